Background: an optimization exercise with open tools, aiming at small area, a short achievable clock period and few clock cycles per item. Do not read the settings as production practice.
In this exercise RTL edits were held to simulation tests only and were not proved equivalent to the original.
Order is by start time. A run may have started before the one above it ended, and the first run may already hold edits.
The series may have gaps, and a smaller design here may also do less where the tests do not look.
No activity file was given, so power comes from the tool's default toggle rates.

==> design.v <==
module vmicro16_bram # (
    parameter MEM_WIDTH     = 16,
    parameter MEM_DEPTH     = 64,
    parameter NAME          = "BRAM"
) (
    input clk,
    input reset,
    input      [$clog2(MEM_DEPTH)-1:0] mem_addr,
    input      [MEM_WIDTH-1:0]         mem_in,
    input                              mem_we,
    output reg [MEM_WIDTH-1:0]         mem_out
);
    reg [MEM_WIDTH-1:0] mem [0:MEM_DEPTH-1];
    always @(posedge clk) begin
        if (mem_we)
            mem[mem_addr] <= mem_in;
        else
            mem_out <= mem[mem_addr];
    end
endmodule
module vmicro16_sregs # (
    parameter MEM_WIDTH = 16,
    parameter R0 = 0,
    parameter R1 = 0,
    parameter R2 = 0,
    parameter R3 = 0
) (
    input clk,
    input      [2:0]           mem_addr,
    output reg [MEM_WIDTH-1:0] mem_out
);
    always @(posedge clk)
        case (mem_addr)
            3'd0:    mem_out <= R0;
            3'd1:    mem_out <= R1;
            3'd2:    mem_out <= R2;
            3'd3:    mem_out <= R3;
            default: mem_out <= 0;
        endcase
endmodule
module vmicro16_core_mmu # (
    parameter MEM_WIDTH     = 16,
    parameter MEM_DEPTH     = 64,
    parameter CORE_ID       = 0,
    parameter CORE_ID_BITS  = $clog2(32)
) (
    input clk,
    input reset,
    input  req,
    output busy,
    input      [MEM_WIDTH-1:0]  mmu_addr,
    input      [MEM_WIDTH-1:0]  mmu_in,
    input                       mmu_we,
    input                       mmu_lwex,
    input                       mmu_swex,
    output reg [MEM_WIDTH-1:0]  mmu_out,
    output reg [16*8-1:0] ints_vector,
    output reg [8-1:0]             ints_mask,
    output reg [(2 + $clog2(32) + 16)-1:0]  M_PADDR,
    output reg                   M_PWRITE,
    output reg                   M_PSELx,
    output reg                   M_PENABLE,
    output reg [MEM_WIDTH-1:0]   M_PWDATA,
    input      [MEM_WIDTH-1:0]   M_PRDATA,
    input                        M_PREADY
);
    localparam MMU_STATE_T1  = 0;
    localparam MMU_STATE_T2  = 1;
    localparam MMU_STATE_T3  = 2;
    reg [1:0]  mmu_state;
    reg  [MEM_WIDTH-1:0] per_out;
    wire [MEM_WIDTH-1:0] tim0_out;
    assign busy = req || (mmu_state == MMU_STATE_T2);
    wire tim0_en = ~mmu_addr[12] && ~mmu_addr[9] && ~mmu_addr[7];
    wire sreg_en = mmu_addr[7] && ~mmu_addr[4] && ~mmu_addr[5];
    wire intv_en = mmu_addr[8] && ~mmu_addr[3];
    wire intm_en = mmu_addr[8] && mmu_addr[3];
    wire apb_en    = !(|{tim0_en, sreg_en, intv_en, intm_en});
    wire tim0_we   = (tim0_en && mmu_we);
    wire intv_we   = (intv_en && mmu_we);
    wire intm_we   = (intm_en && mmu_we);
    localparam SPECIAL_REGS = 8;
    wire [MEM_WIDTH-1:0] sr_val;
    wire [2:0] intv_addr = mmu_addr[$clog2(8)-1:0];
    always @(posedge clk)
        if (intv_we)
            ints_vector[intv_addr*16 +: 16] <= mmu_in;
    always @(posedge clk)
        if (intm_we)
            ints_mask <= mmu_in;
    always @(*)
        if      (tim0_en) mmu_out = tim0_out;
        else if (sreg_en) mmu_out = sr_val;
        else if (intv_en) mmu_out = ints_vector[mmu_addr[2:0]*16
                                                    +: 16];
        else if (intm_en) mmu_out = ints_mask;
        else              mmu_out = per_out;
    always @(posedge clk)
        if (reset) begin
            mmu_state <= MMU_STATE_T1;
            M_PENABLE <= 0;
            M_PADDR   <= 0;
            M_PWDATA  <= 0;
            M_PSELx   <= 0;
            M_PWRITE  <= 0;
        end
        else
            casex (mmu_state)
                MMU_STATE_T1: begin
                    if (req && apb_en) begin
                        M_PADDR   <= {mmu_lwex,
                                      mmu_swex,
                                      CORE_ID[CORE_ID_BITS-1:0],
                                      mmu_addr[MEM_WIDTH-1:0]};
                        M_PWDATA  <= mmu_in;
                        M_PSELx   <= 1;
                        M_PWRITE  <= mmu_we;
                        mmu_state <= MMU_STATE_T2;
                    end
                end
                MMU_STATE_T2: begin
                    if (M_PREADY == 1'b1) begin
                        M_PENABLE <= 0;
                        M_PADDR   <= 0;
                        M_PWDATA  <= 0;
                        M_PSELx   <= 0;
                        M_PWRITE  <= 0;
                        per_out   <= M_PRDATA;
                        mmu_state <= MMU_STATE_T1;
                    end else begin
                        M_PENABLE <= 1;
                    end
                end
            endcase
    vmicro16_sregs # (
        .MEM_WIDTH  (MEM_WIDTH),
        .R0         (CORE_ID),
        .R1         (32),
        .R2         (4096),
        .R3         (9)
    ) ram_sr (
        .clk        (clk),
        .mem_addr   (mmu_addr[$clog2(SPECIAL_REGS)-1:0]),
        .mem_out    (sr_val)
    );
    vmicro16_bram # (
        .MEM_WIDTH  (MEM_WIDTH),
        .MEM_DEPTH  (MEM_DEPTH),
        .NAME       ("TIM0")
    ) TIM0 (
        .clk        (clk),
        .reset      (reset),
        .mem_addr   (mmu_addr[$clog2(MEM_DEPTH)-1:0]),
        .mem_in     (mmu_in),
        .mem_we     (tim0_we),
        .mem_out    (tim0_out)
    );
endmodule
module vmicro16_regs # (
    parameter CELL_WIDTH        = 16,
    parameter CELL_DEPTH        = 8,
    parameter CELL_SEL_BITS     = $clog2(CELL_DEPTH),
    parameter PARAM_DEFAULTS_R0 = 16'h0000,
    parameter PARAM_DEFAULTS_R1 = 16'h0000
) (
    input clk,
    input reset,
    input      [CELL_SEL_BITS-1:0]  rs1,  
    output     [CELL_WIDTH-1   :0]  rd1,
    input                           we,
    input [CELL_SEL_BITS-1:0]       ws1,
    input [CELL_WIDTH-1:0]          wd
);
    reg [CELL_WIDTH-1:0] regs [0:CELL_DEPTH-1];
    integer i;
    always @(posedge clk)
        if (reset) begin
            for(i = 0; i < CELL_DEPTH; i = i + 1)
                regs[i] <= 0;
            regs[0] <= PARAM_DEFAULTS_R0;
            regs[1] <= PARAM_DEFAULTS_R1;
        end
        else if (we) begin
            regs[ws1] <= wd;
        end
    assign rd1 = regs[rs1];
endmodule
module vmicro16_dec # (
    parameter INSTR_WIDTH    = 16,
    parameter INSTR_OP_WIDTH = 5,
    parameter INSTR_RS_WIDTH = 3,
    parameter ALU_OP_WIDTH   = 5
) (
    input  [INSTR_WIDTH-1:0]    instr,
    output [INSTR_OP_WIDTH-1:0] opcode,
    output [INSTR_RS_WIDTH-1:0] rd,
    output [INSTR_RS_WIDTH-1:0] ra,
    output [3:0]                imm4,
    output [7:0]                imm8,
    output [11:0]               imm12,
    output [4:0]                simm5,
    output reg [ALU_OP_WIDTH-1:0] alu_op,
    output reg has_imm4,
    output reg has_imm8,
    output reg has_we,
    output reg has_br,
    output reg has_mem,
    output reg has_mem_we,
    output reg has_cmp,
    output halt,
    output intr,
    output reg has_lwex,
    output reg has_swex
);
    assign opcode = instr[15:11];
    assign rd     = instr[10:8];
    assign ra     = instr[7:5];
    assign imm4   = instr[3:0];
    assign imm8   = instr[7:0];
    assign imm12  = instr[11:0];
    assign simm5  = instr[4:0];
    always @(*) case (opcode)
        5'b00000:            alu_op = 5'h08;
        5'b00001:              alu_op = 5'h06;
        5'b00010:              alu_op = 5'h07;
        5'b01101:            alu_op = 5'h06;
        5'b01110:            alu_op = 5'h07;
        5'b00100:             alu_op = 5'h09;
        5'b00101:            alu_op = 5'h0a;
        5'b01000:              alu_op = 5'h1d;
        5'b01011:            alu_op = 5'h1e;
        5'b01001:             alu_op = 5'h19;
        5'b01010:            alu_op = 5'h1a;
        5'b00011:     casez (simm5)
            5'b00000:      alu_op = 5'h00;
            5'b00001:     alu_op = 5'h01;
            5'b00010:     alu_op = 5'h02;
            5'b00011:     alu_op = 5'h03;
            5'b00100:   alu_op = 5'h04;
            5'b00101:   alu_op = 5'h05;
            default:                  alu_op = 5'h1f; endcase
        5'b00110:     casez (simm5)
            5'b11111:  alu_op = 5'h0c;
            5'b10000:  alu_op = 5'h0d;
            5'b0????: alu_op = 5'h1b;
            default:                  alu_op = 5'h1f; endcase
        5'b00111:     casez (simm5)
            5'b11111:  alu_op = 5'h0e;
            5'b10000:  alu_op = 5'h0f;
            5'b0????: alu_op = 5'h1c;
            default:                  alu_op = 5'h1f; endcase
        default:                      alu_op = 5'h08;
    endcase
    assign halt = ((opcode == 5'b00000) &   instr[0]);
    assign intr = ((opcode == 5'b00000) &   instr[1]);
    always @(*) case (opcode)
        5'b01101,
        5'b01110,
        5'b00001,
        5'b00100,
        5'b00101,
        5'b00110,
        5'b00111,
        5'b01010,
        5'b00011,
        5'b01011:      has_we = 1'b1;
        default:                has_we = 1'b0;
    endcase
    always @(*)
        if( ((opcode == 5'b00110) && (simm5[4] == 0)) ||
            ((opcode == 5'b00111) && (simm5[4] == 0)) )
            has_imm4 = 1'b1;
        else
            has_imm4 = 1'b0;
    always @(*) case (opcode)
        5'b00101,
        5'b01000:        has_imm8 = 1'b1;
        default:                has_imm8 = 1'b0;
    endcase
    always @(*) case (opcode)
        5'b01000:    has_br = 1'b1;
        default:            has_br = 1'b0;
    endcase
    always @(*) case (opcode)
        5'b00001,
        5'b00010,
        5'b01101,
        5'b01110:  has_mem = 1'b1;
        default:            has_mem = 1'b0;
    endcase
    always @(*) case (opcode)
        5'b00010,
        5'b01110:  has_mem_we = 1'b1;
        default:            has_mem_we = 1'b0;
    endcase
    always @(*) case (opcode)
        5'b01001:   has_cmp = 1'b1;
        default:            has_cmp = 1'b0;
    endcase
    always @(*) case (opcode)
        5'b01101:   has_lwex = 1'b1;
        default:             has_lwex = 1'b0;
    endcase
    always @(*) case (opcode)
        5'b01110:   has_swex = 1'b1;
        default:             has_swex = 1'b0;
    endcase
endmodule
module vmicro16_alu # (
    parameter OP_WIDTH   = 5,
    parameter DATA_WIDTH = 16,
    parameter CORE_ID    = 0
) (
    input      [OP_WIDTH-1:0]   op,
    input      [DATA_WIDTH-1:0] a,  
    input      [DATA_WIDTH-1:0] b,  
    input      [3:0]            flags,
    output reg [DATA_WIDTH-1:0] c
);
    localparam TOP_BIT = (DATA_WIDTH-1);
    reg [DATA_WIDTH:0] cmp_tmp;  
    wire r_setc;
    always @(*) begin
        cmp_tmp = 0;
        case (op)
        5'h1d,
        5'h08:          c = {DATA_WIDTH{1'b0}};
        5'h06,
        5'h07:           c = b;
        5'h00:       c = a | b;
        5'h01:      c = a ^ b;
        5'h02:      c = a & b;
        5'h03:      c = ~(b);
        5'h04:    c = a << b;
        5'h05:    c = a >> b;
        5'h09:          c = b;
        5'h0a:         c = b;
        5'h0b:       c = b;
        5'h0c:   c = a + b;
        5'h0d:   c = a - b;
        5'h1b:  c = a + b;
        5'h1e:         c = a * b;
        5'h0e:   c = $signed(a) + $signed(b);
        5'h0f:   c = $signed(a) - $signed(b);
        5'h1c:  c = $signed(a) - $signed(b);
        5'h19: begin
            cmp_tmp = a - b;
            c = 0;
            c[4'h03] = cmp_tmp[TOP_BIT];
            c[4'h02] = (cmp_tmp == 0);
            c[4'h01] = 0;
            case(cmp_tmp[TOP_BIT+1:TOP_BIT])
                2'b01:   c[4'h00] = 1;
                2'b10:   c[4'h00] = 1;
                default: c[4'h00] = 0;
            endcase
        end
        5'h1a: c = { {15{1'b0}}, r_setc };
        default: begin
            c       = 0;
            cmp_tmp = 0;
        end
        endcase
    end
    branch setc_check (
        .flags      (flags),
        .cond       (b[7:0]),
        .en         (r_setc)
    );
endmodule
module branch (
    input [3:0] flags,
    input [7:0] cond,
    output reg  en
);
    always @(*)
        case (cond)
            8'h00:  en = 1;
            8'h01:  en = (flags[4'h02] == 1);
            8'h02: en = (flags[4'h02] == 0);
            8'h03:  en = (flags[4'h02] == 0) &&
                                     (flags[4'h03] == flags[4'h00]);
            8'h05:  en = (flags[4'h02] != flags[4'h03]);
            8'h04: en = (flags[4'h02] == flags[4'h03]);
            8'h06: en = (flags[4'h02] == 1) ||
                                     (flags[4'h03] != flags[4'h00]);
            default:            en = 0;
        endcase
endmodule
module vmicro16_core # (
    parameter DATA_WIDTH        = 16,
    parameter MEM_INSTR_DEPTH   = 4096,
    parameter MEM_SCRATCH_DEPTH = 64,
    parameter MEM_WIDTH         = 16,
    parameter CORE_ID           = 0
) (
    input        clk,
    input        reset,
    output [7:0] dbug,
    output       halt,
    input  [8-1:0]             ints,
    input  [8*16-1:0] ints_data,
    output [8-1:0]             ints_ack,
    output  [(2 + $clog2(32) + 16)-1:0]    w_PADDR,
    output                      w_PWRITE,
    output                      w_PSELx,
    output                      w_PENABLE,
    output  [DATA_WIDTH-1:0]    w_PWDATA,
    input   [DATA_WIDTH-1:0]    w_PRDATA,
    input                       w_PREADY,
    output reg [(2 + $clog2(32) + 16)-1:0]    w2_PADDR,
    output reg                     w2_PWRITE,
    output reg                     w2_PSELx,
    output reg                     w2_PENABLE,
    output reg [DATA_WIDTH-1:0]    w2_PWDATA,
    input      [DATA_WIDTH-1:0]    w2_PRDATA,
    input                          w2_PREADY
);
    localparam STATE_IF = 0;
    localparam STATE_R1 = 1;
    localparam STATE_R2 = 2;
    localparam STATE_ME = 3;
    localparam STATE_WB = 4;
    localparam STATE_FE = 5;
    localparam STATE_IDLE = 6;
    localparam STATE_HALT = 7;
    reg  [2:0] r_state;
    reg  [DATA_WIDTH-1:0] r_pc;
    reg  [DATA_WIDTH-1:0] r_instr;
    wire                  w_halt;
    assign dbug = {7'h00, w_halt};
    assign halt = w_halt;
    assign ints_ack = {8{1'b0}};
    wire [8*16-1:0] ints_vector;
    wire [8-1:0]             ints_mask;
    wire [4:0]            r_instr_alu_op;
    wire [2:0]            r_instr_rsd;
    wire [2:0]            r_instr_rsa;
    reg  [DATA_WIDTH-1:0] r_instr_rdd;
    reg  [DATA_WIDTH-1:0] r_instr_rda;
    wire [3:0]            r_instr_imm4;
    wire [7:0]            r_instr_imm8;
    wire [4:0]            r_instr_simm5;
    wire                  r_instr_has_imm4;
    wire                  r_instr_has_imm8;
    wire                  r_instr_has_we;
    wire                  r_instr_has_br;
    wire                  r_instr_has_cmp;
    wire                  r_instr_has_mem;
    wire                  r_instr_has_mem_we;
    wire                  r_instr_has_lwex;
    wire                  r_instr_has_swex;
    wire [DATA_WIDTH-1:0] r_alu_out;
    wire [DATA_WIDTH-1:0] r_mem_scratch_addr = $signed(r_alu_out) + $signed(r_instr_simm5);
    wire [DATA_WIDTH-1:0] r_mem_scratch_in   = r_instr_rdd;
    wire [DATA_WIDTH-1:0] r_mem_scratch_out;
    wire                  r_mem_scratch_we   = r_instr_has_mem_we && (r_state == STATE_ME);
    reg                   r_mem_scratch_req;
    wire                  r_mem_scratch_busy;
    reg  [2:0]            r_reg_rs1;
    wire [DATA_WIDTH-1:0] r_reg_rd1;
    wire [DATA_WIDTH-1:0] r_reg_wd = (r_instr_has_mem) ? r_mem_scratch_out : r_alu_out;
    wire                  r_reg_we = r_instr_has_we && (r_state == STATE_WB);
    wire        w_intr;
    wire        w_branch_en;
    wire        w_branching   = r_instr_has_br && w_branch_en;
    reg  [3:0]  r_cmp_flags;  
    always @(*) begin
        r_reg_rs1 = 0;
        if (r_state == STATE_R1)
            r_reg_rs1 = r_instr_rsd;
        else if (r_state == STATE_R2)
            r_reg_rs1 = r_instr_rsa;
        else
            r_reg_rs1 = 3'h0;
    end
    always @(posedge clk)
        if (reset)
            r_pc <= 0;
        else if (r_state == STATE_WB) begin
            if (w_branching) begin
                r_pc            <= r_instr_rdd;
            end else if (r_pc < (MEM_INSTR_DEPTH-1)) begin
                r_pc            <= r_pc + 1;
            end
        end
    always @(posedge clk)
        if (reset) begin
            r_state           <= STATE_IF;
            r_instr           <= 0;
            r_mem_scratch_req <= 0;
            r_instr_rdd       <= 0;
            r_instr_rda       <= 0;
            r_cmp_flags       <= 0;
            w2_PSELx          <= 0;
            w2_PENABLE        <= 0;
            w2_PADDR          <= 0;
            w2_PWRITE         <= 0;
            w2_PWDATA         <= 0;
        end
        else begin
            if (r_state == STATE_IF) begin
                if (!w2_PREADY) begin
                    w2_PSELx   <= 1;
                    w2_PWRITE  <= 0;
                    w2_PENABLE <= 1;
                    w2_PWDATA  <= 0;
                    w2_PADDR   <= r_pc;
                end else begin
                    w2_PSELx   <= 0;
                    w2_PWRITE  <= 0;
                    w2_PENABLE <= 0;
                    w2_PWDATA  <= 0;
                    r_instr <= w2_PRDATA;
                    r_state <= STATE_R1;
                end
            end
            else if (r_state == STATE_R1) begin
                if (w_halt) begin
                    r_state <= STATE_HALT;
                end else begin
                    r_instr_rdd <= r_reg_rd1;
                    r_state     <= STATE_R2;
                end
            end
            else if (r_state == STATE_R2) begin
                if      (r_instr_has_imm8)  r_instr_rda <= r_instr_imm8;
                else if (r_instr_has_imm4)  r_instr_rda <= r_reg_rd1 + r_instr_imm4;
                else                        r_instr_rda <= r_reg_rd1;
                if (r_instr_has_mem) begin
                    r_state           <= STATE_ME;
                    r_mem_scratch_req <= 1;
                end else
                    r_state <= STATE_WB;
            end
            else if (r_state == STATE_ME) begin
                r_mem_scratch_req <= 0;
                if (!r_mem_scratch_busy)
                    r_state <= STATE_WB;
            end
            else if (r_state == STATE_WB) begin
                if (r_instr_has_cmp) begin
                    r_cmp_flags <= r_alu_out[3:0];
                end
                r_state <= STATE_FE;
            end
            else if (r_state == STATE_FE)
                r_state <= STATE_IF;
        end
    vmicro16_core_mmu # (
        .MEM_WIDTH      (DATA_WIDTH),
        .MEM_DEPTH      (MEM_SCRATCH_DEPTH),
        .CORE_ID        (CORE_ID)
    ) mmu (
        .clk            (clk),
        .reset          (reset),
        .req            (r_mem_scratch_req),
        .busy           (r_mem_scratch_busy),
        .ints_vector    (ints_vector),
        .ints_mask      (ints_mask),
        .mmu_addr       (r_mem_scratch_addr),
        .mmu_in         (r_mem_scratch_in),
        .mmu_we         (r_mem_scratch_we),
        .mmu_lwex       (r_instr_has_lwex),
        .mmu_swex       (r_instr_has_swex),
        .mmu_out        (r_mem_scratch_out),
        .M_PADDR        (w_PADDR),
        .M_PWRITE       (w_PWRITE),
        .M_PSELx        (w_PSELx),
        .M_PENABLE      (w_PENABLE),
        .M_PWDATA       (w_PWDATA),
        .M_PRDATA       (w_PRDATA),
        .M_PREADY       (w_PREADY)
    );
    vmicro16_dec dec (
        .instr          (r_instr),
        .opcode         (),
        .rd             (r_instr_rsd),
        .ra             (r_instr_rsa),
        .imm4           (r_instr_imm4),
        .imm8           (r_instr_imm8),
        .imm12          (),
        .simm5          (r_instr_simm5),
        .alu_op         (r_instr_alu_op),
        .has_imm4       (r_instr_has_imm4),
        .has_imm8       (r_instr_has_imm8),
        .has_we         (r_instr_has_we),
        .has_br         (r_instr_has_br),
        .has_cmp        (r_instr_has_cmp),
        .has_mem        (r_instr_has_mem),
        .has_mem_we     (r_instr_has_mem_we),
        .halt           (w_halt),
        .intr           (w_intr),
        .has_lwex       (r_instr_has_lwex),
        .has_swex       (r_instr_has_swex)
    );
    vmicro16_regs # (
        .CELL_WIDTH (16)
    ) regs (
        .clk        (clk),
        .reset      (reset),
        .rs1        (r_reg_rs1),
        .rd1        (r_reg_rd1),
        .we         (r_reg_we),
        .ws1        (r_instr_rsd),
        .wd         (r_reg_wd)
    );
    vmicro16_alu # (
        .CORE_ID(CORE_ID)
    ) alu (
        .op         (r_instr_alu_op),
        .a          (r_instr_rdd),
        .b          (r_instr_rda),
        .flags      (r_cmp_flags),
        .c          (r_alu_out)
    );
    branch branch_check (
        .flags      (r_cmp_flags),
        .cond       (r_instr_imm8),
        .en         (w_branch_en)
    );
endmodule
==> run.sh <==
#!/bin/bash
# synth_recipe.tcl (not shown) runs the flow's synth.tcl, then flattens the netlist and writes it again
# the make line also repeats each setting of config.mk as NAME=value (left out here)
make -C /OpenROAD-flow-scripts/flow DESIGN_CONFIG=/design/flow/config.mk WORK_HOME=/design/flow/orfs CLKGATE_MAP_FILE= SYNTH_SCRIPT=/design/flow/synth_recipe.tcl finish
==> config.mk <==
export PLATFORM = sky130hd
export DESIGN_NAME = vmicro16_core
export DESIGN_NICKNAME = vmicro16_core
export VERILOG_FILES = /design/flow/design.v
export SDC_FILE = /design/flow/constraint.sdc
export NUM_CORES = 4
export LEC_CHECK = 0
export CAP_MARGIN = 20
export CORE_MARGIN = 2
export CORE_UTILIZATION = 40
export SLEW_MARGIN = 20
==> constraint.sdc <==
create_clock -name core_clock -period 10.0 [get_ports {clk}]
set_input_delay 2.0000 -clock core_clock [delete_from_list [all_inputs] [get_ports {clk}]]
set_output_delay 2.0000 -clock core_clock [all_outputs]
set_load 0.01 [all_outputs]
==> impl_metrics.csv, run 1 <==
group,metric,value,unit
route,route.detailed.drc,0,
logic_synthesis,synth_cells,4955,
sta,relSlewSlack,22.5,%
sta,tns,0,ns
cts,clk_transition_reported_paths,0.06,ns
route,drt_pass1_iterations,8,
placed_design,hpwlAfterDp,142000,um
cts,cts_buffers,151,
cts,h-tree-depth,4,
logic_synthesis,ys_seq_area_share,64.2,%
cts,clock_path_buffers,3,
sta,rsz0062_at_grt,"false",
logic_synthesis,synthFlopType,"edfxtp_1",
global_routing,grt_use_total,25.3,%
floorplan,core_area,0.163,mm2
global_routing,antenna_found_initial,5,
cts,hold_buffers,0,
sta,timing.fmax,112,MHz
cts,cts.sinks,1449,
cells_and_area,final_cell_count_no_fill,7491,
setup_path,r2r_slack,1.08,ns
placed_design,gp_congestion,0.985,
sta,finalMaxSlewViolations,0,
setup_path,cp-start-kind,"flip-flop",
logic_synthesis,yosysMostFrequentCell,"edfxtp_1",
sta,hold_viol,0,
pwr,powerDensity,248,mW/mm2
route,routed_via_density,6.10,
floorplan,ios,273,
global_routing,grt_max_degree,129,
setup_path,path_class,"reg -> reg",
setup_path,worst_ep_required_time,10.49,ns
cells_and_area,nNetsFinal,5572,
route,vias,45700,
worst_hold_path,holdCritPathClass,"reg -> reg",
placed_design,place_area,0.0712,mm2
logic_synthesis,synth_top_area_cell,"edfxtp_1",
placed_design,dp.cells,7211,
cts,cts_root_buf,"clkbuf_16",
sta,finalSetupViolations,0,
global_routing,grt_pass1_wl,312000,um
setup_path,crit_fanout,51,
logic_synthesis,async_flop_share,0,%
route,routed_wl,217000,um
pwr,p_leak,26.2,nW
sta,finalCriticalPeriod,8.92,ns
setup_path,reg2regPathDepth,24,
logic_synthesis,syn-cell-area,0.0658,mm2
cells_and_area,area_growth_syn_to_layout,15.5,%
route,drt_iter0_drc,6826,
setup_path,crit_start,"r_instr_rdd[7]",
cts,cts_setup_buffers,0,
setup_path,cp_data_arrival_time,9.41,ns
logic_synthesis,netlist_top_cells_area,"edfxtp_1 (60%), dfxtp_1 (3.9%), a222oi_1 (3.1%)",
floorplan,row_count,148,
logic_synthesis,ys_seq_elements,1449,
cells_and_area,diodes,0,
cells_and_area,final_util,46.6,%
cells_and_area,regArea,0.0423,mm2
cts,cts_resized,0,
floorplan,die_area,0.168,mm2
cells_and_area,largest_register_ff_count,1024,
logic_synthesis,synth_top_area_share,60.2,%
floorplan,start_util,40.3,%
logic_synthesis,synth.distinct_cells,105,
pwr,peakVddDrop,0.206,mV
cells_and_area,design_area,0.0760,mm2
global_routing,overflow,0,
cells_and_area,multi_input_area,0.0212,mm2
outcome,status,"finished clean",
logic_synthesis,syn_avg_cell_area,13.3,um2
route,wl_per_cell,28.9,um
pwr,power,18.8,mW
cells_and_area,fill_cells,14300,
logic_synthesis,ys_warn_count,8,
global_routing,grt_pass1_vias,43900,
cts,cts_tree,"done",
cells_and_area,drive_above_1_share,13.6,%
route,antenna_left,0,
sta,worst_slew_pin_slew,1.13,ns
setup_path,cp-end-kind,"flip-flop",
sta,period_share,89.2,%
logic_synthesis,synth_edf_count,1320,
floorplan,die_w,410,um
cts,clock_latency,0.82,ns
logic_synthesis,synth_commonest_cells,"edfxtp_1 (1320), nor2_1 (425), nand2_1 (329), a21oi_1 (278), inv_1 (268)",
sta,clock_skew,0.0439,ns
floorplan,die_y,410,um
placed_design,port_buffers,92,
setup_path,crit_path_end,"mmu.TIM0.mem[55][9]",
setup_path,r2r-start,"r_instr_rdd[7]",
flow_run,maxCapViolCount,0,
setup_path,r2r-end,"mmu.TIM0.mem[55][9]",
## logic make-up after synthesis
group	count (synthesis)	share of synthesized area, %
AOI/OAI and AO/OA	1249	14.3
xor gates and xnor gates	86	1.17
adders and majority gates	211	4.97
buffers and inverters	671	4.24
DFF	1449	64.2
muxes	137	3.25
other	1	0.00570
and+or+nand+nor	1151	7.89
## worst min path at each step
stage	startpoint	endpoint	slack, ns	depth (start not counted)
6_report	w2_PADDR[0]	w2_PADDR[0]	0.46	2
5_1_grt	w2_PADDR[10]	w2_PADDR[10]	0.48	2
4_1_cts	w2_PADDR[0]	w2_PADDR[0]	0.46	2
3_5_place_dp	w2_PADDR[0]	w2_PADDR[0]	0.45	2
3_3_place_gp	w2_PADDR[7]	w2_PADDR[7]	0.45	2
2_1_floorplan	r_pc[14]	w2_PADDR[14]	0.44	2
## routing by layer
layer	up-vias	global-route usage, %	share of wire (%)
li1	19600	-	-
met1	23300	35.9	41
met2	2466	38.7	45
met3	331	5.50	10
met4	0	8.28	3.1
met5	-	0	0
## power breakdown
part | total (mW) | internal (mW) | switching, mW
logic | 6.18 | 1.96 | 4.23
registers | 7.14 | 6.93 | 0.214
clock network | 5.52 | 3.08 | 2.44
## critical path, stage by stage (launching register included)
cell,delay (ns)
dfxtp_4,0.82
buf_4,0.66
nand2_1,0.15
fa_1,0.50
fa_1,0.56
inv_1,0.06
fa_1,0.38
inv_1,0.08
fa_1,0.41
inv_1,0.09
fa_1,0.41
fa_1,0.49
ha_1,0.37
nand2_1,0.07
o31ai_1,0.40
xnor2_1,0.22
nor2_1,0.07
or4b_4,0.53
ha_1,0.35
a21boi_1,0.38
o21ai_2,0.16
buf_4,0.22
or3_1,0.43
nor2_1,0.49
buf_12,0.23
## cell type report
| class | instances | share of cell area (%) |
|---|---|---|
| clock buffer | 190 | 5.24 |
| inverter | 275 | 1.36 |
| tap | 2175 | 3.58 |
| sequential | 1449 | 55.6 |
| timing repair buffer | 434 | 5.19 |
| clock inverter | 90 | 1.16 |
| multi-input combinational | 2878 | 27.8 |
## metrics by stage
stage / worst slack, ns / hold slack (ns)
floorplan: 0.0210 / 0.440
global placement: 1.33 / 0.448
detailed placement: 1.25 / 0.451
CTS: 1.18 / 0.459
global route: 0.740 / 0.480
finish: 1.08 / 0.458
## cell usage in the layout (no fill, tap or decap), types with 50 or more instances in the layout
cell type        instances
xnor2_1                 59
a22oi_1                126
inv_1                  268
clkdlybuf4s50_1         91
nand2_1                329
fa_1                    84
nor3_1                  57
edfxtp_1              1320
a21oi_1                277
clkbuf_16              152
mux2i_1                 59
mux4_2                  50
nand3_1                138
a211oi_1                81
a22o_1                 139
dfxtp_1                109
ha_1                   127
a222oi_1               204
buf_4                  305
a221oi_1                75
nor2_1                 416
o21ai_0                 92
Testbench counts, summed over its fixed seeds: cycles 36,618, items 5,575.
==> inputs of run 2 (changes only) <==
==> design.v (replaced) <==
module vmicro16_core # (
    parameter DATA_WIDTH = 16,
    parameter CORE_ID    = 0
) (
    input         clk,
    input         reset,
    output [7:0]  dbug,
    output        halt,
    input  [7:0]   ints,
    input  [127:0] ints_data,
    output [7:0]   ints_ack,
    output reg [22:0] w_PADDR,
    output reg        w_PWRITE,
    output reg        w_PSELx,
    output reg        w_PENABLE,
    output reg [15:0] w_PWDATA,
    input      [15:0] w_PRDATA,
    input             w_PREADY,
    output [22:0] w2_PADDR,
    output        w2_PWRITE,
    output        w2_PSELx,
    output        w2_PENABLE,
    output [15:0] w2_PWDATA,
    input  [15:0] w2_PRDATA,
    input         w2_PREADY
);
    reg  [15:0] regs [0:7];
    reg  [3:0]  flags;               
    reg  [15:0] tim0 [0:63];         
    reg  [15:0] intv [0:7];          
    reg  [7:0]  intm;                
    reg         freq;                
    reg  [11:0] faddr;               
    reg  [11:0] npc;                 
    reg         fdrop;               
    reg  [15:0] ir, sb;              
    reg         iv, sv;
    reg         ldw;                 
    reg  [5:0]  prevb;               
    assign w2_PADDR   = {11'd0, faddr};
    assign w2_PSELx   = freq;
    assign w2_PENABLE = freq;
    assign w2_PWRITE  = 1'b0;
    assign w2_PWDATA  = 16'd0;
    assign ints_ack   = 8'd0;
    wire [4:0] op   = ir[15:11];
    wire [2:0] rd   = ir[10:8];
    wire [2:0] ra   = ir[7:5];
    wire [4:0] s5   = ir[4:0];
    wire [7:0] imm8 = ir[7:0];
    wire op_spcl  = (op == 5'b00000);
    wire op_lw    = (op == 5'b00001);
    wire op_sw    = (op == 5'b00010);
    wire op_bit   = (op == 5'b00011);
    wire op_mov   = (op == 5'b00100);
    wire op_movi  = (op == 5'b00101);
    wire op_aru   = (op == 5'b00110);
    wire op_ars   = (op == 5'b00111);
    wire op_br    = (op == 5'b01000);
    wire op_cmp   = (op == 5'b01001);
    wire op_setc  = (op == 5'b01010);
    wire op_mult  = (op == 5'b01011);
    wire op_lwex  = (op == 5'b01101);
    wire op_swex  = (op == 5'b01110);
    wire is_halt  = op_spcl & ir[0];
    wire is_mem   = op_lw | op_sw | op_lwex | op_swex;
    wire is_st    = op_sw | op_swex;
    wire is_ld    = op_lw | op_lwex | op_swex;       
    wire has_we   = op_lw | op_lwex | op_swex | op_mov | op_movi | op_aru |
                    op_ars | op_setc | op_bit | op_mult;
    wire [15:0] A = regs[rd];
    wire [15:0] B = regs[ra];
    function cond_ok(input [3:0] f, input [7:0] c);
        reg n, z, v;
        begin
            n = f[3]; z = f[2]; v = f[0];
            case (c)
                8'd0:    cond_ok = 1'b1;
                8'd1:    cond_ok = z;
                8'd2:    cond_ok = ~z;
                8'd3:    cond_ok = ~z & (n == v);
                8'd4:    cond_ok = (z == n);
                8'd5:    cond_ok = (z != n);
                8'd6:    cond_ok = z | (n != v);
                default: cond_ok = 1'b0;
            endcase
        end
    endfunction
    wire        ar_sub  = (op_aru & (s5 == 5'b10000)) |
                          (op_ars & (s5 == 5'b10000 || !s5[4]));
    wire        ar_imm  = !s5[4];
    wire [15:0] ar_i    = ar_imm ? {12'd0, s5[3:0]} : 16'd0;
    wire [15:0] ar_sum  = ar_sub ? (A - B - ar_i) : (A + B + ar_i);
    wire        ar_ok   = (s5 == 5'b11111) | (s5 == 5'b10000) | !s5[4];
    wire [16:0] cmp_t   = {1'b0, A} - {1'b0, B};
    wire [3:0]  cmp_f   = {cmp_t[15], (cmp_t[15:0] == 16'd0), 1'b0,
                           cmp_t[16] ^ cmp_t[15]};
    reg  [15:0] bit_res;
    always @(*)
        case (s5)
            5'd0:    bit_res = A | B;
            5'd1:    bit_res = A ^ B;
            5'd2:    bit_res = A & B;
            5'd3:    bit_res = ~B;
            5'd4:    bit_res = A << B;
            5'd5:    bit_res = A >> B;
            default: bit_res = 16'd0;
        endcase
    wire [15:0] mul_res = A * B;
    reg  [15:0] alu_res;
    always @(*) begin
        alu_res = 16'd0;
        if (op_bit)                 alu_res = bit_res;
        if (op_mov)                 alu_res = B;
        if (op_movi)                alu_res = {8'd0, imm8};
        if ((op_aru | op_ars) & ar_ok) alu_res = ar_sum;
        if (op_setc)                alu_res = {15'd0, cond_ok(flags, B[7:0])};
        if (op_mult)                alu_res = mul_res;
    end
    wire [15:0] addr    = B + {{11{s5[4]}}, s5};
    wire        tim0_en = ~addr[12] & ~addr[9] & ~addr[7];
    wire        sreg_en = addr[7] & ~addr[5] & ~addr[4];
    wire        intv_en = addr[8] & ~addr[3];
    wire        intm_en = addr[8] & addr[3];
    wire        apb_en  = ~(tim0_en | sreg_en | intv_en | intm_en);
    reg  [15:0] sr_val;
    always @(*)
        case (addr[2:0])
            3'd0:    sr_val = CORE_ID;
            3'd1:    sr_val = 16'd32;
            3'd2:    sr_val = 16'd4096;
            3'd3:    sr_val = 16'd9;
            default: sr_val = 16'd0;
        endcase
    wire [5:0]  rd_a6  = op_swex ? prevb + {s5[4], s5} : addr[5:0];
    wire [15:0] loc_rd = tim0_en ? tim0[rd_a6] :
                         sreg_en ? sr_val :
                         intv_en ? intv[addr[2:0]] :
                                   {8'd0, intm};
    wire mem_apb  = is_mem & apb_en;
    wire bus_done = w_PSELx & w_PENABLE & w_PREADY;
    wire bus_free = ~w_PSELx | bus_done;
    wire issue_bus = iv & mem_apb & ~ldw & bus_free;
    wire ex_go     = iv & ~is_halt &
                     (~mem_apb | (op_sw & bus_free) | (ldw & bus_done));
    wire redirect  = ex_go & op_br & cond_ok(flags, imm8);
    assign halt = iv & is_halt & ~w_PSELx;
    assign dbug = {7'd0, halt};
    wire [15:0] wdata = ldw ? w_PRDATA : (is_ld ? loc_rd : alu_res);
    wire        reg_we = ex_go & has_we;
    wire        loc_we = ex_go & is_st & ~apb_en;
    integer i;
    always @(posedge clk)
        if (reset) begin
            for (i = 0; i < 8; i = i + 1)
                regs[i] <= 16'd0;
            flags <= 4'd0;
            prevb <= 6'd0;
        end else begin
            if (reg_we)
                regs[rd] <= wdata;
            if (ex_go & op_cmp)
                flags <= cmp_f;
            if (ex_go)
                prevb <= (op_movi | op_br) ? imm8[5:0] :
                         ((op_aru | op_ars) & ar_imm) ? B[5:0] + s5[3:0] :
                         B[5:0];
        end
    always @(posedge clk) begin
        if (loc_we & tim0_en)
            tim0[addr[5:0]] <= A;
        if (loc_we & intv_en)
            intv[addr[2:0]] <= A;
        if (loc_we & intm_en)
            intm <= A[7:0];
    end
    always @(posedge clk)
        if (reset) begin
            w_PSELx   <= 1'b0;
            w_PENABLE <= 1'b0;
            ldw       <= 1'b0;
        end else begin
            if (issue_bus) begin
                w_PSELx   <= 1'b1;
                w_PENABLE <= 1'b0;
            end else if (bus_done) begin
                w_PSELx   <= 1'b0;
                w_PENABLE <= 1'b0;
            end else if (w_PSELx)
                w_PENABLE <= 1'b1;
            if (issue_bus & is_ld)
                ldw <= 1'b1;
            else if (ex_go)
                ldw <= 1'b0;
        end
    always @(posedge clk)
        if (issue_bus) begin
            w_PADDR  <= {op_lwex, op_swex, 5'd0, addr};
            w_PWRITE <= is_st;
            w_PWDATA <= A;
        end
    wire        fin    = freq & w2_PREADY;
    wire        fgood  = fin & ~fdrop & ~redirect;
    wire        ir_free = ~iv | ex_go;
    reg         iv_n, sv_n;
    always @(*) begin
        if (redirect) begin
            iv_n = 1'b0; sv_n = 1'b0;
        end else if (ir_free) begin
            iv_n = sv | fgood;
            sv_n = sv & fgood;
        end else begin
            iv_n = iv;
            sv_n = sv | fgood;
        end
    end
    wire        still  = freq & ~w2_PREADY;
    wire        issue  = ~still & ~(iv_n & sv_n);
    wire [11:0] npc_e  = redirect ? A[11:0] : npc;
    always @(posedge clk)
        if (reset) begin
            iv    <= 1'b0;
            sv    <= 1'b0;
            freq  <= 1'b1;
            faddr <= 12'd0;
            npc   <= 12'd1;
            fdrop <= 1'b0;
        end else begin
            iv <= iv_n;
            sv <= sv_n;
            freq <= still | issue;
            if (issue) begin
                faddr <= npc_e;
                npc   <= (npc_e == 12'hfff) ? npc_e : npc_e + 12'd1;
            end else if (redirect)
                npc <= npc_e;
            if (redirect & still)
                fdrop <= 1'b1;
            else if (fin)
                fdrop <= 1'b0;
        end
    always @(posedge clk) begin
        if (ir_free) begin
            if (sv)
                ir <= sb;
            else
                ir <= w2_PRDATA;
        end
        if (fin & (ir_free ? sv : ~sv))
            sb <= w2_PRDATA;
    end
endmodule
==> run 2 against run 1 <==
Compared with the run above:
- still clean on timing, DRC and antenna
- first-iteration DRC count is 17% lower
- hold slack better by 0.023 ns
- total power is 9.9% lower
- synthesized area is 4.0% higher
- register-to-register slack better by 0.26 ns
- via count grew 2.3%
==> impl_metrics.csv, run 2 <==
group,metric,value,unit
outcome,status,"finished clean",
route,antenna_left,0,
placed_design,place_area,0.0723,mm2
route,drt_pass1_iterations,6,
cells_and_area,multi_input_area,0.0246,mm2
cells_and_area,mostFrequentLayoutCell,"edfxtp_1",
logic_synthesis,async_flop_share,0,%
logic_synthesis,synth_commonest_cells,"edfxtp_1 (1355), nand2_1 (977), nor2_1 (401), nand3_1 (387), a21oi_1 (184)",
sta,timing.fmax,116,MHz
setup_path,path_cells,"mux2i_1, mux4_2, inv_1, ha_1, fa_1, inv_1, fa_1, fa_1, fa_1, inv_1, fa_1, inv_1, fa_1, inv_1, ha_1, a21o_1, a41oi_1, o21ai_0, xnor2_1, o21ai_1, a211oi_1, or2_1, nor2_1",
placed_design,gp_congestion,0.956,
cts,hold_buffers,0,
cts,clk_transition_reported_paths,0.06,ns
floorplan,core_area,0.170,mm2
sta,hold_viol,0,
placed_design,dp.cells,7684,
setup_path,crit_family,"adder cells",
cts,cts_buffers,150,
pwr,powerDensity,220,mW/mm2
cells_and_area,design_area,0.0770,mm2
logic_synthesis,synth_top_area_share,59.5,%
route,vias,46800,
logic_synthesis,synth.distinct_cells,106,
setup_path,cp-start-kind,"flip-flop",
setup_path,cpMaxStageDelayCell,"dfxtp_2",
sta,finalMaxSlewViolations,0,
logic_synthesis,syn-cell-area,0.0684,mm2
cells_and_area,fill_cells,15200,
global_routing,antenna_found_initial,6,
route,route.detailed.drc,0,
setup_path,path_class,"reg -> reg",
placed_design,hpwlAfterDp,136000,um
route,drt_iter0_drc,5634,
setup_path,crit_top_cell,"fa_1",
sta,finalSetupViolations,0,
sta,rsz0062_at_grt,"false",
sta,fin_ws,1.34,ns
sta,period_share,86.6,%
setup_path,crit_fanout,26,
route,routed_via_density,5.88,
setup_path,crit_buf_inv,5,
setup_path,cp_data_arrival_time,9.17,ns
placed_design,port_buffers,88,
sta,worst_slew_pin_slew,1.11,ns
cells_and_area,final_cell_count_no_fill,7952,
logic_synthesis,ys_warn_count,1,
cells_and_area,final_util,45.4,%
setup_path,cpPeakStageDelay,0.88,ns
route,routed_wl,216000,um
logic_synthesis,yosysMostFrequentCell,"edfxtp_1",
pwr,p_leak,27.0,nW
cts,clock_path_buffers,3,
pwr,peakVddDrop,0.167,mV
cts,cts_resized,0,
cells_and_area,drive_above_1_share,12.4,%
cells_and_area,largest_register_ff_count,1024,
logic_synthesis,synthFlopType,"edfxtp_1",
cts,cts_root_buf,"clkbuf_16",
setup_path,r2r_slack,1.34,ns
logic_synthesis,netlist_top_cells_area,"edfxtp_1 (59%), nand2_1 (5.4%), mux4_2 (4.7%)",
global_routing,grt_pass1_wl,314000,um
setup_path,worst_ep_required_time,10.52,ns
cts,h-tree-depth,4,
logic_synthesis,synth_top_area_cell,"edfxtp_1",
placed_design,pre_cts_slack,1.50,ns
logic_synthesis,ys_seq_area_share,60.8,%
floorplan,die_w,418,um
cts,cts.sinks,1401,
logic_synthesis,ys_seq_elements,1401,
sta,finalCriticalPeriod,8.66,ns
sta,relSlewSlack,26.0,%
cts,cts_tree,"done",
floorplan,ios,273,
pwr,power,17.0,mW
floorplan,start_util,40.3,%
logic_synthesis,synth_edf_count,1355,
flow_run,maxCapViolCount,0,
cells_and_area,final_cell_mix,"edfxtp_1 (1355), nand2_1 (976), nand3_1 (387), nor2_1 (380), buf_4 (195)",
floorplan,die_area,0.174,mm2
cts,clock_latency,0.81,ns
setup_path,cp-end-kind,"flip-flop",
worst_hold_path,holdCritPathClass,"reg -> reg",
logic_synthesis,syn_avg_cell_area,12.4,um2
global_routing,overflow,0,
global_routing,grt_pass1_vias,45400,
cells_and_area,nNetsFinal,6040,
logic_synthesis,synth_cells,5504,
sta,whs,0.481,ns
floorplan,row_count,151,
sta,tns,0,ns
cells_and_area,regArea,0.0416,mm2
route,wl_per_cell,27.2,um
sta,clock_skew,0.0726,ns
global_routing,grt_use_total,24.5,%
cells_and_area,area_growth_syn_to_layout,12.5,%
floorplan,die_y,418,um
cts,cts_setup_buffers,0,
global_routing,grt_max_degree,131,
==> run 2: power breakdown <==
group          internal (mW)  switching, mW
Sequential              6.59         0.0374
Combinational           1.59           3.40
Clock                   2.96           2.39
Total                   11.1           5.83
==> run 2: final timing paths <==
path,start,to,depth (start not counted)
max,flip-flop,regs[0][14],23
min reg2reg,prevb[5],prevb[5],2
max reg2reg,flip-flop,regs[0][14],23
min,prevb[5],prevb[5],2
==> run 2: per-layer routing <==
layer	GRT usage (%)	vias up	wire, um
met5	0	-	13
met1	33.9	23600	88700
met4	11.3	2	10500
met2	38.0	2278	99200
li1	-	20500	-
met3	3.84	444	17800
==> run 2: final cells by class <==
class	instances	share of cell area, %
Tap cell	2218	3.60
Sequential cell	1401	54.0
Clock inverter	76	1.02
Multi-Input combinational cell	3583	31.9
Timing Repair Buffer	296	3.37
Clock buffer	191	5.12
Inverter	186	0.918
Antenna cell	1	0.00325
==> run 2: cells by family (layout without fill, tap and decap cells) <==
family	after synthesis	in the layout	share of synthesized area [%]
mux	276	276	6.93
xor+xnor	104	104	1.37
flops	1401	1401	60.8
simple gates	2136	2136	13.7
buf+inv	567	749	3.87
fa+ha+maj	250	250	5.58
other cells	1	49	0.00548
compound gates	769	769	7.69
==> run 2: worst min-delay path: stages, from the launching register on <==
cell     delay [ns]
dfxtp_1        0.32
nand2_1        0.06
a21oi_1        0.06
Testbench counts for the RTL of run 2, summed over its fixed seeds: cycles 6,046, items 5,575.
==> inputs of run 3 (changes only) <==
--- a/design.v
+++ b/design.v
@@ -35,7 +35,14 @@
     reg         fdrop;               
     reg  [15:0] ir, sb;              
     reg         iv, sv;
-    reg         ldw;                 
+    reg  [15:0] ex;                  
+    reg         ev;
+    reg  [15:0] opA, opB;            
+    reg         pl;                  
+    reg  [2:0]  pl_rd;               
+    reg         mph;                 
+    reg  [15:0] ms, mc;              
+    reg  [7:0]  mhs, mhc;
     reg  [5:0]  prevb;               
     assign w2_PADDR   = {11'd0, faddr};
     assign w2_PSELx   = freq;
@@ -43,11 +50,26 @@
     assign w2_PWRITE  = 1'b0;
     assign w2_PWDATA  = 16'd0;
     assign ints_ack   = 8'd0;
-    wire [4:0] op   = ir[15:11];
-    wire [2:0] rd   = ir[10:8];
-    wire [2:0] ra   = ir[7:5];
-    wire [4:0] s5   = ir[4:0];
-    wire [7:0] imm8 = ir[7:0];
+    function cond_ok(input [3:0] f, input [7:0] c);
+        reg n, z, v;
+        begin
+            n = f[3]; z = f[2]; v = f[0];
+            case (c)
+                8'd0:    cond_ok = 1'b1;
+                8'd1:    cond_ok = z;
+                8'd2:    cond_ok = ~z;
+                8'd3:    cond_ok = ~z & (n == v);
+                8'd4:    cond_ok = (z == n);
+                8'd5:    cond_ok = (z != n);
+                8'd6:    cond_ok = z | (n != v);
+                default: cond_ok = 1'b0;
+            endcase
+        end
+    endfunction
+    wire [4:0] op   = ex[15:11];
+    wire [2:0] rd   = ex[10:8];
+    wire [4:0] s5   = ex[4:0];
+    wire [7:0] imm8 = ex[7:0];
     wire op_spcl  = (op == 5'b00000);
     wire op_lw    = (op == 5'b00001);
     wire op_sw    = (op == 5'b00010);
@@ -62,30 +84,14 @@
     wire op_mult  = (op == 5'b01011);
     wire op_lwex  = (op == 5'b01101);
     wire op_swex  = (op == 5'b01110);
-    wire is_halt  = op_spcl & ir[0];
+    wire is_halt  = op_spcl & ex[0];
     wire is_mem   = op_lw | op_sw | op_lwex | op_swex;
     wire is_st    = op_sw | op_swex;
     wire is_ld    = op_lw | op_lwex | op_swex;       
     wire has_we   = op_lw | op_lwex | op_swex | op_mov | op_movi | op_aru |
                     op_ars | op_setc | op_bit | op_mult;
-    wire [15:0] A = regs[rd];
-    wire [15:0] B = regs[ra];
-    function cond_ok(input [3:0] f, input [7:0] c);
-        reg n, z, v;
-        begin
-            n = f[3]; z = f[2]; v = f[0];
-            case (c)
-                8'd0:    cond_ok = 1'b1;
-                8'd1:    cond_ok = z;
-                8'd2:    cond_ok = ~z;
-                8'd3:    cond_ok = ~z & (n == v);
-                8'd4:    cond_ok = (z == n);
-                8'd5:    cond_ok = (z != n);
-                8'd6:    cond_ok = z | (n != v);
-                default: cond_ok = 1'b0;
-            endcase
-        end
-    endfunction
+    wire [15:0] A = opA;
+    wire [15:0] B = opB;
     wire        ar_sub  = (op_aru & (s5 == 5'b10000)) |
                           (op_ars & (s5 == 5'b10000 || !s5[4]));
     wire        ar_imm  = !s5[4];
@@ -106,16 +112,68 @@
             5'd5:    bit_res = A >> B;
             default: bit_res = 16'd0;
         endcase
-    wire [15:0] mul_res = A * B;
+    wire [15:0] pp0 = B[0] ? A << 0 : 16'd0;
+    wire [15:0] pp1 = B[1] ? A << 1 : 16'd0;
+    wire [15:0] pp2 = B[2] ? A << 2 : 16'd0;
+    wire [15:0] pp3 = B[3] ? A << 3 : 16'd0;
+    wire [15:0] pp4 = B[4] ? A << 4 : 16'd0;
+    wire [15:0] pp5 = B[5] ? A << 5 : 16'd0;
+    wire [15:0] pp6 = B[6] ? A << 6 : 16'd0;
+    wire [15:0] pp7 = B[7] ? A << 7 : 16'd0;
+    wire [7:0]  pp8 = B[8] ? A[7:0] << 0 : 8'd0;
+    wire [7:0]  pp9 = B[9] ? A[7:0] << 1 : 8'd0;
+    wire [7:0]  pp10 = B[10] ? A[7:0] << 2 : 8'd0;
+    wire [7:0]  pp11 = B[11] ? A[7:0] << 3 : 8'd0;
+    wire [7:0]  pp12 = B[12] ? A[7:0] << 4 : 8'd0;
+    wire [7:0]  pp13 = B[13] ? A[7:0] << 5 : 8'd0;
+    wire [7:0]  pp14 = B[14] ? A[7:0] << 6 : 8'd0;
+    wire [7:0]  pp15 = B[15] ? A[7:0] << 7 : 8'd0;
+    wire [15:0] cl0s = pp0 ^ pp1 ^ pp2;
+    wire [15:0] cl0c = ((pp0 & pp1) | (pp0 & pp2) | (pp1 & pp2)) << 1;
+    wire [15:0] cl1s = pp3 ^ pp4 ^ pp5;
+    wire [15:0] cl1c = ((pp3 & pp4) | (pp3 & pp5) | (pp4 & pp5)) << 1;
+    wire [15:0] cl2s = cl0s ^ cl0c ^ cl1s;
+    wire [15:0] cl2c = ((cl0s & cl0c) | (cl0s & cl1s) | (cl0c & cl1s)) << 1;
+    wire [15:0] cl3s = cl1c ^ pp6 ^ pp7;
+    wire [15:0] cl3c = ((cl1c & pp6) | (cl1c & pp7) | (pp6 & pp7)) << 1;
+    wire [15:0] cl4s = cl2s ^ cl2c ^ cl3s;
+    wire [15:0] cl4c = ((cl2s & cl2c) | (cl2s & cl3s) | (cl2c & cl3s)) << 1;
+    wire [15:0] cl5s = cl4s ^ cl4c ^ cl3c;
+    wire [15:0] cl5c = ((cl4s & cl4c) | (cl4s & cl3c) | (cl4c & cl3c)) << 1;
+    wire [7:0] ch0s = pp8 ^ pp9 ^ pp10;
+    wire [7:0] ch0c = ((pp8 & pp9) | (pp8 & pp10) | (pp9 & pp10)) << 1;
+    wire [7:0] ch1s = pp11 ^ pp12 ^ pp13;
+    wire [7:0] ch1c = ((pp11 & pp12) | (pp11 & pp13) | (pp12 & pp13)) << 1;
+    wire [7:0] ch2s = ch0s ^ ch0c ^ ch1s;
+    wire [7:0] ch2c = ((ch0s & ch0c) | (ch0s & ch1s) | (ch0c & ch1s)) << 1;
+    wire [7:0] ch3s = ch1c ^ pp14 ^ pp15;
+    wire [7:0] ch3c = ((ch1c & pp14) | (ch1c & pp15) | (pp14 & pp15)) << 1;
+    wire [7:0] ch4s = ch2s ^ ch2c ^ ch3s;
+    wire [7:0] ch4c = ((ch2s & ch2c) | (ch2s & ch3s) | (ch2c & ch3s)) << 1;
+    wire [7:0] ch5s = ch4s ^ ch4c ^ ch3c;
+    wire [7:0] ch5c = ((ch4s & ch4c) | (ch4s & ch3c) | (ch4c & ch3c)) << 1;
+    always @(posedge clk) begin
+        ms  <= cl5s;
+        mc  <= cl5c;
+        mhs <= ch5s;
+        mhc <= ch5c;
+    end
+    wire [15:0] m2a = {mhs, 8'd0};
+    wire [15:0] m2b = {mhc, 8'd0};
+    wire [15:0] m3s = ms ^ mc ^ m2a;
+    wire [15:0] m3c = ((ms & mc) | (ms & m2a) | (mc & m2a)) << 1;
+    wire [15:0] m4s = m3s ^ m3c ^ m2b;
+    wire [15:0] m4c = ((m3s & m3c) | (m3s & m2b) | (m3c & m2b)) << 1;
+    wire [15:0] mul_res = m4s + m4c;
     reg  [15:0] alu_res;
     always @(*) begin
         alu_res = 16'd0;
-        if (op_bit)                 alu_res = bit_res;
-        if (op_mov)                 alu_res = B;
-        if (op_movi)                alu_res = {8'd0, imm8};
+        if (op_bit)                    alu_res = bit_res;
+        if (op_mov)                    alu_res = B;
+        if (op_movi)                   alu_res = {8'd0, imm8};
         if ((op_aru | op_ars) & ar_ok) alu_res = ar_sum;
-        if (op_setc)                alu_res = {15'd0, cond_ok(flags, B[7:0])};
-        if (op_mult)                alu_res = mul_res;
+        if (op_setc)                   alu_res = {15'd0, cond_ok(flags, B[7:0])};
+        if (op_mult)                   alu_res = mul_res;
     end
     wire [15:0] addr    = B + {{11{s5[4]}}, s5};
     wire        tim0_en = ~addr[12] & ~addr[9] & ~addr[7];
@@ -137,18 +195,23 @@
                          sreg_en ? sr_val :
                          intv_en ? intv[addr[2:0]] :
                                    {8'd0, intm};
-    wire mem_apb  = is_mem & apb_en;
+    wire busy     = w_PSELx;
     wire bus_done = w_PSELx & w_PENABLE & w_PREADY;
-    wire bus_free = ~w_PSELx | bus_done;
-    wire issue_bus = iv & mem_apb & ~ldw & bus_free;
-    wire ex_go     = iv & ~is_halt &
-                     (~mem_apb | (op_sw & bus_free) | (ldw & bus_done));
-    wire redirect  = ex_go & op_br & cond_ok(flags, imm8);
-    assign halt = iv & is_halt & ~w_PSELx;
+    wire pl_done  = pl & bus_done;
+    wire hz       = pl & ((rd == pl_rd) |
+                          ((ex[7:5] == pl_rd) & ~op_movi & ~op_br));
+    wire stall     = is_halt | (op_mult & ~mph) | hz |
+                     (is_mem & busy & ~bus_done) | (pl_done & has_we);
+    wire e_go      = ev & ~stall;
+    wire issue_bus = e_go & is_mem & apb_en;
+    wire redirect  = e_go & op_br & cond_ok(flags, imm8);
+    assign halt = ev & is_halt & ~busy;
     assign dbug = {7'd0, halt};
-    wire [15:0] wdata = ldw ? w_PRDATA : (is_ld ? loc_rd : alu_res);
-    wire        reg_we = ex_go & has_we;
-    wire        loc_we = ex_go & is_st & ~apb_en;
+    wire [15:0] e_wdata = is_ld ? loc_rd : alu_res;
+    wire        wp_en   = (e_go & has_we) | pl_done;
+    wire [2:0]  wp_idx  = pl_done ? pl_rd : rd;
+    wire [15:0] wp_data = pl_done ? w_PRDATA : e_wdata;
+    wire        loc_we  = e_go & is_st;
     integer i;
     always @(posedge clk)
         if (reset) begin
@@ -157,11 +220,11 @@
             flags <= 4'd0;
             prevb <= 6'd0;
         end else begin
-            if (reg_we)
-                regs[rd] <= wdata;
-            if (ex_go & op_cmp)
+            if (wp_en)
+                regs[wp_idx] <= wp_data;
+            if (e_go & op_cmp)
                 flags <= cmp_f;
-            if (ex_go)
+            if (e_go)
                 prevb <= (op_movi | op_br) ? imm8[5:0] :
                          ((op_aru | op_ars) & ar_imm) ? B[5:0] + s5[3:0] :
                          B[5:0];
@@ -178,8 +241,10 @@
         if (reset) begin
             w_PSELx   <= 1'b0;
             w_PENABLE <= 1'b0;
-            ldw       <= 1'b0;
+            pl        <= 1'b0;
+            mph       <= 1'b0;
         end else begin
+            mph <= ev & op_mult & ~e_go & ~hz;
             if (issue_bus) begin
                 w_PSELx   <= 1'b1;
                 w_PENABLE <= 1'b0;
@@ -189,19 +254,45 @@
             end else if (w_PSELx)
                 w_PENABLE <= 1'b1;
             if (issue_bus & is_ld)
-                ldw <= 1'b1;
-            else if (ex_go)
-                ldw <= 1'b0;
-        end
+                pl <= 1'b1;
+            else if (bus_done)
+                pl <= 1'b0;
+        end
+    always @(posedge clk)
+        if (issue_bus & is_ld)
+            pl_rd <= rd;
     always @(posedge clk)
         if (issue_bus) begin
             w_PADDR  <= {op_lwex, op_swex, 5'd0, addr};
             w_PWRITE <= is_st;
             w_PWDATA <= A;
         end
-    wire        fin    = freq & w2_PREADY;
-    wire        fgood  = fin & ~fdrop & ~redirect;
-    wire        ir_free = ~iv | ex_go;
+    wire [2:0]  d_rd = ir[10:8];
+    wire [2:0]  d_ra = ir[7:5];
+    wire [15:0] d_A  = (wp_en && wp_idx == d_rd) ? wp_data : regs[d_rd];
+    wire [15:0] d_B  = (wp_en && wp_idx == d_ra) ? wp_data : regs[d_ra];
+    wire        e_free = ~ev | e_go;
+    wire        d_go   = iv & e_free & ~redirect;
+    always @(posedge clk)
+        if (reset)
+            ev <= 1'b0;
+        else if (e_free)
+            ev <= d_go;
+    always @(posedge clk) begin
+        if (d_go)
+            ex <= ir;
+        if (d_go)
+            opA <= d_A;
+        else if (pl_done & (rd == pl_rd))
+            opA <= w_PRDATA;
+        if (d_go)
+            opB <= d_B;
+        else if (pl_done & (ex[7:5] == pl_rd))
+            opB <= w_PRDATA;
+    end
+    wire        fin     = freq & w2_PREADY;
+    wire        fgood   = fin & ~fdrop & ~redirect;
+    wire        ir_free = ~iv | d_go;
     reg         iv_n, sv_n;
     always @(*) begin
         if (redirect) begin
@@ -217,6 +308,8 @@
     wire        still  = freq & ~w2_PREADY;
     wire        issue  = ~still & ~(iv_n & sv_n);
     wire [11:0] npc_e  = redirect ? A[11:0] : npc;
+    wire [11:0] npc_inc = (npc == 12'hfff) ? npc : npc + 12'd1;
+    wire [11:0] tgt_inc = (A[11:0] == 12'hfff) ? A[11:0] : A[11:0] + 12'd1;
     always @(posedge clk)
         if (reset) begin
             iv    <= 1'b0;
@@ -229,11 +322,12 @@
             iv <= iv_n;
             sv <= sv_n;
             freq <= still | issue;
-            if (issue) begin
+            if (issue)
                 faddr <= npc_e;
-                npc   <= (npc_e == 12'hfff) ? npc_e : npc_e + 12'd1;
-            end else if (redirect)
-                npc <= npc_e;
+            if (issue)
+                npc <= redirect ? tgt_inc : npc_inc;
+            else if (redirect)
+                npc <= A[11:0];
             if (redirect & still)
                 fdrop <= 1'b1;
             else if (fin)
--- a/config.mk
+++ b/config.mk
@@ -8,4 +8,5 @@
 export CAP_MARGIN = 20
 export CORE_MARGIN = 2
 export CORE_UTILIZATION = 40
+export SETUP_SLACK_MARGIN = 5
 export SLEW_MARGIN = 20
==> run 3 against run 2 <==
Compared with the run above:
- flip-flop and latch count rose by 91
- combinational power rose by 3%
- synthesized area rose by 5.3%
- utilization rose by 0.93 points
- fmax rose by 73%
- sequential power rose by 7.5%
- critical endpoint is now regs[3][1]
- largest cell class unchanged
- largest power group unchanged
==> impl_metrics.csv, run 3 <==
group,metric,value,unit
global_routing,use_met3,5.56,%
logic_synthesis,syn-cell-area,0.0721,mm2
setup_path,cpMaxStageDelayCell,"or4_1",
placed_design,hpwlAfterDp,148000,um
cells_and_area,multi_input_area,0.0268,mm2
worst_hold_path,min_path_cells,0,
pwr,p_leak,28.5,nW
cts,clk_transition_reported_paths,0.06,ns
floorplan,ios,273,
cts,cts_buffers,155,
route,routed_wl,243000,um
pwr,power,18.0,mW
route,antenna_left,0,
sta,finalSetupViolations,0,
sta,relSlewSlack,26.8,%
logic_synthesis,ys_warn_count,1,
setup_path,cp-end-kind,"flip-flop",
cells_and_area,nNetsFinal,6030,
floorplan,die_area,0.184,mm2
floorplan,row_count,155,
floorplan,die_y,428,um
setup_path,r2r_slack,5.00,ns
cts,cts_tree,"done",
logic_synthesis,synth_cells,5435,
logic_synthesis,synth_edf_count,1406,
global_routing,grt_use_total,25.6,%
logic_synthesis,synth_commonest_cells,"edfxtp_1 (1406), nand2_1 (526), nor2_1 (462), a211oi_1 (185)",
cts,clock_latency,0.86,ns
cells_and_area,area_growth_syn_to_layout,14.9,%
cells_and_area,drive_above_1_share,16.0,%
floorplan,die_w,428,um
cells_and_area,final_util,46.3,%
setup_path,crit_fanout,15,
logic_synthesis,ys_seq_area_share,61.0,%
cells_and_area,final_cell_mix,"edfxtp_1 (1406), nand2_1 (502), nor2_1 (434), buf_4 (215), a211oi_1 (180)",
global_routing,antenna_found_initial,7,
sta,whs,0.424,ns
cells_and_area,largest_register_ff_count,1024,
setup_path,cp_data_arrival_time,5.65,ns
route,drt_iter0_drc,7375,
setup_path,crit_family,"simple AND/OR/NAND/NOR gates",
global_routing,grt_max_degree,80,
route,route.detailed.drc,0,
cells_and_area,mostFrequentLayoutCell,"edfxtp_1",
logic_synthesis,synthFlopType,"edfxtp_1",
sta,worst_slew_pin_slew,1.10,ns
setup_path,cpPeakStageDelay,0.73,ns
logic_synthesis,syn_avg_cell_area,13.3,um2
sta,tns,0,ns
outcome,status,"finished clean",
route,wl_per_cell,30.0,um
pwr,powerDensity,218,mW/mm2
setup_path,reg2regPathDepth,12,
pwr,peakVddDrop,0.246,mV
logic_synthesis,synth.distinct_cells,109,
setup_path,r2r-start,"opB[13]",
setup_path,path_class,"reg -> reg",
cts,cts_root_buf,"clkbuf_16",
logic_synthesis,netlist_top_cells_area,"edfxtp_1 (59%), mux4_2 (5.6%), nand2_1 (2.7%)",
setup_path,cp-start-kind,"flip-flop",
global_routing,overflow,0,
setup_path,r2r-end,"regs[3][1]",
cells_and_area,fill_cells,15700,
setup_path,crit_buf_inv,2,
setup_path,path_cells,"nor4_1, nand3_1, or4_1, a221oi_1, a211oi_1, o21ai_1, nand4_1, o211ai_1, buf_4, a21oi_4, buf_12, nor2_1",
logic_synthesis,async_flop_share,0,%
logic_synthesis,yosysMostFrequentCell,"edfxtp_1",
floorplan,core_area,0.179,mm2
cells_and_area,regArea,0.0439,mm2
cts,clock_path_buffers,3,
cts,h-tree-depth,4,
logic_synthesis,synth_top_area_share,58.6,%
sta,clock_skew,0.0603,ns
worst_hold_path,holdPathEnd,"ex[14]",
placed_design,port_buffers,88,
worst_hold_path,holdCritPathClass,"reg -> reg",
global_routing,grt_use_met2,38.6,%
sta,rsz0062_at_grt,"true",
floorplan,start_util,40.3,%
flow_run,maxCapViolCount,0,
logic_synthesis,ys_seq_elements,1492,
global_routing,grtUsageMet1,35.2,%
global_routing,grt_pass1_wl,341000,um
sta,timing.fmax,200,MHz
global_routing,grt_pass1_vias,47100,
logic_synthesis,synth_top_area_cell,"edfxtp_1",
placed_design,gp_congestion,0.957,
global_routing,busiest_layer,"met2",
route,vias,50300,
worst_hold_path,min-delay-start,"ir[14]",
sta,finalCriticalPeriod,5.00,ns
sta,hold_viol,0,
sta,period_share,50.0,%
route,drt_pass1_iterations,8,
sta,finalMaxSlewViolations,0,
cts,cts.sinks,1492,
placed_design,dp.cells,7743,
setup_path,worst_ep_required_time,10.65,ns
cells_and_area,final_cell_count_no_fill,8095,
route,routed_via_density,6.21,
## run 3: cell count changes after synthesis, moves of 39 or more
cell / change
a211oi_1: +103
nand3_1: -262
dfxtp_1: +40
nor2_1: +61
nor2b_1: -43
and3_1: +76
clkbuf_1: +43
nand2_1: -451
a311oi_1: -68
edfxtp_1: +51
buf_2: -39
o21ai_0: +57
## run 3: worst max path at each step
stage | end | from | slack [ns] | cells after the start
2_1_floorplan | sb[0] | w_PREADY | 5.10 | 12
3_3_place_gp | sb[8] | w_PREADY | 3.10 | 12
6_report | regs[3][1] | opB[13] | 5.00 | 12
4_1_cts | regs[1][12] | w_PREADY | 4.67 | 9
5_1_grt | opB[13] | ex[0] | 4.99 | 18
3_5_place_dp | sb[8] | w_PREADY | 3.05 | 12
## run 3: per-layer routing
layer  up-vias  routed length (um)
met1     25500               97100
met3       532               26000
met4         0               12200
met5         -                   0
li1      21200                   -
met2      3075              107000
## run 3: worst register-to-register path, delay by kind of cell (launching register included)
family	cells	cell delay, ns
buffers and inverters	2	0.38
flip-flops	1	0.61
AND/OR/NAND/NOR	5	2.45
AO/OA/AOI/OAI	5	1.40
## run 3: per-stage QoR
| stage | instance area [um2] | setup slack (ns) |
|---|---|---|
| after CTS | 82300 | 4.67 |
| after floorplan | 72300 | 5.10 |
| after global placement | 76000 | 3.10 |
| final | 82800 | 5.00 |
| after detailed placement | 76000 | 3.05 |
| after global routing | 82800 | 4.99 |
## run 3: area by class of cell
class	count	area share, %
clock buffer	195	4.91
timing repair buffer	353	4.18
clock inverter	87	1.14
tap	2355	3.56
inverter	174	0.829
multi-input combinational	3437	32.3
timing repair inverter	1	0.00604
antenna	1	0.00302
sequential	1492	53.1
## run 3: report_power, final
part           switching [mW]  internal [mW]  leakage (nW)
registers              0.0898           7.04          13.6
logic                    3.43           1.72          12.5
clock network            2.55           3.19          2.43
total                    6.07           11.9          28.5
## run 3: kinds of logic after synthesis
group,count (synthesis),synth area share (%)
xor gates and xnor gates,108,1.34
buffers and inverters,565,3.60
and+or+nand+nor,1629,10.6
muxes,327,7.70
AOI/OAI and AO/OA,1069,10.5
DFF,1492,61.0
adders and majority gates,244,5.24
other,1,0.00520
## run 3: timing repair
action                     in CTS  in global routing
hold endpoints to repair        0                  0
setup endpoints to repair     466                589
hold buffers                    0                  0
pin swaps                      22                  9
buffers inserted               35                 13
gates cloned                   16                  5
resized for setup             149                 70
Testbench counts for the RTL of run 3, summed over its fixed seeds: cycles 6,322, items 5,575.
==> inputs of run 4 (changes only) <==
--- a/config.mk
+++ b/config.mk
@@ -7,6 +7,6 @@
 export LEC_CHECK = 0
 export CAP_MARGIN = 20
 export CORE_MARGIN = 2
-export CORE_UTILIZATION = 40
+export CORE_UTILIZATION = 60
 export SETUP_SLACK_MARGIN = 5
 export SLEW_MARGIN = 20
==> run 4 against run 3 <==
Compared with the run above:
- hold slack worse by 0.00083 ns
- largest cell class unchanged
- wire length is 4.0% lower
- register-to-register slack worse by 0.02 ns
- non-clock buffer count is 2 lower
- cell area is 1.0% lower
- first-iteration DRC count is 1.1% higher
- clock skew is 0.032 ns lower
- die area is 33% lower
- combinational power hardly changed
- sequential power hardly changed
- still clean on timing, DRC and antenna
- total power is 0.16% lower
==> impl_metrics.csv, run 4 <==
group,metric,value,unit
cells_and_area,nNetsFinal,6016,
global_routing,grt_max_degree,82,
placed_design,hpwlAfterDp,143000,um
cells_and_area,area_growth_syn_to_layout,13.7,%
logic_synthesis,yosysMostFrequentCell,"edfxtp_1",
sta,finalCriticalPeriod,5.17,ns
cts,clock_latency,0.81,ns
logic_synthesis,ys_seq_elements,1492,
route,vias,50100,
sta,finalSetupViolations,0,
setup_path,cpMaxStageDelayCell,"nand3_1",
floorplan,die_w,351,um
setup_path,worst_ep_required_time,10.44,ns
route,drt_pass1_iterations,7,
floorplan,core_area,0.119,mm2
logic_synthesis,async_flop_share,0,%
setup_path,path_class,"in -> reg",
cts,cts_tree,"done",
cells_and_area,diodes,0,
logic_synthesis,synth_edf_count,1406,
sta,worst_slew_pin_slew,1.16,ns
route,wl_per_cell,31.8,um
pwr,power,18.0,mW
global_routing,antenna_found_initial,3,
setup_path,cpPeakStageDelay,0.82,ns
logic_synthesis,ys_seq_area_share,61.0,%
cells_and_area,mostFrequentLayoutCell,"edfxtp_1",
cts,cts_root_buf,"clkbuf_16",
cts,h-tree-depth,4,
route,route.detailed.drc,0,
sta,timing.fmax,193,MHz
logic_synthesis,netlist_top_cells_area,"edfxtp_1 (59%), mux4_2 (5.6%), nand2_1 (2.7%)",
sta,tns,0,ns
sta,clock_skew,0.0283,ns
worst_hold_path,holdCritPathClass,"reg -> reg",
worst_hold_path,min-delay-start,"ir[4]",
route,antenna_left,0,
logic_synthesis,ys_warn_count,1,
logic_synthesis,syn-cell-area,0.0721,mm2
cts,clk_transition_reported_paths,0.06,ns
sta,hold_viol,0,
placed_design,port_buffers,88,
pwr,powerDensity,219,mW/mm2
placed_design,gp_congestion,1.01,
floorplan,ios,273,
global_routing,grt_use_total,37.6,%
sta,relSlewSlack,22.9,%
pwr,p_leak,28.6,nW
cells_and_area,drive_above_1_share,16.1,%
pwr,peakVddDrop,0.349,mV
cts,hold_buffers,0,
floorplan,start_util,60.3,%
cts,cts.sinks,1492,
setup_path,cp-end-kind,"flip-flop",
floorplan,row_count,127,
setup_path,crit_fanout,17,
floorplan,die_area,0.123,mm2
logic_synthesis,synth_commonest_cells,"edfxtp_1 (1406), nand2_1 (526), nor2_1 (462), a211oi_1 (185)",
cts,clock_path_buffers,3,
sta,period_share,51.7,%
outcome,status,"finished clean",
setup_path,r2r-start,"opB[8]",
logic_synthesis,synth_top_area_share,58.6,%
sta,rsz0062_at_grt,"true",
global_routing,grt_pass1_wl,328000,um
setup_path,cp_data_arrival_time,5.61,ns
logic_synthesis,synth_top_area_cell,"edfxtp_1",
cells_and_area,largest_register_ff_count,1024,
route,routed_wl,233000,um
route,drt_iter0_drc,7457,
setup_path,path_cells,"clkdlybuf4s50_1, a21boi_0, nand4_1, o211ai_1, a211oi_1, a31oi_1, nor3_1, nand3_1, nand2b_4",
global_routing,grt_pass1_vias,46500,
cells_and_area,fill_cells,8565,
sta,finalMaxSlewViolations,0,
logic_synthesis,syn_avg_cell_area,13.3,um2
floorplan,die_y,351,um
cells_and_area,final_cell_mix,"edfxtp_1 (1406), nand2_1 (509), nor2_1 (430), buf_4 (203), a211oi_1 (180)",
logic_synthesis,synth_cells,5435,
setup_path,cp-start-kind,"input port",
logic_synthesis,synth.distinct_cells,109,
flow_run,maxCapViolCount,0,
logic_synthesis,synthFlopType,"edfxtp_1",
route,routed_via_density,6.83,
cts,cts_buffers,152,
global_routing,overflow,0,
setup_path,crit_start,"w_PREADY",
==> run 4: cell count changes in the layout (fill, tap and decap cells not counted), moves of 8 or more <==
cell / before / now
clkinv_2: 27 / 36
clkinv_1: 34 / 21
nand2_2: 16 / 8
buf_6: 14 / 24
buf_4: 215 / 203
==> run 4: per-stage QoR <==
step	util [%]	setup WS, ns	hold slack (ns)	instance area [um2]	instances
floorplan	-	5.10	0.400	72300	5482
global placement	62.7	3.70	0.405	74900	6990
detailed placement	62.7	3.62	0.406	75000	6990
CTS	68.1	4.80	0.424	81400	7305
global route	68.6	4.68	0.428	82000	7332
finish	68.6	4.83	0.423	82000	7332
==> run 4: cells by family (layout without fill, tap and decap cells) <==
family                   Yosys count  after routing  share of synthesized area (%)
XOR/XNOR                         108            108                           1.34
AND/OR/NAND/NOR                 1629           1633                           10.6
multiplexers                     327            327                           7.70
other                              1             48                        0.00520
adder cells (fa/ha/maj)          244            244                           5.24
AO/OA/AOI/OAI                   1069           1069                           10.5
flip-flops                      1492           1492                           61.0
buffers and inverters            565            799                           3.60
==> run 4: worst paths after layout <==
| path | cells after the start | to | slack (ns) |
|---|---|---|---|
| setup / recovery | 9 | regs[1][9] | 4.83 |
| hold / removal | 0 | ex[4] | 0.42 |
| setup reg to reg | 12 | regs[0][1] | 4.98 |
| hold reg to reg | 0 | ex[4] | 0.42 |
==> run 4: timing repair <==
action	CTS	global route
gates cloned	11	5
setup buffers	30	21
resized for setup	170	67
endpoints found under the setup margin	981	534
pin swaps	20	10
==> run 4: routing by layer <==
layer / part of all wire [%] / up-vias / global-route usage [%]
li1: - / 21100 / -
met1: 39 / 25100 / 54.4
met2: 44 / 3271 / 54.3
met3: 12 / 565 / 8.78
met4: 4.9 / 0 / 17.2
met5: 0 / - / 0.118
==> run 4: power by group <==
group | switching [mW] | leakage [nW] | total (mW) | internal, mW
clock | 2.43 | 2.44 | 5.70 | 3.27
sequential | 0.0886 | 13.6 | 7.13 | 7.04
combinational | 3.41 | 12.5 | 5.16 | 1.75
==> run 4: critical path, delay by kind of cell <==
kind,cells,cell delay (ns)
AOI/OAI and AO/OA,4,1.00
buffers and inverters,1,0.49
and+or+nand+nor,4,2.13
==> run 4: cell type report <==
cell class | count | area [um2] | area share [%]
sequential | 1492 | 43900 | 53.6
multi-input combinational | 3429 | 26800 | 32.7
clock buffer | 194 | 4120 | 5.03
timing repair buffer | 351 | 3530 | 4.30
tap | 1612 | 2020 | 2.46
clock inverter | 80 | 857 | 1.05
inverter | 174 | 687 | 0.838
==> inputs of run 5 (changes only) <==
--- a/design.v
+++ b/design.v
@@ -31,15 +31,21 @@
     reg  [7:0]  intm;                
     reg         freq;                
     reg  [11:0] faddr;               
-    reg  [11:0] npc;                 
+    reg  [11:0] rtgt;                
+    reg         rpend;
     reg         fdrop;               
     reg  [15:0] ir, sb;              
     reg         iv, sv;
     reg  [15:0] ex;                  
+    reg  [21:0] ec;                  
+    reg         ex_res;              
+    reg         dres;                
     reg         ev;
     reg  [15:0] opA, opB;            
     reg         pl;                  
     reg  [2:0]  pl_rd;               
+    reg         ld_rdy;              
+    reg  [15:0] ld_data;
     reg         mph;                 
     reg  [15:0] ms, mc;              
     reg  [7:0]  mhs, mhc;
@@ -66,38 +72,67 @@
             endcase
         end
     endfunction
+    function [21:0] decode(input [15:0] in);
+        reg [4:0] o, f;
+        reg lw, sw, bt, mv, mvi, aru, ars, br, cmp, setc, mult, lwex, swex;
+        begin
+            o = in[15:11]; f = in[4:0];
+            lw   = (o == 5'b00001);
+            sw   = (o == 5'b00010);
+            bt   = (o == 5'b00011);
+            mv   = (o == 5'b00100);
+            mvi  = (o == 5'b00101);
+            aru  = (o == 5'b00110);
+            ars  = (o == 5'b00111);
+            br   = (o == 5'b01000);
+            cmp  = (o == 5'b01001);
+            setc = (o == 5'b01010);
+            mult = (o == 5'b01011);
+            lwex = (o == 5'b01101);
+            swex = (o == 5'b01110);
+            decode = {
+                (aru | ars) & ~f[4],                             
+                (aru | ars) & ((f == 5'b11111) | (f == 5'b10000) | ~f[4]),  
+                (aru & (f == 5'b10000)) | (ars & ((f == 5'b10000) | ~f[4])),  
+                ~(mvi | br),                                     
+                lw | lwex | swex | mv | mvi | aru | ars | setc | bt | mult,  
+                lw | lwex | swex,                                
+                sw | swex,                                       
+                lw | sw | lwex | swex,                           
+                (o == 5'b00000) & in[0],                         
+                swex, lwex, mult, setc, cmp, br, ars, aru, mvi, mv, bt, sw, lw};
+        end
+    endfunction
     wire [4:0] op   = ex[15:11];
     wire [2:0] rd   = ex[10:8];
     wire [4:0] s5   = ex[4:0];
     wire [7:0] imm8 = ex[7:0];
-    wire op_spcl  = (op == 5'b00000);
-    wire op_lw    = (op == 5'b00001);
-    wire op_sw    = (op == 5'b00010);
-    wire op_bit   = (op == 5'b00011);
-    wire op_mov   = (op == 5'b00100);
-    wire op_movi  = (op == 5'b00101);
-    wire op_aru   = (op == 5'b00110);
-    wire op_ars   = (op == 5'b00111);
-    wire op_br    = (op == 5'b01000);
-    wire op_cmp   = (op == 5'b01001);
-    wire op_setc  = (op == 5'b01010);
-    wire op_mult  = (op == 5'b01011);
-    wire op_lwex  = (op == 5'b01101);
-    wire op_swex  = (op == 5'b01110);
-    wire is_halt  = op_spcl & ex[0];
-    wire is_mem   = op_lw | op_sw | op_lwex | op_swex;
-    wire is_st    = op_sw | op_swex;
-    wire is_ld    = op_lw | op_lwex | op_swex;       
-    wire has_we   = op_lw | op_lwex | op_swex | op_mov | op_movi | op_aru |
-                    op_ars | op_setc | op_bit | op_mult;
+    wire op_lw    = ec[0];
+    wire op_sw    = ec[1];
+    wire op_bit   = ec[2];
+    wire op_mov   = ec[3];
+    wire op_movi  = ec[4];
+    wire op_aru   = ec[5];
+    wire op_ars   = ec[6];
+    wire op_br    = ec[7];
+    wire op_cmp   = ec[8];
+    wire op_setc  = ec[9];
+    wire op_mult  = ec[10];
+    wire op_lwex  = ec[11];
+    wire op_swex  = ec[12];
+    wire is_halt  = ec[13];
+    wire is_mem   = ec[14];
+    wire is_st    = ec[15];
+    wire is_ld    = ec[16];              
+    wire has_we   = ec[17];
+    wire uses_ra  = ec[18];
+    wire ar_sub   = ec[19];
+    wire ar_res   = ec[20];              
+    wire ar_imm   = ec[21];              
     wire [15:0] A = opA;
     wire [15:0] B = opB;
-    wire        ar_sub  = (op_aru & (s5 == 5'b10000)) |
-                          (op_ars & (s5 == 5'b10000 || !s5[4]));
-    wire        ar_imm  = !s5[4];
     wire [15:0] ar_i    = ar_imm ? {12'd0, s5[3:0]} : 16'd0;
     wire [15:0] ar_sum  = ar_sub ? (A - B - ar_i) : (A + B + ar_i);
-    wire        ar_ok   = (s5 == 5'b11111) | (s5 == 5'b10000) | !s5[4];
     wire [16:0] cmp_t   = {1'b0, A} - {1'b0, B};
     wire [3:0]  cmp_f   = {cmp_t[15], (cmp_t[15:0] == 16'd0), 1'b0,
                            cmp_t[16] ^ cmp_t[15]};
@@ -171,7 +206,7 @@
         if (op_bit)                    alu_res = bit_res;
         if (op_mov)                    alu_res = B;
         if (op_movi)                   alu_res = {8'd0, imm8};
-        if ((op_aru | op_ars) & ar_ok) alu_res = ar_sum;
+        if (ar_res)                    alu_res = ar_sum;
         if (op_setc)                   alu_res = {15'd0, cond_ok(flags, B[7:0])};
         if (op_mult)                   alu_res = mul_res;
     end
@@ -197,20 +232,20 @@
                                    {8'd0, intm};
     wire busy     = w_PSELx;
     wire bus_done = w_PSELx & w_PENABLE & w_PREADY;
-    wire pl_done  = pl & bus_done;
+    wire pl_done  = ld_rdy;              
     wire hz       = pl & ((rd == pl_rd) |
-                          ((ex[7:5] == pl_rd) & ~op_movi & ~op_br));
+                          ((ex[7:5] == pl_rd) & uses_ra));
     wire stall     = is_halt | (op_mult & ~mph) | hz |
-                     (is_mem & busy & ~bus_done) | (pl_done & has_we);
+                     (is_mem & busy) | (pl_done & has_we);
     wire e_go      = ev & ~stall;
     wire issue_bus = e_go & is_mem & apb_en;
-    wire redirect  = e_go & op_br & cond_ok(flags, imm8);
+    wire redirect  = e_go & op_br & ~ex_res & cond_ok(flags, imm8);
     assign halt = ev & is_halt & ~busy;
     assign dbug = {7'd0, halt};
     wire [15:0] e_wdata = is_ld ? loc_rd : alu_res;
     wire        wp_en   = (e_go & has_we) | pl_done;
     wire [2:0]  wp_idx  = pl_done ? pl_rd : rd;
-    wire [15:0] wp_data = pl_done ? w_PRDATA : e_wdata;
+    wire [15:0] wp_data = pl_done ? ld_data : e_wdata;
     wire        loc_we  = e_go & is_st;
     integer i;
     always @(posedge clk)
@@ -226,7 +261,7 @@
                 flags <= cmp_f;
             if (e_go)
                 prevb <= (op_movi | op_br) ? imm8[5:0] :
-                         ((op_aru | op_ars) & ar_imm) ? B[5:0] + s5[3:0] :
+                         ar_imm ? B[5:0] + s5[3:0] :
                          B[5:0];
         end
     always @(posedge clk) begin
@@ -242,6 +277,7 @@
             w_PSELx   <= 1'b0;
             w_PENABLE <= 1'b0;
             pl        <= 1'b0;
+            ld_rdy    <= 1'b0;
             mph       <= 1'b0;
         end else begin
             mph <= ev & op_mult & ~e_go & ~hz;
@@ -255,10 +291,14 @@
                 w_PENABLE <= 1'b1;
             if (issue_bus & is_ld)
                 pl <= 1'b1;
-            else if (bus_done)
+            else if (ld_rdy)
                 pl <= 1'b0;
+            ld_rdy <= pl & bus_done;
         end
     always @(posedge clk)
+        if (bus_done)
+            ld_data <= w_PRDATA;
+    always @(posedge clk)
         if (issue_bus & is_ld)
             pl_rd <= rd;
     always @(posedge clk)
@@ -273,6 +313,13 @@
     wire [15:0] d_B  = (wp_en && wp_idx == d_ra) ? wp_data : regs[d_ra];
     wire        e_free = ~ev | e_go;
     wire        d_go   = iv & e_free & ~redirect;
+    wire        d_br     = iv & (ir[15:11] == 5'b01000);
+    wire        e_wr_rd  = ev & has_we & (rd == d_rd);
+    wire        d_tgt_ok = ~(ev & op_cmp) & ~(pl & (pl_rd == d_rd)) &
+                           (~e_wr_rd | op_movi);
+    wire [11:0] d_tgt    = e_wr_rd ? {4'd0, imm8} : regs[d_rd][11:0];
+    wire        d_res    = d_br & d_tgt_ok & ~dres & ~redirect;
+    wire        d_redir  = d_res & cond_ok(flags, ir[7:0]);
     always @(posedge clk)
         if (reset)
             ev <= 1'b0;
@@ -282,21 +329,27 @@
         if (d_go)
             ex <= ir;
         if (d_go)
+            ec <= decode(ir);
+        if (d_go)
+            ex_res <= dres | d_res;
+        if (d_go)
             opA <= d_A;
         else if (pl_done & (rd == pl_rd))
-            opA <= w_PRDATA;
+            opA <= ld_data;
         if (d_go)
             opB <= d_B;
         else if (pl_done & (ex[7:5] == pl_rd))
-            opB <= w_PRDATA;
+            opB <= ld_data;
     end
     wire        fin     = freq & w2_PREADY;
-    wire        fgood   = fin & ~fdrop & ~redirect;
+    wire        fgood   = fin & ~fdrop & ~redirect & ~d_redir;
     wire        ir_free = ~iv | d_go;
     reg         iv_n, sv_n;
     always @(*) begin
         if (redirect) begin
             iv_n = 1'b0; sv_n = 1'b0;
+        end else if (d_redir) begin
+            iv_n = ~d_go; sv_n = 1'b0;
         end else if (ir_free) begin
             iv_n = sv | fgood;
             sv_n = sv & fgood;
@@ -307,28 +360,30 @@
     end
     wire        still  = freq & ~w2_PREADY;
     wire        issue  = ~still & ~(iv_n & sv_n);
-    wire [11:0] npc_e  = redirect ? A[11:0] : npc;
-    wire [11:0] npc_inc = (npc == 12'hfff) ? npc : npc + 12'd1;
-    wire [11:0] tgt_inc = (A[11:0] == 12'hfff) ? A[11:0] : A[11:0] + 12'd1;
+    wire        redir  = redirect | d_redir;
+    wire [11:0] tgt    = redirect ? A[11:0] : d_tgt;
+    wire [11:0] seq    = (faddr == 12'hfff) ? faddr : faddr + 12'd1;
+    wire [11:0] npc_e  = redir ? tgt : rpend ? rtgt : seq;
     always @(posedge clk)
         if (reset) begin
             iv    <= 1'b0;
             sv    <= 1'b0;
             freq  <= 1'b1;
             faddr <= 12'd0;
-            npc   <= 12'd1;
+            rpend <= 1'b0;
             fdrop <= 1'b0;
+            dres  <= 1'b0;
         end else begin
             iv <= iv_n;
             sv <= sv_n;
             freq <= still | issue;
             if (issue)
                 faddr <= npc_e;
-            if (issue)
-                npc <= redirect ? tgt_inc : npc_inc;
-            else if (redirect)
-                npc <= A[11:0];
-            if (redirect & still)
+            if (redir)
+                rtgt <= tgt;
+            rpend <= ~issue & (redir | rpend);
+            dres <= ~redirect & ~ir_free & (dres | d_res);
+            if (redir & still)
                 fdrop <= 1'b1;
             else if (fin)
                 fdrop <= 1'b0;
--- a/config.mk
+++ b/config.mk
@@ -7,6 +7,6 @@
 export LEC_CHECK = 0
 export CAP_MARGIN = 20
 export CORE_MARGIN = 2
-export CORE_UTILIZATION = 60
+export CORE_UTILIZATION = 40
 export SETUP_SLACK_MARGIN = 5
 export SLEW_MARGIN = 20
==> run 5 against run 4 <==
Compared with the run above:
- synthesized area grew 0.51%
- sequential share of layout area rose by 0.85 points
- hold slack improved by 0.032 ns
- cell area grew 0.87%
- non-clock buffer count is 36 lower
- combinational power fell by 39%
- fmax rose by 2.1%
- die area grew 50%
- largest power group unchanged
- highest routed layer unchanged
==> impl_metrics.csv, run 5 <==
group,metric,value,unit
logic_synthesis,synthFlopType,"edfxtp_1",
floorplan,die_area,0.184,mm2
cts,cts.sinks,1525,
cts,cts_tree,"done",
global_routing,overflow,0,
route,routed_via_density,6.00,
global_routing,grt_pass1_wl,317000,um
logic_synthesis,synth_top_area_share,60.0,%
sta,whs,0.455,ns
sta,hold_viol,0,
sta,tns,0,ns
logic_synthesis,ys_seq_elements,1525,
sta,relSlewSlack,24.2,%
logic_synthesis,synth_cells,4929,
setup_path,cp-end-kind,"flip-flop",
cells_and_area,nNetsFinal,5553,
global_routing,grt_pass1_vias,44500,
placed_design,port_buffers,88,
floorplan,die_w,430,um
floorplan,core_area,0.180,mm2
cts,cts_buffers,157,
sta,clock_skew,0.0317,ns
sta,finalMaxSlewViolations,0,
logic_synthesis,synth_top_area_cell,"edfxtp_1",
pwr,peakVddDrop,0.208,mV
sta,worst_slew_pin_slew,1.14,ns
flow_run,maxCapViolCount,0,
global_routing,grt_max_degree,87,
sta,rsz0062_at_grt,"true",
sta,fin_ws,4.93,ns
setup_path,path_cells,"buf_6, ha_1, fa_2, mux2_4, mux4_2, nand2_1, and3_1, o21ai_0, or4b_1, a21o_1, o21ai_0",
logic_synthesis,synth_edf_count,1448,
logic_synthesis,syn_avg_cell_area,14.7,um2
floorplan,ios,273,
setup_path,path_class,"reg -> reg",
cells_and_area,final_cell_mix,"edfxtp_1 (1448), nor2_1 (466), nand2_1 (357), mux4_2 (317), buf_4 (193)",
cts,cts_root_buf,"clkbuf_16",
sta,finalCriticalPeriod,5.07,ns
setup_path,crit_top_cell,"o21ai_0",
cells_and_area,largest_register_ff_count,1024,
logic_synthesis,async_flop_share,0,%
cells_and_area,fill_cells,15800,
route,wl_per_cell,29.0,um
cells_and_area,drive_above_1_share,18.2,%
setup_path,cp_data_arrival_time,5.71,ns
route,vias,45800,
route,drt_iter0_drc,5954,
setup_path,cpMaxStageDelayCell,"fa_2",
route,antenna_left,0,
route,routed_wl,221000,um
worst_hold_path,min_path_cells,0,
floorplan,die_y,430,um
placed_design,gp_congestion,0.966,
setup_path,crit_fanout,32,
outcome,status,"finished clean",
setup_path,crit_family,"compound AO/OA/AOI/OAI gates",
setup_path,path_depth,11,
setup_path,cp-start-kind,"flip-flop",
cts,clock_latency,0.83,ns
cells_and_area,final_util,45.8,%
logic_synthesis,synth_commonest_cells,"edfxtp_1 (1448), nor2_1 (484), nand2_1 (359), mux4_2 (317), mux2i_1 (183)",
cts,clk_transition_reported_paths,0.06,ns
floorplan,start_util,40.2,%
logic_synthesis,ys_warn_count,1,
global_routing,grt_use_total,23.5,%
route,drt_pass1_iterations,6,
worst_hold_path,holdCritPathClass,"reg -> reg",
route,route.detailed.drc,0,
logic_synthesis,ys_seq_area_share,62.2,%
cells_and_area,area_growth_syn_to_layout,14.1,%
sta,timing.fmax,197,MHz
setup_path,reg2regPathDepth,11,
cts,clock_path_buffers,3,
sta,period_share,50.7,%
placed_design,pre_cts_slack,3.88,ns
cts,h-tree-depth,4,
logic_synthesis,yosysMostFrequentCell,"edfxtp_1",
setup_path,cpPeakStageDelay,0.75,ns
logic_synthesis,synth.distinct_cells,91,
sta,finalSetupViolations,0,
logic_synthesis,netlist_top_cells_area,"edfxtp_1 (60%), mux4_2 (9.9%), fa_1 (2.7%)",
floorplan,row_count,156,
global_routing,antenna_found_initial,3,
pwr,p_leak,28.3,nW
setup_path,worst_ep_required_time,10.64,ns
setup_path,crit_buf_inv,1,
placed_design,hpwlAfterDp,139000,um
cells_and_area,mostFrequentLayoutCell,"edfxtp_1",
pwr,powerDensity,195,mW/mm2
logic_synthesis,syn-cell-area,0.0724,mm2
==> run 5: path summary, 6_finish.rpt <==
check	startpoint	end	slack, ns
max	ex[0]	opA[8]	4.93
min	ec[11]	w_PADDR[22]	0.45
max reg2reg	ex[0]	opA[8]	4.93
min reg2reg	ec[11]	w_PADDR[22]	0.45
==> run 5: what timing repair did <==
action,4_1_cts,5_1_grt
gates cloned,5,2
hold buffers,0,0
pin swaps,7,7
endpoints found under the setup margin,221,349
resized for setup,70,53
buffers inserted,19,15
==> run 5: area by class of cell <==
class | count | area [um2] | area share (%)
clock buffers | 192 | 4120 | 4.99
inverters | 174 | 671 | 0.811
diodes | 1 | 2.50 | 0.00303
clock inverters | 98 | 937 | 1.13
well taps | 2370 | 2970 | 3.59
repair inverters | 1 | 5.00 | 0.00605
multi-input cells | 2964 | 26000 | 31.5
flip-flops and latches | 1525 | 45000 | 54.5
repair buffers | 315 | 2930 | 3.55
==> run 5: cell families after synthesis <==
family,share of synthesized area (%)
AO/OA/AOI/OAI,7.23
XOR/XNOR,1.41
adder cells (fa/ha/maj),5.22
buffers and inverters,3.06
flip-flops,62.2
multiplexers,13.2
other,0.00518
AND/OR/NAND/NOR,7.69
==> run 5: through the flow <==
| step | instance area (um2) | cells | total power [mW] |
|---|---|---|---|
| floorplan | 72600 | 4976 | 9.09 |
| global placement | 76500 | 7307 | 10.2 |
| detailed placement | 76500 | 7307 | 10.2 |
| CTS | 82200 | 7621 | 16.1 |
| global route | 82700 | 7639 | 16.6 |
| finish | 82700 | 7640 | 16.1 |
==> run 5: where the power goes <==
group / internal [mW] / switching [mW] / total (mW)
clock network: 3.25 / 2.56 / 5.81
registers: 7.09 / 0.0736 / 7.16
logic: 1.13 / 2.03 / 3.15
==> run 5: routing by layer <==
layer / global-route usage (%) / wire (um) / vias up
met2: 36.1 / 100000 / 2392
met5: 0 / 0 / -
met1: 33.7 / 92200 / 23600
li1: - / - / 19400
met3: 4.00 / 20000 / 396
met4: 8.62 / 8600 / 0
Testbench counts for the RTL of run 5, summed over its fixed seeds: cycles 6,292, items 5,575.
==> inputs of run 6 (changes only) <==
==> flow/run.sh (new file) <==
#!/bin/bash
set -euo pipefail
bash standard.sh SETUP_SLACK_MARGIN=7 finish > standard.log 2>&1
==> standard.sh (new file) <==
#!/bin/bash
# synth_recipe.tcl (not shown) runs the flow's synth.tcl, then flattens the netlist and writes it again
# the make line also repeats each setting of config.mk as NAME=value (left out here)
make -C /OpenROAD-flow-scripts/flow DESIGN_CONFIG=/design/flow/config.mk WORK_HOME=/design/flow/orfs CLKGATE_MAP_FILE= SYNTH_SCRIPT=/design/flow/synth_recipe.tcl "${@:-finish}"
removed: run.sh
==> run 6 against run 5 <==
Compared with the run above:
- fmax is 9.0% higher
- non-clock buffer count increased by 498
- global-route usage increased by 3.6 points
- total power increased by 6.2%
- clock power hardly changed
- utilization rose by 6.6 points
- die area did not move
- largest cell class unchanged
==> impl_metrics.csv, run 6 <==
group,metric,value,unit
cells_and_area,largest_register_ff_count,1024,
floorplan,ios,273,
route,vias,50400,
logic_synthesis,synth_commonest_cells,"edfxtp_1 (1448), nor2_1 (484), nand2_1 (359), mux4_2 (317), mux2i_1 (183)",
route,route.detailed.drc,0,
cts,hold_buffers,0,
setup_path,crit_fanout,8,
floorplan,start_util,40.2,%
sta,finalSetupViolations,0,
global_routing,antenna_found_initial,13,
sta,tns,0,ns
sta,hold_viol,0,
logic_synthesis,synth_fa_ha_area_share,5.22,%
route,drt_pass1_iterations,8,
logic_synthesis,synth_compound_gate_area_share,7.23,%
sta,timing.fmax,215,MHz
sta,finalMaxSlewViolations,0,
cts,cts.sinks,1525,
cts,h-tree-depth,4,
cts,cts_root_buf,"clkbuf_16",
outcome,status,"finished clean",
logic_synthesis,synthFlopType,"edfxtp_1",
global_routing,overflow,0,
floorplan,row_count,156,
cells_and_area,mostFrequentLayoutCell,"edfxtp_1",
placed_design,hpwlAfterDp,140000,um
setup_path,cp_data_arrival_time,5.21,ns
logic_synthesis,ys_warn_count,1,
cts,clk_transition_reported_paths,0.07,ns
logic_synthesis,ys_seq_area_share,62.2,%
sta,period_share,46.5,%
pwr,power,17.1,mW
logic_synthesis,synth_top_family_by_area,"multiplexers",
cells_and_area,multi_input_area,0.0297,mm2
cts,clock_path_buffers,3,
route,routed_wl,262000,um
sta,worst_slew_pin_slew,1.19,ns
cells_and_area,final_util,52.5,%
pwr,peakVddDrop,0.198,mV
route,drt_iter0_drc,7505,
logic_synthesis,synth_edf_count,1448,
setup_path,cp-end-kind,"flip-flop",
sta,clock_skew,0.0629,ns
cts,clock_latency,0.85,ns
setup_path,cp-start-kind,"flip-flop",
cts,cts_buffers,158,
global_routing,grt_use_total,27.2,%
floorplan,core_area,0.180,mm2
cells_and_area,nNetsFinal,6057,
cells_and_area,final_cell_mix,"edfxtp_1 (1448), nor2_1 (327), nand2_1 (322), mux4_2 (317), buf_4 (282)",
placed_design,dp.cells,7229,
pwr,p_leak,32.7,nW
worst_hold_path,holdCritPathClass,"reg -> reg",
flow_run,maxCapViolCount,0,
placed_design,gp_congestion,0.969,
sta,finalCriticalPeriod,4.65,ns
logic_synthesis,synth_top_area_share,60.0,%
logic_synthesis,synth_simple_gate_area_share,7.69,%
logic_synthesis,netlist_top_cells_area,"edfxtp_1 (60%), mux4_2 (9.9%), fa_1 (2.7%)",
setup_path,worst_ep_required_time,10.55,ns
route,antenna_left,0,
logic_synthesis,yosysMostFrequentCell,"edfxtp_1",
sta,rsz0062_at_grt,"true",
logic_synthesis,async_flop_share,0,%
pwr,powerDensity,181,mW/mm2
global_routing,grt_max_degree,86,
global_routing,grt_pass1_vias,47900,
cells_and_area,fill_cells,14300,
cells_and_area,final_cell_count_no_fill,8142,
sta,whs,0.472,ns
cells_and_area,area_growth_syn_to_layout,30.7,%
logic_synthesis,synth_mux_area_share,13.2,%
route,routed_via_density,6.19,
global_routing,grt_pass1_wl,359000,um
logic_synthesis,synth.distinct_cells,91,
cells_and_area,regArea,0.0451,mm2
setup_path,path_class,"reg -> reg",
floorplan,die_w,430,um
cells_and_area,drive_above_1_share,34.5,%
cts,cts_tree,"done",
logic_synthesis,synth_top_area_cell,"edfxtp_1",
logic_synthesis,syn-cell-area,0.0724,mm2
logic_synthesis,syn_avg_cell_area,14.7,um2
floorplan,die_y,430,um
placed_design,port_buffers,88,
logic_synthesis,synth_cells,4929,
floorplan,die_area,0.184,mm2
logic_synthesis,synth_xor_area_share,1.41,%
route,wl_per_cell,32.2,um
logic_synthesis,ys_seq_elements,1525,
sta,relSlewSlack,18.4,%
## run 6: cell types whose count changed in the layout (fill, tap and decap cells not counted), moves of 53 or more
cell | previous run | this run
buf_12 | 10 | 176
buf_6 | 12 | 162
nor2_1 | 466 | 327
nor2_4 | 5 | 110
buf_4 | 193 | 282
clkdlybuf4s50_1 | 87 | 34
## run 6: final cells by class
cell class | instances | area share (%)
clock buffer | 193 | 4.41
sequential | 1525 | 47.6
inverter | 174 | 0.812
multi-input combinational | 2969 | 31.4
antenna | 1 | 0.00264
tap | 2370 | 3.13
clock inverter | 96 | 0.949
timing repair inverter | 1 | 0.00925
timing repair buffer | 813 | 11.7
## run 6: per-stage QoR
| step | cell area [um2] | setup WS [ns] |
|---|---|---|
| CTS | 91900 | 5.50 |
| floorplan | 74100 | 5.77 |
| finish | 94700 | 5.35 |
| detailed placement | 77200 | 3.78 |
| global placement | 77200 | 3.81 |
| global route | 94700 | 5.33 |
## run 6: repair_timing
action                                  in CTS  in global routing
gates resized for setup                    965                297
pin swaps                                  210                176
buffers inserted                           415                118
gates cloned                                68                 22
endpoints found under the setup margin    1713               1681
## run 6: routing by layer
layer / GRT usage, % / wire length, um / vias to the layer above
li1: - / - / 20500
met1: 36.7 / 99800 / 25800
met2: 41.3 / 118000 / 3309
met3: 6.11 / 29000 / 710
met4: 13.7 / 15400 / 6
met5: 0 / 44 / -
## run 6: path summary, 6_finish.rpt
path | start | end | slack [ns] | cells past startpoint
hold / removal | prevb[3] | prevb[3] | 0.47 | 2
hold reg to reg | prevb[3] | prevb[3] | 0.47 | 2
setup reg to reg | ex[0] | regs[2][6] | 5.35 | 15
setup / recovery | ex[0] | regs[2][6] | 5.35 | 15
## run 6: logic make-up (layout without fill, tap and decap cells)
kind of cell / count (synthesis) / count (layout)
adder cells (fa/ha/maj): 245 / 245
flip-flops: 1525 / 1525
XOR/XNOR: 117 / 117
other: 1 / 49
AND/OR/NAND/NOR: 1248 / 1251
buffers and inverters: 490 / 1277
multiplexers: 552 / 556
AO/OA/AOI/OAI: 751 / 752
## run 6: where the power goes
| part | internal [mW] | leakage [nW] | switching [mW] |
|---|---|---|---|
| sequential | 7.09 | 13.9 | 0.0729 |
| clock | 3.21 | 2.46 | 2.63 |
| combinational | 1.64 | 16.4 | 2.47 |
## run 6: critical path, stage by stage, from the launching register on
cell,delay [ns]
edfxtp_1,0.44
buf_12,0.18
ha_4,0.17
fa_2,0.35
a211o_1,0.30
and3_4,0.21
o311ai_4,0.30
buf_12,0.16
buf_12,0.13
buf_16,0.14
mux2_4,0.30
o211ai_1,0.81
o22ai_4,0.28
o31ai_4,0.36
buf_12,0.19
nor2_1,0.04
==> inputs of run 7 (changes only) <==
--- a/design.v
+++ b/design.v
@@ -42,6 +42,9 @@
     reg         dres;                
     reg         ev;
     reg  [15:0] opA, opB;            
+    reg  [15:0] mA, mB;              
+    reg  [15:0] lA, lB;              
+    reg  [15:0] sD;                  
     reg         pl;                  
     reg  [2:0]  pl_rd;               
     reg         ld_rdy;              
@@ -50,6 +53,11 @@
     reg  [15:0] ms, mc;              
     reg  [7:0]  mhs, mhc;
     reg  [5:0]  prevb;               
+    reg  [15:0] eaddr;               
+    reg         e_sub;               
+    reg  [15:0] e_y;                 
+    reg  [4:0]  e_reg;               
+    reg  [5:0]  e_rda6;              
     assign w2_PADDR   = {11'd0, faddr};
     assign w2_PSELx   = freq;
     assign w2_PENABLE = freq;
@@ -131,38 +139,37 @@
     wire ar_imm   = ec[21];              
     wire [15:0] A = opA;
     wire [15:0] B = opB;
-    wire [15:0] ar_i    = ar_imm ? {12'd0, s5[3:0]} : 16'd0;
-    wire [15:0] ar_sum  = ar_sub ? (A - B - ar_i) : (A + B + ar_i);
+    wire [15:0] ar_sum  = A + (B ^ {16{e_sub}}) + e_y;
     wire [16:0] cmp_t   = {1'b0, A} - {1'b0, B};
     wire [3:0]  cmp_f   = {cmp_t[15], (cmp_t[15:0] == 16'd0), 1'b0,
                            cmp_t[16] ^ cmp_t[15]};
     reg  [15:0] bit_res;
     always @(*)
         case (s5)
-            5'd0:    bit_res = A | B;
-            5'd1:    bit_res = A ^ B;
-            5'd2:    bit_res = A & B;
-            5'd3:    bit_res = ~B;
-            5'd4:    bit_res = A << B;
-            5'd5:    bit_res = A >> B;
+            5'd0:    bit_res = lA | lB;
+            5'd1:    bit_res = lA ^ lB;
+            5'd2:    bit_res = lA & lB;
+            5'd3:    bit_res = ~lB;
+            5'd4:    bit_res = lA << lB;
+            5'd5:    bit_res = lA >> lB;
             default: bit_res = 16'd0;
         endcase
-    wire [15:0] pp0 = B[0] ? A << 0 : 16'd0;
-    wire [15:0] pp1 = B[1] ? A << 1 : 16'd0;
-    wire [15:0] pp2 = B[2] ? A << 2 : 16'd0;
-    wire [15:0] pp3 = B[3] ? A << 3 : 16'd0;
-    wire [15:0] pp4 = B[4] ? A << 4 : 16'd0;
-    wire [15:0] pp5 = B[5] ? A << 5 : 16'd0;
-    wire [15:0] pp6 = B[6] ? A << 6 : 16'd0;
-    wire [15:0] pp7 = B[7] ? A << 7 : 16'd0;
-    wire [7:0]  pp8 = B[8] ? A[7:0] << 0 : 8'd0;
-    wire [7:0]  pp9 = B[9] ? A[7:0] << 1 : 8'd0;
-    wire [7:0]  pp10 = B[10] ? A[7:0] << 2 : 8'd0;
-    wire [7:0]  pp11 = B[11] ? A[7:0] << 3 : 8'd0;
-    wire [7:0]  pp12 = B[12] ? A[7:0] << 4 : 8'd0;
-    wire [7:0]  pp13 = B[13] ? A[7:0] << 5 : 8'd0;
-    wire [7:0]  pp14 = B[14] ? A[7:0] << 6 : 8'd0;
-    wire [7:0]  pp15 = B[15] ? A[7:0] << 7 : 8'd0;
+    wire [15:0] pp0 = mB[0] ? mA << 0 : 16'd0;
+    wire [15:0] pp1 = mB[1] ? mA << 1 : 16'd0;
+    wire [15:0] pp2 = mB[2] ? mA << 2 : 16'd0;
+    wire [15:0] pp3 = mB[3] ? mA << 3 : 16'd0;
+    wire [15:0] pp4 = mB[4] ? mA << 4 : 16'd0;
+    wire [15:0] pp5 = mB[5] ? mA << 5 : 16'd0;
+    wire [15:0] pp6 = mB[6] ? mA << 6 : 16'd0;
+    wire [15:0] pp7 = mB[7] ? mA << 7 : 16'd0;
+    wire [7:0]  pp8 = mB[8] ? mA[7:0] << 0 : 8'd0;
+    wire [7:0]  pp9 = mB[9] ? mA[7:0] << 1 : 8'd0;
+    wire [7:0]  pp10 = mB[10] ? mA[7:0] << 2 : 8'd0;
+    wire [7:0]  pp11 = mB[11] ? mA[7:0] << 3 : 8'd0;
+    wire [7:0]  pp12 = mB[12] ? mA[7:0] << 4 : 8'd0;
+    wire [7:0]  pp13 = mB[13] ? mA[7:0] << 5 : 8'd0;
+    wire [7:0]  pp14 = mB[14] ? mA[7:0] << 6 : 8'd0;
+    wire [7:0]  pp15 = mB[15] ? mA[7:0] << 7 : 8'd0;
     wire [15:0] cl0s = pp0 ^ pp1 ^ pp2;
     wire [15:0] cl0c = ((pp0 & pp1) | (pp0 & pp2) | (pp1 & pp2)) << 1;
     wire [15:0] cl1s = pp3 ^ pp4 ^ pp5;
@@ -210,12 +217,12 @@
         if (op_setc)                   alu_res = {15'd0, cond_ok(flags, B[7:0])};
         if (op_mult)                   alu_res = mul_res;
     end
-    wire [15:0] addr    = B + {{11{s5[4]}}, s5};
-    wire        tim0_en = ~addr[12] & ~addr[9] & ~addr[7];
-    wire        sreg_en = addr[7] & ~addr[5] & ~addr[4];
-    wire        intv_en = addr[8] & ~addr[3];
-    wire        intm_en = addr[8] & addr[3];
-    wire        apb_en  = ~(tim0_en | sreg_en | intv_en | intm_en);
+    wire [15:0] addr    = eaddr;
+    wire        tim0_en = e_reg[0];
+    wire        sreg_en = e_reg[1];
+    wire        intv_en = e_reg[2];
+    wire        intm_en = e_reg[3];
+    wire        apb_en  = e_reg[4];
     reg  [15:0] sr_val;
     always @(*)
         case (addr[2:0])
@@ -225,8 +232,7 @@
             3'd3:    sr_val = 16'd9;
             default: sr_val = 16'd0;
         endcase
-    wire [5:0]  rd_a6  = op_swex ? prevb + {s5[4], s5} : addr[5:0];
-    wire [15:0] loc_rd = tim0_en ? tim0[rd_a6] :
+    wire [15:0] loc_rd = tim0_en ? tim0[e_rda6] :
                          sreg_en ? sr_val :
                          intv_en ? intv[addr[2:0]] :
                                    {8'd0, intm};
@@ -247,9 +253,12 @@
     wire [2:0]  wp_idx  = pl_done ? pl_rd : rd;
     wire [15:0] wp_data = pl_done ? ld_data : e_wdata;
     wire        loc_we  = e_go & is_st;
+    reg reset_q;
+    always @(posedge clk)
+        reset_q <= reset;
     integer i;
     always @(posedge clk)
-        if (reset) begin
+        if (reset_q) begin
             for (i = 0; i < 8; i = i + 1)
                 regs[i] <= 16'd0;
             flags <= 4'd0;
@@ -260,17 +269,15 @@
             if (e_go & op_cmp)
                 flags <= cmp_f;
             if (e_go)
-                prevb <= (op_movi | op_br) ? imm8[5:0] :
-                         ar_imm ? B[5:0] + s5[3:0] :
-                         B[5:0];
+                prevb <= e_prevb;
         end
     always @(posedge clk) begin
         if (loc_we & tim0_en)
-            tim0[addr[5:0]] <= A;
+            tim0[addr[5:0]] <= sD;
         if (loc_we & intv_en)
-            intv[addr[2:0]] <= A;
+            intv[addr[2:0]] <= sD;
         if (loc_we & intm_en)
-            intm <= A[7:0];
+            intm <= sD[7:0];
     end
     always @(posedge clk)
         if (reset) begin
@@ -305,14 +312,33 @@
         if (issue_bus) begin
             w_PADDR  <= {op_lwex, op_swex, 5'd0, addr};
             w_PWRITE <= is_st;
-            w_PWDATA <= A;
+            w_PWDATA <= sD;
         end
     wire [2:0]  d_rd = ir[10:8];
     wire [2:0]  d_ra = ir[7:5];
     wire [15:0] d_A  = (wp_en && wp_idx == d_rd) ? wp_data : regs[d_rd];
     wire [15:0] d_B  = (wp_en && wp_idx == d_ra) ? wp_data : regs[d_ra];
     wire        e_free = ~ev | e_go;
-    wire        d_go   = iv & e_free & ~redirect;
+    wire [5:0]  e_prevb  = (op_movi | op_br) ? imm8[5:0] :
+                           ar_imm ? B[5:0] + s5[3:0] : B[5:0];
+    wire [21:0] d_dec    = decode(ir);
+    wire [15:0] d_i      = d_dec[21] ? {12'd0, ir[3:0]} : 16'd0;
+    wire [15:0] d_y      = d_dec[19] ? 16'd1 - d_i : d_i;
+    wire        e_wr_ra  = ev & has_we & (rd == d_ra);
+    wire        d_ld_ra  = pl & (pl_rd == d_ra);
+    wire        d_mstall = d_dec[14] & ((e_wr_ra & ~op_movi) | (d_ld_ra & ~ld_rdy));
+    wire [15:0] d_base   = e_wr_ra ? {8'd0, imm8} :
+                           d_ld_ra ? ld_data : regs[d_ra];
+    wire [15:0] d_addr   = d_base + {{11{ir[4]}}, ir[4:0]};
+    wire        d_tim0   = ~d_addr[12] & ~d_addr[9] & ~d_addr[7];
+    wire        d_sreg   = d_addr[7] & ~d_addr[5] & ~d_addr[4];
+    wire        d_intv   = d_addr[8] & ~d_addr[3];
+    wire        d_intm   = d_addr[8] & d_addr[3];
+    wire        d_apb    = ~(d_tim0 | d_sreg | d_intv | d_intm);
+    wire [5:0]  d_prevb  = ev ? e_prevb : prevb;
+    wire [5:0]  d_rda6   = d_dec[12] ? d_prevb + {ir[4], ir[4:0]} : d_addr[5:0];
+    wire        d_mult = (ir[15:11] == 5'b01011);
+    wire        d_go   = iv & e_free & ~redirect & ~d_mstall;
     wire        d_br     = iv & (ir[15:11] == 5'b01000);
     wire        e_wr_rd  = ev & has_we & (rd == d_rd);
     wire        d_tgt_ok = ~(ev & op_cmp) & ~(pl & (pl_rd == d_rd)) &
@@ -329,13 +355,42 @@
         if (d_go)
             ex <= ir;
         if (d_go)
-            ec <= decode(ir);
+            ec <= d_dec;
+        if (d_go) begin
+            e_sub  <= d_dec[19];
+            e_y    <= d_y;
+            eaddr  <= d_addr;
+            e_reg  <= {d_apb, d_intm, d_intv, d_sreg, d_tim0};
+            e_rda6 <= d_rda6;
+        end
         if (d_go)
             ex_res <= dres | d_res;
         if (d_go)
             opA <= d_A;
         else if (pl_done & (rd == pl_rd))
             opA <= ld_data;
+        if (d_go & d_mult) begin
+            mA <= d_A;
+            mB <= d_B;
+        end else if (pl_done & op_mult) begin
+            if (rd == pl_rd)
+                mA <= ld_data;
+            if (ex[7:5] == pl_rd)
+                mB <= ld_data;
+        end
+        if (d_go & d_dec[2]) begin
+            lA <= d_A;
+            lB <= d_B;
+        end else if (pl_done & op_bit) begin
+            if (rd == pl_rd)
+                lA <= ld_data;
+            if (ex[7:5] == pl_rd)
+                lB <= ld_data;
+        end
+        if (d_go & d_dec[15])
+            sD <= d_A;
+        else if (pl_done & is_st & (rd == pl_rd))
+            sD <= ld_data;
         if (d_go)
             opB <= d_B;
         else if (pl_done & (ex[7:5] == pl_rd))
==> run 7 against run 6 <==
Compared with the run above:
- worst setup slack gained 0.50 ns
- combinational power down 28%
- sequential power increased by 6.6%
- total power down 2.1%
- synthesized cell count shrank 0.53%
- register-to-register slack gained 0.50 ns
- count of clock-buffer cells in the layout up 14
- global-route usage is 2.7 points lower
- via count decreased by 3.1%
- clock power increased by 5.7%
- fmax rose by 12%
- critical path type unchanged
==> impl_metrics.csv, run 7 <==
group,metric,value,unit
outcome,status,"finished clean",
setup_path,cpPeakStageDelay,0.51,ns
pwr,pwr-share-clk,36.8,%
logic_synthesis,synth_top_area_share,60.6,%
cells_and_area,area_growth_syn_to_layout,24.3,%
logic_synthesis,syn-cell-area,0.0772,mm2
pwr,peakVddDrop,0.164,mV
sta,finalMaxSlewViolations,0,
floorplan,start_util,40.2,%
pwr,comb_power_share,17.6,%
setup_path,r2r-start,"ec[19]",
floorplan,die_y,443,um
cells_and_area,nNetsFinal,5846,
logic_synthesis,synthFlopType,"edfxtp_1",
cts,cts.sinks,1647,
route,vias,48800,
sta,tns,0,ns
cts,clock_latency,0.82,ns
worst_hold_path,min-delay-start,"ec[12]",
logic_synthesis,async_flop_share,0,%
route,drt_pass1_iterations,8,
worst_hold_path,holdPathEnd,"w_PADDR[21]",
floorplan,ios,273,
logic_synthesis,netlist_top_cells_area,"edfxtp_1 (61%), mux4_2 (12%), fa_1 (2.7%)",
route,route.detailed.drc,0,
global_routing,grt_pass1_vias,46900,
pwr,p_leak,33.1,nW
pwr,seqPwrFrac,45.5,%
floorplan,row_count,161,
setup_path,r2r_slack,5.84,ns
pwr,p_switching,4.46,mW
logic_synthesis,synth_commonest_cells,"edfxtp_1 (1560), mux4_2 (418), nor2_1 (334), nand2_1 (291), inv_1 (227)",
route,routed_via_density,6.02,
cts,clock_path_buffers,3,
global_routing,grtUsageMet1,33.2,%
global_routing,overflow,0,
route,routed_wl,248000,um
flow_run,maxCapViolCount,0,
global_routing,grt_pass1_wl,347000,um
worst_hold_path,holdCritPathClass,"reg -> reg",
cts,clk_transition_reported_paths,0.07,ns
global_routing,busiest_layer,"met2",
setup_path,cpMaxStageDelayCell,"fa_1",
sta,hold_viol,0,
cells_and_area,largest_register_ff_count,1024,
placed_design,hpwlAfterDp,148000,um
floorplan,core_area,0.192,mm2
pwr,swShare,26.6,%
pwr,p_int,12.3,mW
cells_and_area,final_util,50.0,%
global_routing,antenna_found_initial,7,
sta,relSlewSlack,13.7,%
sta,worst_slew_pin_slew,1.29,ns
floorplan,die_w,443,um
placed_design,place_area,0.0815,mm2
sta,rsz0062_at_grt,"true",
sta,finalCriticalPeriod,4.16,ns
global_routing,grt_use_total,24.5,%
logic_synthesis,syn_avg_cell_area,15.8,um2
sta,finalSetupViolations,0,
setup_path,crit_fanout,6,
route,antenna_left,0,
route,drt_iter0_drc,6185,
setup_path,reg2regPathDepth,16,
cts,cts_buffers,167,
cells_and_area,final_cell_count_no_fill,8113,
logic_synthesis,ys_warn_count,1,
logic_synthesis,synth_top_area_cell,"edfxtp_1",
placed_design,gp_congestion,0.974,
setup_path,cp-start-kind,"flip-flop",
global_routing,grt_use_met2,38.5,%
cells_and_area,mostFrequentLayoutCell,"edfxtp_1",
logic_synthesis,ys_seq_area_share,62.9,%
setup_path,cp-end-kind,"flip-flop",
floorplan,die_area,0.197,mm2
cells_and_area,final_cell_mix,"edfxtp_1 (1560), mux4_2 (418), buf_4 (335), nand2_1 (254), inv_1 (214)",
setup_path,crit_top_cell,"buf_6",
logic_synthesis,yosysMostFrequentCell,"edfxtp_1",
placed_design,dp.cells,7374,
logic_synthesis,synth.distinct_cells,102,
setup_path,r2r-end,"mB[14]",
global_routing,use_met3,4.99,%
sta,timing.fmax,241,MHz
worst_hold_path,min_path_cells,0,
setup_path,worst_ep_required_time,10.64,ns
placed_design,port_buffers,88,
setup_path,path_cells,"buf_6, buf_6, xnor2_2, fa_1, inv_2, ha_4, o21a_1, o211ai_1, buf_4, a211oi_4, nor3_2, or4_4, a32oi_4, buf_6, a2bb2oi_4, o22a_1",
cts,cts_root_buf,"clkbuf_16",
logic_synthesis,synth_edf_count,1560,
cts,h-tree-depth,4,
logic_synthesis,synth_cells,4903,
sta,period_share,41.6,%
route,wl_per_cell,30.5,um
sta,clock_skew,0.0642,ns
global_routing,grt_max_degree,75,
pwr,powerDensity,175,mW/mm2
logic_synthesis,ys_seq_elements,1647,
setup_path,path_class,"reg -> reg",
cells_and_area,design_area,0.0960,mm2
cts,cts_tree,"done",
setup_path,cp_data_arrival_time,4.79,ns
sta,whs,0.424,ns
cells_and_area,drive_above_1_share,35.3,%
cts,hold_buffers,0,
[run 7: critical path: cells and delay by family (launching register included)]
| kind | cells | cell delay [ns] |
|---|---|---|
| AO/OA/AOI/OAI | 6 | 1.34 |
| XOR/XNOR | 1 | 0.13 |
| adder cells (fa/ha/maj) | 2 | 0.77 |
| buffers and inverters | 5 | 0.68 |
| flip-flops | 1 | 0.50 |
| AND/OR/NAND/NOR | 2 | 0.58 |
[run 7: worst max-delay path by stage]
stage                     depth (start not counted)  slack [ns]       from  endpoint
after floorplan                                  13        6.30     opB[1]    lB[13]
after global placement                           10        4.50  flip-flop     lA[0]
after detailed placement                          9        4.42  flip-flop    mA[14]
after CTS                                        15        5.95     opB[1]     mA[5]
after global routing                             14        5.78     ec[19]     lA[7]
final                                            16        5.84     ec[19]    mB[14]
[run 7: layout make-up]
cell class | count | area (um2)
fill | 15800 | 96100
sequential | 1647 | 48700
multi-input combinational | 2743 | 30500
timing repair buffer | 650 | 7340
clock buffer | 207 | 4490
tap | 2526 | 3160
inverter | 235 | 923
clock inverter | 100 | 901
timing repair inverter | 2 | 17.5
antenna | 3 | 7.51
[run 7: through the flow]
step | power, mW | worst slack (ns)
floorplan | 9.16 | 6.30
global placement | 9.86 | 4.50
detailed placement | 9.87 | 4.42
CTS | 16.6 | 5.95
global route | 17.2 | 5.78
finish | 16.8 | 5.84
[run 7: kinds of logic after synthesis]
group	after synthesis	synth area share, %
flops	1647	62.9
simple gates	1058	6.56
mux	646	15.3
compound gates	631	5.72
buf+inv	564	3.30
fa+ha+maj	231	4.74
xor+xnor	125	1.45
other cells	1	0.00485
[run 7: power by group through the flow]
stage | Combinational, mW | Sequential [mW] | Clock [mW]
after detailed placement | 2.06 | 7.81 | 0
after floorplan | 1.42 | 7.74 | 0
after CTS | 2.72 | 7.63 | 6.24
after global routing | 3.05 | 7.64 | 6.51
after global placement | 2.05 | 7.81 | 0
final | 2.96 | 7.63 | 6.17
[run 7: per-layer routing]
| metal | vias up | wire length, um |
|---|---|---|
| li1 | 20100 | - |
| met1 | 25400 | 96700 |
| met4 | 6 | 12500 |
| met3 | 606 | 23600 |
| met5 | - | 69 |
| met2 | 2730 | 115000 |
[run 7: timing repair]
| item | in CTS | in global routing |
|---|---|---|
| cloned | 38 | 6 |
| pin swaps | 186 | 170 |
| resized for setup | 874 | 346 |
| endpoints found under the setup margin | 1791 | 1126 |
| buffers inserted | 309 | 76 |
Testbench counts for the RTL of run 7, summed over its fixed seeds: cycles 6,319, items 5,575.
==> inputs of run 8 (changes only) <==
--- a/design.v
+++ b/design.v
@@ -36,6 +36,7 @@
     reg         fdrop;               
     reg  [15:0] ir, sb;              
     reg         iv, sv;
+    reg         ir_res, sb_res;      
     reg  [15:0] ex;                  
     reg  [21:0] ec;                  
     reg         ex_res;              
@@ -232,7 +233,14 @@
             3'd3:    sr_val = 16'd9;
             default: sr_val = 16'd0;
         endcase
-    wire [15:0] loc_rd = tim0_en ? tim0[e_rda6] :
+    reg  [15:0] tim0_rd;
+    integer w;
+    always @(*) begin
+        tim0_rd = 16'd0;
+        for (w = 0; w < 64; w = w + 1)
+            tim0_rd = tim0_rd | (tim0[w] & {16{e_rda6 == w}});
+    end
+    wire [15:0] loc_rd = tim0_en ? tim0_rd :
                          sreg_en ? sr_val :
                          intv_en ? intv[addr[2:0]] :
                                    {8'd0, intm};
@@ -242,7 +250,7 @@
     wire hz       = pl & ((rd == pl_rd) |
                           ((ex[7:5] == pl_rd) & uses_ra));
     wire stall     = is_halt | (op_mult & ~mph) | hz |
-                     (is_mem & busy) | (pl_done & has_we);
+                     (is_mem & apb_en & busy) | (pl_done & has_we);
     wire e_go      = ev & ~stall;
     wire issue_bus = e_go & is_mem & apb_en;
     wire redirect  = e_go & op_br & ~ex_res & cond_ok(flags, imm8);
@@ -344,7 +352,8 @@
     wire        d_tgt_ok = ~(ev & op_cmp) & ~(pl & (pl_rd == d_rd)) &
                            (~e_wr_rd | op_movi);
     wire [11:0] d_tgt    = e_wr_rd ? {4'd0, imm8} : regs[d_rd][11:0];
-    wire        d_res    = d_br & d_tgt_ok & ~dres & ~redirect;
+    wire        d_done   = dres | ir_res;
+    wire        d_res    = d_br & d_tgt_ok & ~d_done & ~redirect;
     wire        d_redir  = d_res & cond_ok(flags, ir[7:0]);
     always @(posedge clk)
         if (reset)
@@ -364,7 +373,7 @@
             e_rda6 <= d_rda6;
         end
         if (d_go)
-            ex_res <= dres | d_res;
+            ex_res <= d_done | d_res;
         if (d_go)
             opA <= d_A;
         else if (pl_done & (rd == pl_rd))
@@ -399,6 +408,11 @@
     wire        fin     = freq & w2_PREADY;
     wire        fgood   = fin & ~fdrop & ~redirect & ~d_redir;
     wire        ir_free = ~iv | d_go;
+    wire        e_cmp   = ev & op_cmp;
+    wire        f_res   = fgood & (w2_PRDATA[15:11] == 5'b01000) &
+                          iv & ~sv & (ir[15:11] == 5'b00101) &
+                          (ir[10:8] == w2_PRDATA[10:8]) & (~e_cmp | e_go);
+    wire        f_redir = f_res & cond_ok(e_cmp ? cmp_f : flags, w2_PRDATA[7:0]);
     reg         iv_n, sv_n;
     always @(*) begin
         if (redirect) begin
@@ -418,7 +432,8 @@
     wire        redir  = redirect | d_redir;
     wire [11:0] tgt    = redirect ? A[11:0] : d_tgt;
     wire [11:0] seq    = (faddr == 12'hfff) ? faddr : faddr + 12'd1;
-    wire [11:0] npc_e  = redir ? tgt : rpend ? rtgt : seq;
+    wire [11:0] npc_e  = redir ? tgt : f_redir ? {4'd0, ir[7:0]} :
+                         rpend ? rtgt : seq;
     always @(posedge clk)
         if (reset) begin
             iv    <= 1'b0;
@@ -436,7 +451,9 @@
                 faddr <= npc_e;
             if (redir)
                 rtgt <= tgt;
-            rpend <= ~issue & (redir | rpend);
+            else if (f_redir)
+                rtgt <= {4'd0, ir[7:0]};
+            rpend <= ~issue & (redir | f_redir | rpend);
             dres <= ~redirect & ~ir_free & (dres | d_res);
             if (redir & still)
                 fdrop <= 1'b1;
@@ -445,12 +462,17 @@
         end
     always @(posedge clk) begin
         if (ir_free) begin
-            if (sv)
-                ir <= sb;
-            else
-                ir <= w2_PRDATA;
+            if (sv) begin
+                ir     <= sb;
+                ir_res <= sb_res;
+            end else begin
+                ir     <= w2_PRDATA;
+                ir_res <= f_res;
+            end
+        end
+        if (fin & (ir_free ? sv : ~sv)) begin
+            sb     <= w2_PRDATA;
+            sb_res <= f_res;
         end
-        if (fin & (ir_free ? sv : ~sv))
-            sb <= w2_PRDATA;
     end
 endmodule
==> run.sh (new file) <==
#!/bin/bash
# synth_recipe.tcl (not shown) runs the flow's synth.tcl, then flattens the netlist and writes it again
# the make line also repeats each setting of config.mk as NAME=value (left out here)
make -C /OpenROAD-flow-scripts/flow DESIGN_CONFIG=/design/flow/config.mk WORK_HOME=/design/flow/orfs CLKGATE_MAP_FILE= SYNTH_SCRIPT=/design/flow/synth_recipe.tcl finish
--- a/config.mk
+++ b/config.mk
@@ -10,3 +10,4 @@
 export CORE_UTILIZATION = 40
 export SETUP_SLACK_MARGIN = 5
 export SLEW_MARGIN = 20
+export TNS_END_PERCENT = 5
removed: flow/run.sh
removed: standard.sh
==> run 8 against run 7 <==
Compared with the run above:
- die area shrank 3.3%
- clock skew shrank 0.0078 ns
- count of clock-buffer cells in the layout grew 2
- wire length grew 11%
- global-route usage grew 3.7 points
- clock power is essentially flat
- hold slack lost 0.0069 ns
- final cell count grew 0.16%
- worst setup slack lost 1.2 ns
- via count grew 4.1%
- fmax shrank 23%
==> impl_metrics.csv, run 8 <==
group,metric,value,unit
outcome,status,"finished clean",
sta,relSlewSlack,15.1,%
global_routing,grt_use_met2,42.4,%
route,routed_wl,275000,um
cts,cts.sinks,1643,
setup_path,cp_data_arrival_time,5.97,ns
route,routed_via_density,6.26,
logic_synthesis,syn_avg_cell_area,13.9,um2
logic_synthesis,synth_commonest_cells,"edfxtp_1 (1562), a22oi_1 (514), nand2_1 (455), nor2_1 (408), clkbuf_1 (216)",
logic_synthesis,synthFlopType,"edfxtp_1",
logic_synthesis,async_flop_share,0,%
floorplan,row_count,158,
setup_path,crit_path_end,"sD[4]",
sta,clock_skew,0.0564,ns
sta,hold_viol,0,
route,vias,50800,
pwr,p_leak,29.1,nW
sta,rsz0062_at_grt,"true",
placed_design,hpwlAfterDp,173000,um
logic_synthesis,ys_seq_area_share,65.0,%
global_routing,overflow,0,
global_routing,grt_pass1_vias,47500,
floorplan,ios,273,
route,antenna_left,0,
global_routing,grt_use_total,28.2,%
logic_synthesis,synth_top_area_cell,"edfxtp_1",
setup_path,path_class,"reg -> reg",
floorplan,core_area,0.185,mm2
global_routing,busiest_layer,"met2",
cells_and_area,final_util,45.9,%
setup_path,reg2regPathDepth,11,
pwr,peakVddDrop,0.206,mV
logic_synthesis,ys_seq_elements,1643,
logic_synthesis,ys_warn_count,1,
placed_design,pre_cts_slack,4.12,ns
cts,cts_root_buf,"clkbuf_16",
sta,tns,0,ns
sta,finalCriticalPeriod,5.40,ns
cells_and_area,fill_cells,16300,
logic_synthesis,yosysMostFrequentCell,"edfxtp_1",
floorplan,start_util,40.2,%
pwr,powerDensity,180,mW/mm2
worst_hold_path,min-delay-start,"eaddr[8]",
floorplan,die_w,436,um
cts,hold_buffers,0,
cells_and_area,final_cell_mix,"edfxtp_1 (1562), a22oi_1 (513), nand2_1 (449), nor2_1 (323), inv_1 (211)",
route,drt_pass1_iterations,8,
cells_and_area,mostFrequentLayoutCell,"edfxtp_1",
worst_hold_path,holdCritPathClass,"reg -> reg",
cts,clock_path_buffers,3,
floorplan,die_area,0.190,mm2
sta,timing.fmax,185,MHz
floorplan,die_y,436,um
logic_synthesis,synth_cells,5357,
setup_path,path_cells,"or4_1, nor2_1, buf_4, a22oi_1, nand2_1, nor3_1, nand4_1, a21oi_1, o31a_1, mux2i_1, mux2_2",
setup_path,cpMaxStageDelayCell,"nor3_1",
placed_design,port_buffers,88,
logic_synthesis,netlist_top_cells_area,"edfxtp_1 (63%), a22oi_1 (5.2%), mux4_2 (3.5%)",
setup_path,cp-end-kind,"flip-flop",
route,route.detailed.drc,0,
global_routing,grt_max_degree,75,
setup_path,worst_ep_required_time,10.57,ns
setup_path,r2r_slack,4.60,ns
sta,fin_ws,4.60,ns
global_routing,grt_pass1_wl,375000,um
logic_synthesis,synth_top_area_share,62.8,%
sta,period_share,54.0,%
placed_design,gp_congestion,0.952,
cells_and_area,drive_above_1_share,14.3,%
cts,clock_latency,0.84,ns
cells_and_area,largest_register_ff_count,1024,
cells_and_area,final_cell_count_no_fill,8126,
sta,worst_slew_pin_slew,1.27,ns
cells_and_area,nNetsFinal,5912,
cts,h-tree-depth,4,
setup_path,crit_fanout,16,
cts,clk_transition_reported_paths,0.06,ns
logic_synthesis,syn-cell-area,0.0746,mm2
global_routing,use_met3,8.44,%
global_routing,grtUsageMet1,37.5,%
cts,cts_tree,"done",
setup_path,r2r-start,"e_rda6[4]",
cts,cts_buffers,166,
sta,finalMaxSlewViolations,0,
sta,finalSetupViolations,0,
setup_path,cpPeakStageDelay,0.94,ns
flow_run,maxCapViolCount,0,
setup_path,cp-start-kind,"flip-flop",
cells_and_area,area_growth_syn_to_layout,14.0,%
setup_path,crit_start,"e_rda6[4]",
placed_design,dp.cells,7793,
route,drt_iter0_drc,8589,
setup_path,r2r-end,"sD[4]",
logic_synthesis,synth_edf_count,1562,
logic_synthesis,synth.distinct_cells,105,
global_routing,antenna_found_initial,19,
route,wl_per_cell,33.8,um
-- run 8: cell types whose count changed in the layout (fill, tap and decap cells not counted), moves of 53 or more --
cell	before	now
a21oi_1	78	131
mux4_2	418	116
nand2_1	254	449
buf_4	335	177
buf_6	107	1
o21ai_0	63	133
nor2_1	204	323
a22oi_1	23	513
buf_12	78	3
clkdlybuf4s50_1	35	88
-- run 8: repair_timing --
item / 4_1_cts / 5_1_grt
cloned: 0 / 1
setup buffers: 14 / 14
resized for setup: 37 / 36
setup endpoints to repair: 262 / 242
endpoints found under the hold margin: 0 / 0
pin swaps: 2 / 8
-- run 8: kinds of logic (layout without fill, tap and decap cells) --
family	Yosys count	in the layout	share of synthesized area, %
fa+ha+maj	230	230	4.90
buf+inv	547	784	3.11
flops	1643	1643	65.0
xor+xnor	138	138	1.62
mux	289	289	5.96
compound gates	1120	1120	10.6
simple gates	1389	1389	8.79
other cells	1	53	0.00502
-- run 8: where the power goes --
group	internal, mW	switching, mW	leakage (nW)
sequential	7.54	0.0957	15.0
clock	3.48	2.72	2.59
combinational	0.493	0.994	11.6
-- run 8: worst min-delay path by stage --
stage	endpoint	slack [ns]	cells past startpoint
floorplan	w_PADDR[10]	0.40	0
global placement	w_PADDR[13]	0.41	0
detailed placement	w_PADDR[8]	0.41	0
CTS	w_PADDR[8]	0.42	0
global route	w_PADDR[9]	0.43	0
finish	w_PADDR[8]	0.42	0
-- run 8: cell type report --
cell class / count / area, um2 / area share [%]
Clock buffer: 209 / 4370 / 5.13
Tap cell: 2480 / 3100 / 3.65
Multi-Input combinational cell: 3214 / 24900 / 29.3
Timing Repair Buffer: 272 / 2360 / 2.77
Clock inverter: 88 / 961 / 1.13
Antenna cell: 5 / 12.5 / 0.0147
Inverter: 215 / 810 / 0.951
Sequential cell: 1643 / 48500 / 57.0
-- run 8: per-layer routing --
layer | vias up | wire (um)
li1 | 20800 | -
met1 | 25600 | 101000
met2 | 3771 | 121000
met3 | 663 | 37900
met4 | 10 | 14600
met5 | - | 236
-- run 8: per-stage QoR --
stage | instance area (um2) | hold WS (ns) | total power, mW
global placement | 79100 | 0.407 | 9.14
floorplan | 74800 | 0.400 | 8.55
CTS | 84700 | 0.418 | 15.3
global route | 85100 | 0.431 | 15.7
detailed placement | 79100 | 0.407 | 9.15
finish | 85100 | 0.417 | 15.3
-- run 8: critical path: cells and delay by family (launching register included) --
family                 cells  cell delay [ns]
buffers and inverters      1             0.30
multiplexers               2             0.74
flip-flops                 1             0.77
AND/OR/NAND/NOR            5             2.13
AO/OA/AOI/OAI              3             1.16
Testbench counts for the RTL of run 8, summed over its fixed seeds: cycles 6,061, items 5,575.
==> inputs of run 9 (changes only) <==
==> flow/run.sh (new file) <==
#!/bin/bash
set -euo pipefail
bash standard.sh SETUP_SLACK_MARGIN=7 finish > standard.log 2>&1
==> standard.sh (new file) <==
#!/bin/bash
# synth_recipe.tcl (not shown) runs the flow's synth.tcl, then flattens the netlist and writes it again
# the make line also repeats each setting of config.mk as NAME=value (left out here)
make -C /OpenROAD-flow-scripts/flow DESIGN_CONFIG=/design/flow/config.mk WORK_HOME=/design/flow/orfs CLKGATE_MAP_FILE= SYNTH_SCRIPT=/design/flow/synth_recipe.tcl "${@:-finish}"
removed: run.sh
==> run 9 against run 8 <==
Compared with the run above:
- fmax increased by 21%
- first-iteration DRC count is 7.2% higher
- synthesized cell count unchanged
- hold slack better by 0.0033 ns
- worst setup slack better by 0.95 ns
- global-route usage increased by 0.68 points
- clock power is 5.5% higher
- sequential power about the same
- cell area up 6.4%
- count of clock-buffer cells in the layout increased by 5
- largest cell class unchanged
==> impl_metrics.csv, run 9 <==
group,metric,value,unit
logic_synthesis,ys_warn_count,1,
logic_synthesis,synth_cells,5357,
cts,cts_buffers,168,
cts,cts_tree,"done",
route,drt_iter0_drc,9210,
route,drt_pass1_iterations,8,
worst_hold_path,holdCritPathClass,"reg -> reg",
cells_and_area,fill_cells,15900,
sta,period_share,44.5,%
cells_and_area,final_cell_mix,"edfxtp_1 (1562), a22oi_1 (494), nand2_1 (435), buf_4 (301), nor2_1 (288)",
cells_and_area,final_util,48.8,%
floorplan,die_w,436,um
floorplan,die_area,0.190,mm2
logic_synthesis,synth_top_area_share,62.8,%
route,route.met2.wl,122000,um
logic_synthesis,async_flop_share,0,%
sta,clock_skew,0.0950,ns
flow_run,maxCapViolCount,0,
route,highest_layer,"met5",
floorplan,row_count,158,
logic_synthesis,synth.distinct_cells,105,
pwr,peakVddDrop,0.157,mV
route,routed-wl-met3,39500,um
cts,hold_buffers,0,
route,antenna_left,0,
route,wl_per_cell,34.0,um
sta,tns,0,ns
cells_and_area,area_growth_syn_to_layout,21.2,%
route,wl_met1,105000,um
cts,clock_path_buffers,3,
setup_path,cpPeakStageDelay,0.61,ns
sta,hold_viol,0,
setup_path,crit_top_cell,"buf_4",
setup_path,cp-start-kind,"flip-flop",
sta,timing.fmax,225,MHz
sta,finalMaxSlewViolations,0,
placed_design,hpwlAfterDp,174000,um
global_routing,antenna_found_initial,9,
floorplan,start_util,40.2,%
cells_and_area,nNetsFinal,6164,
floorplan,ios,273,
logic_synthesis,syn-cell-area,0.0746,mm2
cts,clk_transition_reported_paths,0.06,ns
floorplan,die_y,436,um
cells_and_area,multi_input_area,0.0271,mm2
logic_synthesis,syn_avg_cell_area,13.9,um2
setup_path,worst_ep_required_time,10.53,ns
placed_design,dp.cells,7791,
pwr,power,16.0,mW
outcome,status,"finished clean",
cells_and_area,drive_above_1_share,22.1,%
cts,clock_latency,0.88,ns
cells_and_area,mostFrequentLayoutCell,"edfxtp_1",
cts,cts_root_buf,"clkbuf_16",
logic_synthesis,yosysMostFrequentCell,"edfxtp_1",
setup_path,path_class,"reg -> reg",
logic_synthesis,ys_seq_elements,1643,
logic_synthesis,synthFlopType,"edfxtp_1",
logic_synthesis,synth_commonest_cells,"edfxtp_1 (1562), a22oi_1 (514), nand2_1 (455), nor2_1 (408), clkbuf_1 (216)",
sta,worst_slew_pin_slew,1.32,ns
global_routing,grt_use_total,28.9,%
sta,relSlewSlack,12.0,%
pwr,p_leak,31.3,nW
placed_design,port_buffers,88,
global_routing,overflow,0,
global_routing,grt_pass1_wl,385000,um
floorplan,core_area,0.185,mm2
route,routed_via_density,6.29,
logic_synthesis,synth_edf_count,1562,
placed_design,gp_congestion,0.976,
logic_synthesis,netlist_top_cells_area,"edfxtp_1 (63%), a22oi_1 (5.2%), mux4_2 (3.5%)",
setup_path,cpMaxStageDelayCell,"nor4_1",
cells_and_area,final_cell_count_no_fill,8387,
cells_and_area,largest_register_ff_count,1024,
cts,h-tree-depth,4,
global_routing,grt_pass1_vias,48900,
sta,finalSetupViolations,0,
logic_synthesis,synth_top_area_cell,"edfxtp_1",
cells_and_area,regArea,0.0485,mm2
sta,rsz0062_at_grt,"true",
route,routed_wl,285000,um
setup_path,crit_fanout,16,
pwr,powerDensity,176,mW/mm2
route,route.detailed.drc,0,
cts,cts.sinks,1643,
setup_path,cp_data_arrival_time,4.97,ns
setup_path,path_cells,"buf_12, buf_4, nand4bb_1, nor2_1, buf_4, a22oi_1, nand2_2, nor4_1, nand4_1, a21oi_4, o21ai_2, o31ai_4, buf_4, mux2_4, o21ai_2",
logic_synthesis,ys_seq_area_share,65.0,%
route,vias,52800,
setup_path,cp-end-kind,"flip-flop",
sta,finalCriticalPeriod,4.45,ns
global_routing,grt_max_degree,75,
==> run 9: cell types whose count changed in the layout (fill, tap and decap cells not counted), moves of 15 or more <==
cell / before / now
nor2_4: 69 / 95
mux2_4: 1 / 16
nor2_1: 323 / 288
a21oi_2: 10 / 31
mux2_2: 74 / 59
buf_12: 3 / 55
buf_4: 177 / 301
a22oi_2: 2 / 21
nand2_8: 0 / 15
o21ai_0: 133 / 107
nor4_1: 47 / 22
buf_6: 1 / 44
a21oi_1: 131 / 102
a22oi_1: 513 / 494
==> run 9: timing repair <==
item / 4_1_cts / 5_1_grt
buffers inserted: 139 / 119
setup endpoints to repair: 1807 / 1807
gates cloned: 15 / 9
pin swaps: 83 / 110
gates resized for setup: 274 / 301
==> run 9: logic make-up (layout without fill, tap and decap cells) <==
group                    Yosys count  count (layout)  share of synthesized area (%)
flip-flops                      1643            1643                           65.0
AND/OR/NAND/NOR                 1389            1400                           8.79
AO/OA/AOI/OAI                   1120            1121                           10.6
buffers and inverters            547            1031                           3.11
multiplexers                     289             289                           5.96
adder cells (fa/ha/maj)          230             230                           4.90
XOR/XNOR                         138             138                           1.62
other                              1              55                        0.00502
==> run 9: through the flow <==
step | hold slack, ns | setup WS [ns] | instance area [um2]
6_report | 0.420 | 5.55 | 90500
5_1_grt | 0.433 | 5.56 | 90500
4_1_cts | 0.419 | 5.65 | 88000
3_5_place_dp | 0.405 | 4.01 | 79300
3_3_place_gp | 0.407 | 4.05 | 79300
2_1_floorplan | 0.400 | 6.04 | 75100
==> run 9: cell type report <==
class | count | share of cell area (%)
Clock buffer | 214 | 4.89
Inverter | 215 | 0.917
Clock inverter | 92 | 1.41
Timing Repair inverter | 1 | 0.00968
Sequential cell | 1643 | 53.6
Antenna cell | 7 | 0.0194
Multi-Input combinational cell | 3226 | 30.0
Tap cell | 2480 | 3.43
Timing Repair Buffer | 509 | 5.72
==> run 9: final timing paths <==
| check | slack [ns] | depth (start not counted) | from | to |
|---|---|---|---|---|
| worst max register to register | 5.55 | 15 | e_rda6[3] | opA[13] |
| worst min register to register | 0.42 | 0 | ec[12] | w_PADDR[21] |
| worst min-delay path | 0.42 | 0 | ec[12] | w_PADDR[21] |
| worst max-delay path | 5.55 | 15 | e_rda6[3] | opA[13] |
==> run 9: metal layers <==
metal  vias up  global-route usage [%]
met3       838                    9.07
met5         -                       0
met4         4                    15.2
met1     26600                    38.7
li1      21300                       -
met2      4022                    41.9
==> run 9: critical path, delay by kind of cell (launching register included) <==
| kind | cells | cell delay [ns] |
|---|---|---|
| compound gates | 5 | 1.10 |
| simple gates | 5 | 1.68 |
| flops | 1 | 0.39 |
| mux | 1 | 0.22 |
| buf+inv | 4 | 0.75 |
==> run 9: power breakdown <==
part	leakage [nW]	switching (mW)	internal (mW)
Combinational	13.6	1.13	0.679
Sequential	15.0	0.0915	7.54
Clock	2.73	2.83	3.70
Total	31.3	4.05	11.9
==> inputs of run 10 (changes only) <==
--- a/design.v
+++ b/design.v
@@ -56,7 +56,7 @@
     reg  [5:0]  prevb;               
     reg  [15:0] eaddr;               
     reg         e_sub;               
-    reg  [15:0] e_y;                 
+    reg  [15:0] opX;                 
     reg  [4:0]  e_reg;               
     reg  [5:0]  e_rda6;              
     assign w2_PADDR   = {11'd0, faddr};
@@ -140,10 +140,13 @@
     wire ar_imm   = ec[21];              
     wire [15:0] A = opA;
     wire [15:0] B = opB;
-    wire [15:0] ar_sum  = A + (B ^ {16{e_sub}}) + e_y;
-    wire [16:0] cmp_t   = {1'b0, A} - {1'b0, B};
-    wire [3:0]  cmp_f   = {cmp_t[15], (cmp_t[15:0] == 16'd0), 1'b0,
-                           cmp_t[16] ^ cmp_t[15]};
+    wire [15:0] ar_sum;
+    vmicro16_add16 ar_add (.a(A), .b(opX ^ {16{e_sub}}), .ci(e_sub),
+                           .s(ar_sum), .co());
+    wire [15:0] cmp_d;
+    wire        cmp_co;
+    vmicro16_add16 cmp_sub (.a(A), .b(~B), .ci(1'b1), .s(cmp_d), .co(cmp_co));
+    wire [3:0]  cmp_f   = {cmp_d[15], (A == B), 1'b0, ~cmp_co ^ cmp_d[15]};
     reg  [15:0] bit_res;
     always @(*)
         case (s5)
@@ -207,7 +210,8 @@
     wire [15:0] m3c = ((ms & mc) | (ms & m2a) | (mc & m2a)) << 1;
     wire [15:0] m4s = m3s ^ m3c ^ m2b;
     wire [15:0] m4c = ((m3s & m3c) | (m3s & m2b) | (m3c & m2b)) << 1;
-    wire [15:0] mul_res = m4s + m4c;
+    wire [15:0] mul_res;
+    vmicro16_add16 mul_add (.a(m4s), .b(m4c), .ci(1'b0), .s(mul_res), .co());
     reg  [15:0] alu_res;
     always @(*) begin
         alu_res = 16'd0;
@@ -328,16 +332,19 @@
     wire [15:0] d_B  = (wp_en && wp_idx == d_ra) ? wp_data : regs[d_ra];
     wire        e_free = ~ev | e_go;
     wire [5:0]  e_prevb  = (op_movi | op_br) ? imm8[5:0] :
-                           ar_imm ? B[5:0] + s5[3:0] : B[5:0];
+                           ar_imm ? opX[5:0] : B[5:0];
     wire [21:0] d_dec    = decode(ir);
-    wire [15:0] d_i      = d_dec[21] ? {12'd0, ir[3:0]} : 16'd0;
-    wire [15:0] d_y      = d_dec[19] ? 16'd1 - d_i : d_i;
     wire        e_wr_ra  = ev & has_we & (rd == d_ra);
     wire        d_ld_ra  = pl & (pl_rd == d_ra);
-    wire        d_mstall = d_dec[14] & ((e_wr_ra & ~op_movi) | (d_ld_ra & ~ld_rdy));
+    wire        d_mstall = (d_dec[14] | d_dec[21]) &
+                           ((e_wr_ra & ~op_movi) | (d_ld_ra & ~ld_rdy));
     wire [15:0] d_base   = e_wr_ra ? {8'd0, imm8} :
                            d_ld_ra ? ld_data : regs[d_ra];
-    wire [15:0] d_addr   = d_base + {{11{ir[4]}}, ir[4:0]};
+    wire [15:0] d_addr, d_basei;
+    vmicro16_add16 addr_add (.a(d_base), .b({{11{ir[4]}}, ir[4:0]}), .ci(1'b0),
+                             .s(d_addr), .co());
+    vmicro16_add16 imm_add (.a(d_base), .b({12'd0, ir[3:0]}), .ci(1'b0),
+                            .s(d_basei), .co());
     wire        d_tim0   = ~d_addr[12] & ~d_addr[9] & ~d_addr[7];
     wire        d_sreg   = d_addr[7] & ~d_addr[5] & ~d_addr[4];
     wire        d_intv   = d_addr[8] & ~d_addr[3];
@@ -367,7 +374,7 @@
             ec <= d_dec;
         if (d_go) begin
             e_sub  <= d_dec[19];
-            e_y    <= d_y;
+            opX    <= d_dec[21] ? d_basei : d_B;
             eaddr  <= d_addr;
             e_reg  <= {d_apb, d_intm, d_intv, d_sreg, d_tim0};
             e_rda6 <= d_rda6;
@@ -404,6 +411,8 @@
             opB <= d_B;
         else if (pl_done & (ex[7:5] == pl_rd))
             opB <= ld_data;
+        if (~d_go & pl_done & (ex[7:5] == pl_rd))
+            opX <= ld_data;
     end
     wire        fin     = freq & w2_PREADY;
     wire        fgood   = fin & ~fdrop & ~redirect & ~d_redir;
@@ -476,3 +485,24 @@
         end
     end
 endmodule
+module vmicro16_add16 (
+    input  [15:0] a,
+    input  [15:0] b,
+    input         ci,
+    output [15:0] s,
+    output        co
+);
+    wire [15:0] p = a ^ b;
+    wire [15:0] g0 = (a & b) | {15'd0, p[0] & ci};
+    wire [15:0] g1, p1, g2, p2, g3, p3, g4;
+    wire [15:0] p0 = {p[15:1], 1'b0};
+    assign g1 = g0 | (p0 & {g0[14:0], 1'b0});
+    assign p1 = p0 & {p0[14:0], 1'b0};
+    assign g2 = g1 | (p1 & {g1[13:0], 2'b0});
+    assign p2 = p1 & {p1[13:0], 2'b0};
+    assign g3 = g2 | (p2 & {g2[11:0], 4'b0});
+    assign p3 = p2 & {p2[11:0], 4'b0};
+    assign g4 = g3 | (p3 & {g3[7:0], 8'b0});
+    assign s  = p ^ {g4[14:0], ci};
+    assign co = g4[15];
+endmodule
--- a/config.mk
+++ b/config.mk
@@ -10,4 +10,3 @@
 export CORE_UTILIZATION = 40
 export SETUP_SLACK_MARGIN = 5
 export SLEW_MARGIN = 20
-export TNS_END_PERCENT = 5
==> run 10 against run 9 <==
Compared with the run above:
- still clean
- count of clock-buffer cells in the layout shrank 2
- largest cell class unchanged
- sequential share of layout area shrank 4.5 points
- clock power grew 0.9%
- highest routed layer unchanged
- global-route usage grew 2.6 points
- largest power group unchanged
==> impl_metrics.csv, run 10 <==
group,metric,value,unit
setup_path,r2r_slack,5.33,ns
setup_path,r2r-start,"e_rda6[0]",
cts,cts_buffers,172,
setup_path,r2r-end,"mB[14]",
setup_path,reg2regPathDepth,16,
placed_design,port_buffers,88,
logic_synthesis,async_flop_share,0,%
pwr,peakVddDrop,0.187,mV
logic_synthesis,synth_edf_count,1573,
sta,finalSetupViolations,0,
cts,cts_tree,"done",
sta,finalCriticalPeriod,4.67,ns
worst_hold_path,min-delay-start,"eaddr[7]",
floorplan,start_util,40.3,%
setup_path,worst_ep_required_time,10.54,ns
global_routing,grt_pass1_vias,52800,
setup_path,path_class,"reg -> reg",
logic_synthesis,syn_avg_cell_area,13.9,um2
route,antenna_left,0,
sta,relSlewSlack,18.3,%
cts,cts_root_buf,"clkbuf_16",
placed_design,hpwlAfterDp,184000,um
sta,clock_skew,0.0647,ns
logic_synthesis,synth_top_area_cell,"edfxtp_1",
floorplan,core_area,0.188,mm2
floorplan,die_w,439,um
floorplan,ios,273,
sta,tns,0,ns
logic_synthesis,yosysMostFrequentCell,"edfxtp_1",
cells_and_area,final_cell_mix,"edfxtp_1 (1573), buf_4 (402), nand2_1 (394), a22oi_1 (338), buf_12 (201)",
cts,clock_path_buffers,3,
floorplan,die_area,0.193,mm2
global_routing,overflow,0,
pwr,powerDensity,164,mW/mm2
sta,whs,0.417,ns
route,route.detailed.drc,0,
route,drt_pass1_iterations,14,
flow_run,maxCapViolCount,0,
cells_and_area,nNetsFinal,6647,
sta,finalMaxSlewViolations,0,
floorplan,die_y,439,um
logic_synthesis,synthFlopType,"edfxtp_1",
route,routed_via_density,6.47,
worst_hold_path,holdCritPathClass,"reg -> reg",
setup_path,cp-start-kind,"flip-flop",
setup_path,crit_fanout,8,
cells_and_area,mostFrequentLayoutCell,"edfxtp_1",
route,wl_per_cell,36.1,um
cts,h-tree-depth,4,
cells_and_area,largest_register_ff_count,1024,
global_routing,grt_use_total,31.5,%
logic_synthesis,netlist_top_cells_area,"edfxtp_1 (62%), a22oi_1 (3.9%), mux4_2 (3.8%)",
logic_synthesis,ys_seq_area_share,64.4,%
global_routing,grt_max_degree,75,
cts,clk_transition_reported_paths,0.06,ns
logic_synthesis,synth_top_area_share,62.3,%
cts,clock_latency,0.87,ns
sta,worst_slew_pin_slew,1.22,ns
cells_and_area,area_growth_syn_to_layout,31.3,%
worst_hold_path,holdPathEnd,"w_PADDR[7]",
sta,rsz0062_at_grt,"true",
route,vias,57700,
logic_synthesis,synth_cells,5470,
sta,period_share,46.7,%
outcome,status,"finished clean",
global_routing,antenna_found_initial,18,
setup_path,cp_data_arrival_time,5.21,ns
global_routing,grt_pass1_wl,421000,um
pwr,p_leak,35.3,nW
route,routed_wl,322000,um
sta,hold_viol,0,
cells_and_area,drive_above_1_share,33.6,%
floorplan,row_count,159,
setup_path,cp-end-kind,"flip-flop",
cts,cts.sinks,1654,
placed_design,gp_congestion,0.979,
logic_synthesis,ys_warn_count,1,
sta,timing.fmax,214,MHz
worst_hold_path,min_path_cells,0,
logic_synthesis,ys_seq_elements,1654,
logic_synthesis,synth.distinct_cells,117,
logic_synthesis,syn-cell-area,0.0758,mm2
route,drt_iter0_drc,10300,
logic_synthesis,synth_commonest_cells,"edfxtp_1 (1573), nand2_1 (453), a22oi_1 (397), nor2_1 (258), clkbuf_1 (197)",
## run 10: final cells by class
| type | instances | area [um2] |
|---|---|---|
| Antenna cell | 14 | 35.0 |
| Tap cell | 2495 | 3120 |
| Clock inverter | 104 | 1250 |
| Multi-Input combinational cell | 3330 | 29700 |
| Inverter | 172 | 692 |
| Fill cell | 15000 | 88400 |
| Timing Repair Buffer | 938 | 11300 |
| Timing Repair inverter | 1 | 16.3 |
| Sequential cell | 1654 | 48900 |
| Clock buffer | 212 | 4460 |
## run 10: worst max-delay path by stage
stage	from	endpoint	slack, ns	cells past startpoint
2_1_floorplan	flip-flop	e_reg[4]	5.92	20
3_3_place_gp	e_rda6[2]	mA[8]	4.33	11
3_5_place_dp	e_rda6[2]	mA[8]	4.30	11
4_1_cts	e_rda6[0]	sD[5]	5.83	15
5_1_grt	e_rda6[0]	mB[14]	5.48	18
6_report	e_rda6[0]	mB[14]	5.33	16
## run 10: what timing repair did
action / in CTS / in global routing
gates resized for setup: 1122 / 517
buffers inserted: 458 / 187
hold buffers: 0 / 0
setup endpoints to repair: 1945 / 1799
pin swaps: 288 / 248
cloned: 27 / 25
endpoints found under the hold margin: 0 / 0
## run 10: logic make-up (layout without fill, tap and decap cells)
family,Yosys count,in the layout,synth area share (%)
AOI/OAI and AO/OA,1041,1042,9.74
xor gates and xnor gates,134,134,1.55
adders and majority gates,207,207,4.27
buffers and inverters,546,1427,3.23
DFF,1654,1654,64.4
muxes,287,287,6.02
other,1,62,0.00494
and+or+nand+nor,1600,1612,10.8
## run 10: worst max-delay path, stage by stage, from the launching register on
cell and delay [ns]:
edfxtp_1 0.42, buf_6 0.16, buf_6 0.14, and4b_1 0.21
buf_12 0.15, and2_4 0.16, buf_12 0.16, buf_12 0.17
a22oi_2 0.18, nand2_1 0.13, nor4_4 0.47, nand4_1 0.69
a21oi_4 0.52, a31oi_1 0.09, buf_6 0.18, o31ai_4 0.37
a21oi_2 0.13
## run 10: power breakdown
group	internal (mW)	switching (mW)	leakage (nW)	total, mW
logic	0.814	1.27	17.5	2.09
clock network	3.70	2.88	2.75	6.59
registers	7.59	0.0819	15.1	7.67
## run 10: layer usage
layer  global-route usage, %  vias up  share of wire [%]
met5                       0        -              0.021
met4                    18.9       10                7.7
met3                    9.61     1212                 15
met2                    45.2     4993                 42
met1                    41.8    28900                 35
li1                        -    22600                  -
## run 10: per-stage QoR
stage,cells,power [mW],setup slack (ns),utilization [%],area (um2)
finish,8920,16.3,5.33,53.0,99500
global route,8907,16.6,5.48,52.9,99500
CTS,8694,16.0,5.83,50.7,95300
detailed placement,7893,9.18,4.30,42.9,80600
global placement,7889,9.17,4.33,42.8,80500
floorplan,5517,8.61,5.92,-,77000
Testbench counts for the RTL of run 10, summed over its fixed seeds: cycles 6,091, items 5,575.
==> inputs of run 11 (changes only) <==
--- a/design.v
+++ b/design.v
@@ -37,6 +37,7 @@
     reg  [15:0] ir, sb;              
     reg         iv, sv;
     reg         ir_res, sb_res;      
+    reg  [7:0]  ir_rd1h, ir_ra1h;    
     reg  [15:0] ex;                  
     reg  [21:0] ec;                  
     reg         ex_res;              
@@ -328,8 +329,18 @@
         end
     wire [2:0]  d_rd = ir[10:8];
     wire [2:0]  d_ra = ir[7:5];
-    wire [15:0] d_A  = (wp_en && wp_idx == d_rd) ? wp_data : regs[d_rd];
-    wire [15:0] d_B  = (wp_en && wp_idx == d_ra) ? wp_data : regs[d_ra];
+    reg  [15:0] rf_A, rf_B;
+    integer r;
+    always @(*) begin
+        rf_A = 16'd0;
+        rf_B = 16'd0;
+        for (r = 0; r < 8; r = r + 1) begin
+            rf_A = rf_A | (regs[r] & {16{ir_rd1h[r]}});
+            rf_B = rf_B | (regs[r] & {16{ir_ra1h[r]}});
+        end
+    end
+    wire [15:0] d_A  = (wp_en && wp_idx == d_rd) ? wp_data : rf_A;
+    wire [15:0] d_B  = (wp_en && wp_idx == d_ra) ? wp_data : rf_B;
     wire        e_free = ~ev | e_go;
     wire [5:0]  e_prevb  = (op_movi | op_br) ? imm8[5:0] :
                            ar_imm ? opX[5:0] : B[5:0];
@@ -339,7 +350,7 @@
     wire        d_mstall = (d_dec[14] | d_dec[21]) &
                            ((e_wr_ra & ~op_movi) | (d_ld_ra & ~ld_rdy));
     wire [15:0] d_base   = e_wr_ra ? {8'd0, imm8} :
-                           d_ld_ra ? ld_data : regs[d_ra];
+                           d_ld_ra ? ld_data : rf_B;
     wire [15:0] d_addr, d_basei;
     vmicro16_add16 addr_add (.a(d_base), .b({{11{ir[4]}}, ir[4:0]}), .ci(1'b0),
                              .s(d_addr), .co());
@@ -358,7 +369,7 @@
     wire        e_wr_rd  = ev & has_we & (rd == d_rd);
     wire        d_tgt_ok = ~(ev & op_cmp) & ~(pl & (pl_rd == d_rd)) &
                            (~e_wr_rd | op_movi);
-    wire [11:0] d_tgt    = e_wr_rd ? {4'd0, imm8} : regs[d_rd][11:0];
+    wire [11:0] d_tgt    = e_wr_rd ? {4'd0, imm8} : rf_A[11:0];
     wire        d_done   = dres | ir_res;
     wire        d_res    = d_br & d_tgt_ok & ~d_done & ~redirect;
     wire        d_redir  = d_res & cond_ok(flags, ir[7:0]);
@@ -474,9 +485,13 @@
             if (sv) begin
                 ir     <= sb;
                 ir_res <= sb_res;
+                ir_rd1h <= 8'd1 << sb[10:8];
+                ir_ra1h <= 8'd1 << sb[7:5];
             end else begin
                 ir     <= w2_PRDATA;
                 ir_res <= f_res;
+                ir_rd1h <= 8'd1 << w2_PRDATA[10:8];
+                ir_ra1h <= 8'd1 << w2_PRDATA[7:5];
             end
         end
         if (fin & (ir_free ? sv : ~sv)) begin
--- a/config.mk
+++ b/config.mk
@@ -8,5 +8,7 @@
 export CAP_MARGIN = 20
 export CORE_MARGIN = 2
 export CORE_UTILIZATION = 40
+export CTS_BUF_LIST = sky130_fd_sc_hd__clkbuf_8
 export SETUP_SLACK_MARGIN = 5
 export SLEW_MARGIN = 20
+export TNS_END_PERCENT = 5
==> run 11 against run 10 <==
Compared with the run above:
- die area decreased by 0.89%
- still clean
- non-clock buffer count decreased by 278
- synthesized cell count unchanged
- flip-flop and latch count increased by 10
- cell area decreased by 7.7%
- sequential share of layout area increased by 4.4 points
- critical endpoint is now opX[8]
==> impl_metrics.csv, run 11 <==
group,metric,value,unit
outcome,status,"finished clean",
logic_synthesis,syn-cell-area,0.0752,mm2
sta,timing.fmax,226,MHz
worst_hold_path,min_path_cells,0,
setup_path,r2r-start,"e_rda6[3]",
placed_design,hpwlAfterDp,182000,um
global_routing,antenna_found_initial,16,
route,routed-wl-met3,41900,um
worst_hold_path,holdPathEnd,"w_PADDR[15]",
global_routing,grt_use_total,30.1,%
floorplan,die_area,0.191,mm2
setup_path,r2r_slack,5.57,ns
logic_synthesis,async_flop_share,0,%
cts,hold_buffers,0,
setup_path,path_cells,"buf_6, buf_12, buf_8, and4b_4, buf_8, and2_4, buf_12, buf_4, a22oi_2, nand4_1, or4_4, o211ai_1, a32oi_4, mux2i_4, a211oi_2, a21o_1",
floorplan,die_y,437,um
cts,cts_buffers,292,
cts,clk_transition_reported_paths,0.06,ns
setup_path,crit_buf_inv,6,
cts,cts.sinks,1664,
placed_design,port_buffers,88,
route,routed_via_density,6.33,
setup_path,crit_fanout,6,
logic_synthesis,synth.distinct_cells,99,
setup_path,path_class,"reg -> reg",
floorplan,start_util,40.1,%
cts,cts_root_buf,"clkbuf_8",
cells_and_area,nNetsFinal,6469,
cells_and_area,mostFrequentLayoutCell,"edfxtp_1",
sta,finalMaxSlewViolations,0,
floorplan,die_w,437,um
logic_synthesis,synth_top_area_cell,"edfxtp_1",
route,wl_per_cell,34.0,um
pwr,powerDensity,168,mW/mm2
route,vias,55500,
global_routing,grt_max_degree,75,
route,drt_pass1_iterations,14,
setup_path,r2r-end,"opX[8]",
logic_synthesis,ys_seq_area_share,65.5,%
route,wl_met1,108000,um
setup_path,crit_family,"simple AND/OR/NAND/NOR gates",
sta,worst_slew_pin_slew,1.26,ns
setup_path,reg2regPathDepth,16,
floorplan,ios,273,
sta,finalCriticalPeriod,4.43,ns
setup_path,worst_ep_required_time,10.82,ns
logic_synthesis,syn_avg_cell_area,13.7,um2
cts,clock_path_buffers,4,
sta,period_share,44.3,%
logic_synthesis,synth_commonest_cells,"edfxtp_1 (1589), a22oi_1 (489), nand2_1 (354), nor2_1 (291), and2_1 (241)",
cts,clock_latency,1.10,ns
worst_hold_path,min-delay-start,"eaddr[15]",
route,routed_wl,298000,um
worst_hold_path,holdCritPathClass,"reg -> reg",
sta,relSlewSlack,15.3,%
cells_and_area,design_area,0.0919,mm2
cells_and_area,area_growth_syn_to_layout,22.3,%
route,drt_iter0_drc,10100,
sta,finalSetupViolations,0,
sta,rsz0062_at_grt,"true",
logic_synthesis,synth_cells,5470,
cts,h-tree-depth,5,
logic_synthesis,synthFlopType,"edfxtp_1",
flow_run,maxCapViolCount,0,
setup_path,cpPeakStageDelay,0.71,ns
logic_synthesis,ys_warn_count,1,
sta,tns,0,ns
logic_synthesis,synth_edf_count,1589,
pwr,p_leak,32.7,nW
global_routing,grt_pass1_wl,402000,um
cells_and_area,largest_register_ff_count,1024,
route,route.met2.wl,129000,um
cells_and_area,final_cell_mix,"edfxtp_1 (1589), a22oi_1 (453), buf_4 (374), nand2_1 (339), clkbuf_8 (307)",
floorplan,row_count,159,
route,route.detailed.drc,0,
cells_and_area,regArea,0.0492,mm2
pwr,peakVddDrop,0.162,mV
logic_synthesis,netlist_top_cells_area,"edfxtp_1 (63%), a22oi_1 (4.9%), fa_1 (2.3%)",
route,antenna_left,0,
floorplan,core_area,0.187,mm2
global_routing,grt_pass1_vias,50800,
cells_and_area,drive_above_1_share,23.8,%
sta,clock_skew,0.0924,ns
setup_path,cp-end-kind,"flip-flop",
cts,cts_tree,"done",
logic_synthesis,synth_top_area_share,63.5,%
sta,hold_viol,0,
logic_synthesis,yosysMostFrequentCell,"edfxtp_1",
placed_design,gp_congestion,0.980,
cells_and_area,multi_input_area,0.0269,mm2
setup_path,cpMaxStageDelayCell,"or4_4",
setup_path,cp-start-kind,"flip-flop",
cells_and_area,fill_cells,15900,
placed_design,place_area,0.0798,mm2
setup_path,cp_data_arrival_time,5.24,ns
sta,whs,0.379,ns
route,highest_layer,"met5",
logic_synthesis,ys_seq_elements,1664,
global_routing,overflow,0,
[run 11: cell count changes in the layout (fill, tap and decap cells not counted), sizes merged, moves of 48 or more]
| cell | before | now |
|---|---|---|
| inv | 173 | 280 |
| mux4 | 128 | 68 |
| nand2 | 461 | 354 |
| a22oi | 397 | 489 |
| and2 | 206 | 254 |
| buf | 882 | 565 |
| clkdlybuf4s50 | 19 | 69 |
| clkbuf | 235 | 314 |
[run 11: through the flow]
step | util, % | worst slack [ns] | power (mW) | instances
detailed placement | 42.6 | 3.90 | 9.38 | 7906
global placement | 42.5 | 3.93 | 9.37 | 7898
CTS | 47.6 | 5.75 | 15.2 | 8602
floorplan | - | 6.15 | 8.69 | 5517
global route | 49.1 | 5.62 | 15.8 | 8769
finish | 49.1 | 5.57 | 15.4 | 8771
[run 11: cell families after synthesis]
logic type	after synthesis	synth area share, %
buf+inv	557	3.18
other cells	1	0.00499
xor+xnor	132	1.54
fa+ha+maj	206	4.30
compound gates	1094	10.3
flops	1664	65.5
simple gates	1589	10.9
mux	227	4.27
[run 11: how the worst max path moves through the flow]
stage	start	endpoint	slack [ns]	depth (start not counted)
6_report	e_rda6[3]	opX[8]	5.57	16
5_1_grt	e_rda6[3]	lA[4]	5.62	17
4_1_cts	w_PSELx	w_PSELx	5.75	1
3_5_place_dp	e_rda6[1]	opX[6]	3.90	11
3_3_place_gp	e_rda6[1]	sD[6]	3.93	11
2_1_floorplan	ir[6]	e_reg[4]	6.15	20
[run 11: repair_timing]
item,4_1_cts,5_1_grt
setup endpoints to repair,1926,1951
pin swaps,144,116
setup buffers,214,163
gates resized for setup,462,283
gates cloned,6,3
[run 11: area by class of cell]
| cell class | count | area share, % |
|---|---|---|
| diodes | 3 | 0.00817 |
| clock buffers | 307 | 4.60 |
| clock inverters | 169 | 0.816 |
| inverters | 176 | 0.728 |
| multi-input cells | 3297 | 29.3 |
| flip-flops and latches | 1664 | 53.6 |
| well taps | 2495 | 3.40 |
| repair buffers | 660 | 7.59 |
[run 11: routing by layer]
metal  vias to the layer above  track usage, %
li1                      22300               -
met1                     27700            40.5
met2                      4583            44.3
met3                       999            8.16
met4                         8            15.9
met5                         -               0
[run 11: power breakdown]
group	switching, mW	internal (mW)
sequential	0.104	7.67
clock	2.78	2.88
combinational	1.27	0.734
total	4.15	11.3
Testbench counts for the RTL of run 11, summed over its fixed seeds: cycles 6,091, items 5,575.
==> inputs of run 12 (changes only) <==
--- a/design.v
+++ b/design.v
@@ -38,28 +38,28 @@
     reg         iv, sv;
     reg         ir_res, sb_res;      
     reg  [7:0]  ir_rd1h, ir_ra1h;    
+    reg  [7:0]  ir_mrd1h, ir_mra1h;  
     reg  [15:0] ex;                  
     reg  [21:0] ec;                  
     reg         ex_res;              
     reg         dres;                
     reg         ev;
     reg  [15:0] opA, opB;            
-    reg  [15:0] mA, mB;              
+    wire [15:0] mA, mB;              
     reg  [15:0] lA, lB;              
     reg  [15:0] sD;                  
     reg         pl;                  
     reg  [2:0]  pl_rd;               
     reg         ld_rdy;              
     reg  [15:0] ld_data;
-    reg         mph;                 
     reg  [15:0] ms, mc;              
     reg  [7:0]  mhs, mhc;
     reg  [5:0]  prevb;               
     reg  [15:0] eaddr;               
     reg         e_sub;               
     reg  [15:0] opX;                 
-    reg  [4:0]  e_reg;               
-    reg  [5:0]  e_rda6;              
+    reg  [1:0]  e_rlo;               
+    reg  [15:0] e_rhi1h;             
     assign w2_PADDR   = {11'd0, faddr};
     assign w2_PSELx   = freq;
     assign w2_PENABLE = freq;
@@ -199,12 +199,6 @@
     wire [7:0] ch4c = ((ch2s & ch2c) | (ch2s & ch3s) | (ch2c & ch3s)) << 1;
     wire [7:0] ch5s = ch4s ^ ch4c ^ ch3c;
     wire [7:0] ch5c = ((ch4s & ch4c) | (ch4s & ch3c) | (ch4c & ch3c)) << 1;
-    always @(posedge clk) begin
-        ms  <= cl5s;
-        mc  <= cl5c;
-        mhs <= ch5s;
-        mhc <= ch5c;
-    end
     wire [15:0] m2a = {mhs, 8'd0};
     wire [15:0] m2b = {mhc, 8'd0};
     wire [15:0] m3s = ms ^ mc ^ m2a;
@@ -224,11 +218,11 @@
         if (op_mult)                   alu_res = mul_res;
     end
     wire [15:0] addr    = eaddr;
-    wire        tim0_en = e_reg[0];
-    wire        sreg_en = e_reg[1];
-    wire        intv_en = e_reg[2];
-    wire        intm_en = e_reg[3];
-    wire        apb_en  = e_reg[4];
+    wire        tim0_en = ~addr[12] & ~addr[9] & ~addr[7];
+    wire        sreg_en = addr[7] & ~addr[5] & ~addr[4];
+    wire        intv_en = addr[8] & ~addr[3];
+    wire        intm_en = addr[8] & addr[3];
+    wire        apb_en  = ~(tim0_en | sreg_en | intv_en | intm_en);
     reg  [15:0] sr_val;
     always @(*)
         case (addr[2:0])
@@ -242,8 +236,8 @@
     integer w;
     always @(*) begin
         tim0_rd = 16'd0;
-        for (w = 0; w < 64; w = w + 1)
-            tim0_rd = tim0_rd | (tim0[w] & {16{e_rda6 == w}});
+        for (w = 0; w < 16; w = w + 1)
+            tim0_rd = tim0_rd | (tim0[4 * w + e_rlo] & {16{e_rhi1h[w]}});
     end
     wire [15:0] loc_rd = tim0_en ? tim0_rd :
                          sreg_en ? sr_val :
@@ -254,7 +248,7 @@
     wire pl_done  = ld_rdy;              
     wire hz       = pl & ((rd == pl_rd) |
                           ((ex[7:5] == pl_rd) & uses_ra));
-    wire stall     = is_halt | (op_mult & ~mph) | hz |
+    wire stall     = is_halt | hz |
                      (is_mem & apb_en & busy) | (pl_done & has_we);
     wire e_go      = ev & ~stall;
     wire issue_bus = e_go & is_mem & apb_en;
@@ -298,9 +292,7 @@
             w_PENABLE <= 1'b0;
             pl        <= 1'b0;
             ld_rdy    <= 1'b0;
-            mph       <= 1'b0;
         end else begin
-            mph <= ev & op_mult & ~e_go & ~hz;
             if (issue_bus) begin
                 w_PSELx   <= 1'b1;
                 w_PENABLE <= 1'b0;
@@ -356,15 +348,31 @@
                              .s(d_addr), .co());
     vmicro16_add16 imm_add (.a(d_base), .b({12'd0, ir[3:0]}), .ci(1'b0),
                             .s(d_basei), .co());
-    wire        d_tim0   = ~d_addr[12] & ~d_addr[9] & ~d_addr[7];
-    wire        d_sreg   = d_addr[7] & ~d_addr[5] & ~d_addr[4];
-    wire        d_intv   = d_addr[8] & ~d_addr[3];
-    wire        d_intm   = d_addr[8] & d_addr[3];
-    wire        d_apb    = ~(d_tim0 | d_sreg | d_intv | d_intm);
     wire [5:0]  d_prevb  = ev ? e_prevb : prevb;
     wire [5:0]  d_rda6   = d_dec[12] ? d_prevb + {ir[4], ir[4:0]} : d_addr[5:0];
     wire        d_mult = (ir[15:11] == 5'b01011);
-    wire        d_go   = iv & e_free & ~redirect & ~d_mstall;
+    wire        d_mulstall = d_mult &
+                    ((ev & has_we & ((rd == d_rd) | (rd == d_ra))) |
+                     (pl & ((pl_rd == d_rd) | (pl_rd == d_ra))));
+    reg  [15:0] rm_A, rm_B;
+    always @(*) begin
+        rm_A = 16'd0;
+        rm_B = 16'd0;
+        for (r = 0; r < 8; r = r + 1) begin
+            rm_A = rm_A | (regs[r] & {16{ir_mrd1h[r]}});
+            rm_B = rm_B | (regs[r] & {16{ir_mra1h[r]}});
+        end
+    end
+    assign mA = rm_A;
+    assign mB = rm_B;
+    wire        d_go   = iv & e_free & ~redirect & ~d_mstall & ~d_mulstall;
+    always @(posedge clk)
+        if (d_go & d_mult) begin
+            ms  <= cl5s;
+            mc  <= cl5c;
+            mhs <= ch5s;
+            mhc <= ch5c;
+        end
     wire        d_br     = iv & (ir[15:11] == 5'b01000);
     wire        e_wr_rd  = ev & has_we & (rd == d_rd);
     wire        d_tgt_ok = ~(ev & op_cmp) & ~(pl & (pl_rd == d_rd)) &
@@ -387,8 +395,8 @@
             e_sub  <= d_dec[19];
             opX    <= d_dec[21] ? d_basei : d_B;
             eaddr  <= d_addr;
-            e_reg  <= {d_apb, d_intm, d_intv, d_sreg, d_tim0};
-            e_rda6 <= d_rda6;
+            e_rlo   <= d_rda6[1:0];
+            e_rhi1h <= 16'd1 << d_rda6[5:2];
         end
         if (d_go)
             ex_res <= d_done | d_res;
@@ -396,15 +404,6 @@
             opA <= d_A;
         else if (pl_done & (rd == pl_rd))
             opA <= ld_data;
-        if (d_go & d_mult) begin
-            mA <= d_A;
-            mB <= d_B;
-        end else if (pl_done & op_mult) begin
-            if (rd == pl_rd)
-                mA <= ld_data;
-            if (ex[7:5] == pl_rd)
-                mB <= ld_data;
-        end
         if (d_go & d_dec[2]) begin
             lA <= d_A;
             lB <= d_B;
@@ -487,11 +486,17 @@
                 ir_res <= sb_res;
                 ir_rd1h <= 8'd1 << sb[10:8];
                 ir_ra1h <= 8'd1 << sb[7:5];
+                ir_mrd1h <= (sb[15:11] == 5'b01011) ? 8'd1 << sb[10:8] : 8'd0;
+                ir_mra1h <= (sb[15:11] == 5'b01011) ? 8'd1 << sb[7:5] : 8'd0;
             end else begin
                 ir     <= w2_PRDATA;
                 ir_res <= f_res;
                 ir_rd1h <= 8'd1 << w2_PRDATA[10:8];
                 ir_ra1h <= 8'd1 << w2_PRDATA[7:5];
+                ir_mrd1h <= (w2_PRDATA[15:11] == 5'b01011) ?
+                            8'd1 << w2_PRDATA[10:8] : 8'd0;
+                ir_mra1h <= (w2_PRDATA[15:11] == 5'b01011) ?
+                            8'd1 << w2_PRDATA[7:5] : 8'd0;
             end
         end
         if (fin & (ir_free ? sv : ~sv)) begin
--- a/config.mk
+++ b/config.mk
@@ -9,6 +9,8 @@
 export CORE_MARGIN = 2
 export CORE_UTILIZATION = 40
 export CTS_BUF_LIST = sky130_fd_sc_hd__clkbuf_8
+export CTS_CLUSTER_SIZE = 16
+export PLACE_DENSITY = 0.7
 export SETUP_SLACK_MARGIN = 5
 export SLEW_MARGIN = 20
 export TNS_END_PERCENT = 5
==> run 12 against run 11 <==
Compared with the run above:
- via count is 4.4% lower
- global-route usage is 4.9 points lower
- register-to-register slack better by 0.19 ns
- synthesized cell count is 6.2% lower
- still clean
- critical endpoint is now lB[0]
- die area is 2.6% higher
- worst setup slack better by 0.19 ns
==> impl_metrics.csv, run 12 <==
group,metric,value,unit
cells_and_area,fill_cells,15800,
pwr,pwr-share-clk,37.4,%
cells_and_area,nNetsFinal,6110,
sta,period_share,42.3,%
logic_synthesis,synth.distinct_cells,102,
logic_synthesis,synth_cells,5131,
route,route.detailed.drc,0,
cells_and_area,final_cell_mix,"edfxtp_1 (1618), nor2_1 (438), buf_4 (411), mux4_2 (313), a22oi_1 (297)",
route,routed_via_density,6.28,
floorplan,die_area,0.196,mm2
pwr,peakVddDrop,0.150,mV
setup_path,reg2regPathDepth,10,
route,routed_wl,259000,um
setup_path,crit_fanout,12,
logic_synthesis,synthFlopType,"edfxtp_1",
setup_path,r2r-start,"e_rlo[1]",
setup_path,r2r_slack,5.77,ns
route,wl_per_cell,30.6,um
logic_synthesis,syn_avg_cell_area,15.0,um2
cts,hold_buffers,0,
logic_synthesis,ys_seq_area_share,64.0,%
floorplan,core_area,0.192,mm2
route,antenna_left,0,
setup_path,cpPeakStageDelay,1.04,ns
logic_synthesis,async_flop_share,0,%
cells_and_area,mostFrequentLayoutCell,"edfxtp_1",
logic_synthesis,synth_top_area_share,63.0,%
cts,cts_buffers,289,
outcome,status,"finished clean",
cts,clock_path_buffers,4,
cts,clk_transition_reported_paths,0.06,ns
sta,whs,0.428,ns
global_routing,grt_pass1_wl,357000,um
logic_synthesis,synth_commonest_cells,"edfxtp_1 (1618), nor2_1 (479), a22oi_1 (374), mux4_2 (313), clkbuf_1 (253)",
pwr,p_int,11.3,mW
setup_path,crit_buf_inv,2,
worst_hold_path,min_path_cells,0,
flow_run,maxCapViolCount,0,
sta,tns,0,ns
sta,finalCriticalPeriod,4.23,ns
sta,timing.fmax,236,MHz
floorplan,die_y,443,um
route,vias,53100,
setup_path,cpMaxStageDelayCell,"a222oi_1",
global_routing,antenna_found_initial,10,
cts,cts_root_buf,"clkbuf_8",
floorplan,die_w,443,um
global_routing,grt_pass1_vias,50400,
logic_synthesis,synth_edf_count,1618,
setup_path,crit_start,"e_rlo[1]",
setup_path,cp-start-kind,"flip-flop",
global_routing,grt_use_total,25.2,%
floorplan,start_util,40.2,%
setup_path,cp-end-kind,"flip-flop",
global_routing,overflow,0,
worst_hold_path,min-delay-start,"eaddr[11]",
setup_path,worst_ep_required_time,10.67,ns
sta,worst_slew_pin_slew,1.21,ns
sta,rsz0062_at_grt,"true",
logic_synthesis,netlist_top_cells_area,"edfxtp_1 (63%), mux4_2 (9.1%), a22oi_1 (3.6%)",
sta,clock_skew,0.157,ns
logic_synthesis,syn-cell-area,0.0771,mm2
cells_and_area,largest_register_ff_count,1024,
placed_design,port_buffers,88,
worst_hold_path,holdCritPathClass,"reg -> reg",
setup_path,r2r-end,"lB[0]",
worst_hold_path,holdPathEnd,"w_PADDR[11]",
logic_synthesis,yosysMostFrequentCell,"edfxtp_1",
setup_path,crit_family,"compound AO/OA/AOI/OAI gates",
floorplan,ios,273,
placed_design,hpwlAfterDp,153000,um
setup_path,path_cells,"buf_4, buf_16, mux4_2, a222oi_1, nand3_1, nor3_4, nor3_2, a221oi_4, a21oi_2, mux2_2",
cts,cts_tree,"done",
route,drt_pass1_iterations,9,
sta,finalSetupViolations,0,
route,drt_iter0_drc,9082,
logic_synthesis,ys_seq_elements,1656,
cells_and_area,area_growth_syn_to_layout,20.3,%
cts,cts.sinks,1656,
pwr,p_switching,3.94,mW
sta,finalMaxSlewViolations,0,
sta,hold_viol,0,
pwr,comb_power_share,11.7,%
cts,clock_latency,1.07,ns
pwr,p_leak,31.7,nW
pwr,seqPwrFrac,50.9,%
pwr,swShare,25.9,%
cells_and_area,drive_above_1_share,29.1,%
floorplan,row_count,161,
global_routing,grt_max_degree,75,
logic_synthesis,synth_top_area_cell,"edfxtp_1",
cts,h-tree-depth,5,
pwr,powerDensity,164,mW/mm2
sta,relSlewSlack,19.5,%
logic_synthesis,ys_warn_count,1,
setup_path,cp_data_arrival_time,4.90,ns
placed_design,gp_congestion,0.977,
setup_path,path_class,"reg -> reg",
==> run 12: changes by cell type after synthesis, sizes merged, moves of 29 or more <==
cell	previous run	this run
nand4	134	74
mux4	68	313
edfxtp	1589	1618
a22oi	489	374
nand3	204	47
and2	254	10
o22ai	5	37
o21ai	178	127
and4	10	41
dfxtp	75	38
nand2	354	248
mux2i	96	67
and3	92	19
nor2	291	481
==> run 12: kinds of logic (layout without fill, tap and decap cells) <==
| group | count (synthesis) | in the layout | share of synthesized area [%] |
|---|---|---|---|
| xor+xnor | 135 | 135 | 1.53 |
| flops | 1656 | 1656 | 64.0 |
| buf+inv | 562 | 1294 | 3.12 |
| other cells | 1 | 54 | 0.00486 |
| compound gates | 955 | 956 | 8.72 |
| fa+ha+maj | 208 | 208 | 4.22 |
| simple gates | 1159 | 1166 | 7.29 |
| mux | 455 | 455 | 11.1 |
==> run 12: per-layer routing <==
layer | part of all wire [%] | vias to the layer above | track usage (%)
li1 | - | 21300 | -
met1 | 35 | 26700 | 32.2
met2 | 45 | 4134 | 38.7
met3 | 14 | 958 | 7.74
met4 | 6.5 | 6 | 12.9
met5 | 0.014 | - | 0
==> run 12: area by class of cell <==
| cell class | count | area [um2] | area share (%) |
|---|---|---|---|
| well taps | 2526 | 3160 | 3.41 |
| repair inverters | 1 | 8.76 | 0.00945 |
| inverters | 173 | 674 | 0.727 |
| flip-flops and latches | 1656 | 49400 | 53.2 |
| multi-input cells | 2968 | 27900 | 30.1 |
| diodes | 6 | 15.0 | 0.0162 |
| clock inverters | 182 | 970 | 1.05 |
| clock buffers | 295 | 4060 | 4.38 |
| repair buffers | 643 | 6540 | 7.05 |
==> run 12: metrics by stage <==
| step | instances | power [mW] | area [um2] | setup WS, ns | util [%] |
|---|---|---|---|---|---|
| floorplan | 5178 | 8.70 | 77600 | 5.70 | - |
| global placement | 7573 | 9.22 | 81000 | 4.02 | 42.2 |
| detailed placement | 7575 | 9.23 | 81100 | 4.24 | 42.2 |
| CTS | 8279 | 15.0 | 90000 | 5.88 | 46.9 |
| global route | 8447 | 15.6 | 92700 | 5.71 | 48.3 |
| finish | 8450 | 15.2 | 92700 | 5.77 | 48.3 |
==> run 12: worst max path at each step <==
stage	end	slack, ns	cells past startpoint
finish	lB[0]	5.77	10
global route	eaddr[14]	5.71	20
CTS	eaddr[14]	5.88	17
detailed placement	lB[0]	4.24	10
global placement	opA[12]	4.02	10
floorplan	rtgt[0]	5.70	9
==> run 12: repair_timing <==
item	CTS	global route
endpoints found under the setup margin	1984	1959
pin swaps	98	149
buffers inserted	199	150
gates cloned	28	14
resized for setup	396	343
==> run 12: power by group through the flow <==
stage,logic (mW),registers [mW],clock network [mW]
after global routing,1.83,7.73,6.02
after CTS,1.58,7.73,5.72
after global placement,1.34,7.88,0
after detailed placement,1.35,7.88,0
after floorplan,0.887,7.81,0
final,1.78,7.74,5.68
Testbench counts for the RTL of run 12, summed over its fixed seeds: cycles 5,964, items 5,575.
==> inputs of run 13 (changes only) <==
--- a/config.mk
+++ b/config.mk
@@ -8,9 +8,6 @@
 export CAP_MARGIN = 20
 export CORE_MARGIN = 2
 export CORE_UTILIZATION = 40
-export CTS_BUF_LIST = sky130_fd_sc_hd__clkbuf_8
-export CTS_CLUSTER_SIZE = 16
-export PLACE_DENSITY = 0.7
 export SETUP_SLACK_MARGIN = 5
 export SLEW_MARGIN = 20
 export TNS_END_PERCENT = 5
==> run 13 against run 12 <==
Compared with the run above:
- critical path type unchanged
- worst setup slack improved by 0.035 ns
- final cell count decreased by 1.6%
- combinational power grew 4%
- clock power grew 14%
- sequential share of layout area down 0.65 points
- cell area increased by 1.2%
- via count shrank 1.7%
- die area unchanged
- largest cell class unchanged
- synthesized cell count did not move
- critical path depth increased by 2
- utilization grew 0.59 points
==> impl_metrics.csv, run 13 <==
group,metric,value,unit
sta,fin_ws,5.80,ns
pwr,seqPwrFrac,48.1,%
logic_synthesis,syn-cell-area,0.0771,mm2
route,drt_iter0_drc,8948,
route,route.met2.wl,119000,um
floorplan,core_area,0.192,mm2
placed_design,pre_cts_slack,4.32,ns
logic_synthesis,synth_top_area_cell,"edfxtp_1",
route,highest_layer,"met5",
global_routing,grt_max_degree,75,
pwr,p_switching,4.09,mW
floorplan,ios,273,
sta,clock_skew,0.0774,ns
sta,finalSetupViolations,0,
route,drt_pass1_iterations,7,
setup_path,cp-start-kind,"flip-flop",
logic_synthesis,ys_seq_elements,1656,
setup_path,worst_ep_required_time,10.69,ns
cts,clk_transition_reported_paths,0.07,ns
logic_synthesis,yosysMostFrequentCell,"edfxtp_1",
global_routing,grt_use_total,26.3,%
logic_synthesis,ys_warn_count,1,
sta,timing.fmax,238,MHz
pwr,p_leak,31.9,nW
route,wl_per_cell,32.1,um
cells_and_area,multi_input_area,0.0280,mm2
cells_and_area,nNetsFinal,6010,
logic_synthesis,synth_cells,5131,
cts,clock_latency,0.88,ns
sta,hold_viol,0,
flow_run,maxCapViolCount,0,
cells_and_area,regArea,0.0494,mm2
cts,cts_tree,"done",
placed_design,place_area,0.0810,mm2
cells_and_area,design_area,0.0939,mm2
global_routing,antenna_found_initial,12,
cts,cts.sinks,1656,
sta,tns,0,ns
setup_path,path_class,"reg -> reg",
floorplan,start_util,40.2,%
floorplan,die_y,443,um
placed_design,hpwlAfterDp,159000,um
logic_synthesis,synth.distinct_cells,102,
route,wl_met1,102000,um
floorplan,row_count,161,
pwr,p_int,11.9,mW
logic_synthesis,syn_avg_cell_area,15.0,um2
setup_path,cp_data_arrival_time,4.89,ns
pwr,pwr-share-clk,40.3,%
cells_and_area,final_cell_mix,"edfxtp_1 (1618), nor2_1 (442), buf_4 (410), mux4_2 (313), a22oi_1 (295)",
logic_synthesis,synth_edf_count,1618,
route,vias,52200,
placed_design,port_buffers,88,
placed_design,gp_congestion,0.961,
logic_synthesis,synth_commonest_cells,"edfxtp_1 (1618), nor2_1 (479), a22oi_1 (374), mux4_2 (313), clkbuf_1 (253)",
logic_synthesis,async_flop_share,0,%
cells_and_area,drive_above_1_share,28.4,%
pwr,comb_power_share,11.6,%
sta,period_share,42.0,%
route,routed-wl-met3,30400,um
global_routing,grt_pass1_vias,49500,
route,antenna_left,0,
logic_synthesis,synthFlopType,"edfxtp_1",
worst_hold_path,holdCritPathClass,"reg -> reg",
logic_synthesis,ys_seq_area_share,64.0,%
route,routed_via_density,6.28,
pwr,powerDensity,171,mW/mm2
pwr,peakVddDrop,0.151,mV
cts,h-tree-depth,4,
logic_synthesis,synth_top_area_share,63.0,%
cts,cts_buffers,173,
logic_synthesis,netlist_top_cells_area,"edfxtp_1 (63%), mux4_2 (9.1%), a22oi_1 (3.6%)",
sta,rsz0062_at_grt,"true",
cells_and_area,fill_cells,16000,
setup_path,cp-end-kind,"flip-flop",
sta,finalCriticalPeriod,4.20,ns
sta,finalMaxSlewViolations,0,
floorplan,die_area,0.196,mm2
global_routing,grt_pass1_wl,369000,um
route,route.detailed.drc,0,
cts,cts_root_buf,"clkbuf_16",
cells_and_area,largest_register_ff_count,1024,
cells_and_area,area_growth_syn_to_layout,21.7,%
setup_path,crit_fanout,11,
floorplan,die_w,443,um
global_routing,overflow,0,
pwr,swShare,25.5,%
cts,clock_path_buffers,3,
sta,worst_slew_pin_slew,1.33,ns
outcome,status,"finished clean",
sta,relSlewSlack,10.9,%
route,routed_wl,267000,um
cells_and_area,mostFrequentLayoutCell,"edfxtp_1",
-- run 13: cell counts after synthesis --
Identical to the previous run, type by type.
-- run 13: cells by family after synthesis --
group / share of synthesized area, %
fa+ha+maj: 4.22
simple gates: 7.29
mux: 11.1
xor+xnor: 1.53
compound gates: 8.72
other cells: 0.00486
flops: 64.0
buf+inv: 3.12
-- run 13: layout make-up --
| class | count | share of cell area (%) |
|---|---|---|
| sequential | 1656 | 52.6 |
| multi-input combinational | 2970 | 29.8 |
| timing repair buffer | 656 | 7.41 |
| clock buffer | 206 | 4.76 |
| tap | 2526 | 3.37 |
| clock inverter | 120 | 1.32 |
| inverter | 173 | 0.717 |
| timing repair inverter | 2 | 0.0147 |
| antenna | 2 | 0.00533 |
-- run 13: timing repair --
action / in CTS / in global routing
setup buffers: 236 / 135
pin swaps: 105 / 160
setup endpoints to repair: 1988 / 1943
hold buffers: 0 / 0
resized for setup: 377 / 307
cloned: 37 / 10
-- run 13: layer usage --
metal / up-vias / global-route usage, %
met5: - / 0.0977
met4: 4 / 11.9
met3: 800 / 6.63
met2: 3617 / 40.0
met1: 26600 / 35.7
li1: 21200 / -
-- run 13: critical path: stages (launching register included) --
cell and delay (ns):
edfxtp_1 0.58, buf_4 0.26, buf_12 0.13, nand2_1 0.07, nand4b_1 0.64, a221oi_1 0.67, a31oi_1 0.20, a311oi_1 0.50
o221ai_4 0.21, nand2_1 0.14, o21ai_2 0.14, mux2_2 0.31, a21oi_1 0.20
-- run 13: final timing paths --
path / start / to / slack (ns) / cells after the start
worst max register to register: ex[1] / opX[6] / 5.80 / 12
worst min register to register: ec[12] / w_PADDR[21] / 0.42 / 0
worst min-delay path: ec[12] / w_PADDR[21] / 0.42 / 0
worst max-delay path: ex[1] / opX[6] / 5.80 / 12
-- run 13: power groups by stage --
stage          Combinational, mW  Sequential (mW)  Clock [mW]
2_1_floorplan              0.887             7.81           0
3_3_place_gp                1.36             7.89           0
3_5_place_dp                1.37             7.89           0
4_1_cts                     1.70             7.71        6.53
5_1_grt                     1.91             7.72        6.79
6_report                    1.86             7.72        6.46
-- run 13: through the flow --
stage,power (mW),utilization (%),hold WS (ns),cells
4_1_cts,15.9,47.6,0.420,8161
6_report,16.0,48.9,0.423,8311
3_5_place_dp,9.26,42.2,0.417,7562
5_1_grt,16.4,48.9,0.436,8310
2_1_floorplan,8.70,-,0.400,5178
3_3_place_gp,9.25,42.2,0.410,7558
==> inputs of run 14 (changes only) <==
--- a/design.v
+++ b/design.v
@@ -241,8 +241,8 @@
     end
     wire [15:0] loc_rd = tim0_en ? tim0_rd :
                          sreg_en ? sr_val :
-                         intv_en ? intv[addr[2:0]] :
-                                   {8'd0, intm};
+                         intv_en ? (op_swex ? sD : intv[addr[2:0]]) :
+                                   {8'd0, op_swex ? sD[7:0] : intm};
     wire busy     = w_PSELx;
     wire bus_done = w_PSELx & w_PENABLE & w_PREADY;
     wire pl_done  = ld_rdy;              
==> flow/run.sh (replaced) <==
#!/bin/bash
set -euo pipefail
bash standard.sh SETUP_SLACK_MARGIN=7 \
    "BUFFER_PORTS_ARGS=-buffer_cell sky130_fd_sc_hd__buf_4" finish > standard.log 2>&1
--- a/config.mk
+++ b/config.mk
@@ -8,6 +8,7 @@
 export CAP_MARGIN = 20
 export CORE_MARGIN = 2
 export CORE_UTILIZATION = 40
+export PLACE_DENSITY = 0.7
 export SETUP_SLACK_MARGIN = 5
 export SLEW_MARGIN = 20
 export TNS_END_PERCENT = 5
==> run 14 against run 13 <==
Compared with the run above:
- final cell count rose by 0.32%
- utilization fell by 0.56 points
- critical path depth did not move
- hold slack improved by 0.0011 ns
- total power rose by 14%
- highest routed layer unchanged
- clock power fell by 2%
- worst setup slack improved by 0.16 ns
- sequential share of layout area rose by 0.39 points
- flip-flop and latch count did not move
- largest power group unchanged
==> impl_metrics.csv, run 14 <==
group,metric,value,unit
logic_synthesis,synth_simple_gate_area_share,7.40,%
worst_hold_path,holdCritPathClass,"reg -> reg",
setup_path,cp-end-kind,"flip-flop",
cells_and_area,mostFrequentLayoutCell,"edfxtp_1",
sta,finalSetupViolations,0,
sta,whs,0.424,ns
pwr,p_leak,31.9,nW
cells_and_area,multi_input_area,0.0282,mm2
placed_design,place_area,0.0812,mm2
sta,fin_ws,5.96,ns
global_routing,grt_use_total,24.9,%
logic_synthesis,synth_mux_area_share,11.0,%
logic_synthesis,synth_top_area_cell,"edfxtp_1",
sta,period_share,40.4,%
placed_design,pre_cts_slack,4.63,ns
logic_synthesis,synth_top_area_share,62.5,%
logic_synthesis,syn-cell-area,0.0777,mm2
setup_path,cpPeakStageDelay,0.54,ns
global_routing,grt_pass1_vias,49700,
cells_and_area,area_growth_syn_to_layout,19.9,%
route,routed-wl-met3,34200,um
cells_and_area,drive_above_1_share,28.9,%
setup_path,crit_fanout,9,
sta,relSlewSlack,20.7,%
cts,clock_path_buffers,3,
route,routed_via_density,6.29,
sta,rsz0062_at_grt,"true",
placed_design,dp.cells,7633,
global_routing,antenna_found_initial,8,
floorplan,row_count,161,
logic_synthesis,synth_edf_count,1618,
floorplan,die_area,0.198,mm2
logic_synthesis,synth_commonest_cells,"edfxtp_1 (1618), nor2_1 (510), a22oi_1 (387), mux4_2 (311), nand2_1 (271)",
logic_synthesis,ys_seq_elements,1656,
logic_synthesis,synth_xor_area_share,1.52,%
worst_hold_path,min-delay-start,"eaddr[13]",
logic_synthesis,ys_seq_area_share,63.5,%
route,route.detailed.drc,0,
logic_synthesis,synth_compound_gate_area_share,9.07,%
cts,cts.sinks,1656,
logic_synthesis,syn_avg_cell_area,14.9,um2
sta,finalMaxSlewViolations,0,
logic_synthesis,async_flop_share,0,%
setup_path,cp_data_arrival_time,4.56,ns
cells_and_area,fill_cells,15700,
pwr,peakVddDrop,0.244,mV
floorplan,core_area,0.193,mm2
logic_synthesis,synth_cells,5200,
cts,clock_latency,0.82,ns
route,drt_iter0_drc,8319,
outcome,status,"finished clean",
global_routing,grt_max_degree,76,
sta,clock_skew,0.0468,ns
sta,worst_slew_pin_slew,1.19,ns
setup_path,path_class,"reg -> reg",
sta,finalCriticalPeriod,4.04,ns
global_routing,overflow,0,
logic_synthesis,netlist_top_cells_area,"edfxtp_1 (63%), mux4_2 (9.0%), a22oi_1 (3.7%)",
sta,timing.fmax,248,MHz
route,route.met2.wl,116000,um
route,vias,52400,
logic_synthesis,yosysMostFrequentCell,"edfxtp_1",
setup_path,r2r-start,"ir_mrd1h[2]",
logic_synthesis,synth_top_family_by_area,"multiplexers",
floorplan,die_y,445,um
route,drt_pass1_iterations,10,
pwr,power,18.3,mW
cells_and_area,final_util,48.3,%
cts,cts_buffers,159,
route,highest_layer,"met5",
route,wl_per_cell,30.8,um
floorplan,ios,273,
logic_synthesis,synth_fa_ha_area_share,4.16,%
route,wl_met1,89800,um
cts,h-tree-depth,4,
cells_and_area,design_area,0.0932,mm2
floorplan,die_w,445,um
cts,cts_root_buf,"clkbuf_16",
setup_path,crit_start,"ir_mrd1h[2]",
setup_path,r2r_slack,5.96,ns
setup_path,path_cells,"buf_4, clkbuf_16, a22oi_1, and4_4, buf_4, nor2_1, fa_1, inv_1, fa_1, inv_1, fa_1, fa_1",
cells_and_area,nNetsFinal,6048,
cells_and_area,final_cell_count_no_fill,8338,
pwr,powerDensity,196,mW/mm2
logic_synthesis,synth.distinct_cells,118,
placed_design,hpwlAfterDp,152000,um
setup_path,cpMaxStageDelayCell,"fa_1",
cells_and_area,final_cell_mix,"edfxtp_1 (1618), buf_4 (508), nor2_1 (495), a22oi_1 (312), mux4_2 (311)",
route,routed_wl,257000,um
cts,cts_tree,"done",
placed_design,port_buffers,88,
sta,tns,0,ns
cells_and_area,regArea,0.0494,mm2
cts,clk_transition_reported_paths,0.06,ns
setup_path,worst_ep_required_time,10.52,ns
logic_synthesis,synthFlopType,"edfxtp_1",
global_routing,grt_pass1_wl,356000,um
setup_path,crit_top_cell,"fa_1",
flow_run,maxCapViolCount,0,
placed_design,gp_congestion,0.985,
setup_path,cp-start-kind,"flip-flop",
route,antenna_left,0,
cells_and_area,largest_register_ff_count,1024,
floorplan,start_util,40.3,%
sta,hold_viol,0,
logic_synthesis,ys_warn_count,1,
-- run 14: cell count changes in the layout (fill, tap and decap cells not counted), sizes merged, moves of 11 or more --
cell / change
a22oi: +13
nand2: +23
clkinv: -31
clkdlybuf4s50: -71
dlymetal6s2s: -12
o21ai: +22
nor3: +21
nor4: -12
nor2: +29
buf: +69
o311ai: -11
-- run 14: repair_timing --
action,4_1_cts,5_1_grt
cloned,25,15
hold buffers,0,0
pin swaps,140,123
buffers inserted,227,134
setup endpoints to repair,1971,1872
gates resized for setup,393,192
-- run 14: worst max-delay path: cells and delay by family (launching register included) --
family / cells / cell delay [ns]
adders and majority gates: 4 / 2.00
DFF: 1 / 0.43
buffers and inverters: 5 / 0.65
AOI/OAI and AO/OA: 1 / 0.25
and+or+nand+nor: 2 / 0.40
-- run 14: cells by family after synthesis --
| group | count (synthesis) |
|---|---|
| DFF | 1656 |
| and+or+nand+nor | 1204 |
| AOI/OAI and AO/OA | 986 |
| buffers and inverters | 564 |
| muxes | 448 |
| adders and majority gates | 206 |
| xor gates and xnor gates | 135 |
| other | 1 |
-- run 14: final timing paths --
path,endpoint,depth (start not counted)
setup / recovery,ms[7],12
hold / removal,w_PADDR[13],0
setup reg to reg,ms[7],12
hold reg to reg,w_PADDR[13],0
-- run 14: where the power goes --
part / leakage, nW / total [mW] / switching, mW / internal, mW
Clock: 2.64 / 6.33 / 2.73 / 3.60
Sequential: 15.2 / 7.96 / 0.191 / 7.77
Combinational: 14.0 / 3.98 / 2.36 / 1.62
-- run 14: final cells by class --
class                           instances  share of cell area, %
Sequential cell                      1656                   53.0
Multi-Input combinational cell       3036                   30.3
Timing Repair Buffer                  638                   6.71
Clock buffer                          194                   4.50
Tap cell                             2526                   3.39
Clock inverter                        102                   1.36
Inverter                              178                  0.747
Antenna cell                            7                 0.0188
Timing Repair inverter                  1                0.00940
-- run 14: metal layers --
metal	vias to the layer above	GRT usage [%]
met1	26100	31.9
met2	4144	38.3
met3	958	7.47
met5	-	0.195
met4	12	12.9
li1	21200	-
Testbench counts for the RTL of run 14, summed over its fixed seeds: cycles 5,964, items 5,575.
==> inputs of run 15 (changes only) <==
--- a/design.v
+++ b/design.v
@@ -253,8 +253,9 @@
     wire e_go      = ev & ~stall;
     wire issue_bus = e_go & is_mem & apb_en;
     wire redirect  = e_go & op_br & ~ex_res & cond_ok(flags, imm8);
-    assign halt = ev & is_halt & ~busy;
-    assign dbug = {7'd0, halt};
+    reg  halt_r;
+    assign halt = halt_r;
+    assign dbug = {7'd0, halt_r};
     wire [15:0] e_wdata = is_ld ? loc_rd : alu_res;
     wire        wp_en   = (e_go & has_we) | pl_done;
     wire [2:0]  wp_idx  = pl_done ? pl_rd : rd;
@@ -386,6 +387,14 @@
             ev <= 1'b0;
         else if (e_free)
             ev <= d_go;
+    wire ev_nx   = e_free ? d_go : ev;
+    wire hlt_nx  = d_go ? d_dec[13] : is_halt;
+    wire psel_nx = issue_bus | (w_PSELx & ~bus_done);
+    always @(posedge clk)
+        if (reset)
+            halt_r <= 1'b0;
+        else
+            halt_r <= ev_nx & hlt_nx & ~psel_nx;
     always @(posedge clk) begin
         if (d_go)
             ex <= ir;
==> run 15 against run 14 <==
Compared with the run above:
- utilization is 0.27 points higher
- combinational power is 1% lower
- sequential share of layout area is 0.10 points lower
- total power is 0.57% higher
- synthesized cell count is 0.83% lower
- hold slack worse by 0.043 ns
- cell area is 0.24% higher
- non-clock buffer count is 16 higher
- final cell count hardly changed
- largest cell class unchanged
==> impl_metrics.csv, run 15 <==
group,metric,value,unit
cells_and_area,largest_register_ff_count,1024,
cells_and_area,area_growth_syn_to_layout,20.9,%
logic_synthesis,synthFlopType,"edfxtp_1",
worst_hold_path,min-delay-start,"eaddr[11]",
global_routing,use_met3,6.52,%
logic_synthesis,ys_warn_count,1,
sta,finalCriticalPeriod,4.29,ns
cts,cts_root_buf,"clkbuf_16",
sta,period_share,42.9,%
cts,h-tree-depth,4,
global_routing,grt_use_met2,37.6,%
cts,cts_buffers,166,
global_routing,grt_pass1_wl,361000,um
floorplan,die_w,443,um
floorplan,die_area,0.197,mm2
cts,clk_transition_reported_paths,0.07,ns
flow_run,maxCapViolCount,0,
logic_synthesis,netlist_top_cells_area,"edfxtp_1 (63%), mux4_2 (9.3%), a22oi_1 (3.8%)",
floorplan,row_count,161,
setup_path,r2r-start,"ir_ra1h[6]",
floorplan,die_y,443,um
outcome,status,"finished clean",
global_routing,grtUsageMet1,34.3,%
setup_path,worst_ep_required_time,10.55,ns
global_routing,grt_max_degree,76,
sta,timing.fmax,233,MHz
pwr,power,18.4,mW
logic_synthesis,synth_top_area_share,62.9,%
setup_path,r2r_slack,5.71,ns
cells_and_area,final_util,48.6,%
route,wl_per_cell,31.2,um
sta,finalSetupViolations,0,
placed_design,port_buffers,88,
logic_synthesis,synth.distinct_cells,106,
global_routing,busiest_layer,"met2",
placed_design,gp_congestion,0.988,
global_routing,grt_use_total,25.3,%
worst_hold_path,holdPathEnd,"w_PADDR[11]",
sta,hold_viol,0,
sta,tns,0,ns
cts,cts.sinks,1657,
setup_path,reg2regPathDepth,18,
route,drt_iter0_drc,9360,
cts,cts_tree,"done",
global_routing,overflow,0,
worst_hold_path,min_path_cells,0,
route,drt_pass1_iterations,10,
setup_path,cp-end-kind,"flip-flop",
route,route.detailed.drc,0,
cts,hold_buffers,0,
logic_synthesis,ys_seq_elements,1657,
cts,clock_path_buffers,3,
floorplan,start_util,40.2,%
route,routed_via_density,6.37,
logic_synthesis,synth_commonest_cells,"edfxtp_1 (1618), nor2_1 (483), a22oi_1 (387), mux4_2 (319), nand2_1 (297)",
setup_path,r2r-end,"eaddr[12]",
placed_design,hpwlAfterDp,155000,um
cells_and_area,final_cell_mix,"edfxtp_1 (1618), buf_4 (503), nor2_1 (450), mux4_2 (319), a22oi_1 (300)",
route,vias,53100,
floorplan,core_area,0.192,mm2
sta,finalMaxSlewViolations,0,
logic_synthesis,async_flop_share,0,%
logic_synthesis,syn-cell-area,0.0772,mm2
pwr,powerDensity,197,mW/mm2
logic_synthesis,syn_avg_cell_area,15.0,um2
sta,rsz0062_at_grt,"true",
worst_hold_path,holdCritPathClass,"reg -> reg",
cells_and_area,nNetsFinal,6036,
cells_and_area,drive_above_1_share,29.5,%
logic_synthesis,ys_seq_area_share,63.9,%
global_routing,antenna_found_initial,10,
route,antenna_left,0,
route,routed_wl,260000,um
sta,clock_skew,0.0600,ns
sta,worst_slew_pin_slew,1.21,ns
cts,clock_latency,0.85,ns
logic_synthesis,synth_top_area_cell,"edfxtp_1",
logic_synthesis,synth_cells,5157,
logic_synthesis,synth_edf_count,1618,
cells_and_area,mostFrequentLayoutCell,"edfxtp_1",
global_routing,grt_pass1_vias,49300,
setup_path,path_class,"reg -> reg",
sta,relSlewSlack,19.0,%
logic_synthesis,yosysMostFrequentCell,"edfxtp_1",
floorplan,ios,273,
pwr,p_leak,32.0,nW
setup_path,cp-start-kind,"flip-flop",
setup_path,cp_data_arrival_time,4.84,ns
pwr,peakVddDrop,0.142,mV
setup_path,crit_fanout,8,
run 15: cell count changes after synthesis, sizes merged, moves of 9 or more:
| cell | delta |
|---|---|
| nor2 | -27 |
| nand2 | +26 |
| buf | -24 |
| mux2i | +20 |
| o21ai | -16 |
| clkbuf | +15 |
| a31oi | -13 |
| a221oi | +9 |
run 15: worst max path at each step:
stage               start        end  slack [ns]  cells after the start
3_3_place_gp     eaddr[4]    opX[12]        4.29                     13
3_5_place_dp     e_rlo[0]      sD[7]        4.28                     12
4_1_cts             ir[7]  eaddr[12]        5.84                     17
2_1_floorplan       ir[6]  eaddr[14]        5.90                     18
6_report       ir_ra1h[6]  eaddr[12]        5.71                     18
5_1_grt             ir[5]  eaddr[12]        5.58                     18
run 15: timing repair:
action                      CTS  global route
buffers inserted            228           144
cloned                       28             9
resized for setup           376           308
pin swaps                    91           131
setup endpoints to repair  1987          1934
run 15: per-stage QoR:
| stage | std cells | hold WS (ns) | setup slack, ns | cell area (um2) |
|---|---|---|---|---|
| after floorplan | 5204 | 0.400 | 5.90 | 77600 |
| after global placement | 7606 | 0.409 | 4.29 | 81000 |
| after detailed placement | 7606 | 0.405 | 4.28 | 81000 |
| after CTS | 8166 | 0.373 | 5.84 | 90700 |
| after global routing | 8323 | 0.380 | 5.58 | 93400 |
| final | 8330 | 0.381 | 5.71 | 93400 |
run 15: metal layers:
metal / wire (um) / vias up
li1: - / 21100
met1: 93400 / 26600
met2: 115000 / 4408
met3: 34800 / 893
met4: 16600 / 4
met5: 34 / -
run 15: cell families after synthesis:
group | after synthesis | share of synthesized area [%]
and+or+nand+nor | 1195 | 7.26
buffers and inverters | 561 | 3.15
adders and majority gates | 206 | 4.18
AOI/OAI and AO/OA | 937 | 8.65
DFF | 1657 | 63.9
xor gates and xnor gates | 130 | 1.47
other | 1 | 0.00486
muxes | 470 | 11.4
run 15: report_power, final:
part / leakage [nW] / switching, mW / internal (mW)
registers: 15.2 / 0.201 / 7.77
logic: 14.1 / 2.33 / 1.61
clock network: 2.72 / 2.82 / 3.64
total: 32.0 / 5.35 / 13.0
run 15: layout make-up:
cell class              instances  area (um2)
repair buffers                654        6430
well taps                    2526        3160
clock inverters               113        1350
flip-flops and latches       1657       49400
multi-input cells            2993       28000
diodes                         10        25.0
fillers                     15800       98800
clock buffers                 191        4280
inverters                     184         716
repair inverters                2        17.5
run 15: critical path: stages, from the launching register on:
cell,delay [ns]
edfxtp_1,0.42
buf_4,0.23
a22oi_2,0.17
nand4_1,0.12
buf_4,0.20
mux2i_4,0.14
o21ai_2,0.08
ha_2,0.18
fa_2,0.35
a21o_1,0.19
a21oi_4,0.22
nor2b_1,0.08
o21a_1,0.18
o21a_1,0.19
o21a_1,0.19
o21a_1,0.21
o21a_1,0.23
o41ai_4,0.43
xnor2_2,0.19
Testbench counts for the RTL of run 15, summed over its fixed seeds: cycles 5,964, items 5,575.
==> inputs of run 16 (changes only) <==
--- a/design.v
+++ b/design.v
@@ -113,7 +113,6 @@
                 swex, lwex, mult, setc, cmp, br, ars, aru, mvi, mv, bt, sw, lw};
         end
     endfunction
-    wire [4:0] op   = ex[15:11];
     wire [2:0] rd   = ex[10:8];
     wire [4:0] s5   = ex[4:0];
     wire [7:0] imm8 = ex[7:0];
==> run 16 against run 15 <==
Compared with the run above:
- die area about the same
- fmax is 1.4% higher
- register-to-register slack improved by 0.06 ns
- sequential share of layout area down 0.58 points
- count of clock-buffer cells in the layout up 4
- via count is 0.23% higher
- synthesized cell count is 0.58% higher
- hold slack improved by 0.032 ns
- synthesized area about the same
- global-route usage rose by 0.41 points
- combinational power shrank 54%
- critical path depth grew 1
- largest power group unchanged
==> impl_metrics.csv, run 16 <==
group,metric,value,unit
sta,relSlewSlack,18.6,%
floorplan,start_util,40.2,%
sta,hold_viol,0,
logic_synthesis,async_flop_share,0,%
placed_design,gp_congestion,0.957,
sta,rsz0062_at_grt,"true",
logic_synthesis,ys_warn_count,1,
setup_path,cp-end-kind,"flip-flop",
cts,cts_root_buf,"clkbuf_16",
setup_path,crit_fanout,6,
logic_synthesis,synth_edf_count,1618,
setup_path,path_cells,"buf_12, buf_4, a22oi_2, nand4_1, buf_4, mux2i_1, o21ai_1, ha_1, a21oi_4, o21bai_4, a21oi_2, nor2b_1, o21a_1, o31a_1, o41ai_4, buf_4, o2111ai_2, a21oi_2, xnor2_1",
route,drt_pass1_iterations,12,
setup_path,crit_top_cell,"buf_4",
cts,hold_buffers,0,
outcome,status,"finished clean",
cts,cts_buffers,166,
floorplan,die_area,0.197,mm2
pwr,powerDensity,167,mW/mm2
sta,worst_slew_pin_slew,1.22,ns
global_routing,grt_max_degree,76,
sta,finalCriticalPeriod,4.24,ns
logic_synthesis,synth.distinct_cells,96,
cts,cts.sinks,1657,
setup_path,cp-start-kind,"flip-flop",
logic_synthesis,syn-cell-area,0.0772,mm2
cells_and_area,final_cell_mix,"edfxtp_1 (1618), buf_4 (537), nor2_1 (468), mux4_2 (310), a22oi_1 (295)",
global_routing,antenna_found_initial,6,
sta,clock_skew,0.0782,ns
cells_and_area,mostFrequentLayoutCell,"edfxtp_1",
cts,clock_path_buffers,3,
pwr,p_leak,32.2,nW
sta,whs,0.413,ns
global_routing,grt_use_total,25.7,%
cells_and_area,final_cell_count_no_fill,8413,
logic_synthesis,ys_seq_area_share,63.9,%
global_routing,grt_pass1_wl,365000,um
placed_design,hpwlAfterDp,154000,um
cells_and_area,final_util,49.1,%
sta,finalSetupViolations,0,
logic_synthesis,synth_top_area_share,62.9,%
global_routing,overflow,0,
route,routed_wl,265000,um
setup_path,cp_data_arrival_time,4.79,ns
cts,h-tree-depth,4,
cells_and_area,fill_cells,15600,
setup_path,path_class,"reg -> reg",
logic_synthesis,syn_avg_cell_area,14.9,um2
cells_and_area,area_growth_syn_to_layout,22.3,%
floorplan,die_w,443,um
logic_synthesis,netlist_top_cells_area,"edfxtp_1 (63%), mux4_2 (9.0%), a22oi_1 (3.7%)",
cells_and_area,largest_register_ff_count,1024,
sta,finalMaxSlewViolations,0,
global_routing,grt_pass1_vias,50100,
route,drt_iter0_drc,8706,
floorplan,ios,273,
placed_design,port_buffers,88,
worst_hold_path,holdCritPathClass,"reg -> reg",
setup_path,cpPeakStageDelay,0.43,ns
logic_synthesis,synthFlopType,"edfxtp_1",
sta,timing.fmax,236,MHz
setup_path,cpMaxStageDelayCell,"edfxtp_1",
cells_and_area,nNetsFinal,6128,
route,antenna_left,0,
route,wl_per_cell,31.5,um
logic_synthesis,synth_top_area_cell,"edfxtp_1",
placed_design,dp.cells,7639,
route,vias,53200,
logic_synthesis,ys_seq_elements,1657,
sta,tns,0,ns
floorplan,row_count,161,
setup_path,worst_ep_required_time,10.55,ns
logic_synthesis,synth_commonest_cells,"edfxtp_1 (1618), nor2_1 (501), a22oi_1 (384), mux4_2 (310), nand2_1 (280)",
cts,clk_transition_reported_paths,0.06,ns
pwr,peakVddDrop,0.155,mV
pwr,power,15.8,mW
floorplan,core_area,0.192,mm2
route,routed_via_density,6.32,
sta,period_share,42.4,%
cts,cts_tree,"done",
floorplan,die_y,443,um
cells_and_area,drive_above_1_share,30.3,%
flow_run,maxCapViolCount,0,
cts,clock_latency,0.87,ns
logic_synthesis,yosysMostFrequentCell,"edfxtp_1",
logic_synthesis,synth_cells,5187,
route,route.detailed.drc,0,
-- run 16: changes by cell type in the layout (fill, tap and decap cells not counted), moves of 18 or more --
cell | previous run | this run
mux2_2 | 52 | 73
buf_12 | 37 | 60
buf_4 | 503 | 537
nand2_1 | 275 | 256
o21ai_2 | 25 | 6
nor2_1 | 450 | 468
-- run 16: power by group --
part | internal, mW | switching (mW) | leakage, nW | total [mW]
Clock | 3.41 | 2.85 | 2.58 | 6.26
Combinational | 0.739 | 1.06 | 14.4 | 1.80
Sequential | 7.62 | 0.104 | 15.2 | 7.73
Total | 11.8 | 4.02 | 32.2 | 15.8
-- run 16: logic make-up (layout without fill, tap and decap cells) --
logic type               Yosys count  in the layout  share of synthesized area [%]
other                              1             51                        0.00486
adder cells (fa/ha/maj)          206            206                           4.18
AND/OR/NAND/NOR                 1207           1215                           7.31
buffers and inverters            560           1198                           3.08
multiplexers                     471            471                           11.3
AO/OA/AOI/OAI                    955            959                           8.76
XOR/XNOR                         130            130                           1.47
flip-flops                      1657           1657                           63.9
-- run 16: layout make-up --
class                           instances  area (um2)  area share (%)
Multi-Input combinational cell       3029       28300            30.0
Tap cell                             2526        3160            3.35
Antenna cell                            3        7.51         0.00795
Timing Repair Buffer                  719        7400            7.84
Sequential cell                      1657       49400            52.3
Clock buffer                          195        4260            4.52
Timing Repair inverter                  4        45.0          0.0477
Clock inverter                        107        1140            1.20
Inverter                              173         681           0.721
-- run 16: what timing repair did --
| item | in CTS | in global routing |
|---|---|---|
| gates resized for setup | 395 | 373 |
| setup endpoints to repair | 1985 | 1982 |
| setup buffers | 214 | 202 |
| gates cloned | 38 | 14 |
| pin swaps | 92 | 171 |
-- run 16: path summary, 6_finish.rpt --
check / from / endpoint / slack [ns] / cells after the start
worst min-delay path: eaddr[10] / w_PADDR[10] / 0.41 / 0
worst min register to register: eaddr[10] / w_PADDR[10] / 0.41 / 0
worst max-delay path: ir_ra1h[5] / eaddr[15] / 5.76 / 19
worst max register to register: ir_ra1h[5] / eaddr[15] / 5.76 / 19
-- run 16: critical path: cells and delay by family (launching register included) --
kind                     cells  cell delay, ns
AO/OA/AOI/OAI               10            1.97
buffers and inverters        4            0.70
flip-flops                   1            0.43
adder cells (fa/ha/maj)      1            0.36
AND/OR/NAND/NOR              2            0.18
multiplexers                 1            0.17
XOR/XNOR                     1            0.09
-- run 16: metal layers --
metal / routed length, um / GRT usage [%]
met2: 118000 / 38.8
met4: 17000 / 13.6
met1: 95300 / 34.1
met3: 34200 / 6.88
met5: 13 / 0
-- run 16: metrics by stage --
step	setup WS (ns)	area (um2)
after floorplan	5.81	77600
after global placement	3.74	81000
after detailed placement	3.71	81100
after CTS	5.88	90900
after global routing	5.64	94400
final	5.76	94400
Testbench counts for the RTL of run 16, summed over its fixed seeds: cycles 5,964, items 5,575.
==> inputs of run 17 (changes only) <==
--- a/config.mk
+++ b/config.mk
@@ -7,8 +7,8 @@
 export LEC_CHECK = 0
 export CAP_MARGIN = 20
 export CORE_MARGIN = 2
-export CORE_UTILIZATION = 40
-export PLACE_DENSITY = 0.7
+export CORE_UTILIZATION = 45
+export PLACE_DENSITY = 0.8
 export SETUP_SLACK_MARGIN = 5
 export SLEW_MARGIN = 20
 export TNS_END_PERCENT = 5
==> run 17 against run 16 <==
Compared with the run above:
- still clean
- non-clock buffer count decreased by 61
- critical path depth decreased by 4
- count of clock-buffer cells in the layout decreased by 10
- hold slack improved by 0.0067 ns
- critical path type unchanged
==> impl_metrics.csv, run 17 <==
group,metric,value,unit
outcome,status,"finished clean",
setup_path,worst_ep_required_time,10.54,ns
logic_synthesis,yosysMostFrequentCell,"edfxtp_1",
route,drt_iter0_drc,11400,
cells_and_area,final_cell_mix,"edfxtp_1 (1618), buf_4 (502), nor2_1 (463), mux4_2 (310), a22oi_1 (292)",
logic_synthesis,ys_warn_count,1,
logic_synthesis,netlist_top_cells_area,"edfxtp_1 (63%), mux4_2 (9.0%), a22oi_1 (3.7%)",
worst_hold_path,holdCritPathClass,"reg -> reg",
global_routing,grt_pass1_wl,396000,um
cells_and_area,area_growth_syn_to_layout,21.1,%
setup_path,crit_top_cell,"buf_12",
global_routing,overflow,0,
pwr,power,16.1,mW
placed_design,gp_congestion,0.988,
floorplan,ios,273,
setup_path,crit_buf_inv,7,
pwr,peakVddDrop,0.183,mV
setup_path,cp-end-kind,"flip-flop",
sta,relSlewSlack,18.9,%
pwr,powerDensity,172,mW/mm2
placed_design,port_buffers,88,
sta,clock_skew,0.114,ns
logic_synthesis,async_flop_share,0,%
cts,cts_root_buf,"clkbuf_16",
route,routed_via_density,7.04,
floorplan,core_area,0.171,mm2
logic_synthesis,syn-cell-area,0.0772,mm2
floorplan,die_y,418,um
logic_synthesis,syn_avg_cell_area,14.9,um2
route,wl_per_cell,36.2,um
sta,whs,0.420,ns
sta,hold_viol,0,
logic_synthesis,synth_top_area_share,62.9,%
cts,h-tree-depth,4,
global_routing,grt_use_total,31.8,%
logic_synthesis,synthFlopType,"edfxtp_1",
setup_path,crit_family,"compound AO/OA/AOI/OAI gates",
floorplan,row_count,152,
sta,finalMaxSlewViolations,0,
cts,clock_path_buffers,3,
sta,timing.fmax,213,MHz
cells_and_area,drive_above_1_share,29.9,%
cts,clk_transition_reported_paths,0.08,ns
setup_path,cpPeakStageDelay,0.55,ns
placed_design,hpwlAfterDp,153000,um
logic_synthesis,synth_commonest_cells,"edfxtp_1 (1618), nor2_1 (501), a22oi_1 (384), mux4_2 (310), nand2_1 (280)",
setup_path,cp-start-kind,"flip-flop",
pwr,pwr-share-clk,40.1,%
flow_run,maxCapViolCount,0,
floorplan,die_w,418,um
pwr,p_leak,31.9,nW
floorplan,die_area,0.175,mm2
pwr,comb_power_share,11.9,%
sta,period_share,47.0,%
logic_synthesis,synth_cells,5187,
setup_path,r2r_slack,5.30,ns
logic_synthesis,ys_seq_area_share,63.9,%
global_routing,grt_max_degree,76,
pwr,p_switching,4.20,mW
global_routing,grt_pass1_vias,53100,
setup_path,path_class,"reg -> reg",
route,drt_pass1_iterations,13,
route,vias,56700,
pwr,swShare,26.1,%
pwr,p_int,11.9,mW
global_routing,antenna_found_initial,22,
setup_path,cpMaxStageDelayCell,"o21ai_4",
sta,finalCriticalPeriod,4.70,ns
sta,worst_slew_pin_slew,1.22,ns
cts,cts_buffers,161,
floorplan,start_util,45.2,%
setup_path,path_cells,"buf_12, buf_6, buf_12, buf_12, buf_16, buf_12, mux4_2, a22oi_2, nand4_1, o21ai_4, o211ai_1, a31oi_4, buf_6, mux2i_4, mux2_4",
logic_synthesis,synth_top_area_cell,"edfxtp_1",
sta,tns,0,ns
pwr,seqPwrFrac,48.0,%
setup_path,cp_data_arrival_time,5.24,ns
logic_synthesis,ys_seq_elements,1657,
cts,clock_latency,0.89,ns
route,antenna_left,0,
cells_and_area,mostFrequentLayoutCell,"edfxtp_1",
route,routed_wl,292000,um
setup_path,crit_fanout,8,
cells_and_area,nNetsFinal,6058,
sta,finalSetupViolations,0,
cts,cts_tree,"done",
route,route.detailed.drc,0,
logic_synthesis,synth.distinct_cells,96,
logic_synthesis,synth_edf_count,1618,
cells_and_area,largest_register_ff_count,1024,
cts,cts.sinks,1657,
sta,rsz0062_at_grt,"true",
run 17: final timing paths:
check | from | endpoint | cells after the start
setup / recovery | e_rlo[0] | opA[10] | 15
hold / removal | eaddr[6] | w_PADDR[6] | 0
setup reg to reg | e_rlo[0] | opA[10] | 15
hold reg to reg | eaddr[6] | w_PADDR[6] | 0
run 17: metal layers:
metal | global-route usage (%) | vias to the layer above | part of all wire, %
met4 | 21.5 | 22 | 9.8
met5 | 0.361 | - | 0.053
li1 | - | 21200 | -
met2 | 48.3 | 6190 | 44
met3 | 10.8 | 1798 | 16
met1 | 38.5 | 27500 | 31
run 17: kinds of logic after synthesis:
group	share of synthesized area, %
xor+xnor	1.47
compound gates	8.76
mux	11.3
simple gates	7.31
fa+ha+maj	4.18
other cells	0.00486
flops	63.9
buf+inv	3.08
run 17: cell type report:
cell class,instances,area [um2]
fillers,12500,77500
flip-flops and latches,1657,49400
multi-input cells,3026,28500
repair buffers,658,6610
clock buffers,185,4120
well taps,2233,2790
clock inverters,112,1350
inverters,173,677
diodes,12,30.0
repair inverters,3,25.0
run 17: worst reg2reg max path: cells and delay by family, from the launching register on:
kind / cells / cell delay (ns)
buffers and inverters: 7 / 1.01
muxes: 3 / 0.90
and+or+nand+nor: 1 / 0.24
AOI/OAI and AO/OA: 4 / 1.82
DFF: 1 / 0.42
run 17: power groups by stage:
stage | Clock [mW] | Sequential (mW) | Combinational (mW)
finish | 6.47 | 7.73 | 1.91
global route | 6.65 | 7.73 | 1.92
CTS | 6.37 | 7.72 | 1.64
detailed placement | 0 | 7.90 | 1.27
global placement | 0 | 7.89 | 1.25
floorplan | 0 | 7.81 | 0.868
run 17: per-stage QoR:
| stage | util [%] | instance area, um2 | worst slack, ns | instances |
|---|---|---|---|---|
| after floorplan | - | 77600 | 5.81 | 5234 |
| after global placement | 47.1 | 80600 | 4.07 | 7336 |
| after detailed placement | 47.2 | 80600 | 4.00 | 7337 |
| after CTS | 53.3 | 91100 | 5.85 | 7899 |
| after global routing | 54.7 | 93500 | 5.43 | 8050 |
| final | 54.7 | 93500 | 5.30 | 8059 |
run 17: what timing repair did:
action | 4_1_cts | 5_1_grt
endpoints found under the setup margin | 1993 | 1981
pin swaps | 149 | 113
gates cloned | 30 | 8
setup buffers | 235 | 137
gates resized for setup | 496 | 263
hold buffers | 0 | 0
==> inputs of run 18 (changes only) <==
--- a/design.v
+++ b/design.v
@@ -113,6 +113,7 @@
                 swex, lwex, mult, setc, cmp, br, ars, aru, mvi, mv, bt, sw, lw};
         end
     endfunction
+    wire [4:0] op   = ex[15:11];
     wire [2:0] rd   = ex[10:8];
     wire [4:0] s5   = ex[4:0];
     wire [7:0] imm8 = ex[7:0];
@@ -252,9 +253,8 @@
     wire e_go      = ev & ~stall;
     wire issue_bus = e_go & is_mem & apb_en;
     wire redirect  = e_go & op_br & ~ex_res & cond_ok(flags, imm8);
-    reg  halt_r;
-    assign halt = halt_r;
-    assign dbug = {7'd0, halt_r};
+    assign halt = ev & is_halt & ~busy;
+    assign dbug = {7'd0, halt};
     wire [15:0] e_wdata = is_ld ? loc_rd : alu_res;
     wire        wp_en   = (e_go & has_we) | pl_done;
     wire [2:0]  wp_idx  = pl_done ? pl_rd : rd;
@@ -386,14 +386,6 @@
             ev <= 1'b0;
         else if (e_free)
             ev <= d_go;
-    wire ev_nx   = e_free ? d_go : ev;
-    wire hlt_nx  = d_go ? d_dec[13] : is_halt;
-    wire psel_nx = issue_bus | (w_PSELx & ~bus_done);
-    always @(posedge clk)
-        if (reset)
-            halt_r <= 1'b0;
-        else
-            halt_r <= ev_nx & hlt_nx & ~psel_nx;
     always @(posedge clk) begin
         if (d_go)
             ex <= ir;
--- a/config.mk
+++ b/config.mk
@@ -7,8 +7,8 @@
 export LEC_CHECK = 0
 export CAP_MARGIN = 20
 export CORE_MARGIN = 2
-export CORE_UTILIZATION = 45
-export PLACE_DENSITY = 0.8
+export CORE_UTILIZATION = 40
+export PLACE_DENSITY = 0.7
 export SETUP_SLACK_MARGIN = 5
 export SLEW_MARGIN = 20
-export TNS_END_PERCENT = 5
+export TNS_END_PERCENT = 10
==> run 18 against run 17 <==
Compared with the run above:
- flip-flop and latch count shrank 1
- fmax grew 14%
- sequential share of layout area shrank 0.58 points
- final cell count grew 3.8%
- non-clock buffer count grew 22
- clock skew shrank 0.049 ns
- wire length shrank 10%
- via count shrank 6.5%
- count of clock-buffer cells in the layout grew 8
==> impl_metrics.csv, run 18 <==
group,metric,value,unit
sta,period_share,41.1,%
cells_and_area,final_cell_mix,"edfxtp_1 (1618), buf_4 (481), nor2_1 (439), mux4_2 (311), a22oi_1 (298)",
route,drt_iter0_drc,8718,
cts,cts_tree,"done",
cells_and_area,area_growth_syn_to_layout,21.6,%
floorplan,start_util,40.3,%
floorplan,ios,273,
setup_path,r2r-start,"e_rlo[0]",
cells_and_area,fill_cells,15600,
route,antenna_left,0,
cts,clock_path_buffers,3,
global_routing,antenna_found_initial,11,
setup_path,crit_buf_inv,7,
pwr,p_leak,32.3,nW
setup_path,path_cells,"buf_12, buf_12, buf_12, buf_12, buf_12, buf_16, buf_4, mux4_2, a22oi_2, nand4_1, o21ai_1, o2111ai_2, o221ai_4, a21oi_4, mux2_2",
setup_path,r2r-end,"lA[2]",
route,routed_via_density,6.34,
logic_synthesis,yosysMostFrequentCell,"edfxtp_1",
floorplan,die_y,445,um
floorplan,die_w,445,um
setup_path,cpPeakStageDelay,0.46,ns
worst_hold_path,min-delay-start,"ec[11]",
logic_synthesis,synth.distinct_cells,118,
placed_design,gp_congestion,1.01,
route,drt_pass1_iterations,14,
global_routing,grt_use_total,25.6,%
cts,cts.sinks,1656,
sta,worst_slew_pin_slew,1.24,ns
cells_and_area,drive_above_1_share,31.2,%
floorplan,core_area,0.193,mm2
logic_synthesis,synth_xor_area_share,1.52,%
route,routed_wl,262000,um
setup_path,crit_top_cell,"buf_12",
global_routing,overflow,0,
logic_synthesis,ys_seq_elements,1656,
placed_design,place_area,0.0813,mm2
flow_run,maxCapViolCount,0,
logic_synthesis,synth_top_area_cell,"edfxtp_1",
pwr,powerDensity,193,mW/mm2
sta,clock_skew,0.0651,ns
setup_path,path_class,"reg -> reg",
global_routing,grt_pass1_wl,366000,um
placed_design,pre_cts_slack,4.64,ns
logic_synthesis,synth_edf_count,1618,
setup_path,crit_family,"compound AO/OA/AOI/OAI gates",
route,vias,53000,
pwr,power,18.3,mW
floorplan,row_count,161,
setup_path,r2r_slack,5.89,ns
setup_path,cp-start-kind,"flip-flop",
cts,cts_buffers,160,
cts,hold_buffers,0,
setup_path,cpMaxStageDelayCell,"edfxtp_1",
setup_path,crit_fanout,5,
sta,tns,0,ns
logic_synthesis,synthFlopType,"edfxtp_1",
cts,clock_latency,0.82,ns
route,wl_per_cell,31.4,um
logic_synthesis,ys_warn_count,1,
cells_and_area,largest_register_ff_count,1024,
logic_synthesis,syn-cell-area,0.0777,mm2
logic_synthesis,async_flop_share,0,%
logic_synthesis,synth_cells,5200,
sta,finalMaxSlewViolations,0,
setup_path,worst_ep_required_time,10.51,ns
worst_hold_path,holdCritPathClass,"reg -> reg",
worst_hold_path,min_path_cells,0,
logic_synthesis,synth_mux_area_share,11.0,%
cells_and_area,design_area,0.0945,mm2
global_routing,grt_max_degree,76,
cts,clk_transition_reported_paths,0.06,ns
sta,hold_viol,0,
logic_synthesis,syn_avg_cell_area,14.9,um2
cells_and_area,nNetsFinal,6086,
cts,cts_root_buf,"clkbuf_16",
global_routing,grt_pass1_vias,50200,
setup_path,reg2regPathDepth,15,
setup_path,cp_data_arrival_time,4.62,ns
floorplan,die_area,0.198,mm2
logic_synthesis,ys_seq_area_share,63.5,%
sta,fin_ws,5.89,ns
sta,timing.fmax,243,MHz
placed_design,port_buffers,88,
logic_synthesis,netlist_top_cells_area,"edfxtp_1 (63%), mux4_2 (9.0%), a22oi_1 (3.7%)",
outcome,status,"finished clean",
sta,finalCriticalPeriod,4.11,ns
logic_synthesis,synth_fa_ha_area_share,4.16,%
worst_hold_path,holdPathEnd,"w_PADDR[22]",
sta,rsz0062_at_grt,"true",
route,route.detailed.drc,0,
cts,h-tree-depth,4,
pwr,peakVddDrop,0.195,mV
logic_synthesis,synth_commonest_cells,"edfxtp_1 (1618), nor2_1 (510), a22oi_1 (387), mux4_2 (311), nand2_1 (271)",
logic_synthesis,synth_compound_gate_area_share,9.07,%
logic_synthesis,synth_top_area_share,62.5,%
sta,finalSetupViolations,0,
cells_and_area,mostFrequentLayoutCell,"edfxtp_1",
placed_design,hpwlAfterDp,154000,um
logic_synthesis,synth_simple_gate_area_share,7.40,%
setup_path,cp-end-kind,"flip-flop",
sta,relSlewSlack,17.5,%
logic_synthesis,synth_top_family_by_area,"multiplexers",
==> run 18: cell count changes in the layout (fill, tap and decap cells not counted), moves of 19 or more <==
cell / previous run / this run
nor2_4: 16 / 45
buf_6: 53 / 80
o21ai_2: 7 / 34
nor2_1: 463 / 439
buf_4: 502 / 481
o21ai_0: 87 / 66
o21ai_1: 13 / 32
==> run 18: power breakdown <==
group          switching [mW]  total, mW  internal (mW)
logic                    2.48       4.23           1.75
registers               0.184       7.95           7.77
clock network            2.69       6.09           3.40
total                    5.35       18.3           12.9
==> run 18: through the flow <==
stage          instances  util (%)  hold WS (ns)
2_1_floorplan       5247         -         0.400
3_3_place_gp        7629      42.1         0.410
3_5_place_dp        7630      42.2         0.405
4_1_cts             8204      47.6         0.420
5_1_grt             8361      49.0         0.428
6_report            8362      49.0         0.418
==> run 18: kinds of logic (layout without fill, tap and decap cells) <==
logic type	Yosys count	after routing
DFF	1656	1656
and+or+nand+nor	1204	1206
AOI/OAI and AO/OA	986	988
buffers and inverters	564	1148
muxes	448	448
adders and majority gates	206	206
xor gates and xnor gates	135	135
other	1	49
==> run 18: how the worst max path moves through the flow <==
stage / depth (start not counted) / slack [ns] / end / from
finish: 15 / 5.89 / lA[2] / e_rlo[0]
global route: 15 / 5.80 / mhs[7] / ir_mra1h[0]
CTS: 16 / 5.99 / ms[15] / ir_mrd1h[2]
detailed placement: 9 / 4.64 / lA[6] / e_rlo[0]
global placement: 9 / 4.59 / lA[6] / e_rlo[0]
floorplan: 17 / 6.02 / eaddr[14] / ex[10]
==> run 18: routing by layer <==
layer | vias up | track usage (%) | wire (um)
met5 | - | 0 | 94
met4 | 12 | 13.3 | 17600
met3 | 951 | 7.20 | 34200
met2 | 4223 | 39.5 | 118000
met1 | 26600 | 32.9 | 92500
li1 | 21300 | - | -
==> run 18: worst reg2reg max path, stage by stage, from the launching register on <==
cell       delay, ns
edfxtp_1        0.46
buf_12          0.17
buf_12          0.14
buf_12          0.12
buf_12          0.13
buf_12          0.13
buf_16          0.13
buf_4           0.16
mux4_2          0.44
a22oi_2         0.23
nand4_1         0.44
o21ai_1         0.30
o2111ai_2       0.29
o221ai_4        0.22
a21oi_4         0.14
mux2_2          0.31
==> run 18: timing repair <==
action	in CTS	in global routing
setup buffers	250	151
endpoints found under the setup margin	1984	1762
hold endpoints to repair	0	0
gates cloned	35	5
pin swaps	211	186
resized for setup	507	328
==> run 18: layout make-up <==
type                            count  area (um2)  area share [%]
Sequential cell                  1656       49400            52.2
Timing Repair inverter              1        8.76         0.00927
Inverter                          178         701           0.741
Timing Repair Buffer              680        7160            7.57
Antenna cell                        1        2.50         0.00265
Multi-Input combinational cell   3031       28900            30.5
Clock inverter                     96        1090            1.15
Tap cell                         2526        3160            3.34
Clock buffer                      193        4170            4.41
Testbench counts for the RTL of run 18, summed over its fixed seeds: cycles 5,964, items 5,575.
==> inputs of run 19 (changes only) <==
==> flow/run.sh (replaced) <==
#!/bin/bash
set -euo pipefail
bash standard.sh SETUP_SLACK_MARGIN=7.5 \
    "BUFFER_PORTS_ARGS=-buffer_cell sky130_fd_sc_hd__buf_4" finish > standard.log 2>&1
--- a/config.mk
+++ b/config.mk
@@ -11,4 +11,4 @@
 export PLACE_DENSITY = 0.7
 export SETUP_SLACK_MARGIN = 5
 export SLEW_MARGIN = 20
-export TNS_END_PERCENT = 10
+export TNS_END_PERCENT = 5
==> run 19 against run 18 <==
Compared with the run above:
- wire length is 0.31% lower
- sequential share of layout area is 1.1 points higher
- flip-flop and latch count is the same
- non-clock buffer count is 90 lower
- combinational power decreased by 6.1%
- count of clock-buffer cells in the layout grew 3
- first-iteration DRC count rose by 5.9%
- utilization shrank 1.0 points
- hold slack improved by 0.0036 ns
- sequential power is essentially flat
- clock skew rose by 0.0023 ns
- die area is the same
- largest cell class unchanged
- highest routed layer unchanged
==> impl_metrics.csv, run 19 <==
group,metric,value,unit
logic_synthesis,synth_cells,5200,
setup_path,cp_data_arrival_time,4.60,ns
cts,clock_path_buffers,3,
cells_and_area,final_util,48.0,%
setup_path,r2r_slack,5.90,ns
logic_synthesis,synth_top_area_share,62.5,%
cells_and_area,largest_register_ff_count,1024,
sta,hold_viol,0,
setup_path,crit_fanout,5,
cts,cts_buffers,158,
setup_path,crit_buf_inv,4,
logic_synthesis,syn_avg_cell_area,14.9,um2
placed_design,pre_cts_slack,4.64,ns
cells_and_area,area_growth_syn_to_layout,19.0,%
cts,h-tree-depth,4,
setup_path,cp-start-kind,"flip-flop",
logic_synthesis,ys_seq_area_share,63.5,%
worst_hold_path,min_path_cells,0,
pwr,p_int,12.6,mW
sta,timing.fmax,244,MHz
cts,cts_root_buf,"clkbuf_16",
setup_path,r2r-end,"ms[15]",
pwr,p_leak,31.5,nW
sta,finalSetupViolations,0,
pwr,swShare,29.6,%
pwr,comb_power_share,22.2,%
sta,period_share,41.0,%
cts,clk_transition_reported_paths,0.07,ns
setup_path,cp-end-kind,"flip-flop",
logic_synthesis,syn-cell-area,0.0777,mm2
setup_path,crit_family,"adder cells",
setup_path,worst_ep_required_time,10.50,ns
sta,fin_ws,5.90,ns
worst_hold_path,holdCritPathClass,"reg -> reg",
global_routing,grt_pass1_wl,366000,um
setup_path,cpMaxStageDelayCell,"fa_1",
pwr,pwr-share-clk,33.5,%
flow_run,maxCapViolCount,0,
global_routing,overflow,0,
floorplan,core_area,0.193,mm2
logic_synthesis,yosysMostFrequentCell,"edfxtp_1",
route,wl_per_cell,31.6,um
route,drt_iter0_drc,9235,
sta,finalCriticalPeriod,4.10,ns
setup_path,cpPeakStageDelay,0.54,ns
outcome,status,"finished clean",
logic_synthesis,netlist_top_cells_area,"edfxtp_1 (63%), mux4_2 (9.0%), a22oi_1 (3.7%)",
setup_path,path_cells,"buf_6, buf_6, a22oi_2, and4_4, nor2_4, fa_1, inv_1, fa_1, inv_2, fa_2, xor2_2, xnor2_1, xnor2_1, xnor2_1, xnor2_1, xnor2_1",
sta,finalMaxSlewViolations,0,
logic_synthesis,synth_edf_count,1618,
cts,hold_buffers,0,
cells_and_area,fill_cells,15800,
route,vias,52800,
setup_path,reg2regPathDepth,16,
route,drt_pass1_iterations,10,
cts,cts_tree,"done",
route,routed_wl,262000,um
floorplan,row_count,161,
sta,rsz0062_at_grt,"true",
cells_and_area,drive_above_1_share,27.7,%
global_routing,grt_use_total,25.6,%
floorplan,ios,273,
setup_path,path_class,"reg -> reg",
pwr,powerDensity,194,mW/mm2
floorplan,start_util,40.3,%
sta,relSlewSlack,23.7,%
cells_and_area,final_cell_mix,"edfxtp_1 (1618), nor2_1 (484), buf_4 (437), a22oi_1 (331), mux4_2 (312)",
floorplan,die_w,445,um
cells_and_area,regArea,0.0493,mm2
logic_synthesis,synth_top_area_cell,"edfxtp_1",
sta,worst_slew_pin_slew,1.14,ns
setup_path,r2r-start,"ir_mrd1h[5]",
placed_design,gp_congestion,0.980,
global_routing,grt_max_degree,76,
pwr,seqPwrFrac,44.4,%
sta,tns,0,ns
cells_and_area,mostFrequentLayoutCell,"edfxtp_1",
cts,cts.sinks,1656,
cells_and_area,multi_input_area,0.0281,mm2
pwr,peakVddDrop,0.211,mV
sta,clock_skew,0.0675,ns
logic_synthesis,ys_warn_count,1,
placed_design,hpwlAfterDp,155000,um
logic_synthesis,synth_commonest_cells,"edfxtp_1 (1618), nor2_1 (510), a22oi_1 (387), mux4_2 (311), nand2_1 (271)",
pwr,p_switching,5.30,mW
global_routing,antenna_found_initial,8,
route,routed_via_density,6.38,
cells_and_area,nNetsFinal,5996,
logic_synthesis,synth.distinct_cells,118,
sta,whs,0.422,ns
setup_path,crit_top_cell,"xnor2_1",
logic_synthesis,async_flop_share,0,%
worst_hold_path,min-delay-start,"ec[11]",
cts,clock_latency,0.84,ns
route,antenna_left,0,
global_routing,grt_pass1_vias,50000,
placed_design,port_buffers,88,
route,route.detailed.drc,0,
logic_synthesis,ys_seq_elements,1656,
floorplan,die_y,445,um
worst_hold_path,holdPathEnd,"w_PADDR[22]",
floorplan,die_area,0.198,mm2
logic_synthesis,synthFlopType,"edfxtp_1",
[run 19: cell types whose count changed in the layout (fill, tap and decap cells not counted), sizes merged]
| cell | change |
|---|---|
| and4 | +1 |
| o31a | -2 |
| clkbuf | +7 |
| diode | +2 |
| bufbuf | -4 |
| clkinv | -1 |
| buf | -90 |
| inv | +3 |
| nand2 | +2 |
| clkinvlp | -2 |
| bufinv | -3 |
[run 19: worst reg2reg max path, stage by stage, from the launching register on]
cell      delay, ns
edfxtp_1       0.50
buf_6          0.21
buf_6          0.14
a22oi_2        0.13
and4_4         0.29
nor2_4         0.05
fa_1           0.54
inv_1          0.05
fa_1           0.50
inv_2          0.04
fa_2           0.37
xor2_2         0.16
xnor2_1        0.14
xnor2_1        0.19
xnor2_1        0.15
xnor2_1        0.18
xnor2_1        0.15
[run 19: layout make-up]
class | count | share of cell area, %
Timing Repair inverter | 2 | 0.0189
Antenna cell | 3 | 0.00812
Clock inverter | 92 | 1.08
Timing Repair Buffer | 590 | 6.56
Multi-Input combinational cell | 3032 | 30.4
Sequential cell | 1656 | 53.3
Clock buffer | 196 | 4.46
Tap cell | 2526 | 3.42
Inverter | 178 | 0.748
[run 19: per-stage QoR]
step	instances	total power, mW	instance area (um2)
after floorplan	5247	10.1	78500
after global placement	7637	11.2	81300
after detailed placement	7639	11.2	81300
after CTS	8150	17.7	90600
after global routing	8273	18.4	92500
final	8275	17.9	92500
[run 19: timing repair]
| item | 4_1_cts | 5_1_grt |
|---|---|---|
| cloned | 32 | 10 |
| setup endpoints to repair | 2001 | 1993 |
| pin swaps | 137 | 99 |
| setup buffers | 191 | 111 |
| hold endpoints to repair | 0 | 0 |
| resized for setup | 414 | 157 |
[run 19: worst max-delay path by stage]
stage,startpoint,endpoint,slack (ns),cells after the start
2_1_floorplan,ex[10],eaddr[14],6.02,17
3_3_place_gp,e_rlo[1],lA[9],4.62,11
3_5_place_dp,e_rlo[1],lB[9],4.64,11
4_1_cts,ir_mra1h[7],ms[15],5.93,16
5_1_grt,ir_mra1h[1],ms[15],5.80,16
6_report,ir_mrd1h[5],ms[15],5.90,16
[run 19: cells by family after synthesis]
logic type,after synthesis,share of synthesized area [%]
fa+ha+maj,206,4.16
xor+xnor,135,1.52
other cells,1,0.00483
simple gates,1204,7.40
flops,1656,63.5
compound gates,986,9.07
buf+inv,564,3.36
mux,448,11.0
[run 19: power by group through the flow]
stage | Sequential [mW] | Clock (mW) | Combinational (mW)
global placement | 8.13 | 0 | 3.11
floorplan | 7.99 | 0 | 2.13
detailed placement | 8.13 | 0 | 3.12
global route | 7.96 | 6.28 | 4.15
CTS | 7.94 | 6.01 | 3.70
finish | 7.96 | 6.01 | 3.97
[run 19: metal layers]
layer / part of all wire [%] / track usage [%]
met1: 35 / 32.9
met2: 45 / 39.6
met3: 13 / 7.33
met4: 6.5 / 13.0
met5: 0.010 / 0
==> inputs of run 20 (changes only) <==
==> flow/run.sh (replaced) <==
#!/bin/bash
set -euo pipefail
bash standard.sh SETUP_SLACK_MARGIN=7 \
    "BUFFER_PORTS_ARGS=-buffer_cell sky130_fd_sc_hd__buf_4" finish > standard.log 2>&1
--- a/config.mk
+++ b/config.mk
@@ -7,7 +7,7 @@
 export LEC_CHECK = 0
 export CAP_MARGIN = 20
 export CORE_MARGIN = 2
-export CORE_UTILIZATION = 40
+export CORE_UTILIZATION = 50
 export PLACE_DENSITY = 0.7
 export SETUP_SLACK_MARGIN = 5
 export SLEW_MARGIN = 20
==> run 20 against run 19 <==
Compared with the run above:
- still clean on timing, DRC and antenna
- sequential share of layout area is 0.32 points higher
- utilization is 12 points higher
- register-to-register slack worse by 0.04 ns
- combinational power is 3% higher
- fmax is 0.89% lower
- count of clock-buffer cells in the layout is 16 higher
- total power is 2.5% higher
- sequential power hardly changed
- via count is 0.61% higher
- critical path type unchanged
- critical endpoint is now opB[6]
- largest power group unchanged
==> impl_metrics.csv, run 20 <==
group,metric,value,unit
outcome,status,"finished clean",
pwr,powerDensity,200,mW/mm2
logic_synthesis,synth_top_area_cell,"edfxtp_1",
cts,cts_tree,"done",
logic_synthesis,async_flop_share,0,%
sta,fin_ws,5.87,ns
logic_synthesis,yosysMostFrequentCell,"edfxtp_1",
floorplan,die_y,398,um
sta,finalMaxSlewViolations,0,
logic_synthesis,synth_cells,5200,
pwr,power,18.4,mW
sta,timing.fmax,242,MHz
floorplan,ios,273,
cts,h-tree-depth,4,
setup_path,reg2regPathDepth,15,
placed_design,port_buffers,88,
flow_run,maxCapViolCount,0,
sta,hold_viol,0,
global_routing,grt_pass1_wl,361000,um
setup_path,cp_data_arrival_time,4.65,ns
cells_and_area,largest_register_ff_count,1024,
sta,finalCriticalPeriod,4.13,ns
cells_and_area,nNetsFinal,5964,
setup_path,r2r-start,"e_rlo[0]",
logic_synthesis,synth_edf_count,1618,
setup_path,crit_buf_inv,7,
logic_synthesis,synth_commonest_cells,"edfxtp_1 (1618), nor2_1 (510), a22oi_1 (387), mux4_2 (311), nand2_1 (271)",
logic_synthesis,synth.distinct_cells,118,
floorplan,core_area,0.154,mm2
setup_path,cp-end-kind,"flip-flop",
route,wl_per_cell,33.6,um
logic_synthesis,ys_seq_area_share,63.5,%
sta,tns,0,ns
cells_and_area,area_growth_syn_to_layout,18.3,%
placed_design,hpwlAfterDp,156000,um
pwr,p_int,12.9,mW
setup_path,path_depth,15,
route,routed_wl,261000,um
setup_path,worst_ep_required_time,10.52,ns
pwr,p_leak,31.4,nW
sta,period_share,41.3,%
sta,relSlewSlack,11.7,%
placed_design,pre_cts_slack,4.45,ns
floorplan,row_count,144,
global_routing,grt_max_degree,76,
cts,cts_buffers,165,
pwr,peakVddDrop,0.179,mV
cells_and_area,final_util,59.6,%
pwr,comb_power_share,22.3,%
setup_path,crit_fanout,8,
cts,hold_buffers,0,
cts,clock_path_buffers,3,
sta,worst_slew_pin_slew,1.31,ns
cells_and_area,final_cell_mix,"edfxtp_1 (1618), nor2_1 (463), buf_4 (440), a22oi_1 (339), mux4_2 (311)",
sta,whs,0.411,ns
cells_and_area,mostFrequentLayoutCell,"edfxtp_1",
logic_synthesis,ys_warn_count,1,
logic_synthesis,synth_top_area_share,62.5,%
setup_path,crit_top_cell,"buf_12",
route,drt_iter0_drc,9938,
cts,clk_transition_reported_paths,0.06,ns
cells_and_area,drive_above_1_share,28.2,%
logic_synthesis,synthFlopType,"edfxtp_1",
logic_synthesis,ys_seq_elements,1656,
floorplan,die_w,398,um
setup_path,cp-start-kind,"flip-flop",
setup_path,path_class,"reg -> reg",
global_routing,grt_pass1_vias,48800,
setup_path,cpMaxStageDelayCell,"mux4_2",
global_routing,antenna_found_initial,11,
cts,clock_latency,0.85,ns
pwr,pwr-share-clk,34.4,%
route,route.detailed.drc,0,
sta,clock_skew,0.0790,ns
logic_synthesis,syn_avg_cell_area,14.9,um2
pwr,swShare,29.5,%
route,vias,53100,
route,routed_via_density,6.84,
logic_synthesis,syn-cell-area,0.0777,mm2
pwr,seqPwrFrac,43.3,%
cts,cts_root_buf,"clkbuf_16",
pwr,p_switching,5.43,mW
global_routing,grt_use_total,32.2,%
setup_path,r2r-end,"opB[6]",
sta,rsz0062_at_grt,"true",
worst_hold_path,holdCritPathClass,"reg -> reg",
cells_and_area,fill_cells,11300,
sta,finalSetupViolations,0,
setup_path,cpPeakStageDelay,0.43,ns
global_routing,overflow,0,
setup_path,crit_start,"e_rlo[0]",
floorplan,die_area,0.159,mm2
cts,cts.sinks,1656,
route,antenna_left,0,
setup_path,path_cells,"buf_12, buf_12, buf_16, buf_12, buf_16, buf_8, buf_12, mux4_2, a22oi_2, nand4_1, o21ai_4, o21ai_1, o221ai_4, a21oi_1, mux2_2",
setup_path,crit_path_end,"opB[6]",
setup_path,r2r_slack,5.87,ns
route,drt_pass1_iterations,10,
floorplan,start_util,50.4,%
setup_path,crit_family,"compound AO/OA/AOI/OAI gates",
logic_synthesis,netlist_top_cells_area,"edfxtp_1 (63%), mux4_2 (9.0%), a22oi_1 (3.7%)",
placed_design,gp_congestion,1.01,
[run 20: metrics by stage]
step	cell area [um2]	instances
after floorplan	78300	5247
after global placement	80700	7160
after detailed placement	80700	7160
after CTS	90000	7659
after global routing	91900	7762
final	92000	7766
[run 20: final cells by class]
class                   instances  area, um2  share of cell area (%)
inverters                     178        701                   0.762
repair buffers                552       5500                    5.98
well taps                    2044       2560                    2.78
multi-input cells            3031      28300                    30.8
flip-flops and latches       1656      49400                    53.7
clock buffers                 212       4450                    4.84
diodes                          4       10.0                  0.0109
repair inverters                2       17.5                  0.0190
clock inverters                87       1020                    1.11
[run 20: worst min path at each step]
stage | startpoint | endpoint | slack (ns) | cells past startpoint
after global placement | eaddr[10] | w_PADDR[10] | 0.41 | 0
after detailed placement | eaddr[6] | w_PADDR[6] | 0.41 | 0
after floorplan | eaddr[10] | w_PADDR[10] | 0.40 | 0
after global routing | ec[11] | w_PADDR[22] | 0.41 | 0
final | ec[11] | w_PADDR[22] | 0.41 | 0
after CTS | ec[11] | w_PADDR[22] | 0.41 | 0
[run 20: layer usage]
metal	vias up	track usage [%]	part of all wire (%)
met5	-	0.121	0.021
met2	4635	46.1	43
met3	788	10.9	16
met1	26600	45.5	36
met4	8	12.4	4.7
li1	21100	-	-
[run 20: logic make-up (layout without fill, tap and decap cells)]
| family | Yosys count | in the layout | synth area share, % |
|---|---|---|---|
| XOR/XNOR | 135 | 135 | 1.52 |
| buffers and inverters | 564 | 1031 | 3.36 |
| AND/OR/NAND/NOR | 1204 | 1204 | 7.40 |
| flip-flops | 1656 | 1656 | 63.5 |
| adder cells (fa/ha/maj) | 206 | 206 | 4.16 |
| AO/OA/AOI/OAI | 986 | 990 | 9.07 |
| multiplexers | 448 | 448 | 11.0 |
| other | 1 | 52 | 0.00483 |
[run 20: power groups by stage]
stage          clock network (mW)  logic (mW)  registers [mW]
2_1_floorplan                   0        2.11            7.99
3_3_place_gp                    0        3.09            8.13
3_5_place_dp                    0        3.13            8.14
4_1_cts                      6.33        3.69            7.95
5_1_grt                      6.59        4.26            7.96
6_report                     6.32        4.10            7.96
[run 20: what timing repair did]
action,in CTS,in global routing
gates cloned,24,7
setup buffers,176,96
gates resized for setup,385,236
pin swaps,117,116
setup endpoints to repair,1983,1929

## port drivers added, routing unchanged
No port has a modelled driver above. Below, the same layouts with a new extraction and two added sets of constraints. Step 1: set_driving_cell puts a clkbuf_16 on clk and a buf_2 on each other input, an assumption about the parent block. Step 2 also shifts input and output timing later by t, the mid clock arrival at the registers, as if the neighbouring blocks saw the same clock. Slacks: no drivers / after step 1 / after step 2; pairs: no drivers / after step 1.
run	t (ns)	slack for setup (ns)	latest minus earliest clock arrival (ns)	pins driven straight from the clock port
run 1	0.887	1.079 / 1.079 / 1.079	0.047 / 0.046	1
run 2	0.864	1.344 / 1.344 / 1.344	0.089 / 0.090	1
run 3	0.908	4.998 / 4.990 / 4.134	0.067 / 0.067	1
run 4	0.874	4.825 / 4.847 / 3.973	0.028 / 0.028	1
run 5	0.902	4.930 / 4.930 / 4.930	0.032 / 0.032	1
run 6	0.906	5.347 / 5.347 / 5.347	0.064 / 0.065	1
run 7	0.881	5.844 / 5.844 / 5.844	0.065 / 0.065	1
run 8	0.897	4.603 / 4.603 / 4.225	0.057 / 0.057	1
run 9	0.914	5.555 / 5.555 / 5.142	0.096 / 0.096	1
run 10	0.932	5.330 / 5.330 / 5.330	0.065 / 0.065	1
run 11	1.143	5.575 / 5.575 / 5.553	0.102 / 0.101	1
run 12	1.074	5.770 / 5.770 / 5.250	0.158 / 0.158	1
run 13	0.940	5.805 / 5.805 / 5.267	0.082 / 0.081	1
run 14	0.891	5.965 / 5.940 / 5.528	0.047 / 0.047	1
run 15	0.906	5.706 / 5.706 / 5.388	0.065 / 0.065	1
run 16	0.917	5.764 / 5.764 / 5.440	0.079 / 0.079	1
run 17	0.911	5.300 / 5.300 / 5.300	0.119 / 0.119	1
run 18	0.879	5.892 / 5.892 / 5.567	0.065 / 0.066	1
run 19	0.897	5.905 / 5.905 / 5.471	0.072 / 0.072	1
run 20	0.893	5.868 / 5.868 / 5.629	0.080 / 0.079	1
After both steps every run listed still meets setup and hold. For run 3, which loses most, drivers alone change the setup slack by -0.008 ns; drivers and shift together by -0.864 ns.
